This is an optimization exercise on Yosys and OpenROAD, whose aim is small area, a short achievable clock period and few clock cycles, not a production implementation. Only simulation tests tie the RTL to the original design; equivalence was not proved. The runs stand in the order in which they began. Some may have run side by side, so a run need not build on the results above it, and the first need not be the original design. Some runs may be left out. An edit can pass the tests and still lose a function that they never use. The flow treats the clock pin as an ideal source, which a real chip does not have. No activity file was given, so power comes from the tool's default toggle rates.

**design/flow/design.v**
```verilog
module mux2x1(x,z,sel,rst,y );
input [31:0]x,z;
input sel,rst;
output [31:0]y;
assign y = ( rst )? 0 : 
            (sel == 0)? x : z;  
endmodule
module mux2x1_4bit(x,z,sel,rst,y );
input [3:0]x,z;
input sel,rst;
output [3:0]y;
assign y = ( rst )? 0 : 
            (sel == 0)? x : z;  
endmodule
module mux3x1 (in0,in1,in2,sel, out );   
 input  [31:0] in0;    
    input  [31:0] in1;    
    input  [31:0] in2;    
    input  [1:0]  sel;    
    output [31:0] out;
assign out = (sel == 2'b00) ? in0 :
             (sel == 2'b01) ? in1 :
             (sel == 2'b10) ? in2 :
             32'b0;  
endmodule
module mux3x1_2sel(x,y,z,sel,out);
input [31:0]x,y,z;
input [1:0]sel;
output [31:0]out;
assign out = (sel == 2'b00) ? x : (sel == 2'b01) ? y : (sel == 2'b10) ? z : 32'b0 ; 
endmodule
module pc_plus4(pc,pcplus4);
input [31:0] pc;
output reg [31:0] pcplus4;
always @(*)
begin
    pcplus4 = pc + 1;  
end
endmodule
module program_counter(clk,add_stall,rst,pcnext,pc);
input [31:0]pcnext;
input clk,rst,add_stall;
output reg [31:0]pc;
always@(posedge clk)
begin
    if(rst)
        begin
            pc <= 32'd0; 
        end
    else if(add_stall)
        begin
            pc <= pc   ;
        end
    else
        begin
            pc <= pcnext;   
        end
end
endmodule
module branch_unit(EQ_flag,GT_flag,isBgt,isBeq,isUbranch,isBranchtaken);
input EQ_flag,GT_flag,isBgt,isBeq,isUbranch;
output isBranchtaken;
wire w1,w2;
and a1(w1,EQ_flag,isBeq);
and a2(w2,GT_flag,isBgt);
or o1(isBranchtaken,w1,w2,isUbranch);
endmodule
module immediate_generator(pc,instruction,immx,branch_target);
input [31:0]pc,instruction;
output reg [31:0]immx,branch_target;
always @(*)
begin
    branch_target = pc + {{5{instruction[26]}}, instruction[26:0]};
    case(instruction[17:16])
    2'b01   : immx = {16'b0, instruction[15:0]};
    2'b10   : immx = {instruction[15:0], 16'b0};
    default : immx = {{16{instruction[15]}},instruction[15:0]}; 
    endcase
end
endmodule
module control_unit(instruction ,isRet,isSt,isWb,isImmediate,alusignals,isBeq,isBgt,isUbranch,isLd,isCall,isHlt);
input [31:0]instruction;
output reg isRet,isSt,isWb,isImmediate,isBeq,isBgt,isUbranch,isLd,isCall,isHlt;
output [4:0]alusignals;
assign alusignals = instruction[31:27];
always @(*)
begin
    case(instruction[31:27])
    5'b00000,5'b00001,5'b00010,5'b00011,5'b00100,5'b00110,5'b00111,5'b01000,5'b01010,5'b01011,5'b01100,5'b01001:{isRet,isSt,isWb,isBeq,isBgt,isUbranch,isLd,isCall,isHlt}=9'b001000000;
    5'b01110 : {isRet,isSt,isWb,isBeq,isBgt,isUbranch,isLd,isCall,isHlt}=9'b001000100;
    5'b01111 : {isRet,isSt,isWb,isBeq,isBgt,isUbranch,isLd,isCall,isHlt}=9'b010000000;
    5'b10000 : {isRet,isSt,isWb,isBeq,isBgt,isUbranch,isLd,isCall,isHlt}=9'b000100000;
    5'b10001 : {isRet,isSt,isWb,isBeq,isBgt,isUbranch,isLd,isCall,isHlt}=9'b000010000;
    5'b10010 : {isRet,isSt,isWb,isBeq,isBgt,isUbranch,isLd,isCall,isHlt}=9'b000001000;
    5'b10011 : {isRet,isSt,isWb,isBeq,isBgt,isUbranch,isLd,isCall,isHlt}=9'b001001010;
    5'b10100 : {isRet,isSt,isWb,isBeq,isBgt,isUbranch,isLd,isCall,isHlt}=9'b100001000;
    5'b00101 : {isRet,isSt,isWb,isBeq,isBgt,isUbranch,isLd,isCall,isHlt}=9'b000000000;
    5'b11111 : {isRet,isSt,isWb,isBeq,isBgt,isUbranch,isLd,isCall,isHlt}=9'b000000001;  
    default  : {isRet,isSt,isWb,isBeq,isBgt,isUbranch,isLd,isCall,isHlt}=9'b000000000;
    endcase
    if(instruction[26]==1)
        isImmediate = 1'b1;
    else
        isImmediate = 1'b0;
end    
endmodule
module instruction_decode(clk,rst,instruction,RS1,RS2,RD,ra,useRS1,useRS2);
input [31:0]instruction;
input clk,rst;
output reg [3:0]RS1,RS2,RD,ra;
output reg useRS1,useRS2;
always @(*)
begin
        RS1 = instruction[21:18];
        RS2 = instruction[17:14];
        RD  = instruction[25:22];
        ra  = 4'd15;
        useRS1 = 1'b0;
        useRS2 = 1'b0;
        case(instruction[31:27])
        5'b00000,5'b00001,5'b00010,5'b00011,5'b00100,5'b00110,5'b00111,5'b01010,5'b01011,5'b01100 : begin
          useRS1 = 1'b1;
                                                            useRS2 = ~instruction[26];
                                                            end
        5'b01000,5'b01001 : begin
                         useRS2 = ~instruction[26];
                                   end
        5'b00101 : begin
                             useRS1 = 1'b1;
                                   useRS2 = ~instruction[26];
                                   end
        5'b01110 : begin
                              useRS1 = 1'b1;
                                   end
        5'b01111 : begin
                              useRS1 = 1'b1;
                                   RS2 = instruction[25:22];
                                   end
        5'b10011 : begin
                            RD = 4'd15;
                                   end
        5'b10100 : begin
                             RS1 = 4'd15;
                                   useRS1 = 1'b1;
                                   end
        default : begin
                                   end
        endcase
end
endmodule
module register__file(clk,rs1,rs2,rd_ra,isWb,data,rd1,rd2);
input clk,isWb;
input [3:0]rs1,rs2,rd_ra;
input [31:0]data;
output  [31:0]rd1,rd2;
reg [31:0]register[15:0];  
assign rd1 = (isWb && (rd_ra == rs1)) ? data : register[rs1];
assign rd2 = (isWb && (rd_ra == rs2)) ? data : register[rs2];
always @(posedge clk)
begin
     if(isWb)
        begin
            register[rd_ra] <= data;  
        end
end
endmodule
module ALU(a,b,alusignals,result,flags );
input [31:0]a,b;
input [4:0]alusignals;
output reg [31:0]result;
output reg [1:0]flags; 
always @(*)
begin
    flags = 2'b0;
    case(alusignals)
    5'b00000 , 5'b01111,5'b01110: begin result = a+b; end   
    5'b00001: begin result = a-b; end  
    5'b00010: begin result = a * b; end  
    5'b00011: begin result = (b == 32'd0) ? 32'hFFFFFFFF : a/b; end  
    5'b00100: begin result = (b == 32'd0) ? a : a % b; end  
    5'b00101: begin if(a==b)flags = 2'b01; else if(a>b) flags = 2'b10; result = 32'b0; end
    5'b00110 : begin result = a & b ; end  
    5'b00111 : begin result =  a| b ; end   
    5'b01000 : begin result = ~b ; end  
    5'b01001: begin result = b; end  
    5'b01010: begin result = a << b; end  
    5'b01011: begin result = a>> b; end   
    5'b01100: begin result = $signed(a) >>> b; end  
    default : begin result = 32'b0; end
    endcase
end
endmodule
module flag(clk,rst,isCMP,flags_in,GT_flag,EQ_flag);
input clk,rst;
input [1:0]flags_in;
input [4:0]isCMP;
output reg GT_flag;
output reg EQ_flag;
always @(posedge clk)
begin
    if(rst)
    begin
         GT_flag <= 1'b0;
         EQ_flag <= 1'b0;
    end
    else if(isCMP == 5'b00101)
    begin
         GT_flag <= flags_in[1] ;
         EQ_flag <= flags_in[0];
    end
end
 endmodule
module data_hazard_stall(clk,isLd_E,RD_E,RS1_D,RS2_D,useRS1_D,useRS2_D,add_stall);
input clk;
input isLd_E;
input [3:0]RD_E,RS1_D,RS2_D;
input useRS1_D,useRS2_D;
output add_stall;
  assign add_stall = (isLd_E & ((useRS1_D & (RD_E == RS1_D)) | (useRS2_D & (RD_E == RS2_D)))) ? 1'b1 : 1'b0 ; 
endmodule
module data_hazard_unit(rst,isWb_M,isLd_M,isWb_RW,isLd_RW,isSt_E,isSt_M,RD_M,RD_RW,RS1_E,RS2_E,RS2_M,useRS1_E,useRS2_E,forwardA_E,forwardB_E,forwardA_M_E,forward_RW_M);
    input  rst;         
    input  isWb_M;       
    input  isWb_RW;      
    input  isLd_M,isLd_RW,isSt_E,isSt_M;
    input  [3:0] RD_M;   
    input  [3:0] RD_RW;  
    input  [3:0] RS1_E;  
    input  [3:0] RS2_E;  
    input  [3:0] RS2_M;  
    input  useRS1_E,useRS2_E;
    output [1:0] forwardA_E;  
    output [1:0] forwardB_E ;  
    output [1:0]forwardA_M_E;  
    output forward_RW_M ;      
assign forwardA_E = (rst == 1'b1) ? 2'b00 :
    (useRS1_E & isWb_M & (RD_M == RS1_E)) ? 2'b10 :    
    (useRS1_E & isWb_RW & (RD_RW == RS1_E)) ? 2'b01 :  
                        2'b00;
assign forwardB_E = (rst == 1'b1) ? 2'b00 : 
    (useRS2_E & isWb_M & (RD_M == RS2_E)) ? 2'b10 :    
    (useRS2_E & isWb_RW & (RD_RW == RS2_E)) ? 2'b01 :  
                        2'b00;
assign forwardA_M_E = (rst == 1'b1) ? 2'b00 : 
    (isSt_E & isWb_M & ~isLd_M & (RD_M == RS2_E)) ? 2'b10 : 
    (isSt_E & isWb_RW & (RD_RW == RS2_E)) ?  2'b01 : 2'b00;
assign forward_RW_M = (rst == 1'b1) ? 1'b0 :
    (isSt_M & isWb_RW & isLd_RW & (RD_RW == RS2_M)) ? 1'b1: 1'b0;
endmodule
module decode_cycle(clk,rst,add_stall,isbranch_taken_E,pc_D,instruction_D,reg_RW,data_RW,iswb_RW,pc_E,
branch_target_E,b_E,a_E,rd2_E,isRet_E,isSt_E,isWb_E,isImmediate_E,isBeq_E,isBgt_E,isUbranch_E,isLd_E,isCall_E,isHlt_E,alusignals_E,RS1_E,RS2_E,RD_E,useRS1_E,useRS2_E,
RS1_D,RS2_D,useRS1_D,useRS2_D);
input clk,rst;
input add_stall;
input isbranch_taken_E;
input [31:0]pc_D,instruction_D;
input [3:0]reg_RW;
input [31:0]data_RW;
input iswb_RW;
output  [31:0]pc_E,branch_target_E,b_E,a_E,rd2_E;
output  isRet_E,isSt_E,isWb_E,isImmediate_E,isBeq_E,isBgt_E,isUbranch_E,isLd_E,isCall_E,isHlt_E;
output  [4:0]alusignals_E;
output [3:0]RS1_E,RS2_E,RD_E;
output useRS1_E,useRS2_E;
output [3:0]RS1_D,RS2_D;
output useRS1_D,useRS2_D;
wire [3:0]RS1_top,RS2_top,RD_top,ra_top;
wire useRS1_top,useRS2_top;
wire isRet_top,isSt_top,isWb_top,isImmediate_top,isBeq_top,isBgt_top,isUbranch_top,isLd_top,isCall_top,isHlt_top;
wire [31:0]rd1_top,rd2_top,immx_top,branch_target_top,b_top;
wire [4:0]alusignals_top;
reg [31:0]pc_d,branch_target_d,b_d,a_d,rd2_d;
reg  isRet_d,isSt_d,isWb_d,isImmediate_d,isBeq_d,isBgt_d,isUbranch_d,isLd_d,isCall_d,isHlt_d;
reg  [4:0]alusignals_d;
reg [3:0]RS1_d,RS2_d,RD_d;
reg useRS1_d,useRS2_d;
instruction_decode id(.clk(clk),.rst(rst),.instruction(instruction_D),.RS1(RS1_top),.RS2(RS2_top),.RD(RD_top),.ra(ra_top),.useRS1(useRS1_top),.useRS2(useRS2_top));
register__file rf(.clk(clk),.rs1(RS1_top),.rs2(RS2_top),.rd_ra(reg_RW),.isWb(iswb_RW),.data(data_RW),.rd1(rd1_top),.rd2(rd2_top));
mux2x1 m4(.x(rd2_top),.z(immx_top),.sel(isImmediate_top),.rst(rst),.y(b_top));
immediate_generator img(.pc(pc_D),.instruction(instruction_D),.immx(immx_top),.branch_target(branch_target_top));
control_unit cu(.instruction(instruction_D),.isRet(isRet_top),.isSt(isSt_top),.isWb(isWb_top),.isImmediate(isImmediate_top),.alusignals(alusignals_top),.isBeq(isBeq_top),.isBgt(isBgt_top),.isUbranch(isUbranch_top),.isLd(isLd_top),.isCall(isCall_top),.isHlt(isHlt_top));
assign RS1_D = RS1_top;
assign RS2_D = RS2_top;
assign useRS1_D = useRS1_top;
assign useRS2_D = useRS2_top;
always @(posedge clk )
begin
    if(rst | isbranch_taken_E | add_stall)
    begin
    pc_d <= 32'b0;
    branch_target_d <= 32'b0;
    b_d <= 32'b0;
    a_d <= 32'b0;
    rd2_d <= 32'b0;
    isRet_d <= 1'b0;
    isSt_d <= 1'b0;
    isWb_d <= 1'b0;
    isImmediate_d <= 1'b0;
    isBeq_d <= 1'b0;
    isBgt_d <= 1'b0;
    isUbranch_d <=1'b0;
    isLd_d <= 1'b0;
    isCall_d <= 1'b0;
    isHlt_d <= 1'b0;
    alusignals_d <=5'b01101;
    RS1_d <= 4'b0;
    RS2_d <= 4'b0;
    RD_d  <= 4'b0;
    useRS1_d <= 1'b0;
    useRS2_d <= 1'b0;
    end
    else
    begin
    pc_d <= pc_D;
    branch_target_d <= branch_target_top ;
    b_d <= b_top;
    a_d <= rd1_top;
    rd2_d <= rd2_top;
    isRet_d <= isRet_top;
    isSt_d <=isSt_top;
    isWb_d <= isWb_top;
    isImmediate_d <= isImmediate_top;
    isBeq_d <= isBeq_top;
    isBgt_d <= isBgt_top;
    isUbranch_d <=isUbranch_top;
    isLd_d <= isLd_top;
    isCall_d <= isCall_top;
    isHlt_d <= isHlt_top;
    alusignals_d <=alusignals_top;
    RS1_d <= RS1_top;
    RS2_d <= RS2_top;
    RD_d  <=RD_top;
    useRS1_d <= useRS1_top;
    useRS2_d <= useRS2_top;
    end
end
 assign   pc_E = pc_d;
 assign    branch_target_E = branch_target_d ;
  assign   b_E = b_d;
  assign   a_E = a_d;
 assign    rd2_E = rd2_d;
 assign    isRet_E = isRet_d;
 assign    isSt_E =isSt_d;
 assign    isWb_E = isWb_d;
 assign    isImmediate_E = isImmediate_d;
 assign    isBeq_E = isBeq_d;
  assign   isBgt_E = isBgt_d;
 assign    isUbranch_E =isUbranch_d;
  assign   isLd_E = isLd_d;
 assign    isCall_E = isCall_d;
 assign    isHlt_E = isHlt_d;
  assign   alusignals_E =alusignals_d;
  assign    RS1_E = RS1_d;
  assign RS2_E = RS2_d;
  assign RD_E = RD_d;
  assign useRS1_E = useRS1_d;
  assign useRS2_E = useRS2_d;
endmodule
module execute_cycle(clk,rst,data_RW_E,data_M_E,forwardA_E,forwardB_E,forwardA,RS2_E,RD_E,pc_E,branch_target_E,b_E,a_E,rd2_E,isRet_E,isSt_E,isWb_E,isBeq_E,isBgt_E,isUbranch_E,isLd_E,isCall_E,isHlt_E,alusignals_E,isbranchtaken_E,pc_branch_E,pc_M,alu_result_M,rd2_M,isSt_M,isWb_M,isLd_M,isCall_M,isHlt_M,RS2_M,RD_M);
input clk,rst;
input [31:0]data_RW_E,data_M_E;
input [1:0]forwardA_E,forwardB_E;
input [1:0]forwardA;
input [3:0]RS2_E,RD_E;
input  [31:0]pc_E,branch_target_E,b_E,a_E,rd2_E;
input  isRet_E,isSt_E,isWb_E,isBeq_E,isBgt_E,isUbranch_E,isLd_E,isCall_E,isHlt_E;
input  [4:0]alusignals_E;
output isbranchtaken_E;
output [31:0]pc_branch_E;
output  [31:0]pc_M,alu_result_M,rd2_M;
output  isSt_M,isWb_M,isLd_M,isCall_M,isHlt_M;
output [3:0]RS2_M,RD_M;
reg  [31:0]pc_e,alu_result_e,rd2_e;
reg  isSt_e,isWb_e,isLd_e,isCall_e,isHlt_e;
reg [3:0]RS2_e,RD_e;
wire [31:0]rd2_mux;
wire [31:0]aluresult_top;
wire [1:0]flags_top;
wire GT_flag_top,EQ_flag_top;
wire [31:0]a_alu_top,b_alu_top;
wire [31:0]target_top;
wire branch_top;
mux3x1_2sel m22(.x(a_E),.y(data_RW_E),.z(data_M_E),.sel(forwardA_E),.out(a_alu_top));  
mux3x1_2sel m23(.x(b_E),.y(data_RW_E),.z(data_M_E),.sel(forwardB_E),.out(b_alu_top));   
mux3x1_2sel m57(.x(rd2_E),.y(data_RW_E),.z(data_M_E),.sel(forwardA),.out(rd2_mux));
mux2x1 m8(.x(branch_target_E),.z(pc_E),.sel(isHlt_E),.rst(rst),.y(target_top));
mux2x1 m7(.x(target_top),.z(a_alu_top),.sel(isRet_E),.rst(rst),.y(pc_branch_E));
ALU alu(.a(a_alu_top),.b(b_alu_top),.alusignals(alusignals_E),.result(aluresult_top),.flags(flags_top));
flag f(.clk(clk),.rst(rst),.isCMP(alusignals_E),.flags_in(flags_top),.GT_flag(GT_flag_top),.EQ_flag(EQ_flag_top));
branch_unit bu(.EQ_flag(EQ_flag_top),.GT_flag(GT_flag_top),.isBgt(isBgt_E),.isBeq(isBeq_E),.isUbranch(isUbranch_E),.isBranchtaken(branch_top));
assign isbranchtaken_E = branch_top | isHlt_E;
always @(posedge clk)
begin
    if(rst)
    begin
    pc_e <=32'b0;
    alu_result_e <= 32'b0;
    rd2_e <= 32'b0; 
    isSt_e <= 1'b0;
    isWb_e <= 1'b0;
    isLd_e <= 1'b0;
    isCall_e <= 1'b0;
    isHlt_e <= 1'b0;
    RS2_e <= 4'b0;
    RD_e <= 4'b0;
    end
    else
    begin
    pc_e <=pc_E;
    alu_result_e <= aluresult_top ;
    rd2_e <= rd2_mux; 
    isSt_e <= isSt_E;
    isWb_e <= isWb_E;
    isLd_e <= isLd_E;
    isCall_e <= isCall_E;
    isHlt_e <= isHlt_E;
    RS2_e <= RS2_E;
    RD_e <= RD_E;
    end
end
assign   pc_M = pc_e;
assign   alu_result_M = alu_result_e;
assign    rd2_M = rd2_e;
assign    isSt_M=isSt_e;
assign    isWb_M = isWb_e;
assign   isLd_M = isLd_e;
assign    isCall_M = isCall_e;
assign    isHlt_M = isHlt_e;
assign  RS2_M = RS2_e;
assign  RD_M = RD_e;
endmodule
module memory_cycle(clk,rst,forward_RW_M,pc_M,alu_result_M,rd2_M,isSt_M,isWb_M,isLd_M,isCall_M,isHlt_M,RD_M,pc_RW,alu_result_RW,ldresult_RW,isWb_RW,isLd_RW,isCall_RW,isHlt_RW,RD_RW,
dmem_addr,dmem_wdata,dmem_we,dmem_re,dmem_rdata);
input clk,rst;
input forward_RW_M;
input [31:0]pc_M,alu_result_M,rd2_M;
input  isSt_M,isWb_M,isLd_M,isCall_M,isHlt_M;
input [3:0]RD_M;
output  [31:0]pc_RW,alu_result_RW,ldresult_RW;
output  isWb_RW,isLd_RW,isCall_RW,isHlt_RW;
output [3:0]RD_RW;
output [31:0]dmem_addr,dmem_wdata;
output dmem_we,dmem_re;
input [31:0]dmem_rdata;
wire [31:0]data_out_top;
wire [31:0]data_in_top;
reg  [31:0]pc_m,alu_result_m,ldresult_m;
reg  isWb_m,isLd_m,isCall_m,isHlt_m;
reg  [3:0]RD_m;
mux2x1 m60(.x(rd2_M),.z(ldresult_RW),.sel(forward_RW_M),.rst(rst),.y(data_in_top));
assign dmem_addr = alu_result_M;
assign dmem_wdata = data_in_top;
assign dmem_we = isSt_M;
assign dmem_re = isLd_M;
assign data_out_top = (isLd_M)? dmem_rdata : 32'h00000000;
always @(posedge clk)
begin
    if(rst)
    begin
    pc_m <=32'b0;
    alu_result_m <= 32'b0;
    ldresult_m <= 32'b0; 
    isWb_m <= 1'b0;
    isLd_m <= 1'b0;
    isCall_m <= 1'b0;
    isHlt_m <= 1'b0;
    RD_m <= 4'b0;
    end
    else
    begin
    pc_m <=pc_M;
    alu_result_m <= alu_result_M ;
    ldresult_m <= data_out_top;
    isWb_m <= isWb_M;
    isLd_m <= isLd_M;
    isCall_m <= isCall_M;
    isHlt_m <= isHlt_M;
    RD_m <= RD_M;
    end
end
assign   pc_RW = pc_m;
assign   alu_result_RW = alu_result_m;
assign    ldresult_RW = ldresult_m;
assign    isWb_RW = isWb_m;
assign   isLd_RW = isLd_m;
assign    isCall_RW = isCall_m;
assign    isHlt_RW = isHlt_m;
assign RD_RW = RD_m;
endmodule
module writeback_cycle(clk,rst,RD_RW,pc_RW,alu_result_RW,ldresult_RW,isWb_RW,isLd_RW,isCall_RW,isHlt_RW,data_RW,iswb_RW_D,reg_RW,halted );
input clk,rst;
input [3:0]RD_RW;
input  [31:0]pc_RW,alu_result_RW,ldresult_RW;
input  isWb_RW,isLd_RW,isCall_RW,isHlt_RW;
output [31:0]data_RW;
output iswb_RW_D;
output [3:0]reg_RW;
output halted;
wire [31:0]pcplus4_top1;
reg halted_r;   
pc_plus4 p4(.pc(pc_RW),.pcplus4(pcplus4_top1));
mux3x1 m10(.in0(alu_result_RW),.in1(ldresult_RW),.in2(pcplus4_top1),.sel({isCall_RW,isLd_RW}), .out(data_RW) );
assign reg_RW = RD_RW;
always @(posedge clk)
begin
    if(rst)
        halted_r <= 1'b0;
    else if(isHlt_RW)
        halted_r <= 1'b1;
end
assign iswb_RW_D = isWb_RW;
assign halted = halted_r | isHlt_RW;
endmodule
module fetch_cycle(clk,rst,add_stall,isbranchtaken_E,pc_branch_E,imem_addr,imem_rdata,instruction_D,pc_D);
input clk,rst;
input isbranchtaken_E;
input add_stall;
input [31:0]pc_branch_E;
output [31:0]imem_addr;
input [31:0]imem_rdata;
output  [31:0]instruction_D,pc_D;
wire [31:0]pcnext_top,pc_top,pc_plus4_top;
reg [31:0]instruction_f,pc_f;
mux2x1 m1(.x(pc_plus4_top),.z(pc_branch_E),.sel(isbranchtaken_E ),.rst(rst),.y(pcnext_top) );
program_counter pc(.clk(clk),.rst(rst),.add_stall(add_stall),.pcnext(pcnext_top),.pc(pc_top));
pc_plus4 pcplus4(.pc(pc_top),.pcplus4(pc_plus4_top));
assign imem_addr = pc_top;
always @(posedge clk)
begin
    if(rst | isbranchtaken_E)
    begin
    pc_f <= 32'd0;
    instruction_f <= 32'b01101000000000000000000000000000;
    end
    else if(!add_stall)
    begin
    pc_f <= pc_top;
    instruction_f <= imem_rdata;  
    end
end
assign instruction_D = (rst == 1'b1) ? 32'b01101000000000000000000000000000 : instruction_f;
assign pc_D = (rst == 1'b1) ? 32'h00000000 : pc_f;
endmodule
module top_module(clk, rst, imem_addr, imem_rdata, dmem_addr, dmem_wdata, dmem_we, dmem_re, dmem_rdata, halted);
    input clk, rst;
    output [31:0] imem_addr;
    input  [31:0] imem_rdata;
    output [31:0] dmem_addr, dmem_wdata;
    output dmem_we, dmem_re;
    input  [31:0] dmem_rdata;
    output halted;
    wire isbranchtaken_E_top;
    wire [31:0] pc_branch_E_top, instruction_D_top, pc_D_top;
    wire [31:0] data_RW_top, pc_E_top, branch_target_E_top, b_E_top, a_E_top, rd2_E_top;
    wire [3:0] reg_RW_top;
    wire isRet_E_top, isSt_E_top, isWb_E_top, isImmediate_E_top, isBeq_E_top, isBgt_E_top, isUbranch_E_top, isLd_E_top, isCall_E_top, isHlt_E_top;
    wire [4:0] alusignals_E_top;
    wire [3:0]RS1_E_top,RS2_E_top,RD_E_top;
    wire useRS1_E_top,useRS2_E_top;
    wire [3:0]RS1_D_top,RS2_D_top;
    wire useRS1_D_top,useRS2_D_top;
    wire [31:0] pc_M_top, alu_result_M_top, rd2_M_top;
    wire isSt_M_top, isWb_M_top, isLd_M_top, isCall_M_top, isHlt_M_top;
    wire [3:0]RS2_M_top,RD_M_top;
    wire [31:0] pc_RW_top, alu_result_RW_top, ldresult_RW_top;
    wire isWb_RW_top, isLd_RW_top, isCall_RW_top, isHlt_RW_top;
    wire [3:0]RD_RW_top;
    wire iswb_RW_top;
    wire [1:0]forwardA_E_top,forwardB_E_top,forwardA_top;
    wire forward_RW_M_top;
    wire add_stall_top;
    fetch_cycle fc(
        .clk(clk),
        .rst(rst),
        .add_stall(add_stall_top),
        .isbranchtaken_E(isbranchtaken_E_top),
        .pc_branch_E(pc_branch_E_top),
        .imem_addr(imem_addr),
        .imem_rdata(imem_rdata),
        .instruction_D(instruction_D_top),
        .pc_D(pc_D_top)
    );
    decode_cycle dc(
        .clk(clk),
        .rst(rst),
        .add_stall(add_stall_top),
        .isbranch_taken_E(isbranchtaken_E_top),
        .pc_D(pc_D_top),
        .instruction_D(instruction_D_top),
        .reg_RW(reg_RW_top),
        .data_RW(data_RW_top),
        .iswb_RW(iswb_RW_top),
        .pc_E(pc_E_top),
        .branch_target_E(branch_target_E_top),
        .b_E(b_E_top),
        .a_E(a_E_top),
        .rd2_E(rd2_E_top),
        .isRet_E(isRet_E_top),
        .isSt_E(isSt_E_top),
        .isWb_E(isWb_E_top),
        .isImmediate_E(isImmediate_E_top),
        .isBeq_E(isBeq_E_top),
        .isBgt_E(isBgt_E_top),
        .isUbranch_E(isUbranch_E_top),
        .isLd_E(isLd_E_top),
        .isCall_E(isCall_E_top),
        .isHlt_E(isHlt_E_top),
        .alusignals_E(alusignals_E_top),
        .RS1_E(RS1_E_top),
        .RS2_E(RS2_E_top),
        .RD_E(RD_E_top),
        .useRS1_E(useRS1_E_top),
        .useRS2_E(useRS2_E_top),
        .RS1_D(RS1_D_top),
        .RS2_D(RS2_D_top),
        .useRS1_D(useRS1_D_top),
        .useRS2_D(useRS2_D_top)
    );
    execute_cycle ec(
        .clk(clk),
        .rst(rst),
        .data_RW_E(data_RW_top),
        .data_M_E(alu_result_M_top),
        .forwardA_E(forwardA_E_top),
        .forwardB_E(forwardB_E_top),
        .forwardA(forwardA_top),
        .RS2_E(RS2_E_top),
        .RD_E(RD_E_top),
        .pc_E(pc_E_top),
        .branch_target_E(branch_target_E_top),
        .b_E(b_E_top),
        .a_E(a_E_top),
        .rd2_E(rd2_E_top),
        .isRet_E(isRet_E_top),
        .isSt_E(isSt_E_top),
        .isWb_E(isWb_E_top),
        .isBeq_E(isBeq_E_top),
        .isBgt_E(isBgt_E_top),
        .isUbranch_E(isUbranch_E_top),
        .isLd_E(isLd_E_top),
        .isCall_E(isCall_E_top),
        .isHlt_E(isHlt_E_top),
        .alusignals_E(alusignals_E_top),
        .isbranchtaken_E(isbranchtaken_E_top),
        .pc_branch_E(pc_branch_E_top),
        .pc_M(pc_M_top),
        .alu_result_M(alu_result_M_top),
        .rd2_M(rd2_M_top),
        .isSt_M(isSt_M_top),
        .isWb_M(isWb_M_top),
        .isLd_M(isLd_M_top),
        .isCall_M(isCall_M_top),
        .isHlt_M(isHlt_M_top),
        .RS2_M(RS2_M_top),
        .RD_M(RD_M_top)
    );
    memory_cycle mc(
        .clk(clk),
        .rst(rst),
        .forward_RW_M(forward_RW_M_top),
        .pc_M(pc_M_top),
        .alu_result_M(alu_result_M_top),
        .rd2_M(rd2_M_top),
        .isSt_M(isSt_M_top),
        .isWb_M(isWb_M_top),
        .isLd_M(isLd_M_top),
        .isCall_M(isCall_M_top),
        .isHlt_M(isHlt_M_top),
        .RD_M(RD_M_top),
        .pc_RW(pc_RW_top),
        .alu_result_RW(alu_result_RW_top),
        .ldresult_RW(ldresult_RW_top),
        .isWb_RW(isWb_RW_top),
        .isLd_RW(isLd_RW_top),
        .isCall_RW(isCall_RW_top),
        .isHlt_RW(isHlt_RW_top),
        .RD_RW(RD_RW_top),
        .dmem_addr(dmem_addr),
        .dmem_wdata(dmem_wdata),
        .dmem_we(dmem_we),
        .dmem_re(dmem_re),
        .dmem_rdata(dmem_rdata)
    );
    writeback_cycle wc(
        .clk(clk),
        .rst(rst),
        .RD_RW(RD_RW_top),
        .pc_RW(pc_RW_top),
        .alu_result_RW(alu_result_RW_top),
        .ldresult_RW(ldresult_RW_top),
        .isWb_RW(isWb_RW_top),
        .isLd_RW(isLd_RW_top),
        .isCall_RW(isCall_RW_top),
        .isHlt_RW(isHlt_RW_top),
        .data_RW(data_RW_top),
        .iswb_RW_D(iswb_RW_top),
        .reg_RW(reg_RW_top),
        .halted(halted)
    );
 data_hazard_unit dhu(
         .rst(rst),
         .isWb_M(isWb_M_top),
         .isLd_M(isLd_M_top),
         .isWb_RW(isWb_RW_top),
         .isLd_RW(isLd_RW_top),
         .isSt_E(isSt_E_top),
         .isSt_M(isSt_M_top),
         .RD_M(RD_M_top),
         .RD_RW(RD_RW_top),
         .RS1_E(RS1_E_top),
         .RS2_E(RS2_E_top),
         .RS2_M(RS2_M_top),
         .useRS1_E(useRS1_E_top),
         .useRS2_E(useRS2_E_top),
         .forwardA_E(forwardA_E_top),
         .forwardB_E(forwardB_E_top),
         .forwardA_M_E(forwardA_top),
         .forward_RW_M(forward_RW_M_top)
         );
  data_hazard_stall dhs(
                .clk(clk),
                .isLd_E(isLd_E_top),
                .RD_E(RD_E_top),
                .RS1_D(RS1_D_top),
                .RS2_D(RS2_D_top),
                .useRS1_D(useRS1_D_top),
                .useRS2_D(useRS2_D_top),
                .add_stall(add_stall_top)
                );
endmodule
```
**design/flow/run.sh**
```bash
#!/bin/bash
# synth_recipe.tcl (not shown) runs the flow's synth.tcl, then flattens the netlist and writes it again
# the make line also repeats each setting of config.mk as NAME=value (left out here)
make -C /OpenROAD-flow-scripts/flow DESIGN_CONFIG=/design/flow/config.mk WORK_HOME=/design/flow/orfs CLKGATE_MAP_FILE= SYNTH_SCRIPT=/design/flow/synth_recipe.tcl finish
```
**design/flow/config.mk**
```make
export PLATFORM = sky130hd
export DESIGN_NAME = top_module
export DESIGN_NICKNAME = top_module
export VERILOG_FILES = /design/flow/design.v
export SDC_FILE = /design/flow/constraint.sdc
export NUM_CORES = 8
export LEC_CHECK = 0
export CAP_MARGIN = 30
export CORE_MARGIN = 2
export CORE_UTILIZATION = 40
export SLEW_MARGIN = 30
```
**design/flow/constraint.sdc**
```tcl
create_clock -name core_clock -period 150.0 [get_ports {clk}]
set_input_delay 30.0000 -clock core_clock [delete_from_list [all_inputs] [get_ports {clk}]]
set_output_delay 30.0000 -clock core_clock [all_outputs]
set_load 0.01 [all_outputs]
```
==> results of run 1 <==
==> cells in the final DEF (no fill, tap or decap), types with 187 or more instances in the layout <==
cell / netlist / final
a211oi_1: 335 / 331
a21o_1: 201 / 199
a21oi_1: 857 / 845
and2_1: 260 / 255
buf_4: 1 / 416
dfxtp_1: 500 / 495
edfxtp_1: 512 / 512
fa_1: 412 / 412
ha_1: 786 / 786
inv_1: 699 / 695
nand2_1: 1850 / 1843
nand3_1: 318 / 317
nor2_1: 1195 / 1164
nor2b_1: 260 / 257
nor3_1: 309 / 291
o21ai_0: 487 / 477
xnor2_1: 323 / 321
xor2_1: 187 / 187
==> cell type report <==
| type | instances | area, sq um | share of cell area (%) |
|---|---|---|---|
| Tap cell | 3348 | 4189 | 3.743 |
| Clock buffer | 146 | 3050 | 2.725 |
| Clock inverter | 61 | 730.7 | 0.6529 |
| Inverter | 727 | 2730 | 2.439 |
| Sequential cell | 1012 | 25390 | 22.69 |
| Antenna cell | 36 | 90.09 | 0.08049 |
| Timing Repair Buffer | 587 | 4871 | 4.352 |
| Multi-Input combinational cell | 10104 | 70870 | 63.32 |
==> cells in the mapped netlist, drive strengths merged, types with 50 or more instances <==
| master | n |
|---|---|
| a21o | 201 |
| nor2b | 260 |
| o211ai | 100 |
| and2 | 261 |
| fa | 412 |
| clkbuf | 617 |
| o21ai | 531 |
| dfxtp | 500 |
| o221ai | 56 |
| o21a | 143 |
| mux2 | 68 |
| o31ai | 73 |
| a211oi | 338 |
| o22ai | 119 |
| a221oi | 60 |
| nand2 | 1850 |
| nor4 | 50 |
| inv | 710 |
| ha | 786 |
| nand2b | 77 |
| xnor2 | 323 |
| nand3 | 321 |
| buf | 142 |
| mux2i | 137 |
| a221o | 79 |
| edfxtp | 512 |
| a311oi | 126 |
| nand4 | 98 |
| or3 | 79 |
| and3 | 118 |
| xor2 | 187 |
| a22oi | 67 |
| o21bai | 57 |
| a21oi | 858 |
| or2 | 52 |
| nor3 | 310 |
| a31oi | 179 |
| a22o | 59 |
| nor2 | 1197 |
==> worst min-delay path by stage <==
stage,startpoint,end,slack [ns],depth (start not counted)
floorplan,dc.isCall_d,ec.isCall_e,0.41,1
global placement,ec.pc_e[28],mc.pc_m[28],0.42,1
detailed placement,ec.pc_e[27],mc.pc_m[27],0.43,1
CTS,ec.isCall_e,mc.isCall_m,0.42,1
global route,ec.isCall_e,mc.isCall_m,0.42,1
finish,ec.isCall_e,mc.isCall_m,0.41,1
==> critical path: cells and delay by family <==
| kind | cells | cell delay [ns] |
|---|---|---|
| AOI/OAI and AO/OA | 172 | 50.48 |
| and+or+nand+nor | 111 | 31.68 |
| muxes | 6 | 2.74 |
| buffers and inverters | 29 | 7.28 |
| adders and majority gates | 31 | 9.74 |
==> per-layer routing <==
metal | part of all wire [%] | track usage [%] | vias up | wire length [microns]
met5 | 0.038 | 0.09259 | - | 226
met1 | 39 | 58.83 | 52846 | 232600
met2 | 41 | 64.34 | 7924 | 243900
li1 | - | - | 45066 | -
met3 | 13 | 13.47 | 1616 | 75370
met4 | 7.7 | 29.59 | 28 | 46340
==> logic make-up (layout without fill, tap and decap cells) <==
| kind of cell | count (synthesis) | in the layout | share of synthesized area [%] |
|---|---|---|---|
| xor gates and xnor gates | 510 | 510 | 4.427 |
| buffers and inverters | 1486 | 1521 | 5.611 |
| other | 0 | 36 | 0 |
| AOI/OAI and AO/OA | 3398 | 3398 | 22.85 |
| DFF | 1012 | 1012 | 25.16 |
| adders and majority gates | 1198 | 1198 | 17.92 |
| muxes | 221 | 221 | 2.483 |
| and+or+nand+nor | 4777 | 4777 | 21.55 |
==> through the flow <==
step	instance area, sq um	utilization (%)	std cells
2_1_floorplan	100900	-	12602
3_3_place_gp	107800	42.92	15772
3_5_place_dp	108000	43.00	15778
4_1_cts	111800	44.51	15985
5_1_grt	111900	44.54	15997
6_report	111900	44.56	16021
==> qor.csv, run 1 <==
stage,metric,value,unit
run_status,status,finished clean,
route,detailed-route via count,107480,
cells_and_area,number of flip-flops in the largest register,512,
clock_tree,H-tree depth,3,
clock_tree,"CTS clk-pin slew, worst paths",0.09,ns
route,First DRT Iteration DRCs,15948,
placement,Place WS,20.26,ns
placement,Placer Congestion,1.103,
critical_path,Worst Setup SP,rst,
clock_tree,Root Driver,clkbuf_16,
cells_and_area,nets,13808,
cells_and_area,P&R area growth vs syn,10.93,%
timing,period utilisation layout,87.84,%
placement,I/O Buffers,164,
clock_tree,hold_buf cts,0,
synth,Post-synth EDFFs,512,
route,vias per cell,6.709,
critical_path,slowest CP cell,a311oi_1,
cells_and_area,Fillers,24933,
cells_and_area,share of layout cells above drive strength 1,7.676,%
synth,Cells after Synth,12602,
clock_tree,Post-CTS Setup Inserts,0,
clock_tree,Longest Clk Path Bufs,3,
critical_path,crit start category,primary input,
critical_path,crit end category,flip-flop,
synth,Async SR Flop Fraction,0,%
critical_path,CP arrival,132.45,ns
synth,sequential share of the synthesized area,25.16,%
route,1st-pass router iterations,9,
run,Max Cap Viol,0,
critical_path,Max stage delay on crit path,1.01,ns
timing,total negative slack,0,ns
clock_tree,CTS tree,built,
die,IO Pins,165,
die,Initial Util,40.17,%
critical_path,R2R Setup Slk,46.82,ns
critical_path,"most used cell, CP",ha_1,
timing,WHS,0.4094,ns
route,# DRC,0,
timing,FMAX,0.007590,GHz
placement,HPWL Detailed,454400,microns
clock_tree,cts repair resizes,0,
global_routing,gr ovfl total,0,
hold_path,worst hold path class,flip-flop to flip-flop,
synth,Synth Area per Inst,8.007,sq um
critical_path,FF-to-FF path depth,348,
cells_and_area,Reg with most FFs,dc.rf.register,
timing,skew final,0.1339,ns
timing,min Tclk post-route,131.76,ns
timing,RSZ-0062 raised after global routing,false,
global_routing,Tot GR Track Use,45.12,%
die,core area,251200,sq um
synth,synthesized flop and latch total,1012,
synth,top cell type's share of synthesized area,15.24,%
route,Detail Route Antenna Nets,0,
route,routed len/inst,37.36,microns
global_routing,number of global-route vias before repair,101417,
global_routing,first-pass GRT wire length,816600,microns
clock_tree,"Clk Latency, worst-skew pair",0.89,ns
route,final WL,598500,microns
timing,"Worst Setup Slack, final",18.24,ns
die,Die ar.,256300,sq um
die,row cnt,184,
synth,ranking of synthesized cells by area,"edfxtp_1 15%, dfxtp_1 9.9%, ha_1 9.7%, fa_1 8.2%, nand2_1 6.9%",
timing,slew at the pin closest to its max-slew limit,1.400,ns
synth,Netlist cell types,115,
critical_path,WP data required,150.69,ns
timing,Fin. Hold Viols,0,
die,Die Width,506.2,microns
timing,max-slew violation count,0,
synth,top cell type by total area after synthesis,edfxtp_1,
critical_path,worst reg2reg path endpoint,ec.alu_result_e[24],
synth,ys flop type,edfxtp_1,
timing,# setup viols final,0,
critical_path,crit path max fanout,58,
global_routing,initial antenna violation count,78,
clock_tree,Sink Count,1012,
clock_tree,CTS Buf Count,112,
global_routing,largest net degree at the start of global routing,193,
critical_path,crit path kind,primary input to flip-flop,
die,Die Ht,506.2,microns
critical_path,Reg2Reg Launch Point,mc.RD_m[2],
synth,Ys Warns,13,
critical_path,CP Capture Point,ec.alu_result_e[24],
timing,Worst slew margin,6.675,%
synth,"Cell Area, Synth",100900,sq um
Testbench counts, summed over its fixed seeds: cycles 181,665.
Power of run 1 is left out: the tool's default activity adds up to more than one toggle a clock period on the data nets, which glitch-free logic cannot reach.
==> run 2: changes to the inputs <==
==> design/flow/design.v (replaced) <==
module top_module(clk, rst, imem_addr, imem_rdata, dmem_addr, dmem_wdata, dmem_we, dmem_re, dmem_rdata, halted);
    input clk, rst;
    output [31:0] imem_addr;
    input  [31:0] imem_rdata;
    output [31:0] dmem_addr, dmem_wdata;
    output dmem_we, dmem_re;
    input  [31:0] dmem_rdata;
    output halted;
    reg [31:0] pc;         
    reg [31:0] ir;         
    reg        iv;         
    reg [31:0] mar;        
    reg [31:0] mdr;        
    reg        m_we, m_re, m_wen;
    reg [3:0]  m_rd;
    reg        f_eq, f_gt;
    reg        halted_r;
    reg        busy;       
    reg [3:0]  cnt;        
    reg        mswap;      
    reg [31:0] rf [0:15];
    assign imem_addr  = pc;
    assign dmem_addr  = mar;
    assign dmem_wdata = mdr;
    assign dmem_we    = m_we;
    assign dmem_re    = m_re;
    assign halted     = halted_r;
    wire [4:0] op    = ir[31:27];
    wire       imm_i = ir[26];
    wire [3:0] f_rd  = ir[25:22];
    wire [3:0] f_rs1 = ir[21:18];
    wire [3:0] f_rs2 = ir[17:14];
    wire o_add = op == 5'd0,  o_sub = op == 5'd1,  o_mul = op == 5'd2,  o_div = op == 5'd3;
    wire o_mod = op == 5'd4,  o_cmp = op == 5'd5,  o_and = op == 5'd6,  o_or  = op == 5'd7;
    wire o_not = op == 5'd8,  o_mov = op == 5'd9,  o_lsl = op == 5'd10, o_lsr = op == 5'd11;
    wire o_asr = op == 5'd12, o_ld  = op == 5'd14, o_st  = op == 5'd15;
    wire o_beq = op == 5'd16, o_bgt = op == 5'd17, o_b   = op == 5'd18, o_call = op == 5'd19;
    wire o_ret = op == 5'd20, o_hlt = op == 5'd31;
    wire o_dm    = o_div | o_mod;
    wire o_md    = o_mul | o_dm;
    wire o_shift = o_lsl | o_lsr | o_asr;
    wire o_logic = o_and | o_or | o_not | o_mov;
    wire o_sum   = o_add | o_sub | o_ld | o_st;
    wire use1 = o_sum | o_md | o_cmp | o_and | o_or | o_shift | o_ret;
    wire use2 = ((o_add | o_sub | o_md | o_cmp | o_logic | o_shift) & ~imm_i) | o_st;
    wire wen  = o_add | o_sub | o_md | o_logic | o_shift | o_ld | o_call;
    wire [3:0] ra1 = o_ret ? 4'd15 : f_rs1;
    wire [3:0] ra2 = o_st ? f_rd : f_rs2;
    wire [3:0] wd  = o_call ? 4'd15 : f_rd;
    wire [31:0] wdata = m_re ? dmem_rdata : mar;
    always @(posedge clk) if (m_wen) rf[m_rd] <= wdata;
    wire [511:0] rf_all;
    genvar gj;
    generate for (gj = 0; gj < 16; gj = gj + 1) begin : rfa
        assign rf_all[32*gj +: 32] = rf[gj];
    end endgenerate
    wire [15:0] sel1, sel2;
    dec4 u_dec1(.a(ra1), .y(sel1));
    dec4 u_dec2(.a(ra2), .y(sel2));
    wire [31:0] rf1, rf2;
    rdport u_rd1(.sel(sel1), .d(rf_all), .y(rf1));
    rdport u_rd2(.sel(sel2), .d(rf_all), .y(rf2));
    wire byp1 = m_wen & (m_rd == ra1);
    wire byp2 = m_wen & (m_rd == ra2);
    wire [31:0] A  = byp1 ? mar : rf1;
    wire [31:0] rb = byp2 ? mar : rf2;
    reg [31:0] immx;
    always @(*) begin
        case (ir[17:16])
            2'b01:   immx = {16'd0, ir[15:0]};
            2'b10:   immx = {ir[15:0], 16'd0};
            default: immx = {{16{ir[15]}}, ir[15:0]};
        endcase
    end
    wire [31:0] B = imm_i ? immx : rb;
    wire        do_sub = o_sub | o_cmp | o_dm;
    wire [31:0] sum;
    wire        a_ge_b;                       
    rca #(32) u_add(.a(A), .b(B ^ {32{do_sub}}), .ci(do_sub), .s(sum), .co(a_ge_b));
    wire        a_eq_b = ~|sum;               
    reg [3:0] lut;
    always @(*) begin
        case (1'b1)
            o_and:   lut = 4'b1000;
            o_or:    lut = 4'b1110;
            o_not:   lut = 4'b0101;
            default: lut = 4'b1010;           
        endcase
    end
    reg [31:0] lres;
    integer li;
    always @(*) for (li = 0; li < 32; li = li + 1) lres[li] = lut[{A[li], B[li]}];
    reg [5:0] sba, sbb;
    integer si;
    always @(*) begin
        sba = 6'd0; sbb = 6'd0;
        for (si = 0; si < 32; si = si + 1) begin
            if (A[si]) sba = si + 1;
            if (B[si]) sbb = si + 1;
        end
    end
    wire [5:0] dsb = sba - sbb;               
    wire [4:0] dn  = {1'b0, dsb[4:1]} + 5'd1;  
    function [31:0] rev32(input [31:0] v);
        integer k;
        for (k = 0; k < 32; k = k + 1) rev32[k] = v[31-k];
    endfunction
    wire [4:0]  sh_amt  = o_dm ? {dn[3:0], 1'b0} : B[4:0];
    wire        sh_big  = o_dm ? dn[4] : |B[31:5];
    wire        sh_fill = o_asr & A[31];
    wire [31:0] sh0 = o_lsl ? rev32(A) : A;
    wire [31:0] sh1 = sh_amt[0] ? {sh_fill, sh0[31:1]} : sh0;
    wire [31:0] sh2 = sh_amt[1] ? {{2{sh_fill}}, sh1[31:2]} : sh1;
    wire [31:0] sh3 = sh_amt[2] ? {{4{sh_fill}}, sh2[31:4]} : sh2;
    wire [31:0] sh4 = sh_amt[3] ? {{8{sh_fill}}, sh3[31:8]} : sh3;
    wire [31:0] sh5 = sh_amt[4] ? {{16{sh_fill}}, sh4[31:16]} : sh4;
    wire [31:0] sh_r   = sh_big ? {32{sh_fill}} : sh5;
    wire [31:0] sh_out = o_lsl ? rev32(sh_r) : sh_r;
    wire first = ~busy;
    wire swap_now = sba < sbb;
    wire [5:0] msb = swap_now ? sba : sbb;             
    wire [2:0] mg0 = (msb == 6'd0) ? 3'd0 : msb[5:2] - {2'b0, ~|msb[1:0]};
    wire swp  = first ? swap_now : mswap;              
    wire [2:0] g  = first ? mg0 : cnt[2:0];
    wire [31:0] mcand  = swp ? B : A;
    wire [31:0] mplier = swp ? A : B;
    wire [3:0]  mdig = mplier[4*g +: 4];
    wire [1:0]  ddig = A[2*cnt +: 2];
    wire        dv   = o_dm;
    wire [31:0] acc = first ? 32'd0 : mar;    
    wire [31:0] nb  = ~B;
    wire [32:0] x1  = {acc, dv & ddig[1]};
    wire [32:0] s1, s2, s3;
    wire [31:0] s4;
    wire        co1, co2, co3, unused_co4;
    rca #(33) u_r1(.a(x1), .b(dv ? {1'b1, nb} : {1'b0, mcand & {32{mdig[3]}}}), .ci(dv), .s(s1), .co(co1));
    rca #(33) u_r2(.a({s1[31:0], dv & ddig[0]}), .b(dv ? {1'b1, nb} : {1'b0, mcand & {32{mdig[2]}}}), .ci(dv), .s(s2), .co(co2));
    rca #(33) u_r3(.a(dv ? {x1[31:0], ddig[0]} : {s2[31:0], 1'b0}), .b(dv ? {1'b1, nb} : {1'b0, mcand & {32{mdig[1]}}}), .ci(dv), .s(s3), .co(co3));
    rca #(32) u_r4(.a({s3[30:0], 1'b0}), .b(mcand & {32{mdig[0]}}), .ci(1'b0), .s(s4), .co(unused_co4));
    wire [31:0] rem_a = co2 ? s2[31:0] : {s1[30:0], ddig[0]};
    wire [31:0] rem_b = co3 ? s3[31:0] : {x1[30:0], ddig[0]};
    wire [31:0] rem   = co1 ? rem_a : rem_b;
    wire        q2    = co1 ? co2 : co3;
    wire [31:0] q_out = {mdr[29:0], co1, q2};
    wire b_zero  = ~|B;
    wire d_fast  = ~a_ge_b | b_zero;                     
    wire md_done = o_mul ? (g == 3'd0) : (first ? d_fast : (cnt == 4'd0));
    wire s_sum   = o_sum;
    wire s_logic = o_logic;
    wire s_shift = o_shift | (o_dm & first & ~d_fast);
    wire s_pc    = o_call;
    wire s_prod  = o_mul;
    wire s_rem   = o_dm & busy & ~(o_div & md_done);
    wire s_quo   = o_div & busy & md_done;
    wire s_a     = o_mod & first & d_fast;
    wire s_ones  = o_div & first & d_fast & b_zero;
    wire [31:0] res = ({32{s_sum}} & sum) | ({32{s_logic}} & lres) | ({32{s_shift}} & sh_out) |
                      ({32{s_pc}} & pc) | ({32{s_prod}} & s4) | ({32{s_rem}} & rem) |
                      ({32{s_quo}} & q_out) | ({32{s_a}} & A) | {32{s_ones}};
    wire [26:0] off_m1;
    dec27 u_dec(.a(ir[26:0]), .y(off_m1));
    wire [31:0] btarget;
    wire        unused_cb;
    rca #(32) u_bt(.a(pc), .b({{5{ir[26] | ~|ir[26:0]}}, off_m1}), .ci(1'b0), .s(btarget), .co(unused_cb));
    wire [31:0] pc_inc;
    inc32 u_inc(.a(pc), .y(pc_inc));
    wire act     = iv & ~halted_r;
    wire lu      = m_re & ((use1 & (m_rd == ra1)) | (use2 & (m_rd == ra2)));
    wire md_wait = o_md & ~md_done;
    wire stall   = act & (lu | md_wait);
    wire go      = act & ~lu & ~md_wait;                 
    wire taken   = go & (o_b | o_call | o_ret | (o_beq & f_eq) | (o_bgt & f_gt));
    always @(posedge clk) begin
        if (rst) begin
            pc <= 32'd0;
            iv <= 1'b0;
            m_we <= 1'b0; m_re <= 1'b0; m_wen <= 1'b0;
            f_eq <= 1'b0; f_gt <= 1'b0;
            halted_r <= 1'b0;
            busy <= 1'b0;
        end else if (!halted_r) begin
            if (!stall) begin
                pc <= taken ? (o_ret ? A : btarget) : pc_inc;
                ir <= imem_rdata;
                iv <= ~taken & ~(go & o_hlt);
            end
            m_we  <= go & o_st;
            m_re  <= go & o_ld;
            m_wen <= go & wen;
            m_rd  <= wd;
            if (go & o_cmp) begin f_eq <= a_eq_b; f_gt <= a_ge_b & ~a_eq_b; end
            if (go & o_hlt) halted_r <= 1'b1;
            busy  <= act & ~lu & md_wait;
            cnt   <= o_mul ? {1'b0, g - 3'd1} : (first ? {1'b0, dsb[4:1]} : cnt - 4'd1);
            mswap <= swp;
        end
    end
    always @(posedge clk) begin
        mar <= res;
        mdr <= (act & o_dm) ? ({32{busy}} & q_out) : rb;
    end
endmodule
module dec4(a, y);
    input  [3:0]  a;
    output [15:0] y;
    assign y = 16'd1 << a;
endmodule
module rdport(sel, d, y);
    input  [15:0]  sel;
    input  [511:0] d;
    output [31:0]  y;
    genvar b;
    generate for (b = 0; b < 32; b = b + 1) begin : bt
        wire [5:0] n;
        aoi222 u0(.a1(sel[0]),  .a2(d[32*0+b]),  .b1(sel[1]),  .b2(d[32*1+b]),  .c1(sel[2]),  .c2(d[32*2+b]),  .y(n[0]));
        aoi222 u1(.a1(sel[3]),  .a2(d[32*3+b]),  .b1(sel[4]),  .b2(d[32*4+b]),  .c1(sel[5]),  .c2(d[32*5+b]),  .y(n[1]));
        aoi222 u2(.a1(sel[6]),  .a2(d[32*6+b]),  .b1(sel[7]),  .b2(d[32*7+b]),  .c1(sel[8]),  .c2(d[32*8+b]),  .y(n[2]));
        aoi222 u3(.a1(sel[9]),  .a2(d[32*9+b]),  .b1(sel[10]), .b2(d[32*10+b]), .c1(sel[11]), .c2(d[32*11+b]), .y(n[3]));
        aoi222 u4(.a1(sel[12]), .a2(d[32*12+b]), .b1(sel[13]), .b2(d[32*13+b]), .c1(sel[14]), .c2(d[32*14+b]), .y(n[4]));
        nand2c u5(.a(sel[15]), .b(d[32*15+b]), .y(n[5]));
        nand6c u6(.a(n), .y(y[b]));
    end endgenerate
endmodule
module aoi222(a1, a2, b1, b2, c1, c2, y);
    input a1, a2, b1, b2, c1, c2;
    output y;
    assign y = ~((a1 & a2) | (b1 & b2) | (c1 & c2));
endmodule
module nand2c(a, b, y);
    input a, b;
    output y;
    assign y = ~(a & b);
endmodule
module nand6c(a, y);
    input [5:0] a;
    output y;
    assign y = ~&a;
endmodule
module rca #(parameter W = 32) (a, b, ci, s, co);
    input  [W-1:0] a, b;
    input          ci;
    output [W-1:0] s;
    output         co;
    wire [W:0] c;
    assign c[0] = ci;
    genvar i;
    generate for (i = 0; i < W; i = i + 1) begin : g
        assign s[i]   = a[i] ^ b[i] ^ c[i];
        assign c[i+1] = (a[i] & b[i]) | (c[i] & (a[i] ^ b[i]));
    end endgenerate
    assign co = c[W];
endmodule
module inc32(a, y);
    input  [31:0] a;
    output [31:0] y;
    wire [32:0] c;
    assign c[0] = 1'b1;
    genvar i;
    generate for (i = 0; i < 32; i = i + 1) begin : g
        assign y[i]   = a[i] ^ c[i];
        assign c[i+1] = a[i] & c[i];
    end endgenerate
endmodule
module dec27(a, y);
    input  [26:0] a;
    output [26:0] y;
    wire [27:0] b;
    assign b[0] = 1'b1;
    genvar i;
    generate for (i = 0; i < 27; i = i + 1) begin : g
        assign y[i]   = a[i] ^ b[i];
        assign b[i+1] = ~a[i] & b[i];
    end endgenerate
endmodule
--- a/design/flow/config.mk
+++ b/design/flow/config.mk
@@ -11 +11,3 @@
 export SLEW_MARGIN = 30
+export SYNTH_HIERARCHICAL = 1
+export SYNTH_MINIMUM_KEEP_SIZE = 0
==> qor.csv, run 2 <==
stage,metric,value,unit,change
synth,Ys Warns,7,,-6
die,Die Width,337.2,microns,-33%
global_routing,number of global-route vias before repair,39495,,-61%
route,1st-pass router iterations,14,,+5
route,# DRC,0,,unchanged
critical_path,CP arrival,2.29,ns,-130.16 ns
global_routing,first-pass GRT wire length,328900,microns,-60%
die,Die Ht,337.2,microns,-33%
hold_path,worst hold path class,flip-flop to flip-flop,,
timing,RSZ-0062 raised after global routing,false,,
critical_path,WP data required,120.00,ns,-30.69 ns
critical_path,R2R Setup Slk,121.57,ns,+74.75 ns
synth,"Cell Area, Synth",44400,sq um,-56%
cells_and_area,P&R area growth vs syn,15.59,%,
placement,Placer Congestion,1.091,,-1.1%
die,row cnt,122,,-34%
timing,min Tclk post-route,32.29,ns,-99.47 ns
route,detailed-route via count,43305,,-60%
clock_tree,H-tree depth,3,,unchanged
cells_and_area,most frequent cells in the layout,"553 x edfxtp_1, 352 x a222oi_1, 310 x nand2_1, 231 x a21oi_1, 206 x buf_4",,
timing,Fin. Hold Viols,0,,unchanged
route,Detail Route Antenna Nets,0,,unchanged
synth,Synth Area per Inst,11.01,sq um,+38%
timing,WHS,0.5004,ns,+0.09094 ns
timing,# setup viols final,0,,unchanged
global_routing,Tot GR Track Use,42.05,%,-3.1 points
placement,HPWL Detailed,169800,microns,-63%
clock_tree,Sink Count,657,,-35%
clock_tree,hold_buf cts,0,,unchanged
cells_and_area,"most common cell after layout, fill and taps aside",edfxtp_1,,
timing,skew final,0.05231,ns,-0.08159 ns
route,First DRT Iteration DRCs,10584,,-34%
run_status,status,finished clean,,
die,Initial Util,40.23,%,+0.055 points
critical_path,FF-to-FF path depth,76,,-78%
timing,"Worst Setup Slack, final",117.71,ns,+99.47 ns
critical_path,crit start category,flip-flop,,
cells_and_area,Final Cell Area,51320,sq um,-54%
hold_path,HP Start,f_gt,,
critical_path,crit end category,output port,,
critical_path,Reg2Reg Launch Point,ir[30],,
clock_tree,"CTS clk-pin slew, worst paths",0.06,ns,-0.03 ns
die,IO Pins,165,,unchanged
synth,Cells after Synth,4031,,-68%
global_routing,gr ovfl total,0,,unchanged
timing,Worst slew margin,20.01,%,+13 points
clock_tree,Post-CTS Setup Inserts,0,,unchanged
placement,Place WS,118.15,ns,+97.89 ns
clock_tree,CTS tree,built,,
clock_tree,CTS Buf Count,73,,-35%
global_routing,largest net degree at the start of global routing,72,,-63%
placement,DP Area,48720,sq um,-55%
critical_path,slowest CP cell,clkdlybuf4s50_1,,
global_routing,initial antenna violation count,33,,-58%
hold_path,Hold EP,f_gt,,
timing,slew at the pin closest to its max-slew limit,1.200,ns,-0.2000 ns
run,Max Cap Viol,0,,unchanged
cells_and_area,nets,4545,,-67%
cells_and_area,Reg with most FFs,rf,,
critical_path,CP Cell Sequence,buf_4 -> clkdlybuf4s50_1,,
timing,FMAX,0.03097,GHz,+310%
placement,I/O Buffers,164,,unchanged
route,final WL,245900,microns,-59%
critical_path,worst reg2reg path endpoint,mar[29],,
timing,total negative slack,0,ns,unchanged
clock_tree,Root Driver,clkbuf_16,,
hold_path,hold path depth,2,,+1
die,Die ar.,113700,sq um,-56%
timing,max-slew violation count,0,,unchanged
die,core area,110400,sq um,-56%
clock_tree,cts repair resizes,0,,unchanged
route,routed len/inst,42.61,microns,+14%
critical_path,largest delay contributor family on the critical path,buffers and inverters,,
route,vias per cell,7.505,,+12%
clock_tree,"Clk Latency, worst-skew pair",0.69,ns,-0.20 ns
cells_and_area,number of flip-flops in the largest register,512,,unchanged
critical_path,crit path max fanout,44,,-24%
critical_path,Max stage delay on crit path,0.69,ns,-0.32 ns
critical_path,crit path kind,flip-flop to output port,,
critical_path,worst path bufs/invs,2,,-93%
clock_tree,Longest Clk Path Bufs,3,,unchanged
timing,period utilisation layout,21.52,%,-66 points
cells_and_area,share of layout cells above drive strength 1,14.39,%,+6.7 points
cells_and_area,Fillers,10196,,-59%
[run 2: metal layers]
metal / vias up / part of all wire (%) / GRT usage [%] / wire length, microns
met4: 22 / 7.7 / 26.31 / 18910
li1: 16848 / - / - / -
met5: - / 0.062 / 0 / 153
met1: 21207 / 36 / 54.57 / 88720
met3: 938 / 17 / 18.04 / 41730
met2: 4290 / 39 / 57.15 / 96340
[run 2: worst max path at each step]
stage	startpoint	endpoint	slack, ns	depth (start not counted)
final	m_re	dmem_re	117.71	2
after global routing	m_re	dmem_re	117.71	2
after CTS	m_re	dmem_re	117.66	2
after detailed placement	rst	ir[25]	118.15	4
after global placement	rst	ir[25]	118.17	4
after floorplan	rst	ir[0]	117.70	3
[run 2: tightest hold or removal path, delay by kind of cell, from the launching register on]
family,cells,cell delay [ns]
simple gates,1,0.07
mux,1,0.07
flops,1,0.32
[run 2: area by class of cell]
type                            count  area (sq um)  area share [%]
Clock inverter                     48         603.1           1.175
Clock buffer                       87          1919           3.740
Antenna cell                        8         20.02         0.03901
Tap cell                         1488          1862           3.628
Multi-Input combinational cell   2925         24320           47.38
Sequential cell                   657         18690           36.43
Timing Repair Buffer              382          3243           6.320
Inverter                          175         659.4           1.285
[run 2: per-stage QoR]
step | cells | utilization (%)
final | 5770 | 46.50
after CTS | 5755 | 46.43
after global routing | 5763 | 46.48
after detailed placement | 5620 | 44.14
after global placement | 5609 | 44.07
after floorplan | 4033 | -
Testbench counts for the RTL of run 2, summed over its fixed seeds: cycles 183,699.
Power of run 2 is not shown: the default activity estimate is doubtful for this run.
==> run 3: changes to the inputs <==
==> design/flow/design.v (replaced) <==
module top_module(clk, rst, imem_addr, imem_rdata, dmem_addr, dmem_wdata, dmem_we, dmem_re, dmem_rdata, halted);
    input clk, rst;
    output [31:0] imem_addr;
    input  [31:0] imem_rdata;
    output [31:0] dmem_addr, dmem_wdata;
    output dmem_we, dmem_re;
    input  [31:0] dmem_rdata;
    output halted;
    reg [31:0] pc;         
    reg [31:0] ir;         
    reg        iv;         
    reg [31:0] mar;        
    reg [31:0] mdr;        
    reg        m_we, m_re, m_wen;
    reg [3:0]  m_rd;
    reg        f_eq, f_gt;
    reg        halted_r;
    reg        re_o, halt_o;   
    reg        busy;       
    reg [3:0]  cnt;        
    reg        mswap;      
    reg [31:0] rf [0:15];
    assign imem_addr  = pc;
    assign dmem_addr  = mar;
    assign dmem_wdata = mdr;
    assign dmem_we    = m_we;
    assign dmem_re    = re_o;
    assign halted     = halt_o;
    wire [4:0] op    = ir[31:27];
    wire       imm_i = ir[26];
    wire [3:0] f_rd  = ir[25:22];
    wire [3:0] f_rs1 = ir[21:18];
    wire [3:0] f_rs2 = ir[17:14];
    wire o_add = op == 5'd0,  o_sub = op == 5'd1,  o_mul = op == 5'd2,  o_div = op == 5'd3;
    wire o_mod = op == 5'd4,  o_cmp = op == 5'd5,  o_and = op == 5'd6,  o_or  = op == 5'd7;
    wire o_not = op == 5'd8,  o_mov = op == 5'd9,  o_lsl = op == 5'd10, o_lsr = op == 5'd11;
    wire o_asr = op == 5'd12, o_ld  = op == 5'd14, o_st  = op == 5'd15;
    wire o_beq = op == 5'd16, o_bgt = op == 5'd17, o_b   = op == 5'd18, o_call = op == 5'd19;
    wire o_ret = op == 5'd20, o_hlt = op == 5'd31;
    wire o_dm    = o_div | o_mod;
    wire o_md    = o_mul | o_dm;
    wire o_shift = o_lsl | o_lsr | o_asr;
    wire o_logic = o_and | o_or | o_not | o_mov;
    wire o_sum   = o_add | o_sub | o_ld | o_st;
    wire use1 = o_sum | o_md | o_cmp | o_and | o_or | o_shift | o_ret;
    wire use2 = ((o_add | o_sub | o_md | o_cmp | o_logic | o_shift) & ~imm_i) | o_st;
    wire wen  = o_add | o_sub | o_md | o_logic | o_shift | o_ld | o_call;
    wire [3:0] ra1 = o_ret ? 4'd15 : f_rs1;
    wire [3:0] ra2 = o_st ? f_rd : f_rs2;
    wire [3:0] wd  = o_call ? 4'd15 : f_rd;
    wire [31:0] wdata;
    wire m_re_n = ~m_re;
    c_a22o u_wd[31:0] (.a1(mar), .a2(m_re_n), .b1(dmem_rdata), .b2(m_re), .y(wdata));
    always @(posedge clk) if (m_wen) rf[m_rd] <= wdata;
    wire [511:0] rf_all;
    genvar gj;
    generate for (gj = 0; gj < 16; gj = gj + 1) begin : rfa
        assign rf_all[32*gj +: 32] = rf[gj];
    end endgenerate
    wire byp1 = m_wen & (m_rd == ra1);
    wire byp2 = m_wen & (m_rd == ra2);
    wire [15:0] sel1, sel2;
    dec4 u_dec1(.a(ra1), .en(~byp1), .y(sel1));
    dec4 u_dec2(.a(ra2), .en(~byp2), .y(sel2));
    wire [31:0] A, rb;
    rdport u_rd1(.sel(sel1), .byp(byp1), .m(mar), .d(rf_all), .y(A));
    rdport u_rd2(.sel(sel2), .byp(byp2), .m(mar), .d(rf_all), .y(rb));
    wire md01 = ~ir[17] & ir[16];
    wire md10 = ir[17] & ~ir[16];
    wire nimm = ~imm_i;
    wire en_lo = imm_i & ~md10;
    wire en_hi = imm_i & md10;
    wire sgn   = imm_i & ~md01 & ~md10 & ir[15];
    wire [31:0] B;
    c_a22o  u_blo[15:0] (.a1(ir[15:0]), .a2(en_lo), .b1(rb[15:0]), .b2(nimm), .y(B[15:0]));
    c_a221o u_bhi[15:0] (.a1(ir[15:0]), .a2(en_hi), .b1(rb[31:16]), .b2(nimm), .c1(sgn), .y(B[31:16]));
    wire        do_sub = o_sub | o_cmp | o_dm;
    wire [31:0] bx;                           
    c_xor2 u_bx[31:0] (.a(B), .b(do_sub), .y(bx));
    wire [31:0] sum;
    wire        a_ge_b;                       
    rca #(32) u_add(.a(A), .b(bx), .ci(do_sub), .s(sum), .co(a_ge_b));
    wire        a_eq_b = ~|sum;               
    reg [5:0] sba, sbb;
    integer si;
    always @(*) begin
        sba = 6'd0; sbb = 6'd0;
        for (si = 0; si < 32; si = si + 1) begin
            if (A[si]) sba = si + 1;
            if (B[si]) sbb = si + 1;
        end
    end
    wire [5:0] dsb = sba - sbb;               
    wire [4:0] dn  = {1'b0, dsb[4:1]} + 5'd1;  
    wire first  = ~busy;
    wire b_zero = ~|B;
    wire d_fast = ~a_ge_b | b_zero;           
    reg [3:0] lut;
    always @(*) begin
        lut = 4'b0000;
        if (o_and) lut = 4'b1000;
        if (o_or)  lut = 4'b1110;
        if (o_not) lut = 4'b0101;
        if (o_mov) lut = 4'b1010;
        if (o_mod & first & d_fast) lut = 4'b1100;            
        if (o_div & first & b_zero) lut = 4'b1111;            
    end
    wire [31:0] lres;
    c_mux4 u_lut[31:0] (.a0(lut[0]), .a1(lut[1]), .a2(lut[2]), .a3(lut[3]), .s0(B), .s1(A), .y(lres));
    wire [4:0] sh_amt = o_dm ? {dn[3:0], 1'b0} : B[4:0];
    wire       sh_big = o_dm ? dn[4] : |B[31:5];
    wire       fill   = o_asr & A[31];
    wire       fill_n = ~fill;
    wire [31:0] arev;
    genvar gr;
    generate for (gr = 0; gr < 32; gr = gr + 1) begin : rv
        assign arev[gr] = A[31-gr];
    end endgenerate
    wire [31:0] t1_n, u1, u2_n, u3, u4_n, u5;
    wire s_fwd = ~o_lsl & ~sh_big;
    wire s_rev = o_lsl & ~sh_big;
    c_a222oi u_s0[31:0] (.a1(A), .a2(s_fwd), .b1(arev), .b2(s_rev), .c1(sh_big), .c2(fill), .y(t1_n));
    c_mux2i  u_s1[31:0] (.a0(t1_n), .a1({fill_n, t1_n[31:1]}), .s(sh_amt[0]), .y(u1));
    c_mux2i  u_s2[31:0] (.a0(u1), .a1({{2{fill}}, u1[31:2]}), .s(sh_amt[1]), .y(u2_n));
    c_mux2i  u_s3[31:0] (.a0(u2_n), .a1({{4{fill_n}}, u2_n[31:4]}), .s(sh_amt[2]), .y(u3));
    c_mux2i  u_s4[31:0] (.a0(u3), .a1({{8{fill}}, u3[31:8]}), .s(sh_amt[3]), .y(u4_n));
    c_mux2i  u_s5[31:0] (.a0(u4_n), .a1({{16{fill_n}}, u4_n[31:16]}), .s(sh_amt[4]), .y(u5));
    wire [31:0] u5rev;
    generate for (gr = 0; gr < 32; gr = gr + 1) begin : rv2
        assign u5rev[gr] = u5[31-gr];
    end endgenerate
    wire swap_now = sba < sbb;
    wire [5:0] msb = swap_now ? sba : sbb;             
    wire [2:0] mg0 = (msb == 6'd0) ? 3'd0 : msb[5:2] - {2'b0, ~|msb[1:0]};
    wire swp  = first ? swap_now : mswap;              
    wire [2:0] g  = first ? mg0 : cnt[2:0];
    wire [3:0] mdig = swp ? A[4*g +: 4] : B[4*g +: 4];
    wire [1:0] ddig = A[2*cnt +: 2];
    wire       dv   = o_dm;
    wire       dv_n = ~dv;
    wire [3:0] bm_n = ~(mdig & {4{dv_n}});              
    wire [31:0] mcand_n;
    c_mux2i u_mc[31:0] (.a0(A), .a1(B), .s(swp), .y(mcand_n));
    wire [31:0] y1, y2, y3, y4;
    c_o22ai u_y1[31:0] (.a1(mcand_n), .a2(bm_n[3]), .b1(B), .b2(dv_n), .y(y1));
    c_o22ai u_y2[31:0] (.a1(mcand_n), .a2(bm_n[2]), .b1(B), .b2(dv_n), .y(y2));
    c_o22ai u_y3[31:0] (.a1(mcand_n), .a2(bm_n[1]), .b1(B), .b2(dv_n), .y(y3));
    c_nor2  u_y4[31:0] (.a(mcand_n), .b(bm_n[0]), .y(y4));
    wire [31:0] acc;                                   
    c_and2 u_acc[31:0] (.a(mar), .b(busy), .y(acc));
    wire d1 = dv & ddig[1];
    wire d0 = dv & ddig[0];
    wire [32:0] x1 = {acc, d1};
    wire [32:0] s1, s2, s3;
    wire [31:0] s4;
    wire        co1, co2, co3, unused_co4;
    rca #(33) u_r1(.a(x1), .b({dv, y1}), .ci(dv), .s(s1), .co(co1));
    rca #(33) u_r2(.a({s1[31:0], d0}), .b({dv, y2}), .ci(dv), .s(s2), .co(co2));
    wire [31:0] x3hi;
    c_a22o u_x3[31:0] (.a1(s2[31:0]), .a2(dv_n), .b1(x1[31:0]), .b2(dv), .y(x3hi));
    rca #(33) u_r3(.a({x3hi, d0}), .b({dv, y3}), .ci(dv), .s(s3), .co(co3));
    rca #(32) u_r4(.a({s3[30:0], 1'b0}), .b(y4), .ci(1'b0), .s(s4), .co(unused_co4));
    wire        q2 = co1 ? co2 : co3;
    wire [31:0] rem;
    c_mux4 u_rem[31:0] (.a0({x1[30:0], d0}), .a1(s3[31:0]), .a2({s1[30:0], d0}), .a3(s2[31:0]),
                        .s0(q2), .s1(co1), .y(rem));
    wire [31:0] q_out = {mdr[29:0], co1, q2};
    wire md_done = o_mul ? (g == 3'd0) : (first ? d_fast : (cnt == 4'd0));
    wire s_sum  = o_sum;
    wire s_srl  = o_lsr | o_asr | (o_dm & first & ~d_fast);
    wire s_lsl  = o_lsl;
    wire s_pc   = o_call;
    wire s_prod = o_mul;
    wire s_rem  = o_dm & busy & ~(o_div & md_done);
    wire s_quo  = o_div & busy & md_done;
    wire [31:0] res, rn1, rn2, rn3;
    c_a222oi u_rs1[31:0] (.a1(sum), .a2(s_sum), .b1(u5), .b2(s_srl), .c1(u5rev), .c2(s_lsl), .y(rn1));
    c_a222oi u_rs2[31:0] (.a1(pc), .a2(s_pc), .b1(s4), .b2(s_prod), .c1(rem), .c2(s_rem), .y(rn2));
    c_a21oi  u_rs3[31:0] (.a1(q_out), .a2(s_quo), .b1(lres), .y(rn3));
    c_nand3  u_rs4[31:0] (.a(rn1), .b(rn2), .c(rn3), .y(res));
    wire [26:0] off_m1;
    dec27 u_dec(.a(ir[26:0]), .y(off_m1));
    wire [31:0] btarget;
    wire        unused_cb;
    rca #(32) u_bt(.a(pc), .b({{5{ir[26] | ~|ir[26:0]}}, off_m1}), .ci(1'b0), .s(btarget), .co(unused_cb));
    wire [31:0] pc_inc;
    inc32 u_inc(.a(pc), .y(pc_inc));
    wire act     = iv & ~halted_r;
    wire lu      = m_re & ((use1 & (m_rd == ra1)) | (use2 & (m_rd == ra2)));
    wire md_wait = o_md & ~md_done;
    wire stall   = act & (lu | md_wait);
    wire go      = act & ~lu & ~md_wait;                 
    wire taken   = go & (o_b | o_call | o_ret | (o_beq & f_eq) | (o_bgt & f_gt));
    wire p_ret = ~rst & taken & o_ret;
    wire p_bt  = ~rst & taken & ~o_ret;
    wire p_inc = ~rst & ~taken;
    wire [31:0] pc_n, pc_d;
    c_a222oi u_pc[31:0] (.a1(A), .a2(p_ret), .b1(btarget), .b2(p_bt), .c1(pc_inc), .c2(p_inc), .y(pc_n));
    c_inv    u_pci[31:0] (.a(pc_n), .y(pc_d));
    wire pc_en = rst | (~halted_r & ~stall);
    always @(posedge clk) begin
        if (pc_en) pc <= pc_d;
        if (rst) begin
            iv <= 1'b0;
            m_we <= 1'b0; m_re <= 1'b0; m_wen <= 1'b0;
            f_eq <= 1'b0; f_gt <= 1'b0;
            halted_r <= 1'b0; halt_o <= 1'b0;
            busy <= 1'b0;
        end else if (!halted_r) begin
            if (!stall) begin
                ir <= imem_rdata;
                iv <= ~taken & ~(go & o_hlt);
            end
            m_we  <= go & o_st;
            m_re  <= go & o_ld;
            m_wen <= go & wen;
            m_rd  <= wd;
            if (go & o_cmp) begin f_eq <= a_eq_b; f_gt <= a_ge_b & ~a_eq_b; end
            if (go & o_hlt) begin halted_r <= 1'b1; halt_o <= 1'b1; end
            busy  <= act & ~lu & md_wait;
            cnt   <= o_mul ? {1'b0, g - 3'd1} : (first ? {1'b0, dsb[4:1]} : cnt - 4'd1);
            mswap <= swp;
        end
    end
    wire q_sel  = act & o_dm & busy;
    wire rb_sel = ~(act & o_dm);
    wire [31:0] mdr_d;
    c_a22o u_mdr[31:0] (.a1(q_out), .a2(q_sel), .b1(rb), .b2(rb_sel), .y(mdr_d));
    always @(posedge clk) re_o <= go & o_ld;
    always @(posedge clk) begin
        mar <= res;
        mdr <= mdr_d;
    end
endmodule
module dec4(a, en, y);
    input  [3:0]  a;
    input         en;
    output [15:0] y;
    assign y = {16{en}} & (16'd1 << a);
endmodule
module rdport(sel, byp, m, d, y);
    input  [15:0]  sel;
    input          byp;
    input  [31:0]  m;
    input  [511:0] d;
    output [31:0]  y;
    genvar b;
    generate for (b = 0; b < 32; b = b + 1) begin : bt
        wire [5:0] n;
        c_a222oi u0(.a1(sel[0]),  .a2(d[32*0+b]),  .b1(sel[1]),  .b2(d[32*1+b]),  .c1(sel[2]),  .c2(d[32*2+b]),  .y(n[0]));
        c_a222oi u1(.a1(sel[3]),  .a2(d[32*3+b]),  .b1(sel[4]),  .b2(d[32*4+b]),  .c1(sel[5]),  .c2(d[32*5+b]),  .y(n[1]));
        c_a222oi u2(.a1(sel[6]),  .a2(d[32*6+b]),  .b1(sel[7]),  .b2(d[32*7+b]),  .c1(sel[8]),  .c2(d[32*8+b]),  .y(n[2]));
        c_a222oi u3(.a1(sel[9]),  .a2(d[32*9+b]),  .b1(sel[10]), .b2(d[32*10+b]), .c1(sel[11]), .c2(d[32*11+b]), .y(n[3]));
        c_a222oi u4(.a1(sel[12]), .a2(d[32*12+b]), .b1(sel[13]), .b2(d[32*13+b]), .c1(sel[14]), .c2(d[32*14+b]), .y(n[4]));
        c_a222oi u5(.a1(sel[15]), .a2(d[32*15+b]), .b1(byp), .b2(m[b]), .c1(1'b0), .c2(1'b0), .y(n[5]));
        c_nand6  u6(.a(n), .y(y[b]));
    end endgenerate
endmodule
module rca #(parameter W = 32) (a, b, ci, s, co);
    input  [W-1:0] a, b;
    input          ci;
    output [W-1:0] s;
    output         co;
    wire [W:0] c;
    assign c[0] = ci;
    genvar i;
    generate for (i = 0; i < W; i = i + 1) begin : g
        assign s[i]   = a[i] ^ b[i] ^ c[i];
        assign c[i+1] = (a[i] & b[i]) | (c[i] & (a[i] ^ b[i]));
    end endgenerate
    assign co = c[W];
endmodule
module inc32(a, y);
    input  [31:0] a;
    output [31:0] y;
    wire [32:0] c;
    assign c[0] = 1'b1;
    genvar i;
    generate for (i = 0; i < 32; i = i + 1) begin : g
        assign y[i]   = a[i] ^ c[i];
        assign c[i+1] = a[i] & c[i];
    end endgenerate
endmodule
module dec27(a, y);
    input  [26:0] a;
    output [26:0] y;
    wire [27:0] bn;                   
    assign bn[0] = 1'b0;
    genvar i;
    generate for (i = 0; i < 27; i = i + 1) begin : g
        c_xnor2 ux(.a(a[i]), .b(bn[i]), .y(y[i]));
        if (i < 26) begin : o
            c_or2 uo(.a(a[i]), .b(bn[i]), .y(bn[i+1]));
        end
    end endgenerate
endmodule
module c_inv(a, y);
    input a; output y;
    assign y = ~a;
endmodule
module c_and2(a, b, y);
    input a, b; output y;
    assign y = a & b;
endmodule
module c_nor2(a, b, y);
    input a, b; output y;
    assign y = ~(a | b);
endmodule
module c_nand3(a, b, c, y);
    input a, b, c; output y;
    assign y = ~(a & b & c);
endmodule
module c_nand6(a, y);
    input [5:0] a; output y;
    assign y = ~&a;
endmodule
module c_xnor2(a, b, y);
    input a, b; output y;
    assign y = ~(a ^ b);
endmodule
module c_or2(a, b, y);
    input a, b; output y;
    assign y = a | b;
endmodule
module c_xor2(a, b, y);
    input a, b; output y;
    assign y = a ^ b;
endmodule
module c_mux2(a0, a1, s, y);
    input a0, a1, s; output y;
    assign y = s ? a1 : a0;
endmodule
module c_mux2i(a0, a1, s, y);
    input a0, a1, s; output y;
    assign y = ~(s ? a1 : a0);
endmodule
module c_mux4(a0, a1, a2, a3, s0, s1, y);
    input a0, a1, a2, a3, s0, s1; output y;
    assign y = s1 ? (s0 ? a3 : a2) : (s0 ? a1 : a0);
endmodule
module c_a21oi(a1, a2, b1, y);
    input a1, a2, b1; output y;
    assign y = ~((a1 & a2) | b1);
endmodule
module c_a22o(a1, a2, b1, b2, y);
    input a1, a2, b1, b2; output y;
    assign y = (a1 & a2) | (b1 & b2);
endmodule
module c_a22oi(a1, a2, b1, b2, y);
    input a1, a2, b1, b2; output y;
    assign y = ~((a1 & a2) | (b1 & b2));
endmodule
module c_a221o(a1, a2, b1, b2, c1, y);
    input a1, a2, b1, b2, c1; output y;
    assign y = (a1 & a2) | (b1 & b2) | c1;
endmodule
module c_a222oi(a1, a2, b1, b2, c1, c2, y);
    input a1, a2, b1, b2, c1, c2; output y;
    assign y = ~((a1 & a2) | (b1 & b2) | (c1 & c2));
endmodule
module c_a2bb2oi(a1_n, a2_n, b1, b2, y);
    input a1_n, a2_n, b1, b2; output y;
    assign y = ~((~a1_n & ~a2_n) | (b1 & b2));
endmodule
module c_o22ai(a1, a2, b1, b2, y);
    input a1, a2, b1, b2; output y;
    assign y = ~((a1 | a2) & (b1 | b2));
endmodule
==> qor.csv, run 3 <==
stage,metric,value,unit,change
clock_tree,cts repair resizes,0,,unchanged
placement,Placer Congestion,1.000,,-8.3%
cells_and_area,most frequent cells in the layout,"585 x edfxtp_1, 512 x a222oi_1, 208 x mux2i_1, 196 x fa_1, 164 x clkdlybuf4s50_1",,
critical_path,crit end category,flip-flop,,
placement,HPWL Detailed,109400,microns,-36%
critical_path,largest delay contributor family on the critical path,buffers and inverters,,
route,1st-pass router iterations,19,,+5
die,Die Ht,320.7,microns,-4.9%
route,Detail Route Antenna Nets,0,,unchanged
timing,total negative slack,0,ns,unchanged
global_routing,gr ovfl total,0,,unchanged
clock_tree,CTS tree,built,,
critical_path,crit path max fanout,32,,-27%
cells_and_area,"most common cell after layout, fill and taps aside",edfxtp_1,,
hold_path,worst hold path class,flip-flop to flip-flop,,
route,# DRC,0,,unchanged
timing,period utilisation layout,21.35,%,-0.18 points
route,vias per cell,7.291,,-2.8%
route,routed len/inst,35.81,microns,-16%
clock_tree,Longest Clk Path Bufs,3,,unchanged
run,Max Cap Viol,0,,unchanged
die,Die Width,320.7,microns,-4.9%
synth,Ys Warns,7,,unchanged
cells_and_area,nets,3676,,-19%
clock_tree,CTS Buf Count,73,,unchanged
die,Initial Util,40.23,%,about the same
route,final WL,169400,microns,-31%
clock_tree,H-tree depth,3,,unchanged
critical_path,crit start category,primary input,,
critical_path,Max stage delay on crit path,0.83,ns,+0.14 ns
timing,FMAX,0.03123,GHz,+0.83%
timing,# setup viols final,0,,unchanged
critical_path,CP Cell Sequence,clkdlybuf4s50_1 -> nor2_1 -> a21boi_4 -> buf_4,,
route,First DRT Iteration DRCs,7457,,-30%
placement,I/O Buffers,164,,unchanged
clock_tree,Root Driver,clkbuf_16,,
cells_and_area,share of layout cells above drive strength 1,13.67,%,-0.72 points
timing,max-slew violation count,0,,unchanged
die,IO Pins,165,,unchanged
clock_tree,"Clk Latency, worst-skew pair",0.65,ns,-0.04 ns
cells_and_area,area of the multi-input gates,21300,sq um,-12%
global_routing,Tot GR Track Use,32.00,%,-10 points
global_routing,number of global-route vias before repair,33468,,-15%
timing,Worst slew margin,30.70,%,+11 points
synth,"Cell Area, Synth",40120,sq um,-9.6%
critical_path,CP arrival,32.31,ns,+30.02 ns
timing,RSZ-0062 raised after global routing,false,,
critical_path,worst path bufs/invs,2,,unchanged
power,Power Dens Cells,20.58,nW/um^2,
cells_and_area,Fillers,8811,,-14%
timing,skew final,0.02614,ns,-0.02618 ns
clock_tree,hold_buf cts,0,,unchanged
power,Final Power,0.9783,mW,
die,core area,99710,sq um,-9.7%
critical_path,slowest CP cell,nor2_1,,
clock_tree,"CTS clk-pin slew, worst paths",0.06,ns,about the same
clock_tree,Sink Count,659,,+0.30%
cells_and_area,number of flip-flops in the largest register,512,,unchanged
run_status,status,finished clean,,
global_routing,initial antenna violation count,2,,-94%
power,LEAKAGE,16.94,nW,
timing,Fin. Hold Viols,0,,unchanged
die,row cnt,116,,-4.9%
timing,WHS,0.4589,ns,-0.04145 ns
die,Die ar.,102800,sq um,-9.5%
route,detailed-route via count,34503,,-20%
cells_and_area,P&R area growth vs syn,18.49,%,
cells_and_area,Reg with most FFs,rf,,
timing,min Tclk post-route,32.02,ns,-0.2660 ns
synth,Synth Area per Inst,13.84,sq um,+26%
cells_and_area,Sequential Area,19050,sq um,+1.9%
global_routing,first-pass GRT wire length,237800,microns,-28%
synth,Cells after Synth,2899,,-28%
power,Max rail drop VDD,0.01556,mV,
timing,slew at the pin closest to its max-slew limit,1.040,ns,-0.1603 ns
critical_path,crit path kind,primary input to flip-flop,,
global_routing,largest net degree at the start of global routing,77,,+6.9%
critical_path,WP data required,150.29,ns,+30.29 ns
clock_tree,Post-CTS Setup Inserts,0,,unchanged
run 3: layer usage:
layer	wire length [microns]	vias to the layer above	part of all wire (%)	GRT usage (%)
li1	-	13817	-	-
met1	61000	17259	36	40.68
met2	74280	2854	44	48.67
met3	23800	569	14	10.03
met4	10340	4	6.1	17.40
met5	23	-	0.014	0
run 3: layout make-up:
type | instances | share of cell area, %
clock inverters | 36 | 0.8002
diodes | 2 | 0.01053
repair buffers | 297 | 5.562
inverters | 130 | 1.035
flip-flops and latches | 659 | 40.08
well taps | 1298 | 3.417
clock buffers | 98 | 4.280
multi-input cells | 2212 | 44.82
run 3: worst register-to-register path, delay by kind of cell (launching register included):
family                     cells  cell delay, ns
buffers and inverters          7            1.62
muxes                          3            1.29
adders and majority gates     35           14.05
AOI/OAI and AO/OA             15            5.86
and+or+nand+nor               14            4.31
xor gates and xnor gates       1            0.17
DFF                            1            0.72
run 3: final timing paths:
check,start,endpoint,slack [ns],depth (start not counted)
worst max-delay path,rst,ir[8],117.98,4
worst min-delay path,f_gt,f_gt,0.46,2
worst max register to register,ir[29],mar[16],121.83,75
worst min register to register,f_gt,f_gt,0.46,2
run 3: stage by stage:
step / utilization, % / area [sq um] / worst slack (ns) / instances
finish: 47.67 / 47530 / 117.98 / 4732
global route: 47.66 / 47530 / 117.93 / 4730
CTS: 47.66 / 47530 / 117.98 / 4730
detailed placement: 45.24 / 45110 / 117.36 / 4596
global placement: 45.22 / 45090 / 117.41 / 4595
floorplan: - / 40600 / 116.63 / 3028
run 3: where the power goes:
| part | switching, mW | internal [mW] |
|---|---|---|
| logic | 0.315 | 0.228 |
| clock network | 0.0776 | 0.106 |
| registers | 0.0238 | 0.227 |
Testbench counts for the RTL of run 3, summed over its fixed seeds: cycles 183,699.
==> run 4: changes to the inputs <==
--- a/design/flow/config.mk
+++ b/design/flow/config.mk
@@ -10,2 +10,4 @@
 export CORE_UTILIZATION = 40
+export CTS_BUF_LIST = sky130_fd_sc_hd__clkbuf_4 sky130_fd_sc_hd__clkbuf_8
+export CTS_CLUSTER_SIZE = 20
 export SLEW_MARGIN = 30
==> qor.csv, run 4 <==
stage,metric,value,unit,change
route,detailed-route via count,34567,,+0.19%
route,First DRT Iteration DRCs,7462,,+0.067%
cells_and_area,number of flip-flops in the largest register,512,,unchanged
power,Power Dens Cells,20.18,nW/um^2,-2.0%
timing,Fin. Hold Viols,0,,unchanged
clock_tree,CTS tree,built,,
clock_tree,Post-CTS Setup Inserts,0,,unchanged
global_routing,Tot GR Track Use,32.08,%,+0.079 points
power,Final Power,0.9547,mW,-2.4%
run,Max Cap Viol,0,,unchanged
timing,slew at the pin closest to its max-slew limit,1.012,ns,-0.02775 ns
critical_path,WP data required,120.00,ns,-30.29 ns
cells_and_area,most frequent cells in the layout,"585 x edfxtp_1, 512 x a222oi_1, 208 x mux2i_1, 196 x fa_1, 164 x clkdlybuf4s50_1",,
global_routing,initial antenna violation count,4,,+2
clock_tree,Longest Clk Path Bufs,3,,unchanged
global_routing,number of global-route vias before repair,33825,,+1.1%
clock_tree,"Clk Latency, worst-skew pair",0.79,ns,+0.14 ns
timing,FMAX,0.03116,GHz,-0.21%
power,Max rail drop VDD,0.01530,mV,-1.7%
clock_tree,"CTS clk-pin slew, worst paths",0.08,ns,+0.02 ns
clock_tree,Root Driver,clkbuf_8,,
clock_tree,hold_buf cts,0,,unchanged
timing,# setup viols final,0,,unchanged
global_routing,gr ovfl total,0,,unchanged
die,row cnt,116,,unchanged
hold_path,worst hold path class,flip-flop to flip-flop,,
timing,Worst slew margin,32.55,%,+1.9 points
route,routed len/inst,35.40,microns,-1.1%
timing,WHS,0.4597,ns,+0.0008110 ns
critical_path,crit end category,output port,,
critical_path,crit start category,flip-flop,,
timing,"Worst Setup Slack, final",117.91,ns,-0.06700 ns
critical_path,Max stage delay on crit path,0.66,ns,-0.17 ns
global_routing,largest net degree at the start of global routing,77,,unchanged
die,Die Ht,320.7,microns,unchanged
synth,"Cell Area, Synth",40120,sq um,unchanged
die,Die Width,320.7,microns,unchanged
cells_and_area,share of layout cells above drive strength 1,15.16,%,+1.5 points
critical_path,slowest CP cell,dfxtp_1,,
clock_tree,cts repair resizes,0,,unchanged
route,# DRC,0,,unchanged
cells_and_area,P&R area growth vs syn,17.94,%,
clock_tree,H-tree depth,3,,unchanged
timing,max-slew violation count,0,,unchanged
synth,Synth Area per Inst,13.84,sq um,unchanged
placement,Place WS,117.36,ns,unchanged
timing,min Tclk post-route,32.09,ns,+0.06700 ns
critical_path,worst path bufs/invs,1,,-1
clock_tree,CTS Buf Count,105,,+44%
timing,skew final,0.04998,ns,+0.02384 ns
route,final WL,169600,microns,+0.13%
critical_path,crit path kind,flip-flop to output port,,
timing,period utilisation layout,21.39,%,+0.045 points
placement,HPWL Detailed,109400,microns,unchanged
timing,total negative slack,0,ns,unchanged
die,IO Pins,165,,unchanged
synth,Cells after Synth,2899,,unchanged
synth,Ys Warns,7,,unchanged
cells_and_area,Reg with most FFs,rf,,
route,1st-pass router iterations,17,,-2
cells_and_area,"most common cell after layout, fill and taps aside",edfxtp_1,,
die,core area,99710,sq um,unchanged
power,LEAKAGE,16.89,nW,-0.33%
cells_and_area,nets,3708,,+0.87%
route,Detail Route Antenna Nets,0,,unchanged
clock_tree,Sink Count,659,,unchanged
die,Die ar.,102800,sq um,unchanged
route,vias per cell,7.212,,-1.1%
placement,I/O Buffers,164,,unchanged
run_status,status,finished clean,,
die,Initial Util,40.23,%,unchanged
critical_path,largest delay contributor family on the critical path,flip-flops,,
global_routing,first-pass GRT wire length,238300,microns,+0.21%
critical_path,crit path max fanout,5,,-84%
critical_path,CP Cell Sequence,clkdlybuf4s50_1,,
critical_path,CP arrival,2.09,ns,-30.22 ns
placement,Placer Congestion,1.000,,unchanged
timing,RSZ-0062 raised after global routing,false,,
## run 4: final cells by class
cell class	count	area [sq um]
Multi-Input combinational cell	2212	21300
Tap cell	1298	1624
Sequential cell	659	19050
Fill cell	8908	52400
Inverter	130	491.7
Clock buffer	143	1774
Antenna cell	5	12.51
Clock inverter	49	414.1
Timing Repair Buffer	297	2644
## run 4: path summary, 6_finish.rpt
path / slack, ns / end / cells past startpoint / start
setup / recovery: 117.91 / dmem_addr[3] / 1 / mar[3]
hold / removal: 0.46 / f_gt / 2 / f_gt
setup reg to reg: 121.71 / mar[16] / 75 / ir[28]
hold reg to reg: 0.46 / f_gt / 2 / f_gt
## run 4: per-stage QoR
stage / instances / util [%] / instance area (sq um)
2_1_floorplan: 3028 / - / 40600
3_3_place_gp: 4595 / 45.22 / 45090
3_5_place_dp: 4596 / 45.24 / 45110
4_1_cts: 4788 / 47.44 / 47300
5_1_grt: 4789 / 47.44 / 47300
6_report: 4793 / 47.45 / 47310
## run 4: worst reg2reg max path: cells and delay by family (launching register included)
kind / cells / cell delay (ns)
adder cells (fa/ha/maj): 35 / 14.10
AO/OA/AOI/OAI: 15 / 5.91
AND/OR/NAND/NOR: 14 / 4.33
buffers and inverters: 7 / 1.62
multiplexers: 3 / 1.31
flip-flops: 1 / 0.68
XOR/XNOR: 1 / 0.17
## run 4: report_power, final
group          internal [mW]  total, mW  switching, mW
sequential             0.227      0.251         0.0238
combinational          0.227      0.540          0.313
clock                 0.0861      0.164         0.0782
## run 4: routing by layer
layer / vias up / wire length (microns) / part of all wire, % / track usage, %
li1: 13883 / - / - / -
met1: 17340 / 61270 / 36 / 40.68
met2: 2774 / 74260 / 44 / 48.56
met3: 564 / 23450 / 14 / 9.989
met4: 6 / 10630 / 6.3 / 18.32
met5: - / 38 / 0.022 / 0
==> run 5: changes to the inputs <==
--- a/design/flow/design.v
+++ b/design/flow/design.v
@@ -19,5 +19,5 @@
     reg        busy;       
+    reg        rst_q;      
     reg [3:0]  cnt;        
     reg        mswap;      
-    reg [31:0] rf [0:15];
     assign imem_addr  = pc;
@@ -53,7 +53,12 @@
     c_a22o u_wd[31:0] (.a1(mar), .a2(m_re_n), .b1(dmem_rdata), .b2(m_re), .y(wdata));
-    always @(posedge clk) if (m_wen) rf[m_rd] <= wdata;
+    wire [15:0] we, we_n;                          
+    dec4w u_wdec(.a(m_rd), .en(m_wen), .y(we), .y_n(we_n));
     wire [511:0] rf_all;
     genvar gj;
-    generate for (gj = 0; gj < 16; gj = gj + 1) begin : rfa
-        assign rf_all[32*gj +: 32] = rf[gj];
+    generate for (gj = 0; gj < 16; gj = gj + 1) begin : rf
+        reg  [31:0] r;                             
+        wire [31:0] d;
+        c_a22o u_h[31:0] (.a1(wdata), .a2(we[gj]), .b1(r), .b2(we_n[gj]), .y(d));
+        always @(posedge clk) r <= d;
+        assign rf_all[32*gj +: 32] = r;
     end endgenerate
@@ -69,9 +74,18 @@
     wire md10 = ir[17] & ~ir[16];
-    wire nimm = ~imm_i;
-    wire en_lo = imm_i & ~md10;
-    wire en_hi = imm_i & md10;
-    wire sgn   = imm_i & ~md01 & ~md10 & ir[15];
+    wire o_br  = o_beq | o_bgt | o_b | o_call;
+    wire [26:0] off_m1;
+    dec27 u_dec(.a(ir[26:0]), .y(off_m1));
+    wire nimm  = ~imm_i & ~o_br;
+    wire en_lo = imm_i & ~md10 & ~o_br;
+    wire en_hi = imm_i & md10 & ~o_br;
+    wire sgn_i = imm_i & ~md01 & ~md10 & ir[15] & ~o_br;      
+    wire sgn   = sgn_i | (o_br & (ir[26] | ~|ir[26:0]));      
+    wire sgn_n = ~sgn_i;
     wire [31:0] B;
-    c_a22o  u_blo[15:0] (.a1(ir[15:0]), .a2(en_lo), .b1(rb[15:0]), .b2(nimm), .y(B[15:0]));
-    c_a221o u_bhi[15:0] (.a1(ir[15:0]), .a2(en_hi), .b1(rb[31:16]), .b2(nimm), .c1(sgn), .y(B[31:16]));
+    wire [26:0] bn_;
+    c_a222oi u_blo[26:0] (.a1({ir[10:0], ir[15:0]}), .a2({{11{en_hi}}, {16{en_lo}}}), .b1(rb[26:0]), .b2(nimm),
+                          .c1(off_m1), .c2(o_br), .y(bn_));
+    c_inv    u_bl1[15:0] (.a(bn_[15:0]), .y(B[15:0]));
+    c_nand2  u_bl2[10:0] (.a(bn_[26:16]), .b(sgn_n), .y(B[26:16]));
+    c_a221o  u_bhi[4:0] (.a1(ir[15:11]), .a2(en_hi), .b1(rb[31:27]), .b2(nimm), .c1(sgn), .y(B[31:27]));
     wire        do_sub = o_sub | o_cmp | o_dm;
@@ -81,3 +95,8 @@
     wire        a_ge_b;                       
-    rca #(32) u_add(.a(A), .b(bx), .ci(do_sub), .s(sum), .co(a_ge_b));
+    wire [31:0] aa, aa_n, x2b;
+    wire s_x  = o_dm & busy;
+    wire s_aa = ~o_br & ~s_x;
+    c_a222oi u_aa[31:0] (.a1(A), .a2(s_aa), .b1(pc), .b2(o_br), .c1(x2b), .c2(s_x), .y(aa_n));
+    c_inv    u_aai[31:0] (.a(aa_n), .y(aa));
+    rca #(32) u_add(.a(aa), .b(bx), .ci(do_sub), .s(sum), .co(a_ge_b));
     wire        a_eq_b = ~|sum;               
@@ -146,3 +165,3 @@
     c_o22ai u_y2[31:0] (.a1(mcand_n), .a2(bm_n[2]), .b1(B), .b2(dv_n), .y(y2));
-    c_o22ai u_y3[31:0] (.a1(mcand_n), .a2(bm_n[1]), .b1(B), .b2(dv_n), .y(y3));
+    c_nor2  u_y3[31:0] (.a(mcand_n), .b(bm_n[1]), .y(y3));
     c_nor2  u_y4[31:0] (.a(mcand_n), .b(bm_n[0]), .y(y4));
@@ -153,10 +172,10 @@
     wire [32:0] x1 = {acc, d1};
-    wire [32:0] s1, s2, s3;
-    wire [31:0] s4;
-    wire        co1, co2, co3, unused_co4;
+    wire [32:0] s1, s2;
+    wire [31:0] s3, s4;
+    wire        co1, co2, unused_co3, unused_co4;
     rca #(33) u_r1(.a(x1), .b({dv, y1}), .ci(dv), .s(s1), .co(co1));
     rca #(33) u_r2(.a({s1[31:0], d0}), .b({dv, y2}), .ci(dv), .s(s2), .co(co2));
-    wire [31:0] x3hi;
-    c_a22o u_x3[31:0] (.a1(s2[31:0]), .a2(dv_n), .b1(x1[31:0]), .b2(dv), .y(x3hi));
-    rca #(33) u_r3(.a({x3hi, d0}), .b({dv, y3}), .ci(dv), .s(s3), .co(co3));
+    rca #(32) u_r3(.a({s2[30:0], 1'b0}), .b(y3), .ci(1'b0), .s(s3), .co(unused_co3));
+    assign x2b = {x1[30:0], d0};
+    wire   co3 = acc[30] | a_ge_b;
     rca #(32) u_r4(.a({s3[30:0], 1'b0}), .b(y4), .ci(1'b0), .s(s4), .co(unused_co4));
@@ -164,3 +183,3 @@
     wire [31:0] rem;
-    c_mux4 u_rem[31:0] (.a0({x1[30:0], d0}), .a1(s3[31:0]), .a2({s1[30:0], d0}), .a3(s2[31:0]),
+    c_mux4 u_rem[31:0] (.a0(x2b), .a1(sum), .a2({s1[30:0], d0}), .a3(s2[31:0]),
                         .s0(q2), .s1(co1), .y(rem));
@@ -180,7 +199,2 @@
     c_nand3  u_rs4[31:0] (.a(rn1), .b(rn2), .c(rn3), .y(res));
-    wire [26:0] off_m1;
-    dec27 u_dec(.a(ir[26:0]), .y(off_m1));
-    wire [31:0] btarget;
-    wire        unused_cb;
-    rca #(32) u_bt(.a(pc), .b({{5{ir[26] | ~|ir[26:0]}}, off_m1}), .ci(1'b0), .s(btarget), .co(unused_cb));
     wire [31:0] pc_inc;
@@ -193,12 +207,14 @@
     wire taken   = go & (o_b | o_call | o_ret | (o_beq & f_eq) | (o_bgt & f_gt));
-    wire p_ret = ~rst & taken & o_ret;
-    wire p_bt  = ~rst & taken & ~o_ret;
-    wire p_inc = ~rst & ~taken;
-    wire [31:0] pc_n, pc_d;
-    c_a222oi u_pc[31:0] (.a1(A), .a2(p_ret), .b1(btarget), .b2(p_bt), .c1(pc_inc), .c2(p_inc), .y(pc_n));
-    c_inv    u_pci[31:0] (.a(pc_n), .y(pc_d));
-    wire pc_en = rst | (~halted_r & ~stall);
+    wire hold  = ~rst_q & (halted_r | stall);
+    wire p_ret = ~rst_q & taken & o_ret;
+    wire p_bt  = ~rst_q & taken & ~o_ret;
+    wire p_inc = ~rst_q & ~hold & ~taken;
+    wire [31:0] pc_n, pc_h, pc_d;
+    c_a222oi u_pc[31:0] (.a1(A), .a2(p_ret), .b1(sum), .b2(p_bt), .c1(pc_inc), .c2(p_inc), .y(pc_n));
+    c_nand2  u_pch[31:0] (.a(pc), .b(hold), .y(pc_h));
+    c_nand2  u_pcd[31:0] (.a(pc_n), .b(pc_h), .y(pc_d));
     always @(posedge clk) begin
-        if (pc_en) pc <= pc_d;
-        if (rst) begin
+        pc <= pc_d;
+        rst_q <= rst;
+        if (rst_q) begin
             iv <= 1'b0;
@@ -209,6 +225,3 @@
         end else if (!halted_r) begin
-            if (!stall) begin
-                ir <= imem_rdata;
-                iv <= ~taken & ~(go & o_hlt);
-            end
+            if (!stall) iv <= ~taken & ~(go & o_hlt);
             m_we  <= go & o_st;
@@ -228,3 +241,8 @@
     c_a22o u_mdr[31:0] (.a1(q_out), .a2(q_sel), .b1(rb), .b2(rb_sel), .y(mdr_d));
-    always @(posedge clk) re_o <= go & o_ld;
+    wire ir_en   = ~halted_r & ~stall;
+    wire ir_en_n = ~ir_en;
+    wire [31:0] ir_d;
+    c_a22o u_ir[31:0] (.a1(imem_rdata), .a2(ir_en), .b1(ir), .b2(ir_en_n), .y(ir_d));
+    always @(posedge clk) ir <= ir_d;
+    always @(posedge clk) re_o <= ~rst_q & go & o_ld;
     always @(posedge clk) begin
@@ -234,2 +252,9 @@
 endmodule
+module dec4w(a, en, y, y_n);
+    input  [3:0]  a;
+    input         en;
+    output [15:0] y, y_n;
+    assign y   = {16{en}} & (16'd1 << a);
+    assign y_n = ~y;
+endmodule
 module dec4(a, en, y);
@@ -286,11 +311,19 @@
     output [26:0] y;
-    wire [27:0] bn;                   
-    assign bn[0] = 1'b0;
-    genvar i;
-    generate for (i = 0; i < 27; i = i + 1) begin : g
-        c_xnor2 ux(.a(a[i]), .b(bn[i]), .y(y[i]));
-        if (i < 26) begin : o
-            c_or2 uo(.a(a[i]), .b(bn[i]), .y(bn[i+1]));
+    wire [26:0] bn;                   
+    wire [6:0]  gp;                   
+    assign gp[0] = 1'b0;
+    genvar i, k;
+    generate
+        for (k = 0; k < 6; k = k + 1) begin : grp
+            c_or2 ug(.a(gp[k]), .b(|a[4*k +: 4]), .y(gp[k+1]));
         end
-    end endgenerate
+        for (i = 0; i < 27; i = i + 1) begin : g
+            if (i % 4 == 0) begin : b0
+                assign bn[i] = gp[i/4];
+            end else begin : bx
+                assign bn[i] = gp[i/4] | (|a[i-1:4*(i/4)]);
+            end
+            c_xnor2 ux(.a(a[i]), .b(bn[i]), .y(y[i]));
+        end
+    endgenerate
 endmodule
@@ -308,2 +341,6 @@
 endmodule
+module c_nand2(a, b, y);
+    input a, b; output y;
+    assign y = ~(a & b);
+endmodule
 module c_nand3(a, b, c, y);
--- a/design/flow/config.mk
+++ b/design/flow/config.mk
@@ -9,3 +9,3 @@
 export CORE_MARGIN = 2
-export CORE_UTILIZATION = 40
+export CORE_UTILIZATION = 60
 export CTS_BUF_LIST = sky130_fd_sc_hd__clkbuf_4 sky130_fd_sc_hd__clkbuf_8
==> qor.csv, run 5 <==
stage,metric,value,unit,change
run_status,status,finished clean,,
cells_and_area,Finished Core Util,71.65,%,+24 points
critical_path,crit start category,flip-flop,,
timing,slew at the pin closest to its max-slew limit,1.199,ns,+0.1873 ns
timing,min Tclk post-route,32.14,ns,+0.05000 ns
die,row cnt,93,,-20%
critical_path,CP Cell Sequence,clkdlybuf4s50_1,,
timing,period utilisation layout,21.43,%,+0.033 points
cells_and_area,"most common cell after layout, fill and taps aside",dfxtp_1,,
cells_and_area,Reg with most FFs,rf.r,,
hold_path,worst hold path class,flip-flop to flip-flop,,
die,core area,64460,sq um,-35%
power,Max rail drop VDD,0.01928,mV,+26%
clock_tree,cts repair resizes,0,,unchanged
route,vias per cell,8.808,,+22%
cells_and_area,share of layout cells above drive strength 1,13.77,%,-1.4 points
clock_tree,Sink Count,660,,+0.15%
die,IO Pins,165,,unchanged
global_routing,initial antenna violation count,16,,+12
critical_path,worst path bufs/invs,1,,unchanged
clock_tree,"CTS clk-pin slew, worst paths",0.06,ns,-0.02 ns
placement,I/O Buffers,164,,unchanged
timing,total negative slack,0,ns,unchanged
critical_path,crit path kind,flip-flop to output port,,
timing,skew final,0.07517,ns,+0.02519 ns
synth,"Cell Area, Synth",39120,sq um,-2.5%
critical_path,WP data required,120.00,ns,about the same
run,Max Cap Viol,0,,unchanged
power,LEAKAGE,18.15,nW,+7.5%
route,detailed-route via count,44655,,+29%
global_routing,Tot GR Track Use,56.45,%,+24 points
critical_path,crit end category,output port,,
die,Initial Util,60.68,%,+20 points
placement,HPWL Detailed,122600,microns,+12%
clock_tree,Post-CTS Setup Inserts,0,,unchanged
cells_and_area,number of flip-flops in the largest register,512,,unchanged
critical_path,crit path max fanout,5,,unchanged
route,1st-pass router iterations,28,,+11
cells_and_area,Fillers,4765,,-47%
power,Power Dens Cells,16.06,nW/um^2,-20%
critical_path,Max stage delay on crit path,0.71,ns,+0.05 ns
cells_and_area,most frequent cells in the layout,"649 x dfxtp_1, 610 x a22o_1, 571 x a222oi_1, 233 x mux2i_1, 164 x clkdlybuf4s50_1",,
die,Die Ht,259.3,microns,-19%
clock_tree,H-tree depth,3,,unchanged
synth,Cells after Synth,3589,,+24%
timing,RSZ-0062 raised after global routing,false,,
route,routed len/inst,38.98,microns,+10%
global_routing,largest net degree at the start of global routing,46,,-40%
clock_tree,CTS tree,built,,
critical_path,slowest CP cell,dfxtp_1,,
clock_tree,Longest Clk Path Bufs,3,,unchanged
timing,max-slew violation count,0,,unchanged
route,First DRT Iteration DRCs,14231,,+91%
global_routing,gr ovfl total,0,,unchanged
timing,FMAX,0.03112,GHz,-0.16%
placement,Placer Congestion,1.049,,+4.8%
clock_tree,Root Driver,clkbuf_8,,
cells_and_area,nets,4378,,+18%
synth,Ys Warns,7,,unchanged
timing,Worst slew margin,19.78,%,-13 points
global_routing,first-pass GRT wire length,282300,microns,+18%
cells_and_area,P&R area growth vs syn,18.09,%,
critical_path,CP arrival,2.14,ns,+0.05 ns
route,final WL,197600,microns,+16%
clock_tree,"Clk Latency, worst-skew pair",0.79,ns,about the same
route,Detail Route Antenna Nets,0,,unchanged
timing,# setup viols final,0,,unchanged
clock_tree,hold_buf cts,0,,unchanged
die,Die Width,259.3,microns,-19%
timing,Fin. Hold Viols,0,,unchanged
critical_path,largest delay contributor family on the critical path,flip-flops,,
global_routing,number of global-route vias before repair,42533,,+26%
route,# DRC,0,,unchanged
synth,Synth Area per Inst,10.90,sq um,-21%
die,Die ar.,67250,sq um,-35%
clock_tree,CTS Buf Count,107,,+1.9%
[run 5: cell type report]
class | count | area [sq um] | area share (%)
Multi-Input combinational cell | 2899 | 26060 | 56.43
Sequential cell | 660 | 13310 | 28.81
Timing Repair Buffer | 307 | 2720 | 5.889
Clock buffer | 167 | 2148 | 4.651
Tap cell | 855 | 1070 | 2.316
Inverter | 134 | 503.0 | 1.089
Clock inverter | 32 | 339.1 | 0.7341
Antenna cell | 16 | 40.04 | 0.08668
[run 5: through the flow]
| step | power [mW] | hold slack [ns] | cell area (sq um) | std cells | setup slack, ns |
|---|---|---|---|---|---|
| CTS | 0.7181 | 0.4578 | 46100 | 5050 | 117.95 |
| detailed placement | 0.5413 | 0.4484 | 43610 | 4851 | 118.51 |
| global placement | 0.5298 | 0.4376 | 43600 | 4851 | 118.57 |
| finish | 0.7418 | 0.4576 | 46190 | 5070 | 117.86 |
| floorplan | 0.4274 | 0.4284 | 39600 | 3719 | 119.30 |
| global route | 0.7623 | 0.4935 | 46170 | 5061 | 117.89 |
[run 5: report_power, final]
group | leakage, nW | switching [mW] | internal, mW | total (mW)
clock network | 1.32 | 0.0822 | 0.0991 | 0.181
logic | 11.5 | 0.205 | 0.125 | 0.330
registers | 5.38 | 0.0316 | 0.198 | 0.230
total | 18.2 | 0.319 | 0.423 | 0.742
[run 5: worst paths after layout]
kind               start  depth (start not counted)      endpoint  slack (ns)
setup / recovery  mar[1]                          1  dmem_addr[1]      117.86
hold / removal      f_gt                          2          f_gt        0.46
setup reg to reg  ir[28]                         78        mar[2]      122.60
hold reg to reg     f_gt                          2          f_gt        0.46
[run 5: per-layer routing]
metal / global-route usage (%) / share of wire, %
met1: 67.66 / 32
met2: 76.51 / 39
met5: 5.342 / 0.14
met3: 28.82 / 19
met4: 41.44 / 9.9
Testbench counts for the RTL of run 5, summed over its fixed seeds: cycles 183,731.
==> run 6: changes to the inputs <==
--- a/design/flow/design.v
+++ b/design/flow/design.v
@@ -177,6 +177,8 @@
     rca #(33) u_r2(.a({s1[31:0], d0}), .b({dv, y2}), .ci(dv), .s(s2), .co(co2));
-    rca #(32) u_r3(.a({s2[30:0], 1'b0}), .b(y3), .ci(1'b0), .s(s3), .co(unused_co3));
+    assign s3[0] = y3[0];
+    rcanc #(31) u_r3(.a(s2[30:0]), .b(y3[31:1]), .s(s3[31:1]), .co(unused_co3));
     assign x2b = {x1[30:0], d0};
     wire   co3 = acc[30] | a_ge_b;
-    rca #(32) u_r4(.a({s3[30:0], 1'b0}), .b(y4), .ci(1'b0), .s(s4), .co(unused_co4));
+    assign s4[0] = y4[0];
+    rcanc #(31) u_r4(.a(s3[30:0]), .b(y4[31:1]), .s(s4[31:1]), .co(unused_co4));
     wire        q2 = co1 ? co2 : co3;
@@ -273,3 +275,3 @@
     generate for (b = 0; b < 32; b = b + 1) begin : bt
-        wire [5:0] n;
+        wire [6:0] n;
         c_a222oi u0(.a1(sel[0]),  .a2(d[32*0+b]),  .b1(sel[1]),  .b2(d[32*1+b]),  .c1(sel[2]),  .c2(d[32*2+b]),  .y(n[0]));
@@ -279,4 +281,5 @@
         c_a222oi u4(.a1(sel[12]), .a2(d[32*12+b]), .b1(sel[13]), .b2(d[32*13+b]), .c1(sel[14]), .c2(d[32*14+b]), .y(n[4]));
-        c_a222oi u5(.a1(sel[15]), .a2(d[32*15+b]), .b1(byp), .b2(m[b]), .c1(1'b0), .c2(1'b0), .y(n[5]));
-        c_nand6  u6(.a(n), .y(y[b]));
+        c_nand2  u5(.a(sel[15]), .b(d[32*15+b]), .y(n[5]));
+        c_nand2  u6(.a(byp), .b(m[b]), .y(n[6]));
+        c_nand7  u7(.a(n), .y(y[b]));
     end endgenerate
@@ -297,2 +300,15 @@
 endmodule
+module rcanc #(parameter W = 32) (a, b, s, co);
+    input  [W-1:0] a, b;
+    output [W-1:0] s;
+    output         co;
+    wire [W:0] c;
+    assign c[0] = 1'b0;
+    genvar i;
+    generate for (i = 0; i < W; i = i + 1) begin : g
+        assign s[i]   = a[i] ^ b[i] ^ c[i];
+        assign c[i+1] = (a[i] & b[i]) | (c[i] & (a[i] ^ b[i]));
+    end endgenerate
+    assign co = c[W];
+endmodule
 module inc32(a, y);
@@ -313,11 +329,13 @@
     wire [6:0]  gp;                   
-    assign gp[0] = 1'b0;
+    assign gp[1] = |a[3:0];
     genvar i, k;
     generate
-        for (k = 0; k < 6; k = k + 1) begin : grp
+        for (k = 1; k < 6; k = k + 1) begin : grp
             c_or2 ug(.a(gp[k]), .b(|a[4*k +: 4]), .y(gp[k+1]));
         end
-        for (i = 0; i < 27; i = i + 1) begin : g
+        for (i = 1; i < 27; i = i + 1) begin : g
             if (i % 4 == 0) begin : b0
                 assign bn[i] = gp[i/4];
+            end else if (i < 4) begin : bl
+                assign bn[i] = |a[i-1:0];
             end else begin : bx
@@ -328,2 +346,3 @@
     endgenerate
+    c_inv u0(.a(a[0]), .y(y[0]));
 endmodule
@@ -349,4 +368,4 @@
 endmodule
-module c_nand6(a, y);
-    input [5:0] a; output y;
+module c_nand7(a, y);
+    input [6:0] a; output y;
     assign y = ~&a;
==> design/flow/flow/run.sh (new file) <==
#!/bin/bash
# Own layout flow: the standard flow (standard.sh) unchanged, except
# that the port buffers that global placement inserts on every input and
# output port are plain sky130_fd_sc_hd__buf_1 cells instead of the
# default pick (a delay buffer). The full output of the standard flow goes
# to standard.log in this folder; ORFS writes each step's own log under
# orfs/logs/.
set -euo pipefail
export BUFFER_PORTS_ARGS="-buffer_cell sky130_fd_sc_hd__buf_1"
bash standard.sh > standard.log 2>&1
==> design/flow/standard.sh (new file) <==
#!/bin/bash
# synth_recipe.tcl (not shown) runs the flow's synth.tcl, then flattens the netlist and writes it again
# the make line also repeats each setting of config.mk as NAME=value (left out here)
make -C /OpenROAD-flow-scripts/flow DESIGN_CONFIG=/design/flow/config.mk WORK_HOME=/design/flow/orfs CLKGATE_MAP_FILE= SYNTH_SCRIPT=/design/flow/synth_recipe.tcl "${@:-finish}"
--- a/design/flow/config.mk
+++ b/design/flow/config.mk
@@ -10,4 +10,4 @@
 export CORE_UTILIZATION = 60
-export CTS_BUF_LIST = sky130_fd_sc_hd__clkbuf_4 sky130_fd_sc_hd__clkbuf_8
-export CTS_CLUSTER_SIZE = 20
+export CTS_CLUSTER_DIAMETER = 60
+export CTS_CLUSTER_SIZE = 30
 export SLEW_MARGIN = 30
removed: design/flow/run.sh
==> qor.csv, run 6 <==
stage,metric,value,unit,change
run_status,status,finished clean,,
die,row cnt,93,,unchanged
hold_path,worst hold path class,flip-flop to flip-flop,,
timing,WHS,0.4563,ns,-0.001289 ns
critical_path,WP data required,120.00,ns,about the same
global_routing,first-pass GRT wire length,272300,microns,-3.5%
placement,I/O Buffers,164,,unchanged
cells_and_area,number of flip-flops in the largest register,512,,unchanged
timing,min Tclk post-route,31.58,ns,-0.5610 ns
synth,Ys Warns,7,,unchanged
route,First DRT Iteration DRCs,12938,,-9.1%
critical_path,worst path bufs/invs,1,,unchanged
timing,max-slew violation count,0,,unchanged
cells_and_area,share of layout cells above drive strength 1,11.48,%,-2.3 points
cells_and_area,most frequent cells in the layout,"649 x dfxtp_1, 610 x a22o_1, 507 x a222oi_1, 272 x nand2_1, 233 x mux2i_1",,
die,Initial Util,60.55,%,-0.13 points
route,Detail Route Antenna Nets,0,,unchanged
critical_path,slowest CP cell,dfxtp_1,,
synth,Synth Area per Inst,10.68,sq um,-2.0%
run,Max Cap Viol,0,,unchanged
timing,skew final,0.05884,ns,-0.01633 ns
clock_tree,cts repair resizes,0,,unchanged
clock_tree,H-tree depth,2,,-1
power,Final Power,0.8121,mW,+9.5%
cells_and_area,P&R area growth vs syn,12.41,%,
clock_tree,Longest Clk Path Bufs,3,,unchanged
critical_path,CP arrival,1.58,ns,-0.56 ns
synth,"Cell Area, Synth",38960,sq um,-0.39%
critical_path,largest delay contributor family on the critical path,flip-flops,,
route,vias per cell,8.870,,+0.71%
placement,HPWL Detailed,116200,microns,-5.2%
die,IO Pins,165,,unchanged
route,detailed-route via count,43260,,-3.1%
synth,Cells after Synth,3649,,+1.7%
critical_path,CP Cell Sequence,buf_1,,
timing,FMAX,0.03167,GHz,+1.8%
cells_and_area,nets,4246,,-3.0%
timing,Worst slew margin,19.06,%,-0.72 points
route,1st-pass router iterations,23,,-18%
cells_and_area,area of the multi-input gates,25410,sq um,-2.5%
power,Max rail drop VDD,0.04712,mV,+140%
critical_path,crit end category,output port,,
timing,slew at the pin closest to its max-slew limit,1.210,ns,+0.01077 ns
critical_path,Max stage delay on crit path,0.71,ns,about the same
critical_path,crit path max fanout,5,,unchanged
clock_tree,Post-CTS Setup Inserts,0,,unchanged
timing,period utilisation layout,21.05,%,-0.37 points
power,Power Dens Cells,18.54,nW/um^2,+15%
global_routing,gr ovfl total,0,,unchanged
global_routing,Tot GR Track Use,54.65,%,-1.8 points
global_routing,number of global-route vias before repair,41269,,-3.0%
cells_and_area,Reg with most FFs,rf.r,,
power,LEAKAGE,16.81,nW,-7.4%
die,core area,64350,sq um,-0.18%
die,Die Ht,258.8,microns,-0.19%
clock_tree,hold_buf cts,0,,unchanged
route,routed len/inst,39.31,microns,+0.85%
critical_path,crit path kind,flip-flop to output port,,
timing,Fin. Hold Viols,0,,unchanged
clock_tree,"CTS clk-pin slew, worst paths",0.09,ns,+0.03 ns
clock_tree,Root Driver,clkbuf_16,,
clock_tree,"Clk Latency, worst-skew pair",0.66,ns,-0.13 ns
route,final WL,191700,microns,-3.0%
timing,# setup viols final,0,,unchanged
timing,RSZ-0062 raised after global routing,false,,
placement,Placer Congestion,1.028,,-2.0%
cells_and_area,"most common cell after layout, fill and taps aside",dfxtp_1,,
timing,total negative slack,0,ns,unchanged
clock_tree,CTS tree,built,,
route,# DRC,0,,unchanged
clock_tree,CTS Buf Count,45,,-58%
die,Die ar.,66990,sq um,-0.39%
global_routing,initial antenna violation count,9,,-7
critical_path,crit start category,flip-flop,,
global_routing,largest net degree at the start of global routing,43,,-6.5%
clock_tree,Sink Count,660,,unchanged
cells_and_area,Sequential Area,13310,sq um,unchanged
cells_and_area,Fillers,4941,,+3.7%
die,Die Width,258.8,microns,-0.19%
## run 6: worst register-to-register path, delay by kind of cell, from the launching register on
kind / cells / cell delay, ns
mux: 2 / 1.20
flops: 1 / 0.70
xor+xnor: 1 / 0.17
fa+ha+maj: 35 / 14.15
simple gates: 17 / 5.27
buf+inv: 9 / 2.09
compound gates: 14 / 4.53
## run 6: report_power, final
| part | leakage (nW) | switching (mW) | internal (mW) |
|---|---|---|---|
| combinational | 10.6 | 0.301 | 0.149 |
| clock | 0.848 | 0.0804 | 0.0684 |
| sequential | 5.36 | 0.0223 | 0.191 |
| total | 16.8 | 0.404 | 0.408 |
## run 6: layer usage
| layer | global-route usage, % | routed length [microns] | up-vias |
|---|---|---|---|
| met3 | 28.28 | 38180 | 1283 |
| li1 | - | - | 16324 |
| met5 | 3.632 | 322 | - |
| met4 | 37.65 | 16740 | 14 |
| met1 | 68.03 | 63240 | 20390 |
| met2 | 72.10 | 73240 | 5249 |
## run 6: final timing paths
check,from,endpoint,slack (ns),cells after the start
worst min register to register,f_gt,f_gt,0.46,2
worst max-delay path,mar[24],dmem_addr[24],118.42,1
worst min-delay path,f_gt,f_gt,0.46,2
worst max register to register,ir[30],mar[10],121.80,78
## run 6: final cells by class
type	instances	area share, %
repair buffers	309	3.894
flip-flops and latches	660	30.38
clock buffers	48	2.643
inverters	136	1.166
multi-input cells	2827	58.03
well taps	855	2.443
clock inverters	34	1.403
diodes	8	0.04571
## run 6: metrics by stage
stage / utilization [%] / setup WS (ns) / std cells / instance area, sq um
final: 68.06 / 118.42 / 4877 / 43800
after global routing: 68.03 / 118.49 / 4870 / 43780
after floorplan: - / 119.30 / 3649 / 38960
after CTS: 67.93 / 118.46 / 4863 / 43710
after detailed placement: 65.18 / 118.99 / 4781 / 41940
after global placement: 65.14 / 119.06 / 4780 / 41920
Testbench counts for the RTL of run 6, summed over its fixed seeds: cycles 183,731.
==> run 7: changes to the inputs <==
--- a/design/flow/config.mk
+++ b/design/flow/config.mk
@@ -10,4 +10,5 @@
 export CORE_UTILIZATION = 60
-export CTS_CLUSTER_DIAMETER = 60
-export CTS_CLUSTER_SIZE = 30
+export CTS_BUF_LIST = sky130_fd_sc_hd__clkbuf_4 sky130_fd_sc_hd__clkbuf_8
+export CTS_CLUSTER_DIAMETER = 50
+export CTS_CLUSTER_SIZE = 16
 export SLEW_MARGIN = 30
==> qor.csv, run 7 <==
stage,metric,value,unit,change
run_status,status,finished clean,,
die,IO Pins,165,,unchanged
clock_tree,CTS tree,built,,
clock_tree,Longest Clk Path Bufs,3,,unchanged
synth,Ys Warns,7,,unchanged
critical_path,crit path kind,flip-flop to output port,,
cells_and_area,most frequent cells in the layout,"649 x dfxtp_1, 610 x a22o_1, 507 x a222oi_1, 272 x nand2_1, 233 x mux2i_1",,
critical_path,crit end category,output port,,
route,# DRC,0,,unchanged
global_routing,largest net degree at the start of global routing,43,,unchanged
timing,# setup viols final,0,,unchanged
synth,"Cell Area, Synth",38960,sq um,unchanged
run,Max Cap Viol,0,,unchanged
die,Die Width,258.8,microns,unchanged
die,Initial Util,60.55,%,unchanged
power,Sw Ratio,49.80,%,+0.089 points
timing,"Worst Setup Slack, final",118.31,ns,-0.1150 ns
clock_tree,CTS Buf Count,72,,+60%
route,routed len/inst,39.01,microns,-0.76%
clock_tree,H-tree depth,3,,+1
route,First DRT Iteration DRCs,13516,,+4.5%
clock_tree,"Clk Latency, worst-skew pair",0.75,ns,+0.09 ns
cells_and_area,P&R area growth vs syn,12.17,%,
route,final WL,192100,microns,+0.20%
power,share of power burned in registers,26.5,%,+0.2 points
cells_and_area,fin cells,4924,,+0.96%
route,1st-pass router iterations,22,,-4.3%
placement,Place WS,118.99,ns,unchanged
die,row cnt,93,,unchanged
timing,max-slew violation count,0,,unchanged
power,Final Power,0.8065,mW,-0.69%
clock_tree,Root Driver,clkbuf_8,,
clock_tree,hold_buf cts,0,,unchanged
power,combinational share of power,56.0,%,+0.6 points
global_routing,first-pass GRT wire length,272700,microns,+0.13%
route,Detail Route Antenna Nets,0,,unchanged
cells_and_area,"most common cell after layout, fill and taps aside",dfxtp_1,,
power,LEAKAGE,16.83,nW,+0.15%
timing,Fin. Hold Viols,0,,unchanged
clock_tree,Post-CTS Setup Inserts,0,,unchanged
critical_path,CP arrival,1.69,ns,+0.11 ns
cells_and_area,Reg with most FFs,rf.r,,
placement,Placed Instances,4781,,unchanged
timing,total negative slack,0,ns,unchanged
placement,Placer Congestion,1.028,,unchanged
placement,I/O Buffers,164,,unchanged
critical_path,FF-to-FF path depth,77,,-1.3%
die,Die Ht,258.8,microns,unchanged
route,vias per cell,8.799,,-0.81%
clock_tree,"CTS clk-pin slew, worst paths",0.09,ns,about the same
global_routing,Tot GR Track Use,54.83,%,+0.19 points
critical_path,slowest CP cell,dfxtp_1,,
timing,FMAX,0.03155,GHz,-0.36%
synth,Cells after Synth,3649,,unchanged
power,Int Power,0.4048,mW,-0.87%
power,Max rail drop VDD,0.04775,mV,+1.3%
cells_and_area,number of flip-flops in the largest register,512,,unchanged
critical_path,worst path bufs/invs,1,,unchanged
critical_path,largest delay contributor family on the critical path,flip-flops,,
route,detailed-route via count,43325,,+0.15%
power,Clock power frac,17.5,%,-0.8 points
power,Power Dens Cells,18.45,nW/um^2,-0.48%
cells_and_area,share of layout cells above drive strength 1,12.51,%,+1.0 points
timing,period utilisation layout,21.13,%,+0.077 points
critical_path,WP data required,120.00,ns,about the same
critical_path,CP Cell Sequence,buf_1,,
die,Die ar.,66990,sq um,unchanged
timing,RSZ-0062 raised after global routing,false,,
timing,skew final,0.08723,ns,+0.02838 ns
timing,slew at the pin closest to its max-slew limit,1.223,ns,+0.01314 ns
timing,Worst slew margin,18.18,%,-0.88 points
timing,min Tclk post-route,31.69,ns,+0.1150 ns
hold_path,worst hold path class,flip-flop to flip-flop,,
critical_path,stages on the worst setup path,1,,unchanged
hold_path,hold path depth,2,,unchanged
cells_and_area,nets,4273,,+0.64%
synth,Synth Area per Inst,10.68,sq um,unchanged
critical_path,Max stage delay on crit path,0.73,ns,+0.02 ns
critical_path,crit path max fanout,5,,unchanged
clock_tree,cts repair resizes,0,,unchanged
global_routing,number of global-route vias before repair,41170,,-0.24%
global_routing,gr ovfl total,0,,unchanged
die,core area,64350,sq um,unchanged
clock_tree,Sink Count,660,,unchanged
power,NetSw,0.4016,mW,-0.51%
critical_path,crit start category,flip-flop,,
global_routing,initial antenna violation count,10,,+1
placement,HPWL Detailed,116200,microns,unchanged
run 7: changes by cell type in the layout (fill, tap and decap cells not counted), moves of 4 or more:
cell	previous run	this run
clkinv_16	5	0
clkbuf_8	3	78
clkinv_4	0	6
inv_12	6	1
inv_16	4	0
inv_6	3	14
clkbuf_16	45	0
clkbuf_4	0	8
run 7: area by class of cell:
type,count,area (sq um)
multi-input cells,2827,25420
diodes,9,22.52
flip-flops and latches,660,13310
repair buffers,309,1715
clock buffers,85,1120
inverters,136,510.5
clock inverters,43,543.0
well taps,855,1070
fillers,4981,20640
run 7: per-layer routing:
layer  global-route usage [%]  up-vias  routed length [microns]
li1                         -    16397                        -
met1                    67.81    20385                    63230
met2                    72.16     5179                    73260
met3                    29.31     1346                    38040
met4                    37.73       18                    17110
met5                    3.917        -                      468
run 7: power groups by stage:
stage	sequential, mW	combinational [mW]	clock [mW]
2_1_floorplan	0.206	0.282	0
3_3_place_gp	0.214	0.409	0
3_5_place_dp	0.216	0.420	0
4_1_cts	0.212	0.425	0.140
5_1_grt	0.214	0.473	0.146
6_report	0.214	0.451	0.142
run 7: final timing paths:
check                            start  slack (ns)           end
worst max-delay path            mar[7]      118.31  dmem_addr[7]
worst min-delay path              f_gt        0.46          f_gt
worst max register to register  ir[30]      121.76       mar[10]
worst min register to register    f_gt        0.46          f_gt
run 7: metrics by stage:
stage	hold WS [ns]	util (%)	cell area, sq um
final	0.4569	67.92	43700
after global routing	0.4976	67.89	43680
after CTS	0.4589	67.76	43600
after detailed placement	0.4450	65.18	41940
after global placement	0.4379	65.14	41920
after floorplan	0.4284	-	38960
==> run 8: changes to the inputs <==
==> design/flow/flow/run.sh (replaced) <==
#!/bin/bash
# Own layout flow: the standard flow (standard.sh), with two changes:
#  - the port buffers that global placement puts on every input and output
#    port are plain sky130_fd_sc_hd__buf_1 cells (not the default pick, a
#    delay buffer);
#  - after CTS, the flip-flops that drive output ports are upsized
#    (upsize_out.tcl), before routing continues as standard.
# Each step's full output goes to its own log in this folder.
set -euo pipefail
export BUFFER_PORTS_ARGS="-buffer_cell sky130_fd_sc_hd__buf_1"
bash standard.sh cts > standard_cts.log 2>&1
R=orfs/results/sky130hd/top_module/base
IN_ODB=$R/4_cts.odb IN_SDC=$R/4_cts.sdc OUT_ODB=$R/4_cts.odb \
  openroad -no_init -exit flow/upsize_out.tcl > upsize_out.log 2>&1
bash standard.sh finish > standard_finish.log 2>&1
==> design/flow/flow/upsize_out.tcl (new file) <==
# Runs between CTS and global routing: the flip-flops that drive an output
# port's buffer get the next drive strength (dfxtp_1 -> dfxtp_2), then the
# placement is legalized again. Reads and rewrites 4_cts.odb.
set P $::env(FLOW_HOME)/platforms/sky130hd
read_lef $P/lef/sky130_fd_sc_hd.tlef
read_lef $P/lef/sky130_fd_sc_hd_merged.lef
read_liberty $P/lib/sky130_fd_sc_hd__tt_025C_1v80.lib
read_db $::env(IN_ODB)
read_sdc $::env(IN_SDC)
source $P/setRC.tcl
estimate_parasitics -placement
set_propagated_clock [all_clocks]
puts "before: worst slack [worst_slack -max]"
set n 0
foreach port [get_ports -filter "direction == output"] {
  set net [get_nets [get_full_name $port]]
  foreach drv [get_pins -of_objects $net -filter "direction == output"] {
    set buf [get_cells -of_objects $drv]
    foreach ip [get_pins -of_objects $buf -filter "direction == input"] {
      set in_net [get_nets -of_objects $ip]
      foreach d2 [get_pins -of_objects $in_net -filter "direction == output"] {
        set c [get_cells -of_objects $d2]
        if {[get_property $c ref_name] == "sky130_fd_sc_hd__dfxtp_1"} {
          replace_cell $c sky130_fd_sc_hd__dfxtp_2
          incr n
        }
      }
    }
  }
}
puts "upsized $n flip-flops"
detailed_placement
check_placement
estimate_parasitics -placement
puts "after: worst slack [worst_slack -max]"
write_db $::env(OUT_ODB)
--- a/design/flow/config.mk
+++ b/design/flow/config.mk
@@ -10,5 +10,4 @@
 export CORE_UTILIZATION = 60
-export CTS_BUF_LIST = sky130_fd_sc_hd__clkbuf_4 sky130_fd_sc_hd__clkbuf_8
-export CTS_CLUSTER_DIAMETER = 50
-export CTS_CLUSTER_SIZE = 16
+export CTS_CLUSTER_DIAMETER = 60
+export CTS_CLUSTER_SIZE = 30
 export SLEW_MARGIN = 30
==> qor.csv, run 8 <==
stage,metric,value,unit,change
run_status,status,finished clean,,
cells_and_area,P&R area growth vs syn,12.67,%,
timing,FMAX,0.03186,GHz,+0.98%
hold_path,worst hold path class,flip-flop to flip-flop,,
clock_tree,cts repair resizes,0,,unchanged
route,vias per cell,8.871,,+0.83%
die,Die ar.,66990,sq um,unchanged
timing,skew final,0.06233,ns,-0.02490 ns
cells_and_area,most frequent cells in the layout,"610 x a22o_1, 551 x dfxtp_1, 507 x a222oi_1, 272 x nand2_1, 233 x mux2i_1",,
route,met2 WL,73270,microns,about the same
route,wl on met1,63480,microns,+0.40%
critical_path,crit end category,output port,,
global_routing,number of global-route vias before repair,41296,,+0.31%
placement,I/O Buffers,164,,unchanged
critical_path,crit path max fanout,5,,unchanged
critical_path,Max stage delay on crit path,0.54,ns,-0.19 ns
synth,Synth Area per Inst,10.68,sq um,unchanged
timing,min Tclk post-route,31.38,ns,-0.3080 ns
power,LEAKAGE,16.85,nW,about the same
power,Power Dens Cells,18.53,nW/um^2,+0.42%
clock_tree,"Clk Latency, worst-skew pair",0.66,ns,-0.09 ns
critical_path,Worst Setup SP,mar[24],,
cells_and_area,Reg with most FFs,rf.r,,
route,1st-pass router iterations,20,,-9.1%
route,First DRT Iteration DRCs,13156,,-2.7%
clock_tree,"CTS clk-pin slew, worst paths",0.09,ns,about the same
timing,RSZ-0062 raised after global routing,false,,
clock_tree,CTS tree,built,,
cells_and_area,Fillers,4922,,-1.2%
clock_tree,Root Driver,clkbuf_16,,
global_routing,first-pass GRT wire length,272300,microns,-0.12%
hold_path,HP Start,f_gt,,
synth,Cells after Synth,3649,,unchanged
cells_and_area,share of layout cells above drive strength 1,13.90,%,+1.4 points
critical_path,CP arrival,1.38,ns,-0.31 ns
route,routed len/inst,39.32,microns,+0.79%
cells_and_area,area of the multi-input gates,25410,sq um,about the same
route,DR top layer,met5,,
timing,Worst slew margin,19.85,%,+1.7 points
route,final WL,191600,microns,-0.26%
critical_path,Reg2Reg Launch Point,ir[30],,
timing,# setup viols final,0,,unchanged
global_routing,initial antenna violation count,8,,-2
timing,slew at the pin closest to its max-slew limit,1.191,ns,-0.03180 ns
critical_path,slowest CP cell,dfxtp_2,,
die,Initial Util,60.55,%,unchanged
cells_and_area,number of flip-flops in the largest register,512,,unchanged
cells_and_area,nets,4245,,-0.66%
timing,max-slew violation count,0,,unchanged
timing,total negative slack,0,ns,unchanged
cells_and_area,"most common cell after layout, fill and taps aside",a22o_1,,
timing,Fin. Hold Viols,0,,unchanged
placement,HPWL Detailed,116200,microns,unchanged
run,Max Cap Viol,0,,unchanged
placement,DP Area,41940,sq um,unchanged
route,detailed-route via count,43230,,-0.22%
die,core area,64350,sq um,unchanged
placement,Place WS,118.99,ns,unchanged
critical_path,crit start category,flip-flop,,
route,metal3 WL,37530,microns,-1.3%
clock_tree,CTS Buf Count,45,,-38%
die,Die Ht,258.8,microns,unchanged
cells_and_area,Sequential Area,13430,sq um,+0.92%
synth,Ys Warns,7,,unchanged
clock_tree,Longest Clk Path Bufs,3,,unchanged
critical_path,WP data required,120.00,ns,about the same
placement,Placer Congestion,1.028,,unchanged
power,Max rail drop VDD,0.04697,mV,-1.6%
route,Detail Route Antenna Nets,0,,unchanged
critical_path,largest delay contributor family on the critical path,flip-flops,,
clock_tree,hold_buf cts,0,,unchanged
die,row cnt,93,,unchanged
critical_path,crit path kind,flip-flop to output port,,
die,Die Width,258.8,microns,unchanged
timing,period utilisation layout,20.92,%,-0.21 points
clock_tree,H-tree depth,2,,-1
timing,"Worst Setup Slack, final",118.62,ns,+0.3080 ns
synth,"Cell Area, Synth",38960,sq um,unchanged
route,# DRC,0,,unchanged
critical_path,worst path bufs/invs,1,,unchanged
clock_tree,Sink Count,660,,unchanged
critical_path,CP Cell Sequence,buf_1,,
global_routing,Tot GR Track Use,54.69,%,-0.15 points
cells_and_area,Final Cell Area,43900,sq um,+0.44%
clock_tree,Post-CTS Setup Inserts,0,,unchanged
global_routing,gr ovfl total,0,,unchanged
global_routing,largest net degree at the start of global routing,43,,unchanged
die,IO Pins,165,,unchanged
-- run 8: path summary, 6_finish.rpt --
kind / end / slack, ns / depth (start not counted)
hold reg to reg: f_gt / 0.46 / 2
setup reg to reg: mar[9] / 121.70 / 78
setup / recovery: dmem_addr[24] / 118.62 / 1
hold / removal: f_gt / 0.46 / 2
-- run 8: final cells by class --
type	count	area share (%)
Antenna cell	5	0.02850
Clock buffer	48	2.637
Clock inverter	34	1.399
Inverter	136	1.163
Multi-Input combinational cell	2827	57.89
Sequential cell	660	30.59
Tap cell	855	2.437
Timing Repair Buffer	308	3.854
-- run 8: power by group --
part	leakage, nW	total [mW]	switching (mW)	internal [mW]
registers	5.41	0.214	0.0223	0.192
clock network	0.848	0.149	0.0806	0.0684
logic	10.6	0.450	0.301	0.149
total	16.8	0.813	0.404	0.410
-- run 8: layer usage --
metal | vias up | global-route usage [%]
met5 | - | 4.060
met4 | 18 | 38.26
met3 | 1315 | 28.78
met2 | 5146 | 71.95
met1 | 20450 | 67.69
li1 | 16301 | -
-- run 8: stage by stage --
step | hold WS [ns] | utilization (%) | total power, mW | cells
after global placement | 0.4379 | 65.14 | 0.6236 | 4780
final | 0.4570 | 68.22 | 0.8134 | 4873
after detailed placement | 0.4450 | 65.18 | 0.6358 | 4781
after floorplan | 0.4284 | - | 0.4884 | 3649
after global routing | 0.4962 | 68.20 | 0.8408 | 4868
after CTS | 0.4580 | 67.93 | 0.7838 | 4863
==> run 9: changes to the inputs <==
--- a/design/flow/config.mk
+++ b/design/flow/config.mk
@@ -10,4 +10,4 @@
 export CORE_UTILIZATION = 60
-export CTS_CLUSTER_DIAMETER = 60
-export CTS_CLUSTER_SIZE = 30
+export CTS_CLUSTER_DIAMETER = 100
+export CTS_CLUSTER_SIZE = 20
 export SLEW_MARGIN = 30
==> qor.csv, run 9 <==
stage,metric,value,unit,change
critical_path,crit end category,output port,,
critical_path,FF-to-FF path depth,78,,unchanged
timing,"Worst Setup Slack, final",118.63,ns,+0.01200 ns
clock_tree,Sink Count,660,,unchanged
route,vias per cell,8.894,,+0.25%
route,final WL,190300,microns,-0.67%
power,LEAKAGE,16.56,nW,-1.7%
synth,Ys Warns,7,,unchanged
global_routing,largest net degree at the start of global routing,43,,unchanged
timing,period utilisation layout,20.91,%,about the same
global_routing,number of global-route vias before repair,40871,,-1.0%
critical_path,worst reg2reg path endpoint,mar[10],,
placement,Place WS,118.99,ns,unchanged
timing,FMAX,0.03188,GHz,about the same
timing,min Tclk post-route,31.37,ns,-0.01200 ns
timing,slew at the pin closest to its max-slew limit,1.234,ns,+0.04306 ns
cells_and_area,Reg with most FFs,rf.r,,
clock_tree,Longest Clk Path Bufs,3,,unchanged
placement,HPWL Detailed,116200,microns,unchanged
die,Die Ht,258.8,microns,unchanged
power,Max rail drop VDD,0.04735,mV,+0.81%
critical_path,Reg2Reg Launch Point,ir[30],,
clock_tree,H-tree depth,2,,unchanged
die,core area,64350,sq um,unchanged
timing,Fin. Hold Viols,0,,unchanged
timing,total negative slack,0,ns,unchanged
placement,Placer Congestion,1.028,,unchanged
cells_and_area,"most common cell after layout, fill and taps aside",a22o_1,,
route,1st-pass router iterations,20,,unchanged
die,Die Width,258.8,microns,unchanged
timing,max-slew violation count,0,,unchanged
die,Die ar.,66990,sq um,unchanged
critical_path,crit start category,flip-flop,,
timing,RSZ-0062 raised after global routing,false,,
route,routed len/inst,39.31,microns,about the same
clock_tree,"Clk Latency, worst-skew pair",0.64,ns,-0.02 ns
run_status,status,finished clean,,
placement,I/O Buffers,164,,unchanged
hold_path,worst hold path class,flip-flop to flip-flop,,
global_routing,Tot GR Track Use,54.28,%,-0.41 points
timing,# setup viols final,0,,unchanged
run,Max Cap Viol,0,,unchanged
cells_and_area,P&R area growth vs syn,11.06,%,
critical_path,R2R Setup Slk,122.15,ns,+0.45 ns
cells_and_area,nets,4240,,-0.12%
cells_and_area,fin cells,4841,,-0.66%
clock_tree,Post-CTS Setup Inserts,0,,unchanged
placement,Placed Instances,4781,,unchanged
critical_path,crit path max fanout,5,,unchanged
timing,WHS,0.4547,ns,-0.002271 ns
die,IO Pins,165,,unchanged
cells_and_area,share of layout cells above drive strength 1,13.22,%,-0.69 points
critical_path,WP data required,120.00,ns,about the same
route,detailed-route via count,43055,,-0.40%
cells_and_area,number of flip-flops in the largest register,512,,unchanged
route,Detail Route Antenna Nets,0,,unchanged
hold_path,Hold EP,f_gt,,
hold_path,HP Start,f_gt,,
clock_tree,CTS Buf Count,40,,-11%
synth,Synth Area per Inst,10.68,sq um,unchanged
route,# DRC,0,,unchanged
hold_path,hold path depth,2,,unchanged
die,row cnt,93,,unchanged
clock_tree,"CTS clk-pin slew, worst paths",0.08,ns,about the same
clock_tree,hold_buf cts,0,,unchanged
global_routing,initial antenna violation count,12,,+4
critical_path,CP arrival,1.37,ns,about the same
clock_tree,CTS tree,built,,
clock_tree,cts repair resizes,0,,unchanged
global_routing,first-pass GRT wire length,270500,microns,-0.66%
die,Initial Util,60.55,%,unchanged
cells_and_area,most frequent cells in the layout,"610 x a22o_1, 551 x dfxtp_1, 507 x a222oi_1, 272 x nand2_1, 233 x mux2i_1",,
timing,Worst slew margin,17.71,%,-2.1 points
clock_tree,Root Driver,clkbuf_16,,
global_routing,gr ovfl total,0,,unchanged
critical_path,crit path kind,flip-flop to output port,,
route,First DRT Iteration DRCs,13076,,-0.61%
synth,Cells after Synth,3649,,unchanged
power,Power Dens Cells,17.98,nW/um^2,-3.0%
synth,"Cell Area, Synth",38960,sq um,unchanged
timing,skew final,0.04818,ns,-0.01415 ns
[run 9: area by class of cell]
class,instances,area [sq um]
inverter,136,510.5
clock buffer,42,1030
antenna,6,15.01
fill,4993,21080
multi-input combinational,2827,25420
clock inverter,7,95.09
tap,855,1070
timing repair buffer,308,1702
sequential,660,13430
[run 9: power breakdown]
group	switching, mW	internal, mW
sequential	0.0222	0.192
combinational	0.300	0.149
clock	0.0648	0.0501
total	0.387	0.391
[run 9: worst max path at each step]
stage | from | end | slack [ns] | cells after the start
final | mar[2] | dmem_addr[2] | 118.63 | 2
after global routing | mar[2] | dmem_addr[2] | 118.65 | 2
after CTS | mar[3] | dmem_addr[3] | 118.45 | 1
after detailed placement | dmem_rdata[0] | rf[0].r[0] | 118.99 | 3
after global placement | dmem_rdata[0] | rf[1].r[0] | 119.06 | 3
after floorplan | dmem_rdata[0] | rf[11].r[0] | 119.30 | 2
[run 9: critical path: stages (launching register included)]
cell and delay [ns]:
dfxtp_1 0.32, buf_4 0.25, buf_1 0.18
[run 9: per-stage QoR]
stage	instance area (sq um)	utilization (%)	power, mW
after CTS	43060	66.92	0.7490
after detailed placement	41940	65.18	0.6358
after global placement	41920	65.14	0.6236
after global routing	43250	67.22	0.8055
after floorplan	38960	-	0.4884
final	43270	67.24	0.7779
[run 9: metal layers]
metal	vias up	track usage, %	routed length, microns
li1	16276	-	-
met2	5139	71.48	72580
met1	20310	67.25	63420
met5	-	2.991	345
met4	20	37.88	16640
met3	1310	28.57	37340
==> run 10: changes to the inputs <==
--- a/design/flow/design.v
+++ b/design/flow/design.v
@@ -126,4 +126,5 @@
     end
-    wire [31:0] lres;
-    c_mux4 u_lut[31:0] (.a0(lut[0]), .a1(lut[1]), .a2(lut[2]), .a3(lut[3]), .s0(B), .s1(A), .y(lres));
+    wire [31:0] lres_n;                       
+    wire [3:0]  lut_n = ~lut;
+    c_mux4 u_lut[31:0] (.a0(lut_n[0]), .a1(lut_n[1]), .a2(lut_n[2]), .a3(lut_n[3]), .s0(B), .s1(A), .y(lres_n));
     wire [4:0] sh_amt = o_dm ? {dn[3:0], 1'b0} : B[4:0];
@@ -199,4 +200,4 @@
     c_a222oi u_rs2[31:0] (.a1(pc), .a2(s_pc), .b1(s4), .b2(s_prod), .c1(rem), .c2(s_rem), .y(rn2));
-    c_a21oi  u_rs3[31:0] (.a1(q_out), .a2(s_quo), .b1(lres), .y(rn3));
-    c_nand3  u_rs4[31:0] (.a(rn1), .b(rn2), .c(rn3), .y(res));
+    c_nand2  u_rs3[31:0] (.a(q_out), .b(s_quo), .y(rn3));
+    c_nand4  u_rs4[31:0] (.a(rn1), .b(rn2), .c(rn3), .d(lres_n), .y(res));
     wire [31:0] pc_inc;
@@ -368,2 +369,6 @@
 endmodule
+module c_nand4(a, b, c, d, y);
+    input a, b, c, d; output y;
+    assign y = ~(a & b & c & d);
+endmodule
 module c_nand7(a, y);
==> qor.csv, run 10 <==
stage,metric,value,unit,change
clock_tree,CTS Buf Count,41,,+2.5%
timing,period utilisation layout,20.99,%,+0.075 points
die,Initial Util,60.29,%,-0.26 points
route,metal3 WL,36020,microns,-3.5%
route,wl on met1,62500,microns,-1.5%
critical_path,CP Cell Sequence,buf_1,,
synth,Cells after Synth,3620,,-0.79%
global_routing,number of global-route vias before repair,41130,,+0.63%
critical_path,largest delay contributor family on the critical path,flip-flops,,
clock_tree,CTS tree,built,,
die,Die Ht,257.8,microns,-0.39%
hold_path,worst hold path class,flip-flop to flip-flop,,
route,vias per cell,8.909,,+0.17%
clock_tree,hold_buf cts,0,,unchanged
die,row cnt,93,,unchanged
critical_path,worst reg2reg path endpoint,mar[4],,
cells_and_area,Reg with most FFs,rf.r,,
die,Die ar.,66470,sq um,-0.77%
critical_path,FF-to-FF path depth,75,,-3.8%
critical_path,worst path bufs/invs,1,,-1
critical_path,crit start category,flip-flop,,
timing,FMAX,0.03176,GHz,-0.36%
timing,max-slew violation count,0,,unchanged
critical_path,Reg2Reg Launch Point,ir[29],,
route,met2 WL,73180,microns,+0.83%
clock_tree,Root Driver,clkbuf_16,,
critical_path,crit end category,output port,,
run_status,status,finished clean,,
timing,slew at the pin closest to its max-slew limit,1.147,ns,-0.08749 ns
placement,HPWL Detailed,116600,microns,+0.31%
timing,# setup viols final,0,,unchanged
route,final WL,189900,microns,-0.24%
cells_and_area,most frequent cells in the layout,"610 x a22o_1, 550 x dfxtp_1, 507 x a222oi_1, 291 x nand2_1, 222 x mux2i_1",,
hold_path,HP Start,f_gt,,
cells_and_area,number of flip-flops in the largest register,512,,unchanged
critical_path,slowest CP cell,dfxtp_2,,
clock_tree,Post-CTS Setup Inserts,0,,unchanged
clock_tree,Sink Count,660,,unchanged
hold_path,hold path depth,2,,unchanged
die,Die Width,257.8,microns,-0.39%
route,routed len/inst,39.45,microns,+0.34%
synth,"Cell Area, Synth",38660,sq um,-0.78%
cells_and_area,Fillers,5057,,+1.3%
route,Detail Route Antenna Nets,0,,unchanged
cells_and_area,share of layout cells above drive strength 1,12.38,%,-0.84 points
timing,Worst slew margin,23.28,%,+5.6 points
synth,Synth Area per Inst,10.68,sq um,about the same
placement,I/O Buffers,164,,unchanged
clock_tree,"CTS clk-pin slew, worst paths",0.09,ns,about the same
clock_tree,"Clk Latency, worst-skew pair",0.64,ns,about the same
synth,Ys Warns,7,,unchanged
die,IO Pins,165,,unchanged
global_routing,first-pass GRT wire length,270700,microns,about the same
critical_path,crit path max fanout,5,,unchanged
placement,Placer Congestion,0.9963,,-3.1%
die,core area,64120,sq um,-0.36%
route,1st-pass router iterations,28,,+40%
cells_and_area,P&R area growth vs syn,11.27,%,
critical_path,Max stage delay on crit path,0.52,ns,+0.20 ns
critical_path,WP data required,120.00,ns,about the same
global_routing,gr ovfl total,0,,unchanged
global_routing,Tot GR Track Use,54.52,%,+0.24 points
timing,RSZ-0062 raised after global routing,false,,
route,# DRC,0,,unchanged
clock_tree,Longest Clk Path Bufs,3,,unchanged
route,First DRT Iteration DRCs,12816,,-2.0%
cells_and_area,nets,4208,,-0.75%
cells_and_area,"most common cell after layout, fill and taps aside",a22o_1,,
clock_tree,H-tree depth,2,,unchanged
timing,min Tclk post-route,31.49,ns,+0.1130 ns
critical_path,stages on the worst setup path,1,,-1
critical_path,R2R Setup Slk,122.99,ns,+0.84 ns
global_routing,largest net degree at the start of global routing,48,,+12%
global_routing,initial antenna violation count,8,,-4
critical_path,CP arrival,1.48,ns,+0.11 ns
run,Max Cap Viol,0,,unchanged
timing,total negative slack,0,ns,unchanged
route,detailed-route via count,42877,,-0.41%
clock_tree,cts repair resizes,0,,unchanged
critical_path,crit path kind,flip-flop to output port,,
route,DR top layer,met5,,
timing,Fin. Hold Viols,0,,unchanged
timing,skew final,0.02812,ns,-0.02006 ns
hold_path,Hold EP,f_gt,,
==> run 10: metal layers <==
metal / vias to the layer above / track usage, %
li1: 16169 / -
met1: 20333 / 66.66
met2: 4999 / 72.16
met3: 1360 / 27.54
met4: 16 / 41.47
met5: - / 3.846
==> run 10: worst max path at each step <==
stage | startpoint | to
6_report | mar[15] | dmem_addr[15]
5_1_grt | mar[15] | dmem_addr[15]
4_1_cts | mar[12] | dmem_addr[12]
3_5_place_dp | dmem_rdata[16] | rf[8].r[16]
3_3_place_gp | dmem_rdata[16] | rf[1].r[16]
2_1_floorplan | dmem_rdata[0] | rf[11].r[0]
==> run 10: layout make-up <==
type / count / area (sq um) / area share [%]
multi-input combinational: 2794 / 25130 / 58.43
sequential: 660 / 13430 / 31.22
timing repair buffer: 305 / 1714 / 3.985
tap: 855 / 1070 / 2.487
clock buffer: 44 / 1037 / 2.412
inverter: 138 / 518.0 / 1.204
clock inverter: 10 / 92.59 / 0.2153
antenna: 7 / 17.52 / 0.04073
==> run 10: worst min-delay path, stage by stage, from the launching register on <==
cell	delay [ns]
dfxtp_1	0.31
nand2_1	0.05
a21oi_1	0.06
==> run 10: through the flow <==
step / setup WS, ns / cell area (sq um) / utilization (%) / hold WS, ns / instances
after global routing: 118.59 / 43000 / 67.06 / 0.4993 / 4808
after detailed placement: 119.00 / 41600 / 64.89 / 0.4530 / 4744
after floorplan: 119.30 / 38660 / - / 0.4284 / 3620
final: 118.52 / 43010 / 67.08 / 0.4672 / 4813
after global placement: 119.03 / 41580 / 64.85 / 0.4379 / 4743
after CTS: 118.49 / 42730 / 66.65 / 0.4637 / 4798
Testbench counts for the RTL of run 10, summed over its fixed seeds: cycles 183,731.
Power of run 10 is not shown: the default activity estimate is doubtful for this run.
==> run 11: changes to the inputs <==
--- a/design/flow/flow/run.sh
+++ b/design/flow/flow/run.sh
@@ -5,4 +5,5 @@
 #    delay buffer);
-#  - after CTS, the flip-flops that drive output ports are upsized
-#    (upsize_out.tcl), before routing continues as standard.
+#  - after CTS, the flip-flops that drive output ports are upsized, and so
+#    are output port buffers placed far from their pins (upsize_out.tcl),
+#    before routing continues as standard.
 # Each step's full output goes to its own log in this folder.
==> design/flow/flow/upsize_out.tcl (replaced) <==
# Runs between CTS and global routing. (1) The flip-flops that drive an
# output port's buffer get the next drive strength (dfxtp_1 -> dfxtp_2).
# (2) An output port buffer placed far from its pin gets a stronger cell
# (buf_1 -> buf_2 beyond 25 um, buf_4 beyond 60 um). Then the placement is
# legalized again. Reads and rewrites 4_cts.odb.
set P $::env(FLOW_HOME)/platforms/sky130hd
read_lef $P/lef/sky130_fd_sc_hd.tlef
read_lef $P/lef/sky130_fd_sc_hd_merged.lef
read_liberty $P/lib/sky130_fd_sc_hd__tt_025C_1v80.lib
read_db $::env(IN_ODB)
read_sdc $::env(IN_SDC)
source $P/setRC.tcl
estimate_parasitics -placement
set_propagated_clock [all_clocks]
puts "before: worst slack [worst_slack -max]"
set nf 0
set nb 0
set block [ord::get_db_block]
foreach bt [$block getBTerms] {
  if {[$bt getIoType] != "OUTPUT"} continue
  set bb [$bt getBBox]
  set px [expr {([$bb xMin] + [$bb xMax]) / 2.0}]
  set py [expr {([$bb yMin] + [$bb yMax]) / 2.0}]
  foreach it [[$bt getNet] getITerms] {
    if {![$it isOutputSignal]} continue
    set buf [$it getInst]
    set loc [$buf getLocation]
    set d [expr {(abs([lindex $loc 0] - $px) + abs([lindex $loc 1] - $py)) / [$block getDbUnitsPerMicron]}]
    if {[[$buf getMaster] getName] == "sky130_fd_sc_hd__buf_1"} {
      if {$d > 60} {
        replace_cell [get_cells [$buf getName]] sky130_fd_sc_hd__buf_4; incr nb
      } elseif {$d > 25} {
        replace_cell [get_cells [$buf getName]] sky130_fd_sc_hd__buf_2; incr nb
      }
    }
    # the flip-flop that drives the buffer
    foreach bit [$buf getITerms] {
      if {![$bit isInputSignal]} continue
      foreach fit [[$bit getNet] getITerms] {
        if {![$fit isOutputSignal]} continue
        set ff [$fit getInst]
        if {[[$ff getMaster] getName] == "sky130_fd_sc_hd__dfxtp_1"} {
          replace_cell [get_cells [$ff getName]] sky130_fd_sc_hd__dfxtp_2; incr nf
        }
      }
    }
  }
}
puts "upsized $nf flip-flops and $nb port buffers"
detailed_placement
check_placement
estimate_parasitics -placement
puts "after: worst slack [worst_slack -max]"
write_db $::env(OUT_ODB)
==> qor.csv, run 11 <==
stage,metric,value,unit,change
global_routing,initial antenna violation count,8,,unchanged
route,1st-pass router iterations,22,,-21%
timing,FMAX,0.03184,GHz,+0.24%
global_routing,number of global-route vias before repair,41124,,-0.015%
timing,max-slew violation count,0,,unchanged
cells_and_area,fin cells,4815,,+0.042%
timing,# setup viols final,0,,unchanged
timing,"Worst Setup Slack, final",118.59,ns,+0.07600 ns
critical_path,Max stage delay on crit path,0.59,ns,+0.07 ns
cells_and_area,Reg with most FFs,rf.r,,
run_status,status,finished clean,,
clock_tree,CTS Buf Count,41,,unchanged
critical_path,largest delay contributor family on the critical path,flip-flops,,
clock_tree,Longest Clk Path Bufs,3,,unchanged
placement,Placed Instances,4744,,unchanged
hold_path,HP Start,f_gt,,
run,Max Cap Viol,0,,unchanged
clock_tree,CTS tree,built,,
synth,"Cell Area, Synth",38660,sq um,unchanged
placement,HPWL Detailed,116600,microns,unchanged
global_routing,Tot GR Track Use,54.54,%,about the same
die,Die Ht,257.8,microns,unchanged
global_routing,largest net degree at the start of global routing,48,,unchanged
global_routing,first-pass GRT wire length,270800,microns,about the same
placement,Place WS,119.00,ns,unchanged
clock_tree,H-tree depth,2,,unchanged
route,vias per cell,8.898,,-0.12%
cells_and_area,"most common cell after layout, fill and taps aside",a22o_1,,
die,core area,64120,sq um,unchanged
placement,I/O Buffers,164,,unchanged
die,Initial Util,60.29,%,unchanged
route,routed len/inst,39.30,microns,-0.38%
route,# DRC,0,,unchanged
clock_tree,Post-CTS Setup Inserts,0,,unchanged
clock_tree,"Clk Latency, worst-skew pair",0.64,ns,about the same
timing,slew at the pin closest to its max-slew limit,1.152,ns,+0.004842 ns
cells_and_area,nets,4208,,unchanged
critical_path,Worst Setup SP,mar[29],,
timing,min Tclk post-route,31.41,ns,-0.07600 ns
timing,WHS,0.4668,ns,-0.0003310 ns
cells_and_area,number of flip-flops in the largest register,512,,unchanged
timing,Worst slew margin,22.95,%,-0.32 points
critical_path,crit start category,flip-flop,,
cells_and_area,most frequent cells in the layout,"610 x a22o_1, 550 x dfxtp_1, 507 x a222oi_1, 291 x nand2_1, 222 x mux2i_1",,
timing,RSZ-0062 raised after global routing,false,,
die,Die ar.,66470,sq um,unchanged
critical_path,Reg2Reg Launch Point,ir[29],,
clock_tree,"CTS clk-pin slew, worst paths",0.08,ns,about the same
timing,period utilisation layout,20.94,%,-0.051 points
hold_path,worst hold path class,flip-flop to flip-flop,,
clock_tree,Root Driver,clkbuf_16,,
clock_tree,cts repair resizes,0,,unchanged
critical_path,worst path bufs/invs,1,,unchanged
timing,Fin. Hold Viols,0,,unchanged
critical_path,CP arrival,1.41,ns,-0.07 ns
critical_path,crit end category,output port,,
die,row cnt,93,,unchanged
global_routing,gr ovfl total,0,,unchanged
route,final WL,189200,microns,-0.34%
critical_path,crit path max fanout,5,,unchanged
route,First DRT Iteration DRCs,12738,,-0.61%
die,Die Width,257.8,microns,unchanged
cells_and_area,share of layout cells above drive strength 1,12.66,%,+0.28 points
route,detailed-route via count,42845,,-0.075%
critical_path,WP data required,120.00,ns,about the same
route,Detail Route Antenna Nets,0,,unchanged
synth,Ys Warns,7,,unchanged
timing,total negative slack,0,ns,unchanged
synth,Cells after Synth,3620,,unchanged
clock_tree,Sink Count,660,,unchanged
critical_path,CP Cell Sequence,buf_1,,
critical_path,crit path kind,flip-flop to output port,,
critical_path,R2R Setup Slk,122.92,ns,-0.07 ns
timing,skew final,0.02798,ns,-0.0001366 ns
die,IO Pins,165,,unchanged
clock_tree,hold_buf cts,0,,unchanged
placement,Placer Congestion,0.9963,,unchanged
cells_and_area,P&R area growth vs syn,11.35,%,about the same
synth,Synth Area per Inst,10.68,sq um,unchanged
critical_path,slowest CP cell,dfxtp_2,,
## run 11: cell count changes in the layout (fill, tap and decap cells not counted), sizes merged
| cell | before | now |
|---|---|---|
| diode | 7 | 9 |
## run 11: final cells by class
type	count	area, sq um
antenna	9	22.52
clock buffer	44	1037
clock inverter	10	92.59
fill	5062	21070
inverter	138	518.0
multi-input combinational	2794	25130
sequential	660	13430
tap	855	1070
timing repair buffer	305	1740
## run 11: final timing paths
path,end,cells after the start
max,dmem_addr[29],1
min,f_gt,2
max reg2reg,mar[4],75
min reg2reg,f_gt,2
## run 11: routing by layer
metal | wire, microns | share of wire, % | track usage, %
met1 | 62200 | 33 | 66.61
met2 | 72850 | 38 | 72.13
met3 | 35780 | 19 | 27.67
met4 | 17790 | 9.4 | 41.54
met5 | 604 | 0.32 | 3.846
## run 11: stage by stage
| step | instance area (sq um) | utilization [%] |
|---|---|---|
| after global placement | 41580 | 64.85 |
| after CTS | 42730 | 66.65 |
| after detailed placement | 41600 | 64.89 |
| after global routing | 43030 | 67.11 |
| after floorplan | 38660 | - |
| final | 43040 | 67.13 |
Power of run 11 is not shown: the default activity estimate is doubtful for this run.
==> run 12: changes to the inputs <==
==> design/flow/run.sh (new file) <==
#!/bin/bash
# synth_recipe.tcl (not shown) runs the flow's synth.tcl, then flattens the netlist and writes it again
# the make line also repeats each setting of config.mk as NAME=value (left out here)
make -C /OpenROAD-flow-scripts/flow DESIGN_CONFIG=/design/flow/config.mk WORK_HOME=/design/flow/orfs CLKGATE_MAP_FILE= SYNTH_SCRIPT=/design/flow/synth_recipe.tcl finish
removed: design/flow/flow/run.sh
removed: design/flow/flow/upsize_out.tcl
removed: design/flow/standard.sh
==> qor.csv, run 12 <==
stage,metric,value,unit,change
clock_tree,hold_buf cts,0,,unchanged
critical_path,CP Cell Sequence,clkdlybuf4s50_1,,
route,routed len/inst,39.41,microns,+0.29%
critical_path,slowest CP cell,dfxtp_1,,
clock_tree,H-tree depth,2,,unchanged
die,IO Pins,165,,unchanged
synth,Cells after Synth,3620,,unchanged
synth,Ys Warns,7,,unchanged
cells_and_area,Reg with most FFs,rf.r,,
cells_and_area,number of flip-flops in the largest register,512,,unchanged
route,Detail Route Antenna Nets,0,,unchanged
clock_tree,Root Driver,clkbuf_16,,
timing,Worst slew margin,20.14,%,-2.8 points
timing,Fin. Hold Viols,0,,unchanged
global_routing,largest net degree at the start of global routing,53,,+10%
critical_path,crit end category,output port,,
timing,FMAX,0.03118,GHz,-2.1%
cells_and_area,P&R area growth vs syn,13.98,%,
clock_tree,"Clk Latency, worst-skew pair",0.64,ns,about the same
critical_path,crit path max fanout,5,,unchanged
die,row cnt,93,,unchanged
cells_and_area,most frequent cells in the layout,"650 x dfxtp_1, 610 x a22o_1, 507 x a222oi_1, 291 x nand2_1, 222 x mux2i_1",,
cells_and_area,share of layout cells above drive strength 1,9.944,%,-2.7 points
die,Die Ht,257.8,microns,unchanged
timing,RSZ-0062 raised after global routing,false,,
timing,skew final,0.02797,ns,-0.000007000 ns
hold_path,HP Start,f_gt,,
route,1st-pass router iterations,22,,unchanged
critical_path,largest delay contributor family on the critical path,flip-flops,,
synth,"Cell Area, Synth",38660,sq um,unchanged
timing,total negative slack,0,ns,unchanged
placement,HPWL Detailed,116500,microns,about the same
route,vias per cell,8.923,,+0.28%
global_routing,first-pass GRT wire length,271200,microns,+0.15%
critical_path,Worst Setup SP,mar[15],,
timing,slew at the pin closest to its max-slew limit,1.194,ns,+0.04206 ns
die,Die Width,257.8,microns,unchanged
synth,Synth Area per Inst,10.68,sq um,unchanged
critical_path,crit path kind,flip-flop to output port,,
cells_and_area,Fillers,4882,,-3.6%
critical_path,worst path bufs/invs,1,,unchanged
global_routing,gr ovfl total,0,,unchanged
global_routing,initial antenna violation count,9,,+1
cells_and_area,nets,4209,,+0.024%
hold_path,worst hold path class,flip-flop to flip-flop,,
global_routing,number of global-route vias before repair,41189,,+0.16%
clock_tree,Post-CTS Setup Inserts,0,,unchanged
route,# DRC,0,,unchanged
clock_tree,"CTS clk-pin slew, worst paths",0.09,ns,about the same
clock_tree,cts repair resizes,0,,unchanged
clock_tree,CTS tree,built,,
run_status,status,finished clean,,
timing,max-slew violation count,0,,unchanged
placement,Placer Congestion,1.040,,+4.4%
critical_path,Max stage delay on crit path,0.76,ns,+0.17 ns
cells_and_area,"most common cell after layout, fill and taps aside",dfxtp_1,,
die,core area,64120,sq um,unchanged
critical_path,crit start category,flip-flop,,
die,Initial Util,60.29,%,unchanged
timing,period utilisation layout,21.38,%,+0.44 points
clock_tree,CTS Buf Count,42,,+2.4%
critical_path,CP arrival,2.07,ns,+0.66 ns
die,Die ar.,66470,sq um,unchanged
timing,# setup viols final,0,,unchanged
route,First DRT Iteration DRCs,13558,,+6.4%
cells_and_area,fin cells,4817,,+0.042%
critical_path,WP data required,120.00,ns,about the same
run,Max Cap Viol,0,,unchanged
clock_tree,Longest Clk Path Bufs,3,,unchanged
placement,Placed Instances,4742,,-0.042%
critical_path,Reg2Reg Launch Point,ir[29],,
placement,I/O Buffers,164,,unchanged
route,detailed-route via count,42983,,+0.32%
timing,min Tclk post-route,32.07,ns,+0.6580 ns
clock_tree,Sink Count,660,,unchanged
global_routing,Tot GR Track Use,54.50,%,about the same
route,final WL,189800,microns,+0.33%
[run 12: final timing paths]
path                            slack [ns]            end  depth (start not counted)
worst max-delay path                117.93  dmem_addr[15]                          1
worst min-delay path                  0.46           f_gt                          2
worst max register to register      122.76         mar[2]                         77
worst min register to register        0.46           f_gt                          2
[run 12: per-stage QoR]
| step | utilization (%) | hold WS, ns | setup slack [ns] | cell area, sq um |
|---|---|---|---|---|
| 6_report | 68.72 | 0.4580 | 117.93 | 44060 |
| 3_3_place_gp | 66.39 | 0.4385 | 118.67 | 42570 |
| 2_1_floorplan | - | 0.4284 | 119.30 | 38660 |
| 5_1_grt | 68.68 | 0.4862 | 118.00 | 44040 |
| 3_5_place_dp | 66.51 | 0.4494 | 118.63 | 42640 |
| 4_1_cts | 68.40 | 0.4615 | 118.04 | 43860 |
[run 12: cell type report]
type	instances	area (sq um)	share of cell area [%]
Inverter	138	518.0	1.176
Timing Repair Buffer	305	2789	6.330
Clock inverter	11	156.4	0.3550
Multi-Input combinational cell	2794	25140	57.06
Sequential cell	660	13300	30.20
Antenna cell	10	25.02	0.05680
Tap cell	855	1070	2.428
Clock buffer	44	1059	2.403
[run 12: metal layers]
| layer | wire, microns | part of all wire, % | global-route usage [%] | vias to the layer above |
|---|---|---|---|---|
| li1 | - | - | - | 16195 |
| met1 | 61420 | 32 | 67.56 | 20207 |
| met2 | 72490 | 38 | 71.81 | 5237 |
| met3 | 38580 | 20 | 28.64 | 1328 |
| met4 | 17050 | 9.0 | 38.42 | 16 |
| met5 | 282 | 0.15 | 1.994 | - |
Power of run 12 is not shown: the default activity estimate is doubtful for this run.
==> run 13: changes to the inputs <==
==> design/flow/flow/run.sh (new file) <==
#!/bin/bash
# Own layout flow: the standard flow (standard.sh), with two changes:
#  - the port buffers that global placement puts on every input and output
#    port are plain sky130_fd_sc_hd__buf_1 cells (not the default pick, a
#    delay buffer);
#  - after CTS, the flip-flops that drive output ports are upsized, and so
#    are output port buffers placed far from their pins (upsize_out.tcl),
#    before routing continues as standard.
# Each step's full output goes to its own log in this folder.
set -euo pipefail
export BUFFER_PORTS_ARGS="-buffer_cell sky130_fd_sc_hd__buf_1"
bash standard.sh cts > standard_cts.log 2>&1
R=orfs/results/sky130hd/top_module/base
IN_ODB=$R/4_cts.odb IN_SDC=$R/4_cts.sdc OUT_ODB=$R/4_cts.odb \
  openroad -no_init -exit flow/upsize_out.tcl > upsize_out.log 2>&1
bash standard.sh finish > standard_finish.log 2>&1
==> design/flow/flow/upsize_out.tcl (new file) <==
# Runs between CTS and global routing. (1) The flip-flops that drive an
# output port's buffer get the next drive strength (dfxtp_1 -> dfxtp_2).
# (2) An output port buffer placed far from its pin gets a stronger cell
# (buf_1 -> buf_2 beyond 25 um, buf_4 beyond 60 um). Then the placement is
# legalized again. Reads and rewrites 4_cts.odb.
set P $::env(FLOW_HOME)/platforms/sky130hd
read_lef $P/lef/sky130_fd_sc_hd.tlef
read_lef $P/lef/sky130_fd_sc_hd_merged.lef
read_liberty $P/lib/sky130_fd_sc_hd__tt_025C_1v80.lib
read_db $::env(IN_ODB)
read_sdc $::env(IN_SDC)
source $P/setRC.tcl
estimate_parasitics -placement
set_propagated_clock [all_clocks]
puts "before: worst slack [worst_slack -max]"
set nf 0
set nb 0
set block [ord::get_db_block]
foreach bt [$block getBTerms] {
  if {[$bt getIoType] != "OUTPUT"} continue
  set bb [$bt getBBox]
  set px [expr {([$bb xMin] + [$bb xMax]) / 2.0}]
  set py [expr {([$bb yMin] + [$bb yMax]) / 2.0}]
  foreach it [[$bt getNet] getITerms] {
    if {![$it isOutputSignal]} continue
    set buf [$it getInst]
    set loc [$buf getLocation]
    set d [expr {(abs([lindex $loc 0] - $px) + abs([lindex $loc 1] - $py)) / [$block getDbUnitsPerMicron]}]
    if {[[$buf getMaster] getName] == "sky130_fd_sc_hd__buf_1"} {
      if {$d > 60} {
        replace_cell [get_cells [$buf getName]] sky130_fd_sc_hd__buf_4; incr nb
      } elseif {$d > 25} {
        replace_cell [get_cells [$buf getName]] sky130_fd_sc_hd__buf_2; incr nb
      }
    }
    # the flip-flop that drives the buffer
    foreach bit [$buf getITerms] {
      if {![$bit isInputSignal]} continue
      foreach fit [[$bit getNet] getITerms] {
        if {![$fit isOutputSignal]} continue
        set ff [$fit getInst]
        if {[[$ff getMaster] getName] == "sky130_fd_sc_hd__dfxtp_1"} {
          replace_cell [get_cells [$ff getName]] sky130_fd_sc_hd__dfxtp_2; incr nf
        }
      }
    }
  }
}
puts "upsized $nf flip-flops and $nb port buffers"
detailed_placement
check_placement
estimate_parasitics -placement
puts "after: worst slack [worst_slack -max]"
write_db $::env(OUT_ODB)
==> design/flow/standard.sh (new file) <==
#!/bin/bash
# synth_recipe.tcl (not shown) runs the flow's synth.tcl, then flattens the netlist and writes it again
# the make line also repeats each setting of config.mk as NAME=value (left out here)
make -C /OpenROAD-flow-scripts/flow DESIGN_CONFIG=/design/flow/config.mk WORK_HOME=/design/flow/orfs CLKGATE_MAP_FILE= SYNTH_SCRIPT=/design/flow/synth_recipe.tcl "${@:-finish}"
--- a/design/flow/config.mk
+++ b/design/flow/config.mk
@@ -10,4 +10,4 @@
 export CORE_UTILIZATION = 60
-export CTS_CLUSTER_DIAMETER = 100
-export CTS_CLUSTER_SIZE = 20
+export CTS_CLUSTER_DIAMETER = 120
+export CTS_CLUSTER_SIZE = 24
 export SLEW_MARGIN = 30
removed: design/flow/run.sh
==> qor.csv, run 13 <==
stage,metric,value,unit,change
timing,slew at the pin closest to its max-slew limit,1.164,ns,-0.02968 ns
synth,Synth Area per Inst,10.68,sq um,unchanged
critical_path,largest delay contributor family on the critical path,flip-flops,,
cells_and_area,share of layout cells above drive strength 1,12.44,%,+2.5 points
cells_and_area,P&R area growth vs syn,10.88,%,
critical_path,Max stage delay on crit path,0.56,ns,-0.20 ns
global_routing,Tot GR Track Use,54.26,%,-0.24 points
hold_path,worst hold path class,flip-flop to flip-flop,,
timing,min Tclk post-route,31.39,ns,-0.6780 ns
die,core area,64120,sq um,unchanged
placement,I/O Buffers,164,,unchanged
route,final WL,188600,microns,-0.65%
clock_tree,hold_buf cts,0,,unchanged
placement,HPWL Detailed,116600,microns,about the same
global_routing,met2 Use GR,72.45,%,+0.64 points
synth,"Cell Area, Synth",38660,sq um,unchanged
run_status,status,finished clean,,
critical_path,crit path kind,flip-flop to output port,,
clock_tree,Longest Clk Path Bufs,3,,unchanged
critical_path,CP arrival,1.39,ns,-0.68 ns
critical_path,crit end category,output port,,
timing,RSZ-0062 raised after global routing,false,,
route,First DRT Iteration DRCs,12722,,-6.2%
synth,Cells after Synth,3620,,unchanged
timing,Fin. Hold Viols,0,,unchanged
clock_tree,cts repair resizes,0,,unchanged
route,routed len/inst,39.29,microns,-0.30%
die,IO Pins,165,,unchanged
die,Die ar.,66470,sq um,unchanged
global_routing,initial antenna violation count,7,,-2
critical_path,worst path bufs/invs,1,,unchanged
timing,Worst slew margin,22.12,%,+2.0 points
critical_path,WP data required,120.00,ns,about the same
clock_tree,CTS tree,built,,
cells_and_area,Finished Core Util,66.85,%,-1.9 points
die,Initial Util,60.29,%,unchanged
global_routing,largest net degree at the start of global routing,48,,-9.4%
cells_and_area,number of flip-flops in the largest register,512,,unchanged
cells_and_area,Reg with most FFs,rf.r,,
clock_tree,CTS Buf Count,34,,-19%
route,# DRC,0,,unchanged
clock_tree,Root Driver,clkbuf_16,,
die,Die Ht,257.8,microns,unchanged
timing,"Worst Setup Slack, final",118.61,ns,+0.6780 ns
cells_and_area,most frequent cells in the layout,"610 x a22o_1, 550 x dfxtp_1, 507 x a222oi_1, 291 x nand2_1, 222 x mux2i_1",,
timing,skew final,0.02975,ns,+0.001775 ns
timing,max-slew violation count,0,,unchanged
timing,FMAX,0.03186,GHz,+2.2%
clock_tree,"Clk Latency, worst-skew pair",0.63,ns,about the same
clock_tree,Sink Count,660,,unchanged
timing,period utilisation layout,20.93,%,-0.45 points
route,detailed-route via count,42729,,-0.59%
synth,Ys Warns,7,,unchanged
placement,Place WS,119.00,ns,+0.3740 ns
route,vias per cell,8.902,,-0.24%
die,row cnt,93,,unchanged
global_routing,first-pass GRT wire length,269400,microns,-0.66%
clock_tree,"CTS clk-pin slew, worst paths",0.10,ns,about the same
timing,total negative slack,0,ns,unchanged
cells_and_area,fin cells,4800,,-0.35%
critical_path,slowest CP cell,dfxtp_2,,
cells_and_area,"most common cell after layout, fill and taps aside",a22o_1,,
placement,Placer Congestion,0.9963,,-4.2%
cells_and_area,nets,4201,,-0.19%
run,Max Cap Viol,0,,unchanged
global_routing,met3 usage,25.55,%,-3.1 points
clock_tree,Post-CTS Setup Inserts,0,,unchanged
route,Detail Route Antenna Nets,0,,unchanged
critical_path,crit path max fanout,5,,unchanged
critical_path,CP Cell Sequence,buf_1,,
global_routing,number of global-route vias before repair,40996,,-0.47%
global_routing,gr busiest metal,met2,,
placement,Placed Instances,4744,,+0.042%
die,Die Width,257.8,microns,unchanged
global_routing,gr ovfl total,0,,unchanged
clock_tree,H-tree depth,2,,unchanged
timing,# setup viols final,0,,unchanged
global_routing,met1 Use GR,67.32,%,-0.24 points
route,1st-pass router iterations,17,,-23%
critical_path,crit start category,flip-flop,,
run 13: through the flow:
stage	hold slack [ns]	instance area (sq um)
floorplan	0.4284	38660
global placement	0.4379	41580
detailed placement	0.4530	41600
CTS	0.4675	42560
global route	0.4978	42850
finish	0.4696	42860
run 13: path summary, 6_finish.rpt:
path / from / end / slack (ns) / depth (start not counted)
min reg2reg: f_gt / f_gt / 0.47 / 2
max reg2reg: ir[29] / mar[2] / 122.99 / 75
max: mar[14] / dmem_addr[14] / 118.61 / 1
min: f_gt / f_gt / 0.47 / 2
run 13: cell type report:
class	instances	area, sq um
multi-input combinational	2794	25130
fill	5067	21250
sequential	660	13430
timing repair buffer	305	1740
tap	855	1070
clock buffer	36	879.6
inverter	138	518.0
clock inverter	6	77.57
antenna	6	15.01
run 13: layer usage:
metal,wire (microns),vias to the layer above
met3,35950,1299
met2,73160,5009
met1,61890,20241
li1,-,16170
met5,391,-
met4,17220,10
Power of run 13 is not shown: the default activity estimate is doubtful for this run.

==> static timing again, ports no longer ideal <==
Ports are ideal in the flow. The routed layouts listed here were re-timed in OpenROAD.
Step 1 sets driving cells, clkbuf_16 on the clock port and buf_2 on the other inputs (assumed; they add their load-dependent delay and slew).
Step 2 times the ports against the registers' clock, not the clock port: input delays grow and output delays shrink by t, the midpoint of the rising clock arrivals with the driver on.
Slacks: ideal / step 1 / step 2; pairs: ideal / step 1.
run	t (ns)	setup slack, ns	clock arrival spread, ns	worst slew at a driven data input, ns
run 1	0.905	18.240 / 18.287 / 17.382	0.134 / 0.134	0.14
run 2	0.743	117.713 / 117.637 / 118.176	0.052 / 0.052	0.07
run 3	0.714	117.979 / 117.945 / 117.307	0.026 / 0.027	0.04
run 4	0.839	117.912 / 117.843 / 117.310	0.050 / 0.050	0.05
run 5	0.825	117.862 / 117.793 / 118.282	0.075 / 0.075	0.11
run 6	0.702	118.423 / 118.354 / 118.847	0.059 / 0.058	0.06
run 7	0.775	118.308 / 118.241 / 118.840	0.087 / 0.087	0.05
run 8	0.699	118.616 / 118.547 / 118.830	0.062 / 0.062	0.05
run 9	0.687	118.628 / 118.555 / 118.873	0.048 / 0.048	0.05
run 10	0.700	118.515 / 118.443 / 118.871	0.028 / 0.028	0.06
run 11	0.698	118.591 / 118.518 / 118.870	0.028 / 0.027	0.06
run 12	0.697	117.933 / 117.862 / 118.549	0.029 / 0.029	0.05
run 13	0.687	118.611 / 118.540 / 118.857	0.037 / 0.038	0.06
After both steps every run listed still meets setup and hold. The setup slack of run 1, which loses most, moves by +0.047 ns with the drivers and by -0.858 ns with both steps.
